Context: an optimization exercise on an open-source flow, tuned for small area, a short achievable clock period and few clock cycles. The choices shown serve that exercise and are no tape-out recipe. At most, simulation tests tie the RTL to the original design; equivalence was not proved. The runs stand in the order in which they began. Some may have run side by side, so a run need not build on the results above it, and the first need not be the original design. Some runs may be left out. An edit can pass the tests and still lose a function that they never use. Only the layout flow was run in runs 2, 5, 6, 8 and 10; the RTL was not checked for function there.

==> design.v <==
module bitcoin_hash(	input logic clk, reset_n, start,
								input logic [15:0] message_addr, output_addr,
								output logic done, mem_we,
								output logic [15:0] mem_addr,
								output logic [31:0] mem_write_data,
								input logic [31:0] mem_read_data);
enum logic [3:0] {IDLE, STEP1, STEP2, STEP3,STEP1b, STEP2b, STEP3b, STEP2c, STEP3c, COMPUTE1, COMPUTE2, COMPUTE3, PRE, WRITE} state;
localparam logic [2047:0] K_ALL = {
   32'H428a2f98,32'H71374491,32'Hb5c0fbcf,32'He9b5dba5,32'H3956c25b,32'H59f111f1,32'H923f82a4,32'Hab1c5ed5,
   32'Hd807aa98,32'H12835b01,32'H243185be,32'H550c7dc3,32'H72be5d74,32'H80deb1fe,32'H9bdc06a7,32'Hc19bf174,
   32'He49b69c1,32'Hefbe4786,32'H0fc19dc6,32'H240ca1cc,32'H2de92c6f,32'H4a7484aa,32'H5cb0a9dc,32'H76f988da,
   32'H983e5152,32'Ha831c66d,32'Hb00327c8,32'Hbf597fc7,32'Hc6e00bf3,32'Hd5a79147,32'H06ca6351,32'H14292967,
   32'H27b70a85,32'H2e1b2138,32'H4d2c6dfc,32'H53380d13,32'H650a7354,32'H766a0abb,32'H81c2c92e,32'H92722c85,
   32'Ha2bfe8a1,32'Ha81a664b,32'Hc24b8b70,32'Hc76c51a3,32'Hd192e819,32'Hd6990624,32'Hf40e3585,32'H106aa070,
   32'H19a4c116,32'H1e376c08,32'H2748774c,32'H34b0bcb5,32'H391c0cb3,32'H4ed8aa4a,32'H5b9cca4f,32'H682e6ff3,
   32'H748f82ee,32'H78a5636f,32'H84c87814,32'H8cc70208,32'H90befffa,32'Ha4506ceb,32'Hbef9a3f7,32'Hc67178f2
};
function logic [31:0] k(input logic [6:0] i);
   k = K_ALL[(63-i[5:0])*32 +: 32];
endfunction
logic [6:0]t;
logic [31:0] a,b,c,d,e,f,g,h; 
logic [31:0] H0, H1, H2, H3, H4, H5, H6, H7;
logic [31:0] B0,B1,B2,B3,B4,B5,B6,B7;
logic [31:0] A[8]; 
logic [31:0] w[16];
logic [31:0] rc;  
logic [3:0] nc;
logic [31:0] temp; 
function logic [31:0] rightrotate(input logic [31:0] x,
                                  input logic [7:0] r);
begin
    rightrotate = (x >> r) | (x << (32-r));
end
endfunction
function logic [255:0] sha256_op(input logic [31:0] a, b, c, d, e, f, g, temp);
    logic [31:0] S1, S0, cH, maj, t1, t2;  
begin
    S1 = rightrotate(e, 6) ^ rightrotate(e, 11) ^ rightrotate(e, 25);
    cH = (e & f) ^ ((~e) & g);
    t1 =  S1 + cH + temp;
    S0 = rightrotate(a, 2) ^ rightrotate(a, 13) ^ rightrotate(a, 22);
    maj = (a & b) ^ (a & c) ^ (b & c);
    t2 = S0 + maj;
    sha256_op = {t1 + t2, a, b, c, d + t1, e, f, g};
end
endfunction
function logic [31:0] wtnew(input logic [31:0] w0, w1, w9, w14);
 logic [31:0] s0, s1;
 s0 = rightrotate(w1,7)^rightrotate(w1,18)^(w1>>3);
 s1 = rightrotate(w14,17)^rightrotate(w14,19)^(w14>>10);
 wtnew = w0 + s0 + w9 + s1;
endfunction
always_ff @(posedge clk, negedge reset_n) 
	begin
    if (!reset_n) begin
    	state <= IDLE;	
		done<=0;
		mem_we<=0;
    end else 
    case (state)
    	IDLE: begin  
        	if (start) begin 
            mem_we <= 0;
				done <= 0;
				mem_addr <= message_addr; 
				rc<=1;
				nc<= 0;
				{H0, H1, H2, H3, H4, H5, H6, H7} <= {32'h6a09e667, 32'hbb67ae85, 32'h3c6ef372, 32'ha54ff53a, 32'h510e527f, 32'h9b05688c, 32'h1f83d9ab, 32'h5be0cd19};
				state <= STEP1;
			end
		end	
		STEP1: begin 
         mem_addr <= message_addr+rc; 
			rc<=rc+1;
			state <= STEP2;	  
		end	
		STEP2: begin  
			t <= 0;
			w[15]<=mem_read_data;  
			mem_addr <= message_addr+rc; 
			rc<=rc+1;
			state <= STEP3;
			{a,b,c,d,e,f,g,h} <= {H0, H1, H2, H3, H4, H5, H6, H7};							
		end		
		STEP3: begin  
         temp <= w[15]+k(t)+h; 
			for(int n=0; n<15;n ++) w[n] <= w[n+1]; 
			w[15]<=mem_read_data;  
			mem_addr <= message_addr+ rc; 
			rc<=rc+1;
			t<=t+1;
			state <= COMPUTE1;
		end
		COMPUTE1: begin
			if(t<65)begin
				for(int n=0; n<15;n ++) w[n] <= w[n+1];
				if(t<15) begin
					w[15] <=mem_read_data;
					mem_addr <= message_addr+rc; 
					rc<=rc+1;
				end else begin
					w[15] <=wtnew(w[0], w[1], w[9], w[14]);
					mem_addr <= message_addr+16; 
					rc<=17;
				end
				{a, b, c, d, e, f, g, h} <= sha256_op(a, b, c, d, e, f, g, temp);  
				t<=t+1;
				temp<= w[15]+k(t)+g;
				state<=COMPUTE1;
			end else begin  
				{B0,B1,B2,B3,B4,B5,B6,B7}<={H0 + a,H1 +b,H2 +c,H3 + d,H4 + e,H5 + f,H6 + g,H7 +h};
				state<=STEP1b;
			end	
		end
		STEP1b:begin
		{H0,H1,H2,H3,H4,H5,H6,H7}<={B0,B1,B2,B3,B4,B5,B6,B7};
		mem_addr <= message_addr+rc; 
		rc<=rc+1;
		state <= STEP2b;
		end
		STEP2b: begin  
			w[15]<=mem_read_data;  
			mem_addr <= message_addr+rc; 
			rc<=rc+1;
			for (int n = 0; n < 15; n++) w[n] <= w[n+1];			
			t <= 0;
			{a,b,c,d,e,f,g,h}<={H0,H1,H2,H3,H4,H5,H6,H7};
			state <= STEP3b;			
		end		
		STEP3b: begin  
         	temp <= w[15]+k(t)+h; 
			for(int n=0; n<15;n ++) w[n] <= w[n+1]; 
			w[15]<=mem_read_data;  
			mem_addr <= message_addr+ rc; 
			rc<=rc+1;
			state<=COMPUTE2;
			t<=t+1;
		end
		COMPUTE2:begin 
			if(t<65)begin  
				{a, b, c, d, e, f, g, h} <= sha256_op(a, b, c, d, e, f, g, temp);  
				temp<= w[15]+k(t)+g;				
				for(int n=0; n<15;n ++) w[n] <= w[n+1];
				if(t<2) begin w[15] <=mem_read_data;
				mem_addr <= message_addr+rc;
				rc<=rc+1;
				end else if(t==2) w[15] <= nc;
				else if(t==3) w[15] <=32'h80000000;
				else if(t<14) w[15] <= 32'h00000000;
				else if(t==14) w[15]<=32'h00000280;					
				else w[15]<=wtnew(w[0], w[1], w[9], w[14]);
				t<=t+1;
				state<=COMPUTE2;
			end else begin  
				{A[0], A[1], A[2], A[3], A[4], A[5], A[6], A[7]} <= {H0 + a, H1 + b, H2 + c, H3 + d, H4 + e, H5 + f, H6 + g, H7 + h};					
            	{H0, H1, H2, H3, H4, H5, H6, H7} <= {32'h6a09e667, 32'hbb67ae85, 32'h3c6ef372, 32'ha54ff53a, 32'h510e527f, 32'h9b05688c, 32'h1f83d9ab, 32'h5be0cd19};
				t<=0;
				state<=STEP2c;
			 end  
		end 
		STEP2c: begin  
			w[15]<=A[t];  
			{a,b,c,d,e,f,g,h}<={H0,H1,H2,H3,H4,H5,H6,H7};
			state <= STEP3c;			
		end		
		STEP3c: begin  
         	temp <= w[15]+k(t)+h; 
			for(int n=0; n<15;n ++) w[n] <= w[n+1]; 
			w[15]<=A[t+1];
			t<=t+1;
			state<=COMPUTE3;
		end
		COMPUTE3:begin
			if(t<65)begin 
				{a, b, c, d, e, f, g, h} <= sha256_op(a, b, c, d, e, f, g, temp);  
				temp<= w[15]+k(t)+g; 
				for(int n=0; n<15;n ++) w[n] <= w[n+1];
				if(t<7) w[15]<=A[t+1];
				else if(t==7) w[15] <=32'h80000000;
				else if(t>7 && t<14) w[15] <= 32'h00000000;
				else if(t==14) w[15]<=32'h00000100;
				else w[15]<=wtnew(w[0], w[1], w[9], w[14]);
				t<=t+1;
				state<=COMPUTE3;
			end else begin  
            mem_we<=1;
				mem_addr<=output_addr+nc;
				mem_write_data <= H0+a;
				rc<=16;
				state <= WRITE;					
			end  
		end  
		WRITE: begin
			if (nc< 15) begin
				state <= STEP1b; 
				nc<=nc+1;
				mem_we <= 0;
				mem_addr <= message_addr + rc;
				rc<=rc+1;
			end else begin  
				state <= IDLE;
				done <= 1;
				mem_we <= 0;
			end
		end
	endcase
 end
endmodule
==> constraint.sdc <==
create_clock -name core_clock -period 8.5 [get_ports {clk}]
set_input_delay 1.7000 -clock core_clock [delete_from_list [all_inputs] [get_ports {clk}]]
set_output_delay 1.7000 -clock core_clock [all_outputs]
set_load 0.01 [all_outputs]
==> run.sh <==
#!/bin/bash
# synth_recipe.tcl (not shown) runs the flow's synth.tcl, then flattens the netlist and writes it again
# the make line also repeats each setting of config.mk as NAME=value (left out here)
make -C /OpenROAD-flow-scripts/flow DESIGN_CONFIG=/design/flow/config.mk WORK_HOME=/design/flow/orfs CLKGATE_MAP_FILE= SYNTH_SCRIPT=/design/flow/synth_recipe.tcl finish
==> config.mk <==
export PLATFORM = sky130hd
export DESIGN_NAME = bitcoin_hash
export DESIGN_NICKNAME = bitcoin_hash
export VERILOG_FILES = /design/flow/design.v
export SDC_FILE = /design/flow/constraint.sdc
export NUM_CORES = 8
export LEC_CHECK = 0
export CAP_MARGIN = 20
export CORE_MARGIN = 2
export CORE_UTILIZATION = 40
export SLEW_MARGIN = 20
==> metrics.md, run 1 <==
| Metric | Value |
|---|---|
| Status | `timing/DRC/antenna clean` |
| Die span in x | `481 µm` |
| Quantity of hold-fixing buffers added after cts | `0` |
| CTS sink count | `1649` |
| Post-route worst hold slack | `0.412 ns` |
| Highest attainable clock frequency | `0.129 GHz` |
| Area of the mapped netlist | `0.0910 mm²` |
| Clock-pin slew of the registers on the worst-case setup and hold paths | `0.06 ns` |
| Accumulated negative setup slack | `0 ns` |
| Number of enable flip-flop cells after synthesis | `1643` |
| Crit path to | `e[30]$_DFFE_PP_` |
| Maximum number of pins on one net before global-route repair | `209` |
| Worst slack after detailed placement | `0.937 ns` |
| Total global routing track utilization | `0.282` |
| Final worst path period share | `0.910` |
| Clock latency on the worst-skew pair | `0.86 ns` |
| Via count | `66.0k` |
| Most used standard cell by instance count after synthesis | `edfxtp_1` |
| Boundary Pins | `117` |
| Setup crit start | `e[12]$_DFFE_PP_` |
| Number of fill cells | `21.0k` |
| Weighted congestion reported at the end of routability-driven placement | `1.01` |
| Wire length of the first global-routing pass | `467 mm` |
| Count of nets after finishing | `8659` |
| Detail-routed via count per cell | `5.91` |
| Clock tree from TritonCTS | `yes` |
| Post-detailed-placement half-perimeter wirelength | `245 mm` |
| Met2 wire length | `142 mm` |
| Fraction of registers with async set/reset | `0.00364` |
| Syn Inst Count | `7877` |
| RSZ-0062 raised after global routing | `false` |
| Post-Synthesis Net Count | `8554` |
| Cell types with the highest counts after synthesis | `edfxtp_1, nand2_1, a21oi_1, xnor2_1, ha_1` |
| Arrival time reported for the critical path endpoint | `8.19 ns` |
| Antenna Nets Post-Route | `0` |
| Setup slack of the worst register-to-register path | `0.76 ns` |
| Combined area of the multi-input logic cells | `0.0388 mm²` |
| Share of synthesized area occupied by flip-flops and latches | `0.544` |
| DRC violation count after routing | `0` |
| Post-CTS sizing | `0` |
| Worst reg2reg path depth | `26` |
| Number of hold-slack violations in the final timing report | `0` |
| Buffer cell driving the clock tree root | `clkbuf_16` |
| Max-cap violations | `0` |
| Total routed wire length on the met1 layer | `142 mm` |
| Highest routing layer actually used | `met5` |
| Register Area | `0.0495 mm²` |
| Type of origin of the critical path | `flip-flop` |
| Mean cell area of the mapped netlist | `11.6 µm²` |
| Fraction of final layout cells sized beyond drive strength 1 | `0.0783` |
| Top flip-flop cell by instance count after synthesis | `edfxtp_1` |
| Register with the most flip-flops | `w` |
| Worst Skew | `0.0676 ns` |
| Transition time of the tightest slew-check pin | `1.26 ns` |
| Final critical path time including I/O delays and setup | `7.74 ns` |
| Post-CTS Setup Repair Bufs | `0` |
| Origin of the critical flop-to-flop path | `e[12]$_DFFE_PP_` |
| Effective utilization at floorplan | `0.401` |
| CP Capture Type | `flip-flop` |
| Distinct cells, synth | `97` |
| Crit path setup slack, layout | `0.761 ns` |
| Routed Wire Length | `332 mm` |
| Initial DRC count | `8285` |
| Inserted Clock Buffers | `186` |
| Antenna violations before repair | `31` |
| H-tree level count | `4` |
| Drt first pass iters | `10` |
| Count of pins over their slew limit | `0` |
| Kind of critical path | `reg2reg` |
| Grt ovf | `0` |
| Max FFs per register | `512` |
| Worst-path maximum fanout | `7` |
| Die H | `481 µm` |
| Met3 routed WL | `30.8 mm` |
| Number of buffers inserted by port buffering | `116` |
| Hold Crit Class | `reg2reg` |
| Worst relative slew slack | `0.153` |
| Routed wire per std cell | `29.7 µm` |
| Die area | `0.231 mm²` |
| Capture point of the worst reg-to-reg path | `e[30]$_DFFE_PP_` |
| Non-Filler Cell Area, Final | `0.102 mm²` |
| Area share of the largest cell type after synthesis | `0.542` |
| Endpoints failing setup | `0` |
| Leading area contributor after synthesis | `edfxtp_1` |
| Area overhead of the layout relative to synthesis | `12.5%` |
| Number of global-route vias before repair | `62.7k` |
| Required @ worst endpoint | `8.95 ns` |
| Placeable core area | `0.227 mm²` |
| Number of core rows | `175` |
| Post-placement cell area | `0.0961 mm²` |
| Maximum count of clock buffers along a single path | `3` |
| Yosys synthesis warning count | `3` |
| Seq cells post-synth | `1649` |
| Area contributors post-synth | `edfxtp_1, ha_1, xnor2_1` |
-- cells in the final DEF (no fill, tap or decap), types with 55 or more instances in the layout --
master           count
nor2_1             358
clkbuf_16          186
o21a_1              81
inv_1              439
nand3_1            104
nand2_1            994
xnor2_1            478
and3_1             174
a21oi_1            516
a31oi_1             55
o21ai_0            391
clkdlybuf4s50_1    116
edfxtp_1          1643
nor3_1              79
ha_1               467
nand2b_1            64
mux2_2             139
a222oi_1            61
or3_1              160
fa_1               139
nor2b_1             71
a21o_1             232
buf_4              124
xor2_1             210
-- metal layers --
layer	global-route usage	up-vias
li1	-	29100
met5	0	-
met2	0.415	3235
met1	0.397	33100
met4	0.127	14
met3	0.0628	559
-- area by class of cell --
cell class,count,share of cell area
sequential,1649,0.483
multi-input combinational,5448,0.379
clock buffer,214,0.0465
tap,3009,0.0368
timing repair buffer,255,0.0235
inverter,442,0.0162
clock inverter,127,0.0141
antenna,17,0.000416
-- cell families (layout without fill, tap and decap cells) --
group                      Yosys count  in the layout  share of synthesized area
and+or+nand+nor                   2131           2131                      0.107
AOI/OAI and AO/OA                 1819           1819                      0.130
adders and majority gates          614            614                     0.0958
DFF                               1649           1649                      0.544
xor gates and xnor gates           690            690                     0.0667
muxes                              194            194                     0.0243
other                                0             17                          0
buffers and inverters              780           1038                     0.0322
-- per-stage QoR --
step,utilization,cells
after global placement,0.423,10800
after floorplan,-,7877
after global routing,0.451,11100
final,0.451,11200
after CTS,0.451,11100
after detailed placement,0.424,10800
-- critical path: stages (launching register included) --
cell	delay, ns
edfxtp_1	0.54
xor2_1	0.32
xnor2_1	0.18
fa_1	0.50
inv_1	0.04
ha_1	0.21
fa_1	0.48
a211oi_1	0.26
nor2_1	0.14
o2111ai_1	0.42
nand2_1	0.16
and3_1	0.25
o21ai_0	0.17
nand2b_1	0.07
a21oi_1	0.17
xnor2_1	0.19
ha_1	0.36
and4_1	0.26
a31o_2	0.24
a21oi_1	0.15
o21ai_0	0.10
a21oi_1	0.45
o2111ai_1	0.16
o211ai_1	0.19
o21ai_0	0.20
xnor2_1	0.16
o21ai_0	0.97
-- worst min-delay path by stage --
| stage | endpoint | start | slack (ns) | depth (start not counted) |
|---|---|---|---|---|
| 2_1_floorplan | w[10][0]$_DFFE_PP_ | w[11][0]$_DFFE_PP_ | 0.40 | 0 |
| 3_3_place_gp | w[3][21]$_DFFE_PP_ | w[4][21]$_DFFE_PP_ | 0.40 | 0 |
| 3_5_place_dp | w[10][7]$_DFFE_PP_ | w[11][7]$_DFFE_PP_ | 0.40 | 0 |
| 4_1_cts | w[4][24]$_DFFE_PP_ | w[5][24]$_DFFE_PP_ | 0.41 | 0 |
| 5_1_grt | w[10][7]$_DFFE_PP_ | w[11][7]$_DFFE_PP_ | 0.42 | 0 |
| 6_report | w[11][14]$_DFFE_PP_ | w[12][14]$_DFFE_PP_ | 0.41 | 0 |
Testbench counts, summed over its fixed seeds: cycles 71,840.
Power of run 1 is not shown: default switching activity piles up to over one toggle a cycle in this logic, so the estimate is an artifact.
==> inputs of run 2 (changes only) <==
==> design.v (replaced) <==
module bitcoin_hash(input logic clk, reset_n, start,
                    input logic [15:0] message_addr, output_addr,
                    output logic done, mem_we,
                    output logic [15:0] mem_addr,
                    output logic [31:0] mem_write_data,
                    input logic [31:0] mem_read_data);
localparam logic [2047:0] K_ALL = {
   32'h428a2f98,32'h71374491,32'hb5c0fbcf,32'he9b5dba5,32'h3956c25b,32'h59f111f1,32'h923f82a4,32'hab1c5ed5,
   32'hd807aa98,32'h12835b01,32'h243185be,32'h550c7dc3,32'h72be5d74,32'h80deb1fe,32'h9bdc06a7,32'hc19bf174,
   32'he49b69c1,32'hefbe4786,32'h0fc19dc6,32'h240ca1cc,32'h2de92c6f,32'h4a7484aa,32'h5cb0a9dc,32'h76f988da,
   32'h983e5152,32'ha831c66d,32'hb00327c8,32'hbf597fc7,32'hc6e00bf3,32'hd5a79147,32'h06ca6351,32'h14292967,
   32'h27b70a85,32'h2e1b2138,32'h4d2c6dfc,32'h53380d13,32'h650a7354,32'h766a0abb,32'h81c2c92e,32'h92722c85,
   32'ha2bfe8a1,32'ha81a664b,32'hc24b8b70,32'hc76c51a3,32'hd192e819,32'hd6990624,32'hf40e3585,32'h106aa070,
   32'h19a4c116,32'h1e376c08,32'h2748774c,32'h34b0bcb5,32'h391c0cb3,32'h4ed8aa4a,32'h5b9cca4f,32'h682e6ff3,
   32'h748f82ee,32'h78a5636f,32'h84c87814,32'h8cc70208,32'h90befffa,32'ha4506ceb,32'hbef9a3f7,32'hc67178f2
};
localparam logic [255:0] IV = {32'h6a09e667, 32'hbb67ae85, 32'h3c6ef372, 32'ha54ff53a,
                               32'h510e527f, 32'h9b05688c, 32'h1f83d9ab, 32'h5be0cd19};
function automatic logic [31:0] kc(input logic [5:0] i);
   kc = K_ALL[(63-i)*32 +: 32];
endfunction
function automatic logic [31:0] iv(input logic [2:0] i);
   iv = IV[(7-i)*32 +: 32];
endfunction
function automatic logic [31:0] rotr(input logic [31:0] x, input int r);
   rotr = (x >> r) | (x << (32-r));
endfunction
localparam logic [1:0] B_LOAD = 2'd0, B_ONE = 2'd1, B_TWO = 2'd2, B_THREE = 2'd3;
logic        busy;
logic [1:0]  blk;
logic [6:0]  cyc;
logic [3:0]  nonce;
logic [31:0] a, b, c, d, e, f, g, h, hk;
logic [31:0] w [16];
logic [31:0] ra [4];    
logic [31:0] re [4];    
logic [31:0] s0, s1, ch, mj, t1, a_rnd, e_rnd;
always_comb begin
   s1    = rotr(e, 6) ^ rotr(e, 11) ^ rotr(e, 25);
   ch    = (e & f) ^ (~e & g);
   s0    = rotr(a, 2) ^ rotr(a, 13) ^ rotr(a, 22);
   mj    = (a & b) ^ (a & c) ^ (b & c);
   t1    = hk + s1 + ch;
   a_rnd = t1 + s0 + mj;
   e_rnd = d + t1;
end
logic [31:0] wexp;
always_comb
   wexp = (rotr(w[14], 17) ^ rotr(w[14], 19) ^ (w[14] >> 10)) + w[9]
        + (rotr(w[1], 7) ^ rotr(w[1], 18) ^ (w[1] >> 3)) + w[0];
logic [31:0] kv;
always_comb begin
   if (cyc == 7'd67)
      kv = kc(6'd0);
   else if (cyc == 7'd62 && blk == B_THREE)
      kv = kc(6'd63) + iv(3'd0);            
   else
      kv = kc(cyc[5:0] + 6'd1);
end
logic [1:0] nblk;
always_comb
   case (blk)
      B_LOAD:  nblk = B_ONE;
      B_ONE:   nblk = B_TWO;
      B_TWO:   nblk = B_THREE;
      default: nblk = B_TWO;
   endcase
logic [31:0] wtop;
always_comb begin
   wtop = wexp;
   if (cyc >= 7'd52) begin
      if (nblk == B_ONE)
         wtop = mem_read_data;
      else if (nblk == B_TWO) begin
         if (cyc <= 7'd54)       wtop = mem_read_data;
         else if (cyc == 7'd55)  wtop = {28'd0, nonce};
         else if (cyc == 7'd56)  wtop = 32'h80000000;
         else if (cyc == 7'd67)  wtop = 32'h00000280;
         else                    wtop = 32'd0;
      end else begin
         if (cyc == 7'd60)       wtop = 32'h80000000;
         else if (cyc == 7'd67)  wtop = 32'h00000100;
         else                    wtop = 32'd0;
      end
   end
end
logic [1:0]  fj;
logic [31:0] ffa, ffe;
always_comb begin
   fj  = 2'd3 - (cyc[1:0] - 2'd1);     
   ffa = a + ((blk == B_ONE) ? iv({1'b0, fj}) : ra[3]);
   ffe = e + ((blk == B_ONE) ? iv({1'b1, fj}) : re[3]);
end
wire ff_win = (cyc >= 7'd61) && (cyc <= 7'd64);
wire inj    = (cyc >= 7'd64);
always_ff @(posedge clk) begin
   b <= a; c <= b; d <= c;
   f <= e; g <= f; h <= g;
   if (inj) begin
      if (nblk == B_TWO) begin
         a <= ra[0];
         e <= re[0];
      end else begin
         a <= iv({1'b0, 2'd3 - cyc[1:0]});    
         e <= iv({1'b1, 2'd3 - cyc[1:0]});    
      end
   end else begin
      a <= a_rnd;
      e <= e_rnd;
   end
   hk <= g + kv + w[1];
   ra[0] <= ra[1]; ra[1] <= ra[2]; ra[3] <= ra[0];
   re[0] <= re[1]; re[1] <= re[2]; re[3] <= re[0];
   if (blk == B_ONE && ff_win) begin
      ra[2] <= ffa;
      re[2] <= ffe;
   end else begin
      ra[2] <= ra[3];
      re[2] <= re[3];
   end
   for (int i = 0; i < 15; i++) w[i] <= w[i+1];
   w[15] <= wtop;
   if (blk == B_TWO && ff_win) begin
      case (cyc[1:0])
         2'd1: begin w[9] <= ffa; w[13] <= ffe; end    
         2'd2: begin w[7] <= ffa; w[11] <= ffe; end    
         2'd3: begin w[5] <= ffa; w[9]  <= ffe; end    
         2'd0: begin w[3] <= ffa; w[7]  <= ffe; end    
      endcase
   end
end
assign mem_write_data = a;
always_ff @(posedge clk, negedge reset_n) begin
   if (!reset_n) begin
      busy   <= 1'b0;
      done   <= 1'b0;
      mem_we <= 1'b0;
   end else begin
      mem_we <= 1'b0;
      if (!busy) begin
         if (start) begin
            busy <= 1'b1;
            done <= 1'b0;
         end
      end else if (blk == B_THREE && cyc == 7'd63) begin
         mem_we <= 1'b1;
      end else if (blk == B_THREE && cyc == 7'd64 && nonce == 4'd0) begin
         busy <= 1'b0;
         done <= 1'b1;
      end
   end
end
always_ff @(posedge clk) begin
   if (!busy) begin
      blk      <= B_LOAD;
      cyc      <= 7'd51;
      nonce    <= 4'd0;
      mem_addr <= message_addr;
   end else begin
      if (cyc == 7'd67) begin
         cyc <= 7'd0;
         blk <= nblk;
         if (blk == B_TWO) nonce <= nonce + 4'd1;
      end else
         cyc <= cyc + 7'd1;
      if (blk == B_LOAD)
         mem_addr <= mem_addr + 16'd1;
      else if (cyc == 7'd50)
         mem_addr <= message_addr + 16'd16;
      else if (cyc == 7'd51 || cyc == 7'd52)
         mem_addr <= mem_addr + 16'd1;
      else if (cyc == 7'd63)
         mem_addr <= output_addr + {12'd0, nonce - 4'd1};
   end
end
endmodule
==> metrics.md, run 2 <==
| Metric | Value |
|---|---|
| Post-CTS Setup Repair Bufs | `0 (unchanged)` |
| Leading cell types in the layout, fill and taps excluded | `dfxtp_1, nand2_1, o21ai_0 (was edfxtp_1, nand2_1, a21oi_1)` |
| Antenna violations before repair | `2 (was 31)` |
| Arrival time reported for the critical path endpoint | `7.57 ns (was 8.19 ns)` |
| Most used standard cell by instance count after synthesis | `dfxtp_1 (was edfxtp_1)` |
| Post-synthesis share of cell area spent on full adders, half adders and majority gates | `0.134 (was 0.0958)` |
| Transition time of the tightest slew-check pin | `1.17 ns (was 1.26 ns)` |
| Count of nets after finishing | `5570 (was 8659)` |
| Proportion of synthesized area in mux cells | `0.0110 (was 0.0243)` |
| Effective utilization at floorplan | `0.403 (was 0.401)` |
| Setup slack of the worst register-to-register path | `1.53 ns (was 0.76 ns)` |
| Mean cell area of the mapped netlist | `9.59 µm² (was 11.6 µm²)` |
| Dominant combinational cell family by area after synthesis | `compound AO/OA/AOI/OAI gates (unchanged)` |
| Clock tree from TritonCTS | `yes (unchanged)` |
| Number of enable flip-flop cells after synthesis | `16 (was 1643)` |
| Worst Skew | `0.0650 ns (was 0.0676 ns)` |
| CTS sink count | `1056 (was 1649)` |
| Compound-cell area share of the yosys netlist | `0.179 (was 0.130)` |
| Routed wire per std cell | `24.5 µm (was 29.7 µm)` |
| Buffers & Inverters on Critical Path | `3 (was 1)` |
| Type of origin of the critical path | `flip-flop (unchanged)` |
| Clock latency on the worst-skew pair | `0.72 ns (was 0.86 ns)` |
| Final critical path time including I/O delays and setup | `6.97 ns (was 7.74 ns)` |
| Final core occ | `0.460 (was 0.451)` |
| Xor/xnor share of the synthesized area | `0.0878 (was 0.0667)` |
| Share of synthesized cell area in and, or, nand and nor gates | `0.108 (was 0.107)` |
| Critical Path Max Stage Delay | `0.82 ns (was 0.97 ns)` |
| Drt first pass iters | `6 (was 10)` |
| Quantity of hold-fixing buffers added after cts | `0 (unchanged)` |
| Register with the most flip-flops | `w (unchanged)` |
| Die area | `0.124 mm² (was 0.231 mm²)` |
| DRC violation count after routing | `0 (unchanged)` |
| Detail-routed via count per cell | `5.54 (was 5.91)` |
| Cell types with the highest counts after synthesis | `dfxtp_1, nand2_1, o21ai_0, xnor2_1, a21oi_1 (was edfxtp_1, nand2_1, a21oi_1, xnor2_1, ha_1)` |
| Buffer cell driving the clock tree root | `clkbuf_16 (unchanged)` |
| RSZ-0062 raised after global routing | `false (unchanged)` |
| Accumulated negative setup slack | `0 ns (unchanged)` |
| Origin of the critical flop-to-flop path | `cyc[1]$_SDFF_PN1_ (was e[12]$_DFFE_PP_)` |
| Seq cells post-synth | `1056 (was 1649)` |
| Post-route worst hold slack | `0.303 ns (was 0.412 ns)` |
| Top flip-flop cell by instance count after synthesis | `dfxtp_1 (was edfxtp_1)` |
| Placeable core area | `0.120 mm² (was 0.227 mm²)` |
| Setup crit start | `cyc[1]$_SDFF_PN1_ (was e[12]$_DFFE_PP_)` |
| Required @ worst endpoint | `9.10 ns (was 8.95 ns)` |
| Grt ovf | `0 (unchanged)` |
| H-tree level count | `3 (was 4)` |
| Highest attainable clock frequency | `0.144 GHz (was 0.129 GHz)` |
| Area overhead of the layout relative to synthesis | `14.0% (was 12.5%)` |
| Antenna Nets Post-Route | `0 (unchanged)` |
| Status | `timing/DRC/antenna clean (unchanged)` |
| Die span in x | `352 µm (was 481 µm)` |
| Worst relative slew slack | `0.215 (was 0.153)` |
| Number of buffers inserted by port buffering | `116 (unchanged)` |
| Area share of the largest cell type after synthesis | `0.430 (was 0.542)` |
| Layout Cells excl Fill | `6806 (was 11.2k)` |
| Fraction of registers with async set/reset | `0.00284 (was 0.00364)` |
| Routed Wire Length | `167 mm (was 332 mm)` |
| Distinct cells, synth | `98 (was 97)` |
| Final worst path period share | `0.820 (was 0.910)` |
| Area of the mapped netlist | `0.0483 mm² (was 0.0910 mm²)` |
| Hold Crit Class | `reg2reg (unchanged)` |
| Number of hold-slack violations in the final timing report | `0 (unchanged)` |
| Endpoints failing setup | `0 (unchanged)` |
| Maximum count of clock buffers along a single path | `3 (unchanged)` |
| Cell chain of the critical path | `clkinv_1, ha_1, buf_4, ha_1, nand2_1, a31oi_1, a21oi_1, o21ai_0, nor2_1, fa_1, inv_1, ha_1, a21o_1, a21o_1, a21oi_1, o21ai_1, a21o_1, a41o_1, a211oi_2, nor3_1, or4b_1, and3_1` |
| DP Cell Count | `6608 (was 10.8k)` |
| Wire length of the first global-routing pass | `243 mm (was 467 mm)` |
| Max FFs per register | `512 (unchanged)` |
| Clock-pin slew of the registers on the worst-case setup and hold paths | `0.06 ns (about the same)` |
| Number of fill cells | `11.5k (was 21.0k)` |
| Post-Synthesis Net Count | `5507 (was 8554)` |
| Area contributors post-synth | `dfxtp_1, fa_1, xnor2_1 (was edfxtp_1, ha_1, xnor2_1)` |
| Count of pins over their slew limit | `0 (unchanged)` |
| Via count | `37.7k (was 66.0k)` |
| Post-CTS sizing | `0 (unchanged)` |
| Maximum number of pins on one net before global-route repair | `99 (was 209)` |
| Fraction of final layout cells sized beyond drive strength 1 | `0.0587 (was 0.0783)` |
| CP Capture Type | `flip-flop (unchanged)` |
| Number of core rows | `127 (was 175)` |
| Die H | `352 µm (was 481 µm)` |
| Syn Inst Count | `5040 (was 7877)` |
| Total global routing track utilization | `0.266 (was 0.282)` |
| Post-detailed-placement half-perimeter wirelength | `129 mm (was 245 mm)` |
| Share of synthesized area occupied by flip-flops and latches | `0.441 (was 0.544)` |
| Boundary Pins | `117 (unchanged)` |
| Slowest cell on the critical path | `ha_1 (was o21ai_0)` |
| Category of cells accounting for the largest share of critical-path delay | `adder cells (was compound AO/OA/AOI/OAI gates)` |
| Initial DRC count | `3590 (was 8285)` |
| Leading area contributor after synthesis | `dfxtp_1 (was edfxtp_1)` |
| Kind of critical path | `reg2reg (unchanged)` |
| Worst-path maximum fanout | `12 (was 7)` |
| Inserted Clock Buffers | `105 (was 186)` |
| Max-cap violations | `0 (unchanged)` |
| Most frequent standard cell in the layout excluding fill and tap cells | `dfxtp_1 (was edfxtp_1)` |
| Source of the worst hold timing path | `ra[1][7]$_DFF_P_ (was w[12][14]$_DFFE_PP_)` |
| Number of global-route vias before repair | `36.2k (was 62.7k)` |
| Weighted congestion reported at the end of routability-driven placement | `0.979 (was 1.01)` |
| Yosys synthesis warning count | `4 (was 3)` |
run 2: cell types whose count changed in the layout (fill, tap and decap cells not counted), moves of 83 or more:
cell,delta
edfxtp_1,-1627
dfxtp_1,+1035
nand2_1,-496
ha_1,-231
a21oi_1,-206
inv_1,-161
or3_1,-143
and3_1,-140
mux2_2,-133
xnor2_1,-130
a21o_1,-115
xor2_1,-83
run 2: path summary, 6_finish.rpt:
check / depth (start not counted) / end
hold / removal: 0 / ra[0][7]$_DFF_P_
setup reg to reg: 22 / hk[30]$_DFF_P_
hold reg to reg: 0 / ra[0][7]$_DFF_P_
max in group asynchronous: 1 / done$_DFFE_PN0P_
setup / recovery: 22 / hk[30]$_DFF_P_
min in group asynchronous: 1 / mem_we$_DFF_PN0_
run 2: kinds of logic after synthesis:
kind of cell,count (synthesis)
simple gates,1176
compound gates,1348
xor+xnor,482
buf+inv,504
flops,1056
fa+ha+maj,423
mux,51
run 2: through the flow:
| step | cell area, µm² | setup WS [ns] |
|---|---|---|
| after global placement | 51300 | 1.72 |
| after global routing | 55100 | 1.22 |
| after CTS | 55100 | 1.66 |
| after floorplan | 48300 | 2.65 |
| final | 55100 | 1.53 |
| after detailed placement | 51300 | 1.66 |
run 2: layer usage:
layer / track usage / vias up / wire length [µm]
met3: 0.0316 / 303 / 9820
met2: 0.425 / 1367 / 75700
met4: 0.103 / 0 / 6930
li1: - / 17600 / -
met1: 0.368 / 18400 / 74600
met5: 0 / - / 0
run 2: final cells by class:
cell class / count / area (µm²) / area share
clock buffers: 142 / 2950 / 0.0535
inverters: 282 / 1060 / 0.0192
well taps: 1612 / 2020 / 0.0366
flip-flops and latches: 1056 / 21300 / 0.387
repair buffers: 178 / 1650 / 0.0300
clock inverters: 55 / 858 / 0.0156
multi-input cells: 3480 / 25200 / 0.458
diodes: 1 / 2.50 / 0.0000454
Power of run 2 is left out for the same reason.
==> inputs of run 3 (changes only) <==
==> design.v (replaced) <==
module bitcoin_hash(input logic clk, reset_n, start,
                    input logic [15:0] message_addr, output_addr,
                    output logic done, mem_we,
                    output logic [15:0] mem_addr,
                    output logic [31:0] mem_write_data,
                    input logic [31:0] mem_read_data);
localparam logic [2047:0] K_ALL = {
   32'h428a2f98,32'h71374491,32'hb5c0fbcf,32'he9b5dba5,32'h3956c25b,32'h59f111f1,32'h923f82a4,32'hab1c5ed5,
   32'hd807aa98,32'h12835b01,32'h243185be,32'h550c7dc3,32'h72be5d74,32'h80deb1fe,32'h9bdc06a7,32'hc19bf174,
   32'he49b69c1,32'hefbe4786,32'h0fc19dc6,32'h240ca1cc,32'h2de92c6f,32'h4a7484aa,32'h5cb0a9dc,32'h76f988da,
   32'h983e5152,32'ha831c66d,32'hb00327c8,32'hbf597fc7,32'hc6e00bf3,32'hd5a79147,32'h06ca6351,32'h14292967,
   32'h27b70a85,32'h2e1b2138,32'h4d2c6dfc,32'h53380d13,32'h650a7354,32'h766a0abb,32'h81c2c92e,32'h92722c85,
   32'ha2bfe8a1,32'ha81a664b,32'hc24b8b70,32'hc76c51a3,32'hd192e819,32'hd6990624,32'hf40e3585,32'h106aa070,
   32'h19a4c116,32'h1e376c08,32'h2748774c,32'h34b0bcb5,32'h391c0cb3,32'h4ed8aa4a,32'h5b9cca4f,32'h682e6ff3,
   32'h748f82ee,32'h78a5636f,32'h84c87814,32'h8cc70208,32'h90befffa,32'ha4506ceb,32'hbef9a3f7,32'hc67178f2
};
localparam logic [255:0] IV = {32'h6a09e667, 32'hbb67ae85, 32'h3c6ef372, 32'ha54ff53a,
                               32'h510e527f, 32'h9b05688c, 32'h1f83d9ab, 32'h5be0cd19};
function automatic logic [31:0] kc(input logic [5:0] i);
   kc = K_ALL[(63-i)*32 +: 32];
endfunction
function automatic logic [31:0] iv(input logic [2:0] i);
   iv = IV[(7-i)*32 +: 32];
endfunction
function automatic logic [31:0] rotr(input logic [31:0] x, input int r);
   rotr = (x >> r) | (x << (32-r));
endfunction
localparam logic [1:0] B_LOAD = 2'd0, B_ONE = 2'd1, B_TWO = 2'd2, B_THREE = 2'd3;
logic        busy;
logic [1:0]  blk;
logic [6:0]  cyc;
logic [3:0]  nonce;
logic        c_inj, c_injring, c_ffiv, c_ffr, c_topexp, c_topmem;
logic        c_wn, c_w8, c_w280, c_w100;
logic [3:0]  c_ffw;
logic [1:0]  c_fj, c_ivi;       
logic [31:0] a, b, c, d, e, f, g, h, hk;
logic [31:0] w [16];
logic [31:0] ra [4];    
logic [31:0] re [4];    
function automatic logic [63:0] csa(input logic [31:0] x, y, z);
   csa = {x ^ y ^ z, ((x & y) | (x & z) | (y & z)) << 1};
endfunction
function automatic logic [31:0] add_bk(input logic [31:0] x, y);
   logic [31:0] gg, pp;
   gg = x & y;
   pp = x ^ y;
   for (int dd = 1; dd < 32; dd = dd * 2)
      for (int i = 2*dd - 1; i < 32; i += 2*dd) begin
         gg[i] = gg[i] | (pp[i] & gg[i-dd]);
         pp[i] = pp[i] & pp[i-dd];
      end
   for (int dd = 8; dd >= 1; dd = dd / 2)
      for (int i = 3*dd - 1; i < 32; i += 2*dd) begin
         gg[i] = gg[i] | (pp[i] & gg[i-dd]);
         pp[i] = pp[i] & pp[i-dd];
      end
   add_bk = (x ^ y) ^ {gg[30:0], 1'b0};
endfunction
logic [31:0] s0, s1, ch, mj, a_rnd, e_rnd;
logic [31:0] p1, q1, p2, q2, p3, q3, p4, q4;
always_comb begin
   s1    = rotr(e, 6) ^ rotr(e, 11) ^ rotr(e, 25);
   ch    = (e & f) ^ (~e & g);
   s0    = rotr(a, 2) ^ rotr(a, 13) ^ rotr(a, 22);
   mj    = (a & b) ^ (a & c) ^ (b & c);
   {p1, q1} = csa(hk, s1, ch);
   {p2, q2} = csa(p1, q1, s0);
   {p3, q3} = csa(p2, q2, mj);
   a_rnd = p3 + q3;
   {p4, q4} = csa(p1, q1, d);
   e_rnd = p4 + q4;
end
logic [31:0] wexp, x1, y1, x2, y2;
always_comb begin
   {x1, y1} = csa(rotr(w[14], 17) ^ rotr(w[14], 19) ^ (w[14] >> 10), w[9],
                  rotr(w[1], 7) ^ rotr(w[1], 18) ^ (w[1] >> 3));
   {x2, y2} = csa(x1, y1, w[0]);
   wexp = add_bk(x2, y2);
end
logic [31:0] kv, kreg;
always_comb begin
   if (cyc == 7'd66)
      kv = kc(6'd0);
   else if (cyc == 7'd67)
      kv = kc(6'd1);
   else if (cyc == 7'd61 && blk == B_THREE)
      kv = kc(6'd63) + iv(3'd0);            
   else
      kv = kc(cyc[5:0] + 6'd2);
end
logic [31:0] hx, hy;
always_comb {hx, hy} = csa(g, kreg, w[1]);
function automatic logic [1:0] next_blk(input logic [1:0] bk);
   case (bk)
      B_LOAD:  next_blk = B_ONE;
      B_ONE:   next_blk = B_TWO;
      B_TWO:   next_blk = B_THREE;
      default: next_blk = B_TWO;
   endcase
endfunction
logic [6:0] cyc_n;
logic [1:0] blk_n, nb_n;
logic [3:0] nonce_n;
always_comb begin
   if (!busy) begin
      cyc_n   = 7'd51;
      blk_n   = B_LOAD;
      nonce_n = 4'd0;
   end else if (cyc == 7'd67) begin
      cyc_n   = 7'd0;
      blk_n   = next_blk(blk);
      nonce_n = (blk == B_TWO) ? nonce + 4'd1 : nonce;
   end else begin
      cyc_n   = cyc + 7'd1;
      blk_n   = blk;
      nonce_n = nonce;
   end
   nb_n = next_blk(blk_n);
end
always_ff @(posedge clk) begin
   cyc   <= cyc_n;
   blk   <= blk_n;
   nonce <= nonce_n;
   c_inj     <= (cyc_n >= 7'd64);
   c_injring <= (nb_n == B_TWO);
   c_ffiv    <= (blk_n == B_ONE);
   c_fj      <= 2'd1 - cyc_n[1:0];
   c_ivi     <= 2'd3 - cyc_n[1:0];
   c_ffr     <= (blk_n == B_ONE) && (cyc_n >= 7'd62) && (cyc_n <= 7'd65);
   for (int i = 0; i < 4; i++)
      c_ffw[i] <= (blk_n == B_TWO) && (cyc_n == 7'd62 + i);
   c_topexp  <= (cyc_n < 7'd52);
   c_topmem  <= (cyc_n >= 7'd52) && (nb_n == B_ONE || (nb_n == B_TWO && cyc_n <= 7'd54));
   c_wn      <= (nb_n == B_TWO) && (cyc_n == 7'd55);
   c_w8      <= ((nb_n == B_TWO) && (cyc_n == 7'd56)) || ((nb_n == B_THREE) && (cyc_n == 7'd60));
   c_w280    <= (nb_n == B_TWO) && (cyc_n == 7'd67);
   c_w100    <= (nb_n == B_THREE) && (cyc_n == 7'd67);
end
logic [31:0] wtop;
always_comb begin
   if (c_topexp)
      wtop = wexp;
   else if (c_topmem)
      wtop = mem_read_data;
   else
      wtop = {c_w8, 21'd0, c_w280, c_w100, c_w280, 3'd0, nonce & {4{c_wn}}};
end
logic [31:0] ffa, ffe;
always_comb begin
   ffa = add_bk(b, c_ffiv ? iv({1'b0, c_fj}) : ra[2]);
   ffe = add_bk(f, c_ffiv ? iv({1'b1, c_fj}) : re[2]);
end
always_ff @(posedge clk) begin
   b <= a; c <= b; d <= c;
   f <= e; g <= f; h <= g;
   if (c_inj) begin
      if (c_injring) begin
         a <= ra[0];
         e <= re[0];
      end else begin
         a <= iv({1'b0, c_ivi});    
         e <= iv({1'b1, c_ivi});    
      end
   end else begin
      a <= a_rnd;
      e <= e_rnd;
   end
   hk <= add_bk(hx, hy);
   kreg <= kv;
   ra[0] <= ra[1]; ra[2] <= ra[3]; ra[3] <= ra[0];
   re[0] <= re[1]; re[2] <= re[3]; re[3] <= re[0];
   if (c_ffr) begin
      ra[1] <= ffa;
      re[1] <= ffe;
   end else begin
      ra[1] <= ra[2];
      re[1] <= re[2];
   end
   for (int i = 0; i < 15; i++) w[i] <= w[i+1];
   w[15] <= wtop;
   if (c_ffw[0]) begin w[8] <= ffa; w[12] <= ffe; end    
   if (c_ffw[1]) begin w[6] <= ffa; w[10] <= ffe; end    
   if (c_ffw[2]) begin w[4] <= ffa; w[8]  <= ffe; end    
   if (c_ffw[3]) begin w[2] <= ffa; w[6]  <= ffe; end    
end
assign mem_write_data = a;
always_ff @(posedge clk, negedge reset_n) begin
   if (!reset_n) begin
      busy   <= 1'b0;
      done   <= 1'b0;
      mem_we <= 1'b0;
   end else begin
      mem_we <= 1'b0;
      if (!busy) begin
         if (start) begin
            busy <= 1'b1;
            done <= 1'b0;
         end
      end else if (blk == B_THREE && cyc == 7'd63) begin
         mem_we <= 1'b1;
      end else if (blk == B_THREE && cyc == 7'd64 && nonce == 4'd0) begin
         busy <= 1'b0;
         done <= 1'b1;
      end
   end
end
always_ff @(posedge clk) begin
   if (!busy)
      mem_addr <= message_addr;
   else if (blk == B_LOAD)
      mem_addr <= mem_addr + 16'd1;
   else if (cyc == 7'd50)
      mem_addr <= message_addr + 16'd16;
   else if (cyc == 7'd51 || cyc == 7'd52)
      mem_addr <= mem_addr + 16'd1;
   else if (cyc == 7'd63)
      mem_addr <= output_addr + {12'd0, nonce - 4'd1};
end
endmodule
==> metrics.md, run 3 <==
| Metric | Value |
|---|---|
| Status | `timing/DRC/antenna clean (unchanged)` |
| Fraction of registers with async set/reset | `0.00272 (was 0.00284)` |
| Highest routing layer actually used | `met4 (unchanged)` |
| Cell types with the highest counts after synthesis | `dfxtp_1, a21oi_1, xnor2_1, inv_1, nand2_1 (was dfxtp_1, nand2_1, o21ai_0, xnor2_1, a21oi_1)` |
| Die span in x | `352 µm (about the same)` |
| H-tree level count | `3 (unchanged)` |
| Most used standard cell by instance count after synthesis | `dfxtp_1 (unchanged)` |
| Worst-path maximum fanout | `11 (was 12)` |
| Area overhead of the layout relative to synthesis | `14.4% (was 14.0%)` |
| Count of nets after finishing | `5246 (was 5570)` |
| Antenna Nets Post-Route | `0 (unchanged)` |
| Cell chain of the critical path | `inv_1, ha_1, nand2b_1, nor2_1, nor2_1, ha_1, a21oi_1, nor2_1, a211oi_1, o311ai_1, a311oi_1, o21ai_1, a41oi_1, a211o_1, fa_1, xnor2_1, xnor2_1, mux2i_1, o21ai_0 (was clkinv_1, ha_1, buf_4, ha_1, nand2_1, a31oi_1, a21oi_1, o21ai_0, nor2_1, fa_1, inv_1, ha_1, a21o_1, a21o_1, a21oi_1, o21ai_1, a21o_1, a41o_1, a211oi_2, nor3_1, or4b_1, and3_1)` |
| Capture point of the worst reg-to-reg path | `w[8][31]$_DFF_P_ (was hk[30]$_DFF_P_)` |
| Syn Inst Count | `4592 (was 5040)` |
| Yosys synthesis warning count | `4 (unchanged)` |
| Maximum count of clock buffers along a single path | `3 (unchanged)` |
| Distinct cells, synth | `79 (was 98)` |
| Endpoints failing setup | `0 (unchanged)` |
| Most frequent standard cell in the layout excluding fill and tap cells | `dfxtp_1 (unchanged)` |
| Quantity of hold-fixing buffers added after cts | `0 (unchanged)` |
| Final worst path period share | `0.708 (was 0.820)` |
| Placeable core area | `0.120 mm² (about the same)` |
| Crit path setup slack, layout | `2.48 ns (was 1.53 ns)` |
| Initial DRC count | `3371 (was 3590)` |
| Detail-routed via count per cell | `5.31 (was 5.54)` |
| Worst relative slew slack | `0.130 (was 0.215)` |
| Die H | `352 µm (about the same)` |
| Maximum number of pins on one net before global-route repair | `92 (was 99)` |
| Highest attainable clock frequency | `0.166 GHz (was 0.144 GHz)` |
| Leading area contributor after synthesis | `dfxtp_1 (unchanged)` |
| Area of the mapped netlist | `0.0485 mm² (was 0.0483 mm²)` |
| Worst reg2reg path depth | `19 (was 22)` |
| Worst Skew | `0.0685 ns (was 0.0650 ns)` |
| Top flip-flop cell by instance count after synthesis | `dfxtp_1 (unchanged)` |
| Number of buffers inserted by port buffering | `116 (unchanged)` |
| Met3 routed WL | `10.4 mm (was 9.82 mm)` |
| Number of hold-slack violations in the final timing report | `0 (unchanged)` |
| Fraction of final layout cells sized beyond drive strength 1 | `0.0821 (was 0.0587)` |
| Clock latency on the worst-skew pair | `0.72 ns (about the same)` |
| Kind of critical path | `reg2reg (unchanged)` |
| Critical Path Max Stage Delay | `1.00 ns (was 0.82 ns)` |
| Register with the most flip-flops | `w (unchanged)` |
| Most repeated library cell on the critical path | `nor2_1` |
| CTS sink count | `1102 (was 1056)` |
| Leading cell types in the layout, fill and taps excluded | `dfxtp_1, a21oi_1, inv_1 (was dfxtp_1, nand2_1, o21ai_0)` |
| Mean cell area of the mapped netlist | `10.6 µm² (was 9.59 µm²)` |
| Post-CTS Setup Repair Bufs | `0 (unchanged)` |
| Total routed wire length on the met1 layer | `69.4 mm (was 74.6 mm)` |
| Post-CTS sizing | `0 (unchanged)` |
| Boundary Pins | `117 (unchanged)` |
| Clock-pin slew of the registers on the worst-case setup and hold paths | `0.06 ns (about the same)` |
| Area contributors post-synth | `dfxtp_1, fa_1, ha_1 (was dfxtp_1, fa_1, xnor2_1)` |
| Origin of the critical flop-to-flop path | `c_ivi[0]$_DFF_P_ (was cyc[1]$_SDFF_PN1_)` |
| Final core occ | `0.462 (was 0.460)` |
| Setup slack of the worst register-to-register path | `2.48 ns (was 1.53 ns)` |
| Total global routing track utilization | `0.247 (was 0.266)` |
| Wire length of the first global-routing pass | `227 mm (was 243 mm)` |
| RSZ-0062 raised after global routing | `false (unchanged)` |
| Max FFs per register | `512 (unchanged)` |
| Slowest cell on the critical path | `a311oi_1 (was ha_1)` |
| Share of synthesized area occupied by flip-flops and latches | `0.459 (was 0.441)` |
| Accumulated negative setup slack | `0 ns (unchanged)` |
| Post-route worst hold slack | `0.285 ns (was 0.303 ns)` |
| Seq cells post-synth | `1102 (was 1056)` |
| Post-detailed-placement half-perimeter wirelength | `120 mm (was 129 mm)` |
| Clock tree from TritonCTS | `yes (unchanged)` |
| DRC violation count after routing | `0 (unchanged)` |
| Number of stages on the worst hold path | `0 (unchanged)` |
| Antenna violations before repair | `6 (was 2)` |
| Transition time of the tightest slew-check pin | `1.30 ns (was 1.17 ns)` |
| Post-Synthesis Net Count | `5161 (was 5507)` |
| Inserted Clock Buffers | `114 (was 105)` |
| Weighted congestion reported at the end of routability-driven placement | `0.989 (was 0.979)` |
| Drt first pass iters | `9 (was 6)` |
| Arrival time reported for the critical path endpoint | `6.65 ns (was 7.57 ns)` |
| Routed Wire Length | `156 mm (was 167 mm)` |
| Die area | `0.124 mm² (about the same)` |
| Max-cap violations | `0 (unchanged)` |
| Area share of the largest cell type after synthesis | `0.447 (was 0.430)` |
| CP Capture Type | `flip-flop (unchanged)` |
| Number of enable flip-flop cells after synthesis | `16 (unchanged)` |
| Routed wire per std cell | `24.5 µm (about the same)` |
| Buffer cell driving the clock tree root | `clkbuf_16 (unchanged)` |
| Hold Crit Endpoint | `re[2][4]$_DFF_P_ (was ra[0][7]$_DFF_P_)` |
| Met2 wire length | `70.7 mm (was 75.7 mm)` |
| Via count | `33.9k (was 37.7k)` |
| Type of origin of the critical path | `flip-flop (unchanged)` |
| Effective utilization at floorplan | `0.403 (about the same)` |
| Final critical path time including I/O delays and setup | `6.02 ns (was 6.97 ns)` |
| Source of the worst hold timing path | `re[3][4]$_DFF_P_ (was ra[1][7]$_DFF_P_)` |
| Hold Crit Class | `reg2reg (unchanged)` |
| Required @ worst endpoint | `9.13 ns (was 9.10 ns)` |
| Grt ovf | `0 (unchanged)` |
| Worst slack after detailed placement | `2.57 ns (was 1.66 ns)` |
| Count of pins over their slew limit | `0 (unchanged)` |
| Number of global-route vias before repair | `33.0k (was 36.2k)` |
| Number of core rows | `127 (unchanged)` |
run 3: cell types whose count changed in the layout (fill, tap and decap cells not counted), moves of 43 or more:
cell	previous run	this run
o221ai_1	61	10
mux2_2	6	97
fa_1	163	282
nand2_1	498	294
xnor2_1	348	305
o21ai_0	403	280
run 3: per-layer routing:
metal  vias to the layer above  track usage
met1                     16700        0.343
met5                         -            0
li1                      15700            -
met4                         0       0.0848
met2                      1256        0.394
met3                       217       0.0371
run 3: critical path, delay by kind of cell, from the launching register on:
family | cells | cell delay (ns)
AO/OA/AOI/OAI | 8 | 2.71
AND/OR/NAND/NOR | 4 | 0.75
XOR/XNOR | 2 | 0.47
flip-flops | 1 | 0.77
buffers and inverters | 1 | 0.34
adder cells (fa/ha/maj) | 3 | 0.75
multiplexers | 1 | 0.13
run 3: area by class of cell:
| cell class | count | area, µm² |
|---|---|---|
| timing repair buffer | 160 | 1490 |
| multi-input combinational | 2988 | 24400 |
| clock buffer | 150 | 3210 |
| tap | 1612 | 2020 |
| antenna | 2 | 5.00 |
| inverter | 311 | 1170 |
| clock inverter | 61 | 853 |
| sequential | 1102 | 22300 |
| fill | 11200 | 64700 |
run 3: worst max-delay path by stage:
stage / startpoint / end / slack (ns) / depth (start not counted)
2_1_floorplan: w[1][9]$_DFF_P_ / w[15][31]$_DFF_P_ / 3.48 / 21
3_3_place_gp: c_ivi[0]$_DFF_P_ / w[6][31]$_DFF_P_ / 2.79 / 19
3_5_place_dp: c_ivi[0]$_DFF_P_ / w[8][31]$_DFF_P_ / 2.57 / 19
4_1_cts: c_ivi[0]$_DFF_P_ / w[8][31]$_DFF_P_ / 2.51 / 19
5_1_grt: c_ivi[0]$_DFF_P_ / w[8][31]$_DFF_P_ / 2.17 / 19
6_report: c_ivi[0]$_DFF_P_ / w[8][31]$_DFF_P_ / 2.48 / 19
run 3: logic make-up (layout without fill, tap and decap cells):
kind of cell / count (synthesis) / in the layout / share of synthesized area
flops: 1102 / 1102 / 0.459
compound gates: 988 / 988 / 0.124
simple gates: 856 / 856 / 0.0793
fa+ha+maj: 534 / 534 / 0.180
buf+inv: 502 / 682 / 0.0392
xor+xnor: 425 / 425 / 0.0771
mux: 185 / 185 / 0.0417
other cells: 0 / 2 / 0
run 3: metrics by stage:
step / area (µm²) / instances
final: 55400 / 6386
after global routing: 55400 / 6385
after CTS: 55400 / 6384
after detailed placement: 51400 / 6173
after global placement: 51400 / 6173
after floorplan: 48500 / 4592
Testbench counts for the RTL of run 3, summed over its fixed seeds: cycles 72,288.
Power of run 3 is left out for the same reason.
==> inputs of run 4 (changes only) <==
--- a/config.mk
+++ b/config.mk
@@ -10,2 +10,3 @@
 export CORE_UTILIZATION = 40
+export SETUP_SLACK_MARGIN = 3.5
 export SLEW_MARGIN = 20
==> metrics.md, run 4 <==
| Metric | Value |
|---|---|
| Most used standard cell by instance count after synthesis | `dfxtp_1 (unchanged)` |
| Grt ovf | `0 (unchanged)` |
| Detail-routed via count per cell | `5.28 (was 5.31)` |
| Number of buffers inserted by port buffering | `116 (unchanged)` |
| Effective utilization at floorplan | `0.403 (unchanged)` |
| Placeable core area | `0.120 mm² (unchanged)` |
| Register with the most flip-flops | `w (unchanged)` |
| Number of enable flip-flop cells after synthesis | `16 (unchanged)` |
| Count of nets after finishing | `5270 (was 5246)` |
| Type of origin of the critical path | `flip-flop (unchanged)` |
| Number of stages on the worst hold path | `0 (unchanged)` |
| Most frequent standard cell in the layout excluding fill and tap cells | `dfxtp_1 (unchanged)` |
| Leading cell types in the layout, fill and taps excluded | `dfxtp_1, a21oi_1, inv_1 (unchanged)` |
| Final worst path period share | `0.602 (was 0.708)` |
| Kind of critical path | `reg2reg (unchanged)` |
| Cell types with the highest counts after synthesis | `dfxtp_1, a21oi_1, xnor2_1, inv_1, nand2_1 (unchanged)` |
| Area of the mapped netlist | `0.0485 mm² (unchanged)` |
| Routed Wire Length | `157 mm (was 156 mm)` |
| Fraction of final layout cells sized beyond drive strength 1 | `0.113 (was 0.0821)` |
| Count of pins over their slew limit | `0 (unchanged)` |
| Yosys synthesis warning count | `4 (unchanged)` |
| Final core occ | `0.468 (was 0.462)` |
| Number of hold-slack violations in the final timing report | `0 (unchanged)` |
| Clock latency on the worst-skew pair | `0.73 ns (was 0.72 ns)` |
| CP Capture Type | `flip-flop (unchanged)` |
| Wire length of the first global-routing pass | `228 mm (was 227 mm)` |
| RSZ-0062 raised after global routing | `true (was false)` |
| Accumulated negative setup slack | `0 ns (unchanged)` |
| Seq cells post-synth | `1102 (unchanged)` |
| Top flip-flop cell by instance count after synthesis | `dfxtp_1 (unchanged)` |
| Leading area contributor after synthesis | `dfxtp_1 (unchanged)` |
| Setup crit start | `w[1][9]$_DFF_P_ (was c_ivi[0]$_DFF_P_)` |
| DRC violation count after routing | `0 (unchanged)` |
| Area contributors post-synth | `dfxtp_1, fa_1, ha_1 (unchanged)` |
| Die span in x | `352 µm (unchanged)` |
| Maximum number of pins on one net before global-route repair | `81 (was 92)` |
| Number of global-route vias before repair | `32.9k (was 33.0k)` |
| Die area | `0.124 mm² (unchanged)` |
| Final critical path time including I/O delays and setup | `5.12 ns (was 6.02 ns)` |
| Hold Crit Class | `reg2reg (unchanged)` |
| Worst relative slew slack | `0.169 (was 0.130)` |
| Worst Skew | `0.0403 ns (was 0.0685 ns)` |
| Clock tree from TritonCTS | `yes (unchanged)` |
| Initial DRC count | `3299 (was 3371)` |
| Inserted Clock Buffers | `114 (unchanged)` |
| Boundary Pins | `117 (unchanged)` |
| Origin of the critical flop-to-flop path | `w[1][9]$_DFF_P_ (was c_ivi[0]$_DFF_P_)` |
| Fraction of registers with async set/reset | `0.00272 (unchanged)` |
| Arrival time reported for the critical path endpoint | `5.77 ns (was 6.65 ns)` |
| Post-Synthesis Net Count | `5161 (unchanged)` |
| Highest attainable clock frequency | `0.195 GHz (was 0.166 GHz)` |
| Total global routing track utilization | `0.249 (was 0.247)` |
| Share of synthesized area occupied by flip-flops and latches | `0.459 (unchanged)` |
| Max-cap violations | `0 (unchanged)` |
| Status | `timing/DRC/antenna clean (unchanged)` |
| Worst reg2reg path depth | `22 (was 19)` |
| H-tree level count | `3 (unchanged)` |
| Max FFs per register | `512 (unchanged)` |
| Via count | `33.8k (was 33.9k)` |
| Transition time of the tightest slew-check pin | `1.24 ns (was 1.30 ns)` |
| Post-detailed-placement half-perimeter wirelength | `121 mm (was 120 mm)` |
| Endpoints failing setup | `0 (unchanged)` |
| Antenna Nets Post-Route | `0 (unchanged)` |
| Required @ worst endpoint | `9.15 ns (was 9.13 ns)` |
| Area overhead of the layout relative to synthesis | `16.0% (was 14.4%)` |
| Syn Inst Count | `4592 (unchanged)` |
| Drt first pass iters | `6 (was 9)` |
| Worst-path maximum fanout | `3 (was 11)` |
| Die H | `352 µm (unchanged)` |
| Distinct cells, synth | `79 (unchanged)` |
| Maximum count of clock buffers along a single path | `3 (unchanged)` |
| Buffer cell driving the clock tree root | `clkbuf_16 (unchanged)` |
| CTS sink count | `1102 (unchanged)` |
| Source of the worst hold timing path | `re[3][8]$_DFF_P_ (was re[3][4]$_DFF_P_)` |
| Area share of the largest cell type after synthesis | `0.447 (unchanged)` |
| Antenna violations before repair | `6 (unchanged)` |
| Weighted congestion reported at the end of routability-driven placement | `0.965 (was 0.989)` |
| Routed wire per std cell | `24.6 µm (was 24.5 µm)` |
| Number of core rows | `127 (unchanged)` |
| Mean cell area of the mapped netlist | `10.6 µm² (unchanged)` |
| Clock-pin slew of the registers on the worst-case setup and hold paths | `0.06 ns (about the same)` |
## run 4: changes by cell type in the layout (fill, tap and decap cells not counted), moves of 4 or more
cell and change:
fa_2 +5, dfxtp_2 +48, xnor2_2 +19, clkbuf_1 +4, a21oi_2 +6, fa_1 -5
a21oi_1 -8, dfxtp_1 -68, o21ai_0 -5, dfxtp_4 +20, clkinv_4 -4, xnor2_1 -21
buf_4 +24, o21ai_2 +4
## run 4: cells by family (layout without fill, tap and decap cells)
group | count (synthesis) | in the layout | synth area share
buffers and inverters | 502 | 705 | 0.0392
adders and majority gates | 534 | 534 | 0.180
muxes | 185 | 185 | 0.0417
xor gates and xnor gates | 425 | 425 | 0.0771
and+or+nand+nor | 856 | 856 | 0.0793
DFF | 1102 | 1102 | 0.459
other | 0 | 1 | 0
AOI/OAI and AO/OA | 988 | 988 | 0.124
## run 4: repair_timing
item,CTS,global route
hold buffers,0,0
pin swaps,29,21
gates resized for setup,109,62
buffers inserted,15,8
endpoints found under the setup margin,145,56
gates cloned,0,0
## run 4: path summary, 6_finish.rpt
kind,end,slack (ns)
max in group asynchronous,mem_we$_DFF_PN0_,7.19
max reg2reg,w[15][31]$_DFF_P_,3.38
min reg2reg,re[2][8]$_DFF_P_,0.31
min,re[2][8]$_DFF_P_,0.31
min in group asynchronous,done$_DFFE_PN0P_,1.17
max,w[15][31]$_DFF_P_,3.38
## run 4: worst max-delay path, stage by stage, from the launching register on
cell and delay (ns):
dfxtp_4 0.36, buf_4 0.15, xnor2_2 0.14, xnor2_2 0.16, fa_1 0.58, fa_1 0.46
ha_1 0.24, a21o_1 0.22, or3_1 0.34, o2111ai_2 0.14, o31ai_4 0.11, a211oi_4 0.30
o311ai_2 0.13, a21o_1 0.17, a21o_1 0.17, a31o_1 0.22, fa_2 0.37, xnor2_2 0.15
xnor2_1 0.14, xnor2_1 0.21, xnor2_1 0.14, nand2_1 0.06, o21ai_1 0.08
## run 4: layout make-up
cell class,instances,area (µm²)
fillers,11200,63900
multi-input cells,2988,24900
flip-flops and latches,1102,22400
clock buffers,158,3290
well taps,1612,2020
repair buffers,184,1670
inverters,311,1180
clock inverters,52,792
diodes,1,2.50
## run 4: per-layer routing
metal / global-route usage / vias to the layer above / part of all wire
met2: 0.392 / 1296 / 0.45
met3: 0.0397 / 264 / 0.068
met4: 0.0861 / 2 / 0.038
met5: 0 / - / 0.000057
met1: 0.346 / 16600 / 0.44
li1: - / 15700 / -
## run 4: metrics by stage
stage / cell area [µm²] / hold slack, ns / instances / worst slack [ns]
final: 56200 / 0.310 / 6408 / 3.38
after global routing: 56200 / 0.317 / 6407 / 3.20
after CTS: 55900 / 0.305 / 6399 / 3.30
after detailed placement: 51400 / 0.312 / 6174 / 2.45
after global placement: 51400 / 0.310 / 6174 / 2.57
after floorplan: 48500 / 0.310 / 4592 / 3.52
Power of run 4 is left out for the same reason.
==> inputs of run 5 (changes only) <==
--- a/design.v
+++ b/design.v
@@ -78,3 +78,3 @@
    {x2, y2} = csa(x1, y1, w[0]);
-   wexp = add_bk(x2, y2);
+   wexp = x2 + y2;
 end
--- a/config.mk
+++ b/config.mk
@@ -9,4 +9,5 @@
 export CORE_MARGIN = 2
-export CORE_UTILIZATION = 40
-export SETUP_SLACK_MARGIN = 3.5
+export CORE_UTILIZATION = 60
+export PLACE_DENSITY = 0.75
+export SETUP_SLACK_MARGIN = 4.0
 export SLEW_MARGIN = 20
==> metrics.md, run 5 <==
| Metric | Value |
|---|---|
| Status | `timing/DRC/antenna clean (unchanged)` |
| Die area | `0.0837 mm² (was 0.124 mm²)` |
| Max FFs per register | `512 (unchanged)` |
| Setup crit start | `e[12]$_DFF_P_ (was w[1][9]$_DFF_P_)` |
| Placeable core area | `0.0805 mm² (was 0.120 mm²)` |
| Clock tree from TritonCTS | `yes (unchanged)` |
| Transition time of the tightest slew-check pin | `1.05 ns (was 1.24 ns)` |
| Worst relative slew slack | `0.293 (was 0.169)` |
| Number of enable flip-flop cells after synthesis | `16 (unchanged)` |
| Die span in x | `289 µm (was 352 µm)` |
| Fraction of registers with async set/reset | `0.00272 (unchanged)` |
| Number of global-route vias before repair | `34.9k (was 32.9k)` |
| Hold Crit Class | `reg2reg (unchanged)` |
| Type of origin of the critical path | `flip-flop (unchanged)` |
| Required @ worst endpoint | `9.04 ns (was 9.15 ns)` |
| Number of buffers inserted by port buffering | `116 (unchanged)` |
| Accumulated negative setup slack | `0 ns (unchanged)` |
| Grt ovf | `0 (unchanged)` |
| Via count | `35.8k (was 33.8k)` |
| Number of core rows | `104 (was 127)` |
| Maximum count of clock buffers along a single path | `3 (unchanged)` |
| Endpoints failing setup | `0 (unchanged)` |
| Layout Cells excl Fill | `5989 (was 6408)` |
| Count of nets after finishing | `5386 (was 5270)` |
| Source of the worst hold timing path | `re[3][25]$_DFF_P_ (was re[3][8]$_DFF_P_)` |
| Origin of the critical flop-to-flop path | `e[12]$_DFF_P_ (was w[1][9]$_DFF_P_)` |
| CTS sink count | `1102 (unchanged)` |
| Die H | `289 µm (was 352 µm)` |
| Detail-routed via count per cell | `5.98 (was 5.28)` |
| DP Cell Count | `5728 (was 6174)` |
| Effective utilization at floorplan | `0.607 (was 0.403)` |
| Highest attainable clock frequency | `0.211 GHz (was 0.195 GHz)` |
| Initial DRC count | `3559 (was 3299)` |
| Register with the most flip-flops | `w (unchanged)` |
| Post-Synthesis Net Count | `5265 (was 5161)` |
| Kind of critical path | `reg2reg (unchanged)` |
| Leading area contributor after synthesis | `dfxtp_1 (unchanged)` |
| Share of synthesized area occupied by flip-flops and latches | `0.455 (was 0.459)` |
| Clock latency on the worst-skew pair | `0.68 ns (was 0.73 ns)` |
| Drt first pass iters | `6 (unchanged)` |
| Number of hold-slack violations in the final timing report | `0 (unchanged)` |
| Seq cells post-synth | `1102 (unchanged)` |
| Area contributors post-synth | `dfxtp_1, fa_1, xnor2_1 (was dfxtp_1, fa_1, ha_1)` |
| Syn Inst Count | `4717 (was 4592)` |
| Wire length of the first global-routing pass | `220 mm (was 228 mm)` |
| Final worst path period share | `0.559 (was 0.602)` |
| Antenna Nets Post-Route | `0 (unchanged)` |
| Yosys synthesis warning count | `4 (unchanged)` |
| Maximum number of pins on one net before global-route repair | `86 (was 81)` |
| Mean cell area of the mapped netlist | `10.4 µm² (was 10.6 µm²)` |
| Weighted congestion reported at the end of routability-driven placement | `1.00 (was 0.965)` |
| Antenna violations before repair | `10 (was 6)` |
| Most used standard cell by instance count after synthesis | `dfxtp_1 (unchanged)` |
| Worst-path maximum fanout | `4 (was 3)` |
| Buffer cell driving the clock tree root | `clkbuf_16 (unchanged)` |
| Cell types with the highest counts after synthesis | `dfxtp_1, inv_1, a21oi_1, xnor2_1, nor2_1 (was dfxtp_1, a21oi_1, xnor2_1, inv_1, nand2_1)` |
| Final critical path time including I/O delays and setup | `4.75 ns (was 5.12 ns)` |
| RSZ-0062 raised after global routing | `true (unchanged)` |
| Arrival time reported for the critical path endpoint | `5.29 ns (was 5.77 ns)` |
| Number of fill cells | `5821 (was 11.2k)` |
| Fraction of final layout cells sized beyond drive strength 1 | `0.128 (was 0.113)` |
| H-tree level count | `3 (unchanged)` |
| Inserted Clock Buffers | `107 (was 114)` |
| Total global routing track utilization | `0.359 (was 0.249)` |
| Boundary Pins | `117 (unchanged)` |
| Area share of the largest cell type after synthesis | `0.444 (was 0.447)` |
| DRC violation count after routing | `0 (unchanged)` |
| Max-cap violations | `0 (unchanged)` |
| Post-detailed-placement half-perimeter wirelength | `112 mm (was 121 mm)` |
| Distinct cells, synth | `89 (was 79)` |
| Leading cell types in the layout, fill and taps excluded | `dfxtp_1, inv_1, a21oi_1 (was dfxtp_1, a21oi_1, inv_1)` |
| CP Capture Type | `flip-flop (unchanged)` |
| Routed wire per std cell | `25.3 µm (was 24.6 µm)` |
| Routed Wire Length | `151 mm (was 157 mm)` |
| Worst Skew | `0.0384 ns (was 0.0403 ns)` |
| Area overhead of the layout relative to synthesis | `15.4% (was 16.0%)` |
| Top flip-flop cell by instance count after synthesis | `dfxtp_1 (unchanged)` |
| Most frequent standard cell in the layout excluding fill and tap cells | `dfxtp_1 (unchanged)` |
| Count of pins over their slew limit | `0 (unchanged)` |
| Clock-pin slew of the registers on the worst-case setup and hold paths | `0.06 ns (about the same)` |
| Area of the mapped netlist | `0.0489 mm² (was 0.0485 mm²)` |
## run 5: cell types whose count changed in the layout (fill, tap and decap cells not counted), moves of 13 or more
cell      previous run  this run
a221oi_1             4        19
buf_4               68        83
dfxtp_4             26        42
fa_1               277       255
ha_1               217       198
inv_1              307       351
mux2i_1             84        69
nand2_1            291       262
nor2_1             273       301
nor3_1              44        60
o211ai_1            29        55
o22ai_1              8        21
## run 5: cell type report
cell class	instances	area, µm²	share of cell area
Antenna cell	1	2.50	0.0000444
Clock buffer	143	3050	0.0542
Clock inverter	56	830	0.0147
Inverter	362	1370	0.0243
Multi-Input combinational cell	3059	25500	0.452
Sequential cell	1102	22400	0.398
Tap cell	1060	1330	0.0235
Timing Repair Buffer	206	1890	0.0335
## run 5: what timing repair did
action | CTS | global route
buffers inserted | 27 | 34
resized for setup | 153 | 127
endpoints found under the setup margin | 200 | 105
pin swaps | 34 | 67
hold buffers | 0 | 0
## run 5: path summary, 6_finish.rpt
path,slack (ns),cells after the start,end
worst max-delay path,3.75,19,a[31]$_DFF_P_
worst min-delay path,0.32,0,re[2][25]$_DFF_P_
worst max register to register,3.75,19,a[31]$_DFF_P_
worst min register to register,0.32,0,re[2][25]$_DFF_P_
max in group asynchronous,7.13,1,mem_we$_DFF_PN0_
min in group asynchronous,1.23,1,done$_DFFE_PN0P_
## run 5: kinds of logic (layout without fill, tap and decap cells)
family                     count (synthesis)  after routing  share of synthesized area
other                                      0              1                          0
and+or+nand+nor                          871            871                     0.0798
adders and majority gates                512            512                      0.170
buffers and inverters                    556            767                     0.0431
DFF                                     1102           1102                      0.455
xor gates and xnor gates                 430            430                     0.0771
muxes                                    177            177                     0.0390
AOI/OAI and AO/OA                       1069           1069                      0.136
## run 5: routing by layer
metal  vias up  part of all wire  global-route usage
met5         -          0.000086                   0
met4         2             0.065               0.203
met3       381             0.090              0.0814
met2      1722              0.44               0.544
met1     17500              0.40               0.474
li1      16200                 -                   -
## run 5: per-stage QoR
step                worst slack [ns]  area (µm²)  hold slack [ns]  utilization
floorplan                       4.02       48900            0.310            -
global placement                3.21       50900            0.310        0.632
detailed placement              3.00       50900            0.312        0.632
CTS                             3.78       55600            0.303        0.690
global route                    3.64       56400            0.308        0.700
finish                          3.75       56400            0.316        0.700
## run 5: critical path, cell delays in order (launching register included)
cell and delay, ns:
dfxtp_4 0.37, xnor2_4 0.13, xnor2_2 0.24, fa_1 0.47, inv_2 0.08, fa_1 0.44
fa_1 0.51, inv_1 0.05, ha_2 0.19, inv_2 0.06, fa_2 0.22, nor2b_2 0.05
o31a_1 0.31, o2111ai_4 0.30, a31oi_4 0.17, o41ai_4 0.38, o21ai_1 0.11, a21oi_1 0.18
xnor2_1 0.08, mux2_2 0.27
Power of run 5 is left out for the same reason.
==> inputs of run 6 (changes only) <==
--- a/design.v
+++ b/design.v
@@ -27,17 +27,30 @@
 endfunction
-localparam logic [1:0] B_LOAD = 2'd0, B_ONE = 2'd1, B_TWO = 2'd2, B_THREE = 2'd3;
-logic        busy;
-logic [1:0]  blk;
-logic [6:0]  cyc;
-logic [3:0]  nonce;
-logic        c_inj, c_injring, c_ffiv, c_ffr, c_topexp, c_topmem;
-logic        c_wn, c_w8, c_w280, c_w100;
-logic [3:0]  c_ffw;
-logic [1:0]  c_fj, c_ivi;       
-logic [31:0] a, b, c, d, e, f, g, h, hk;
-logic [31:0] w [16];
-logic [31:0] ra [4];    
-logic [31:0] re [4];    
 function automatic logic [63:0] csa(input logic [31:0] x, y, z);
-   csa = {x ^ y ^ z, ((x & y) | (x & z) | (y & z)) << 1};
+   logic [31:0] u;
+   u = x ^ y;
+   csa = {u ^ z, ((u & z) | (~u & x)) << 1};
+endfunction
+function automatic logic [63:0] c42(input logic [31:0] x1, x2, x3, x4);
+   logic [31:0] u, uv, co, ci, sm, cy;
+   u  = x1 ^ x2;
+   uv = u ^ x3 ^ x4;
+   co = (u & x3) | (~u & x1);
+   ci = {co[30:0], 1'b0};
+   sm = uv ^ ci;
+   cy = (uv & ci) | (~uv & x4);
+   c42 = {sm, cy << 1};
+endfunction
+function automatic logic [31:0] add_ks(input logic [31:0] x, y);
+   logic [31:0] gg, pp, g2, p2;
+   gg = x & y;
+   pp = x ^ y;
+   for (int dd = 1; dd < 32; dd = dd * 2) begin
+      g2 = gg; p2 = pp;
+      for (int i = dd; i < 32; i++) begin
+         g2[i] = gg[i] | (pp[i] & gg[i-dd]);
+         p2[i] = pp[i] & pp[i-dd];
+      end
+      gg = g2; pp = p2;
+   end
+   add_ks = (x ^ y) ^ {gg[30:0], 1'b0};
 endfunction
@@ -59,36 +72,3 @@
 endfunction
-logic [31:0] s0, s1, ch, mj, a_rnd, e_rnd;
-logic [31:0] p1, q1, p2, q2, p3, q3, p4, q4;
-always_comb begin
-   s1    = rotr(e, 6) ^ rotr(e, 11) ^ rotr(e, 25);
-   ch    = (e & f) ^ (~e & g);
-   s0    = rotr(a, 2) ^ rotr(a, 13) ^ rotr(a, 22);
-   mj    = (a & b) ^ (a & c) ^ (b & c);
-   {p1, q1} = csa(hk, s1, ch);
-   {p2, q2} = csa(p1, q1, s0);
-   {p3, q3} = csa(p2, q2, mj);
-   a_rnd = p3 + q3;
-   {p4, q4} = csa(p1, q1, d);
-   e_rnd = p4 + q4;
-end
-logic [31:0] wexp, x1, y1, x2, y2;
-always_comb begin
-   {x1, y1} = csa(rotr(w[14], 17) ^ rotr(w[14], 19) ^ (w[14] >> 10), w[9],
-                  rotr(w[1], 7) ^ rotr(w[1], 18) ^ (w[1] >> 3));
-   {x2, y2} = csa(x1, y1, w[0]);
-   wexp = x2 + y2;
-end
-logic [31:0] kv, kreg;
-always_comb begin
-   if (cyc == 7'd66)
-      kv = kc(6'd0);
-   else if (cyc == 7'd67)
-      kv = kc(6'd1);
-   else if (cyc == 7'd61 && blk == B_THREE)
-      kv = kc(6'd63) + iv(3'd0);            
-   else
-      kv = kc(cyc[5:0] + 6'd2);
-end
-logic [31:0] hx, hy;
-always_comb {hx, hy} = csa(g, kreg, w[1]);
+localparam logic [1:0] B_LOAD = 2'd0, B_ONE = 2'd1, B_TWO = 2'd2, B_THREE = 2'd3;
 function automatic logic [1:0] next_blk(input logic [1:0] bk);
@@ -101,2 +81,51 @@
 endfunction
+logic        busy;
+logic [1:0]  blk;
+logic [6:0]  cyc;
+logic [3:0]  nonce;
+logic [5:0]  kidx;        
+logic        c_inj, c_injring, c_injhk, c_ffiv, c_ffr, c_err, c_topexp, c_topmem;
+logic        c_wn, c_w8, c_w280, c_w100, c_kring, c_kiv, c_kfold;
+logic [3:0]  c_ffw;       
+logic [3:0]  c_hkw;       
+logic [1:0]  c_fj, c_ivi;
+logic [31:0] a, b, c, d, e, f, g, hk, kreg;
+logic [31:0] w [16];
+logic [31:0] ra [4];      
+logic [31:0] re [4];      
+logic [31:0] s0, s1, ch, mj, a_rnd, e_rnd;
+logic [31:0] p1, q1, p3, q3, p4, q4;
+always_comb begin
+   s1    = rotr(e, 6) ^ rotr(e, 11) ^ rotr(e, 25);
+   ch    = (e & f) ^ (~e & g);
+   s0    = rotr(a, 2) ^ rotr(a, 13) ^ rotr(a, 22);
+   mj    = (a & b) ^ (a & c) ^ (b & c);
+   {p1, q1} = csa(hk, s1, ch);
+   {p3, q3} = c42(s0, mj, p1, q1);
+   a_rnd = add_ks(p3, q3);
+   {p4, q4} = csa(p1, q1, d);
+   e_rnd = add_ks(p4, q4);
+end
+logic [31:0] wexp, x2, y2;
+always_comb begin
+   {x2, y2} = c42(w[9], w[0], rotr(w[14], 17) ^ rotr(w[14], 19) ^ (w[14] >> 10),
+                  rotr(w[1], 7) ^ rotr(w[1], 18) ^ (w[1] >> 3));
+   wexp = x2 + y2;
+end
+logic [31:0] hx, hy, hk_n;
+always_comb begin
+   {hx, hy} = csa(g, kreg, w[1]);
+   hk_n = add_bk(hx, hy);
+end
+logic [31:0] kv;
+always_comb begin
+   if (c_kiv)
+      kv = iv({1'b1, c_fj});                
+   else if (c_kring)
+      kv = re[2];                           
+   else if (c_kfold)
+      kv = kc(6'd63) + iv(3'd0);            
+   else
+      kv = kc(kidx);
+end
 logic [6:0] cyc_n;
@@ -104,2 +133,3 @@
 logic [3:0] nonce_n;
+logic [5:0] kidx_n;
 always_comb begin
@@ -119,2 +149,8 @@
    nb_n = next_blk(blk_n);
+   if (cyc_n == 7'd66)
+      kidx_n = 6'd0;
+   else if (cyc_n >= 7'd62 && cyc_n <= 7'd65)
+      kidx_n = kidx;
+   else
+      kidx_n = kidx + 6'd1;
 end
@@ -124,4 +160,6 @@
    nonce <= nonce_n;
+   kidx  <= kidx_n;
    c_inj     <= (cyc_n >= 7'd64);
    c_injring <= (nb_n == B_TWO);
+   c_injhk   <= (blk_n == B_ONE);
    c_ffiv    <= (blk_n == B_ONE);
@@ -130,5 +168,11 @@
    c_ffr     <= (blk_n == B_ONE) && (cyc_n >= 7'd62) && (cyc_n <= 7'd65);
-   for (int i = 0; i < 4; i++)
+   c_err     <= (blk_n == B_ONE) && (cyc_n >= 7'd64);
+   c_kiv     <= (blk_n == B_ONE) && (cyc_n >= 7'd62) && (cyc_n <= 7'd65);
+   c_kring   <= (blk_n == B_TWO) && (cyc_n >= 7'd62) && (cyc_n <= 7'd65);
+   c_kfold   <= (blk_n == B_THREE) && (cyc_n == 7'd61);
+   for (int i = 0; i < 4; i++) begin
       c_ffw[i] <= (blk_n == B_TWO) && (cyc_n == 7'd62 + i);
-   c_topexp  <= (cyc_n < 7'd52);
+      c_hkw[i] <= (blk_n == B_TWO) && (cyc_n == 7'd64 + i);
+   end
+   c_topexp  <= (cyc_n < 7'd48);
    c_topmem  <= (cyc_n >= 7'd52) && (nb_n == B_ONE || (nb_n == B_TWO && cyc_n <= 7'd54));
@@ -148,10 +192,7 @@
 end
-logic [31:0] ffa, ffe;
-always_comb begin
-   ffa = add_bk(b, c_ffiv ? iv({1'b0, c_fj}) : ra[2]);
-   ffe = add_bk(f, c_ffiv ? iv({1'b1, c_fj}) : re[2]);
-end
+logic [31:0] ffa;
+always_comb ffa = b + (c_ffiv ? iv({1'b0, c_fj}) : ra[2]);
 always_ff @(posedge clk) begin
    b <= a; c <= b; d <= c;
-   f <= e; g <= f; h <= g;
+   f <= e; g <= f;
    if (c_inj) begin
@@ -159,3 +200,3 @@
          a <= ra[0];
-         e <= re[0];
+         e <= c_injhk ? hk : re[0];
       end else begin
@@ -168,19 +209,18 @@
    end
-   hk <= add_bk(hx, hy);
+   hk   <= hk_n;
    kreg <= kv;
    ra[0] <= ra[1]; ra[2] <= ra[3]; ra[3] <= ra[0];
-   re[0] <= re[1]; re[2] <= re[3]; re[3] <= re[0];
-   if (c_ffr) begin
-      ra[1] <= ffa;
-      re[1] <= ffe;
-   end else begin
-      ra[1] <= ra[2];
-      re[1] <= re[2];
-   end
+   ra[1] <= c_ffr ? ffa : ra[2];
+   re[0] <= re[1]; re[1] <= re[2]; re[2] <= re[3];
+   re[3] <= c_err ? hk : re[0];
    for (int i = 0; i < 15; i++) w[i] <= w[i+1];
    w[15] <= wtop;
-   if (c_ffw[0]) begin w[8] <= ffa; w[12] <= ffe; end    
-   if (c_ffw[1]) begin w[6] <= ffa; w[10] <= ffe; end    
-   if (c_ffw[2]) begin w[4] <= ffa; w[8]  <= ffe; end    
-   if (c_ffw[3]) begin w[2] <= ffa; w[6]  <= ffe; end    
+   if (c_ffw[0]) w[8] <= ffa;     
+   if (c_ffw[1]) w[6] <= ffa;     
+   if (c_ffw[2]) w[4] <= ffa;     
+   if (c_ffw[3]) w[2] <= ffa;     
+   if (c_hkw[0]) w[10] <= hk;     
+   if (c_hkw[1]) w[8]  <= hk;     
+   if (c_hkw[2]) w[6]  <= hk;     
+   if (c_hkw[3]) w[4]  <= hk;     
 end
--- a/config.mk
+++ b/config.mk
@@ -7,2 +7,3 @@
 export LEC_CHECK = 0
+export ABC_AREA = 1
 export CAP_MARGIN = 20
==> metrics.md, run 6 <==
| Metric | Value |
|---|---|
| Drt first pass iters | `9 (was 6)` |
| Leading area contributor after synthesis | `dfxtp_1 (unchanged)` |
| Count of nets after finishing | `6926 (was 5386)` |
| Number of core rows | `107 (was 104)` |
| Buffer cell driving the clock tree root | `clkbuf_16 (unchanged)` |
| Type of origin of the critical path | `flip-flop (unchanged)` |
| Boundary Pins | `117 (unchanged)` |
| Final worst path period share | `0.527 (was 0.559)` |
| Area of the mapped netlist | `0.0513 mm² (was 0.0489 mm²)` |
| Wire length of the first global-routing pass | `279 mm (was 220 mm)` |
| CP Capture Type | `flip-flop (unchanged)` |
| Fraction of final layout cells sized beyond drive strength 1 | `0.0537 (was 0.128)` |
| Quantity of hold-fixing buffers added after cts | `0 (unchanged)` |
| Die H | `296 µm (was 289 µm)` |
| Inserted Clock Buffers | `106 (was 107)` |
| Seq cells post-synth | `1113 (was 1102)` |
| Count of pins over their slew limit | `0 (unchanged)` |
| Worst relative slew slack | `0.193 (was 0.293)` |
| CTS sink count | `1113 (was 1102)` |
| Final core occ | `0.675 (was 0.700)` |
| Area contributors post-synth | `dfxtp_1, nand2_1, xor2_1 (was dfxtp_1, fa_1, xnor2_1)` |
| Register with the most flip-flops | `w (unchanged)` |
| Number of fill cells | `7070 (was 5821)` |
| Status | `timing/DRC/antenna clean (unchanged)` |
| Detail-routed via count per cell | `5.99 (was 5.98)` |
| Final critical path time including I/O delays and setup | `4.48 ns (was 4.75 ns)` |
| Required @ worst endpoint | `9.08 ns (was 9.04 ns)` |
| Clock latency on the worst-skew pair | `0.72 ns (was 0.68 ns)` |
| Placeable core area | `0.0849 mm² (was 0.0805 mm²)` |
| Clock-pin slew of the registers on the worst-case setup and hold paths | `0.07 ns (was 0.06 ns)` |
| Crit path setup slack, layout | `4.02 ns (was 3.75 ns)` |
| Worst slack after detailed placement | `3.97 ns (was 3.00 ns)` |
| Clock tree from TritonCTS | `yes (unchanged)` |
| Kind of critical path | `reg2reg (unchanged)` |
| Worst Skew | `0.0316 ns (was 0.0384 ns)` |
| RSZ-0062 raised after global routing | `true (unchanged)` |
| Highest attainable clock frequency | `0.223 GHz (was 0.211 GHz)` |
| Post-Synthesis Net Count | `6860 (was 5265)` |
| Weighted congestion reported at the end of routability-driven placement | `1.10 (was 1.00)` |
| Via count | `47.2k (was 35.8k)` |
| Total global routing track utilization | `0.434 (was 0.359)` |
| Number of buffers inserted by port buffering | `116 (unchanged)` |
| Grt ovf | `0 (unchanged)` |
| Most used standard cell by instance count after synthesis | `nand2_1 (was dfxtp_1)` |
| DRC violation count after routing | `0 (unchanged)` |
| Arrival time reported for the critical path endpoint | `5.06 ns (was 5.29 ns)` |
| Number of global-route vias before repair | `43.7k (was 34.9k)` |
| Leading cell types in the layout, fill and taps excluded | `nand2_1, dfxtp_1, inv_1 (was dfxtp_1, inv_1, a21oi_1)` |
| Top flip-flop cell by instance count after synthesis | `dfxtp_1 (unchanged)` |
| Transition time of the tightest slew-check pin | `1.21 ns (was 1.05 ns)` |
| Number of enable flip-flop cells after synthesis | `16 (unchanged)` |
| Worst-path maximum fanout | `6 (was 4)` |
| Routed Wire Length | `195 mm (was 151 mm)` |
| Fraction of registers with async set/reset | `0.00270 (was 0.00272)` |
| Max-cap violations | `0 (unchanged)` |
| Endpoints failing setup | `0 (unchanged)` |
| Initial DRC count | `5801 (was 3559)` |
| Syn Inst Count | `6573 (was 4717)` |
| Die span in x | `296 µm (was 289 µm)` |
| Effective utilization at floorplan | `0.604 (was 0.607)` |
| Yosys synthesis warning count | `4 (unchanged)` |
| Number of hold-slack violations in the final timing report | `0 (unchanged)` |
| Max FFs per register | `512 (unchanged)` |
| H-tree level count | `3 (unchanged)` |
| Accumulated negative setup slack | `0 ns (unchanged)` |
| Routed wire per std cell | `24.7 µm (was 25.3 µm)` |
| Mean cell area of the mapped netlist | `7.80 µm² (was 10.4 µm²)` |
| Share of synthesized area occupied by flip-flops and latches | `0.438 (was 0.455)` |
| Hold Crit Class | `reg2reg (unchanged)` |
| Antenna violations before repair | `12 (was 10)` |
| Cell types with the highest counts after synthesis | `nand2_1, dfxtp_1, inv_1, nor2_1, o21ai_0 (was dfxtp_1, inv_1, a21oi_1, xnor2_1, nor2_1)` |
| Maximum number of pins on one net before global-route repair | `83 (was 86)` |
| Die area | `0.0878 mm² (was 0.0837 mm²)` |
| Maximum count of clock buffers along a single path | `3 (unchanged)` |
| Area overhead of the layout relative to synthesis | `11.7% (was 15.4%)` |
| Post-detailed-placement half-perimeter wirelength | `148 mm (was 112 mm)` |
| Most frequent standard cell in the layout excluding fill and tap cells | `nand2_1 (was dfxtp_1)` |
| Area share of the largest cell type after synthesis | `0.427 (was 0.444)` |
| Distinct cells, synth | `77 (was 89)` |
| Antenna Nets Post-Route | `0 (unchanged)` |
run 6: changes by cell type in the layout (fill, tap and decap cells not counted), sizes merged, moves of 173 or more:
cell,previous run,this run
fa,264,20
nor2,305,609
o21ai,291,500
nand3,70,279
inv,363,687
nand2,268,1454
xor2,117,290
run 6: what timing repair did:
| item | 4_1_cts | 5_1_grt |
|---|---|---|
| endpoints found under the setup margin | 3 | 95 |
| cloned | 0 | 1 |
| buffers inserted | 0 | 1 |
| pin swaps | 0 | 2 |
| resized for setup | 3 | 36 |
run 6: cell type report:
class                   count  area (µm²)  share of cell area
multi-input cells        4575       25500               0.445
flip-flops and latches   1113       22500               0.392
clock buffers             143        3010              0.0526
inverters                 688        2590              0.0452
repair buffers            154        1450              0.0253
well taps                1144        1430              0.0250
clock inverters            50         788              0.0138
diodes                      8        20.0            0.000350
repair inverters            1        5.00           0.0000874
run 6: final timing paths:
kind | startpoint | end | slack (ns) | depth (start not counted)
max | e[23]$_DFF_P_ | e[27]$_DFF_P_ | 4.02 | 16
min | w[13][20]$_DFF_P_ | w[12][20]$_DFF_P_ | 0.31 | 0
max reg2reg | e[23]$_DFF_P_ | e[27]$_DFF_P_ | 4.02 | 16
min reg2reg | w[13][20]$_DFF_P_ | w[12][20]$_DFF_P_ | 0.31 | 0
max in group asynchronous | reset_n | busy$_DFF_PN0_ | 7.19 | 1
min in group asynchronous | reset_n | mem_we$_DFF_PN0_ | 1.17 | 1
run 6: logic make-up (layout without fill, tap and decap cells):
kind of cell,count (synthesis),in the layout,share of synthesized area
buf+inv,885,1036,0.0664
compound gates,1293,1293,0.146
flops,1113,1113,0.438
mux,22,22,0.00447
other cells,0,8,0
simple gates,2552,2552,0.205
xor+xnor,473,473,0.0808
fa+ha+maj,235,235,0.0595
run 6: critical path, stage by stage, from the launching register on:
cell	delay, ns
dfxtp_1	0.62
xnor2_1	0.16
xor2_1	0.17
inv_1	0.07
nand2_1	0.06
a21boi_0	0.76
nand2_1	0.22
nand2_1	0.16
xor2_1	0.27
ha_1	0.35
a21oi_1	0.28
o21ai_0	0.31
a21oi_1	0.25
o211ai_1	0.14
or2_2	0.29
nand3_1	0.12
o211ai_1	0.11
run 6: stage by stage:
step | hold slack, ns | cell area, µm² | cells
final | 0.309 | 57300 | 7876
after floorplan | 0.310 | 51300 | 6573
after global placement | 0.309 | 53300 | 7673
after global routing | 0.322 | 57300 | 7868
after CTS | 0.310 | 57200 | 7866
after detailed placement | 0.312 | 53300 | 7673
run 6: per-layer routing:
metal / part of all wire / GRT usage
met1: 0.38 / 0.558
met2: 0.41 / 0.636
met3: 0.12 / 0.0982
met4: 0.091 / 0.331
met5: 0.00015 / 0
Power of run 6 is left out for the same reason.
==> inputs of run 7 (changes only) <==
--- a/design.v
+++ b/design.v
@@ -193,3 +193,3 @@
 logic [31:0] ffa;
-always_comb ffa = b + (c_ffiv ? iv({1'b0, c_fj}) : ra[2]);
+always_comb ffa = add_bk(b, c_ffiv ? iv({1'b0, c_fj}) : ra[2]);
 always_ff @(posedge clk) begin
==> metrics.md, run 7 <==
| Metric | Value |
|---|---|
| DRC violation count after routing | `0 (unchanged)` |
| Number of enable flip-flop cells after synthesis | `16 (unchanged)` |
| Drt first pass iters | `8 (was 9)` |
| Seq cells post-synth | `1113 (unchanged)` |
| Area of the mapped netlist | `0.0503 mm² (was 0.0513 mm²)` |
| Grt ovf | `0 (unchanged)` |
| Routed wire per std cell | `24.4 µm (was 24.7 µm)` |
| Setup slack of the worst register-to-register path | `4.05 ns (was 4.02 ns)` |
| Wire length of the first global-routing pass | `268 mm (was 279 mm)` |
| Antenna violations before repair | `6 (was 12)` |
| Maximum number of pins on one net before global-route repair | `83 (unchanged)` |
| Origin of the critical flop-to-flop path | `a[25]$_DFF_P_ (was e[23]$_DFF_P_)` |
| Worst slack after detailed placement | `3.74 ns (was 3.97 ns)` |
| Area contributors post-synth | `dfxtp_1, nand2_1, xor2_1 (unchanged)` |
| Worst-path maximum fanout | `6 (unchanged)` |
| Leading cell types in the layout, fill and taps excluded | `nand2_1, dfxtp_1, inv_1 (unchanged)` |
| Share of synthesized area occupied by flip-flops and latches | `0.446 (was 0.438)` |
| Kind of critical path | `reg2reg (unchanged)` |
| Fraction of final layout cells sized beyond drive strength 1 | `0.0593 (was 0.0537)` |
| Hold Crit Class | `reg2reg (unchanged)` |
| Placeable core area | `0.0833 mm² (was 0.0849 mm²)` |
| Most frequent standard cell in the layout excluding fill and tap cells | `nand2_1 (unchanged)` |
| Die H | `294 µm (was 296 µm)` |
| Clock tree from TritonCTS | `yes (unchanged)` |
| Register with the most flip-flops | `w (unchanged)` |
| Clock latency on the worst-skew pair | `0.73 ns (was 0.72 ns)` |
| Worst relative slew slack | `0.231 (was 0.193)` |
| Maximum count of clock buffers along a single path | `3 (unchanged)` |
| Post-detailed-placement half-perimeter wirelength | `140 mm (was 148 mm)` |
| Top flip-flop cell by instance count after synthesis | `dfxtp_1 (unchanged)` |
| Number of core rows | `106 (was 107)` |
| RSZ-0062 raised after global routing | `false (was true)` |
| Number of fill cells | `6796 (was 7070)` |
| Hold Crit Endpoint | `d[24]$_DFF_P_ (was w[12][20]$_DFF_P_)` |
| Clock-pin slew of the registers on the worst-case setup and hold paths | `0.07 ns (about the same)` |
| Mean cell area of the mapped netlist | `8.01 µm² (was 7.80 µm²)` |
| Routed Wire Length | `184 mm (was 195 mm)` |
| Highest attainable clock frequency | `0.225 GHz (was 0.223 GHz)` |
| Required @ worst endpoint | `9.03 ns (was 9.08 ns)` |
| H-tree level count | `3 (unchanged)` |
| Antenna Nets Post-Route | `0 (unchanged)` |
| Worst reg2reg path depth | `14 (was 16)` |
| Type of origin of the critical path | `flip-flop (unchanged)` |
| Area share of the largest cell type after synthesis | `0.435 (was 0.427)` |
| Final worst path period share | `0.523 (was 0.527)` |
| Accumulated negative setup slack | `0 ns (unchanged)` |
| Most used standard cell by instance count after synthesis | `nand2_1 (unchanged)` |
| Number of hold-slack violations in the final timing report | `0 (unchanged)` |
| CP Capture Type | `flip-flop (unchanged)` |
| Post-Synthesis Net Count | `6582 (was 6860)` |
| Capture point of the worst reg-to-reg path | `a[24]$_DFF_P_ (was e[27]$_DFF_P_)` |
| Transition time of the tightest slew-check pin | `1.15 ns (was 1.21 ns)` |
| Via count | `44.7k (was 47.2k)` |
| Yosys synthesis warning count | `4 (unchanged)` |
| Fraction of registers with async set/reset | `0.00270 (unchanged)` |
| Status | `timing/DRC/antenna clean (unchanged)` |
| Boundary Pins | `117 (unchanged)` |
| Detail-routed via count per cell | `5.93 (was 5.99)` |
| Arrival time reported for the critical path endpoint | `4.97 ns (was 5.06 ns)` |
| Source of the worst hold timing path | `c[24]$_DFF_P_ (was w[13][20]$_DFF_P_)` |
| Quantity of hold-fixing buffers added after cts | `0 (unchanged)` |
| Number of buffers inserted by port buffering | `116 (unchanged)` |
| Total global routing track utilization | `0.420 (was 0.434)` |
| Weighted congestion reported at the end of routability-driven placement | `1.04 (was 1.10)` |
| Endpoints failing setup | `0 (unchanged)` |
| Syn Inst Count | `6282 (was 6573)` |
| Max-cap violations | `0 (unchanged)` |
| Die span in x | `294 µm (was 296 µm)` |
| Crit path setup slack, layout | `4.05 ns (was 4.02 ns)` |
| Number of stages on the worst hold path | `0 (unchanged)` |
| Post-route worst hold slack | `0.291 ns (was 0.309 ns)` |
| Cell types with the highest counts after synthesis | `nand2_1, dfxtp_1, inv_1, o21ai_0, nor2_1 (was nand2_1, dfxtp_1, inv_1, nor2_1, o21ai_0)` |
| Count of nets after finishing | `6677 (was 6926)` |
| Max FFs per register | `512 (unchanged)` |
| Count of pins over their slew limit | `0 (unchanged)` |
| Die area | `0.0862 mm² (was 0.0878 mm²)` |
| Area overhead of the layout relative to synthesis | `12.3% (was 11.7%)` |
| Worst Skew | `0.0740 ns (was 0.0316 ns)` |
| Number of global-route vias before repair | `42.2k (was 43.7k)` |
| Inserted Clock Buffers | `106 (unchanged)` |
| Initial DRC count | `4899 (was 5801)` |
| Leading area contributor after synthesis | `dfxtp_1 (unchanged)` |
| Final critical path time including I/O delays and setup | `4.45 ns (was 4.48 ns)` |
| Effective utilization at floorplan | `0.604 (about the same)` |
| Buffer cell driving the clock tree root | `clkbuf_16 (unchanged)` |
| Distinct cells, synth | `75 (was 77)` |
| CTS sink count | `1113 (unchanged)` |
-- run 7: cells by family (layout without fill, tap and decap cells) --
group | after synthesis | in the layout | share of synthesized area
AOI/OAI and AO/OA | 1289 | 1289 | 0.147
buffers and inverters | 847 | 1027 | 0.0638
muxes | 16 | 16 | 0.00348
adders and majority gates | 252 | 252 | 0.0669
other | 0 | 2 | 0
xor gates and xnor gates | 478 | 478 | 0.0838
DFF | 1113 | 1113 | 0.446
and+or+nand+nor | 2287 | 2287 | 0.189
-- run 7: worst max-delay path, cell delays in order (launching register included) --
cell and delay, ns:
dfxtp_1 0.69, xnor2_1 0.20, xor2_1 0.55, xor2_1 0.22, xor2_2 0.22, or2_1 0.24
nand3_1 0.07, nand2_1 0.06, ha_1 0.45, a21oi_1 0.57, o21ai_0 0.19, a21oi_1 0.19
nand3_1 0.21, o21ai_0 0.28, nand2_1 0.09
-- run 7: layer usage --
layer / GRT usage / routed length [µm] / vias to the layer above
met5: 0 / 41 / -
met4: 0.303 / 15900 / 6
met3: 0.0793 / 18400 / 598
met2: 0.637 / 78100 / 2358
met1: 0.537 / 71700 / 21100
li1: - / - / 20700
-- run 7: final cells by class --
type	count	area (µm²)	share of cell area
timing repair buffer	169	1600	0.0283
inverter	664	2500	0.0442
sequential	1113	22500	0.398
tap	1080	1350	0.0239
clock buffer	146	3040	0.0537
timing repair inverter	1	5.00	0.0000886
antenna	2	5.00	0.0000886
multi-input combinational	4322	24800	0.438
clock inverter	47	759	0.0134
-- run 7: what timing repair did --
item | in CTS | in global routing
endpoints found under the setup margin | 20 | 59
gates cloned | 1 | 1
buffers inserted | 0 | 6
hold endpoints to repair | 0 | 0
gates resized for setup | 7 | 44
pin swaps | 1 | 5
-- run 7: worst max-delay path by stage --
stage	startpoint	end	slack, ns	depth (start not counted)
final	a[25]$_DFF_P_	a[24]$_DFF_P_	4.05	14
after global routing	c_injhk$_DFF_P_	w[6][31]$_DFF_P_	3.95	26
after CTS	c_injhk$_DFF_P_	w[4][31]$_DFF_P_	4.01	26
after detailed placement	c_injhk$_DFF_P_	w[6][31]$_DFF_P_	3.74	26
after global placement	c_injhk$_DFF_P_	w[6][31]$_DFF_P_	3.83	26
after floorplan	c_injhk$_DFF_P_	w[6][31]$_DFF_P_	4.46	24
-- run 7: metrics by stage --
| step | util | cells | area [µm²] |
|---|---|---|---|
| after floorplan | - | 6282 | 50300 |
| after global placement | 0.630 | 7341 | 52500 |
| after detailed placement | 0.630 | 7341 | 52500 |
| after CTS | 0.676 | 7535 | 56300 |
| after global routing | 0.678 | 7542 | 56500 |
| final | 0.678 | 7544 | 56500 |
Testbench counts for the RTL of run 7, summed over its fixed seeds: cycles 72,288.
Power of run 7 is left out for the same reason.
==> inputs of run 8 (changes only) <==
--- a/design.v
+++ b/design.v
@@ -193,3 +193,3 @@
 logic [31:0] ffa;
-always_comb ffa = add_bk(b, c_ffiv ? iv({1'b0, c_fj}) : ra[2]);
+always_comb ffa = b + (c_ffiv ? iv({1'b0, c_fj}) : ra[2]);
 always_ff @(posedge clk) begin
--- a/config.mk
+++ b/config.mk
@@ -10,5 +10,7 @@
 export CORE_MARGIN = 2
-export CORE_UTILIZATION = 60
-export PLACE_DENSITY = 0.75
-export SETUP_SLACK_MARGIN = 4.0
+export CORE_UTILIZATION = 50
+export CTS_CLUSTER_DIAMETER = 80
+export CTS_CLUSTER_SIZE = 20
+export PLACE_DENSITY = 0.65
+export SETUP_SLACK_MARGIN = 5.0
 export SLEW_MARGIN = 20
==> metrics.md, run 8 <==
| Metric | Value |
|---|---|
| Transition time of the tightest slew-check pin | `1.16 ns (was 1.15 ns)` |
| Effective utilization at floorplan | `0.504 (was 0.604)` |
| Max FFs per register | `512 (unchanged)` |
| Area overhead of the layout relative to synthesis | `19.7% (was 12.3%)` |
| Register with the most flip-flops | `w (unchanged)` |
| Leading cell types in the layout, fill and taps excluded | `nand2_1, dfxtp_1, inv_1 (unchanged)` |
| Maximum number of pins on one net before global-route repair | `81 (was 83)` |
| Worst Skew | `0.0455 ns (was 0.0740 ns)` |
| Via count | `46.5k (was 44.7k)` |
| Number of stages on the worst hold path | `0 (unchanged)` |
| Initial DRC count | `4974 (was 4899)` |
| Category of cells accounting for the largest share of critical-path delay | `simple AND/OR/NAND/NOR gates (was compound AO/OA/AOI/OAI gates)` |
| Total global routing track utilization | `0.371 (was 0.420)` |
| Highest attainable clock frequency | `0.261 GHz (was 0.225 GHz)` |
| Placeable core area | `0.102 mm² (was 0.0833 mm²)` |
| Worst reg2reg path depth | `22 (was 14)` |
| Clock latency on the worst-skew pair | `0.69 ns (was 0.73 ns)` |
| Worst-path maximum fanout | `4 (was 6)` |
| Distinct cells, synth | `77 (was 75)` |
| Share of synthesized area occupied by flip-flops and latches | `0.438 (was 0.446)` |
| Weighted congestion reported at the end of routability-driven placement | `1.05 (was 1.04)` |
| Source of the worst hold timing path | `re[3][3]$_DFF_P_ (was c[24]$_DFF_P_)` |
| Most repeated library cell on the critical path | `nand2_1` |
| Die area | `0.105 mm² (was 0.0862 mm²)` |
| Setup slack of the worst register-to-register path | `4.66 ns (was 4.05 ns)` |
| Hold Crit Class | `reg2reg (unchanged)` |
| Type of origin of the critical path | `flip-flop (unchanged)` |
| Detail-routed via count per cell | `5.66 (was 5.93)` |
| Post-detailed-placement half-perimeter wirelength | `152 mm (was 140 mm)` |
| Arrival time reported for the critical path endpoint | `4.39 ns (was 4.97 ns)` |
| Accumulated negative setup slack | `0 ns (unchanged)` |
| Worst relative slew slack | `0.223 (was 0.231)` |
| Die H | `324 µm (was 294 µm)` |
| Capture point of the worst reg-to-reg path | `a[20]$_DFF_P_ (was a[24]$_DFF_P_)` |
| Count of pins over their slew limit | `0 (unchanged)` |
| Die span in x | `324 µm (was 294 µm)` |
| Clock-pin slew of the registers on the worst-case setup and hold paths | `0.08 ns (was 0.07 ns)` |
| Buffers & Inverters on Critical Path | `3 (was 0)` |
| Inserted Clock Buffers | `72 (was 106)` |
| Seq cells post-synth | `1113 (unchanged)` |
| Grt ovf | `0 (unchanged)` |
| Cell types with the highest counts after synthesis | `nand2_1, dfxtp_1, inv_1, nor2_1, o21ai_0 (was nand2_1, dfxtp_1, inv_1, o21ai_0, nor2_1)` |
| Hold Crit Endpoint | `re[2][3]$_DFF_P_ (was d[24]$_DFF_P_)` |
| Final core occ | `0.603 (was 0.678)` |
| Antenna Nets Post-Route | `0 (unchanged)` |
| Number of enable flip-flop cells after synthesis | `16 (unchanged)` |
| RSZ-0062 raised after global routing | `true (was false)` |
| Critical Path Max Stage Delay | `0.65 ns (was 0.69 ns)` |
| Antenna violations before repair | `2 (was 6)` |
| Final worst path period share | `0.452 (was 0.523)` |
| Final critical path time including I/O delays and setup | `3.84 ns (was 4.45 ns)` |
| Boundary Pins | `117 (unchanged)` |
| CTS sink count | `1113 (unchanged)` |
| Area share of the largest cell type after synthesis | `0.427 (was 0.435)` |
| Cell chain of the critical path | `a21oi_1, o21ai_0, nand2_1, inv_1, nand3_1, nand2_1, nand2_1, nand2_1, inv_2, ha_4, fa_2, nand2_4, o21ai_4, a21oi_4, inv_1, nand2_1, nand2_2, a21oi_2, o21bai_2, or2_1, nand3_1, nand2_1 (was xnor2_1, xor2_1, xor2_1, xor2_2, or2_1, nand3_1, nand2_1, ha_1, a21oi_1, o21ai_0, a21oi_1, nand3_1, o21ai_0, nand2_1)` |
| Routed wire per std cell | `24.7 µm (was 24.4 µm)` |
| Fraction of registers with async set/reset | `0.00270 (unchanged)` |
| Origin of the critical flop-to-flop path | `b[2]$_DFF_P_ (was a[25]$_DFF_P_)` |
| Maximum count of clock buffers along a single path | `3 (unchanged)` |
| Mean cell area of the mapped netlist | `7.80 µm² (was 8.01 µm²)` |
| Number of global-route vias before repair | `42.0k (was 42.2k)` |
| DRC violation count after routing | `0 (unchanged)` |
| Post-Synthesis Net Count | `6860 (was 6582)` |
| Most frequent standard cell in the layout excluding fill and tap cells | `nand2_1 (unchanged)` |
| H-tree level count | `3 (unchanged)` |
| Area contributors post-synth | `dfxtp_1, nand2_1, xor2_1 (unchanged)` |
| Drt first pass iters | `6 (was 8)` |
| Kind of critical path | `reg2reg (unchanged)` |
| Endpoints failing setup | `0 (unchanged)` |
| Status | `timing/DRC/antenna clean (unchanged)` |
| Clock tree from TritonCTS | `yes (unchanged)` |
| Count of nets after finishing | `7098 (was 6677)` |
| Area of the mapped netlist | `0.0513 mm² (was 0.0503 mm²)` |
| Max-cap violations | `0 (unchanged)` |
| Wire length of the first global-routing pass | `283 mm (was 268 mm)` |
| Syn Inst Count | `6573 (was 6282)` |
| Number of hold-slack violations in the final timing report | `0 (unchanged)` |
| Number of core rows | `117 (was 106)` |
| CP Capture Type | `flip-flop (unchanged)` |
| Slowest cell on the critical path | `dfxtp_1 (unchanged)` |
| Most used standard cell by instance count after synthesis | `nand2_1 (unchanged)` |
| Routed Wire Length | `203 mm (was 184 mm)` |
| Yosys synthesis warning count | `4 (unchanged)` |
| Required @ worst endpoint | `9.05 ns (was 9.03 ns)` |
| Leading area contributor after synthesis | `dfxtp_1 (unchanged)` |
| Top flip-flop cell by instance count after synthesis | `dfxtp_1 (unchanged)` |
| Number of buffers inserted by port buffering | `116 (unchanged)` |
| Buffer cell driving the clock tree root | `clkbuf_16 (unchanged)` |
| Fraction of final layout cells sized beyond drive strength 1 | `0.167 (was 0.0593)` |
## run 8: cell types whose count changed in the layout (fill, tap and decap cells not counted), sizes merged, moves of 35 or more
cell    change
a31oi      +35
clkbuf     -70
buf       +191
nor2      +157
nand2      +85
a22oi      -42
a21oi      -53
## run 8: worst max path at each step
stage                  startpoint             to  slack, ns  cells after the start
finish               b[2]$_DFF_P_  a[20]$_DFF_P_       4.66                     22
global route        a[15]$_DFF_P_  a[20]$_DFF_P_       4.53                     22
floorplan            e[8]$_DFF_P_  a[26]$_DFF_P_       5.00                     25
detailed placement  e[12]$_DFF_P_  e[25]$_DFF_P_       3.93                     26
CTS                  e[2]$_DFF_P_  a[31]$_DFF_P_       4.86                     23
global placement    e[12]$_DFF_P_  e[25]$_DFF_P_       3.99                     26
## run 8: logic make-up (layout without fill, tap and decap cells)
| group | Yosys count | after routing | share of synthesized area |
|---|---|---|---|
| and+or+nand+nor | 2552 | 2552 | 0.205 |
| AOI/OAI and AO/OA | 1293 | 1293 | 0.146 |
| DFF | 1113 | 1113 | 0.438 |
| buffers and inverters | 885 | 1146 | 0.0664 |
| xor gates and xnor gates | 473 | 473 | 0.0808 |
| adders and majority gates | 235 | 235 | 0.0595 |
| muxes | 22 | 22 | 0.00447 |
| other | 0 | 3 | 0 |
## run 8: per-layer routing
metal,part of all wire,wire [µm],track usage
met5,0,0,0
met4,0.073,14700,0.220
met3,0.085,17300,0.0572
met2,0.42,84600,0.549
met1,0.42,86000,0.511
## run 8: through the flow
step / instances / setup WS (ns) / hold WS (ns) / area, µm²
floorplan: 6573 / 5.00 / 0.310 / 51300
global placement: 7898 / 3.99 / 0.310 / 53600
detailed placement: 7898 / 3.93 / 0.312 / 53600
CTS: 8096 / 4.86 / 0.317 / 58200
global route: 8202 / 4.53 / 0.316 / 61400
finish: 8205 / 4.66 / 0.315 / 61400
## run 8: area by class of cell
| cell class | count | area, µm² |
|---|---|---|
| multi-input cells | 4575 | 28800 |
| clock buffers | 76 | 1860 |
| clock inverters | 21 | 313 |
| repair inverters | 1 | 5.00 |
| inverters | 688 | 2640 |
| fillers | 9068 | 40400 |
| diodes | 3 | 7.51 |
| flip-flops and latches | 1113 | 22800 |
| repair buffers | 360 | 3230 |
| well taps | 1368 | 1710 |
## run 8: repair_timing
item / 4_1_cts / 5_1_grt
pin swaps: 84 / 191
endpoints found under the setup margin: 282 / 176
gates resized for setup: 482 / 550
hold buffers: 0 / 0
cloned: 1 / 1
buffers inserted: 100 / 105
Power of run 8 is left out for the same reason.
==> inputs of run 9 (changes only) <==
--- a/design.v
+++ b/design.v
@@ -193,3 +193,3 @@
 logic [31:0] ffa;
-always_comb ffa = b + (c_ffiv ? iv({1'b0, c_fj}) : ra[2]);
+always_comb ffa = add_bk(b, c_ffiv ? iv({1'b0, c_fj}) : ra[2]);
 always_ff @(posedge clk) begin
--- a/config.mk
+++ b/config.mk
@@ -11,4 +11,4 @@
 export CORE_UTILIZATION = 50
-export CTS_CLUSTER_DIAMETER = 80
-export CTS_CLUSTER_SIZE = 20
+export CTS_CLUSTER_DIAMETER = 100
+export CTS_CLUSTER_SIZE = 30
 export PLACE_DENSITY = 0.65
==> metrics.md, run 9 <==
| Metric | Value |
|---|---|
| Proportion of synthesized area in mux cells | `0.00348 (was 0.00447)` |
| Total global routing track utilization | `0.350 (was 0.371)` |
| Busiest metal layer after global routing | `met2 (unchanged)` |
| Worst Skew | `0.0340 ns (was 0.0455 ns)` |
| Area share of the largest cell type after synthesis | `0.435 (was 0.427)` |
| Seq cells post-synth | `1113 (unchanged)` |
| Die H | `321 µm (was 324 µm)` |
| Leading area contributor after synthesis | `dfxtp_1 (unchanged)` |
| Number of stages on the worst hold path | `0 (unchanged)` |
| Area of the mapped netlist | `0.0503 mm² (was 0.0513 mm²)` |
| Post-detailed-placement half-perimeter wirelength | `142 mm (was 152 mm)` |
| Wire length of the first global-routing pass | `266 mm (was 283 mm)` |
| Area overhead of the layout relative to synthesis | `20.5% (was 19.7%)` |
| Grt ovf | `0 (unchanged)` |
| Weighted congestion reported at the end of routability-driven placement | `1.05 (about the same)` |
| Inserted Clock Buffers | `48 (was 72)` |
| Post-Synthesis Net Count | `6582 (was 6860)` |
| RSZ-0062 raised after global routing | `true (unchanged)` |
| Routed Wire Length | `190 mm (was 203 mm)` |
| Effective utilization at floorplan | `0.503 (was 0.504)` |
| Syn Inst Count | `6282 (was 6573)` |
| M1 GR Usage | `0.480 (was 0.511)` |
| Most used standard cell by instance count after synthesis | `nand2_1 (unchanged)` |
| CP Capture Type | `flip-flop (unchanged)` |
| Hold Crit Endpoint | `w[14][24]$_DFF_P_ (was re[2][3]$_DFF_P_)` |
| Initial DRC count | `4896 (was 4974)` |
| Max-cap violations | `0 (unchanged)` |
| Mean cell area of the mapped netlist | `8.01 µm² (was 7.80 µm²)` |
| Yosys synthesis warning count | `4 (unchanged)` |
| Final critical path time including I/O delays and setup | `3.82 ns (was 3.84 ns)` |
| Drt first pass iters | `7 (was 6)` |
| Origin of the critical flop-to-flop path | `cyc[1]$_DFF_P_ (was b[2]$_DFF_P_)` |
| Transition time of the tightest slew-check pin | `1.07 ns (was 1.16 ns)` |
| Number of global-route vias before repair | `40.1k (was 42.0k)` |
| Kind of critical path | `reg2reg (unchanged)` |
| Routed wire per std cell | `24.2 µm (was 24.7 µm)` |
| Area contributors post-synth | `dfxtp_1, nand2_1, xor2_1 (unchanged)` |
| Leading cell types in the layout, fill and taps excluded | `nand2_1, dfxtp_1, inv_1 (unchanged)` |
| Worst reg2reg path depth | `26 (was 22)` |
| Clock-pin slew of the registers on the worst-case setup and hold paths | `0.11 ns (was 0.08 ns)` |
| Required @ worst endpoint | `9.06 ns (was 9.05 ns)` |
| Share of synthesized area occupied by flip-flops and latches | `0.446 (was 0.438)` |
| Buffer cell driving the clock tree root | `clkbuf_16 (unchanged)` |
| Setup crit start | `cyc[1]$_DFF_P_ (was b[2]$_DFF_P_)` |
| Die area | `0.103 mm² (was 0.105 mm²)` |
| Antenna Nets Post-Route | `0 (unchanged)` |
| Register Area | `0.0228 mm² (about the same)` |
| Dominant combinational cell family by area after synthesis | `simple AND/OR/NAND/NOR gates (unchanged)` |
| Worst-path maximum fanout | `3 (was 4)` |
| Clock latency on the worst-skew pair | `0.70 ns (was 0.69 ns)` |
| Maximum count of clock buffers along a single path | `3 (unchanged)` |
| Type of origin of the critical path | `flip-flop (unchanged)` |
| Distinct cells, synth | `75 (was 77)` |
| Worst relative slew slack | `0.285 (was 0.223)` |
| CTS sink count | `1113 (unchanged)` |
| Detail-routed via count per cell | `5.67 (was 5.66)` |
| Number of enable flip-flop cells after synthesis | `16 (unchanged)` |
| Source of the worst hold timing path | `w[15][24]$_DFF_P_ (was re[3][3]$_DFF_P_)` |
| H-tree level count | `2 (was 3)` |
| Clock tree from TritonCTS | `yes (unchanged)` |
| Fraction of met3 tracks used by global routing | `0.0448 (was 0.0572)` |
| Placeable core area | `0.100 mm² (was 0.102 mm²)` |
| Share of synthesized cell area in and, or, nand and nor gates | `0.189 (was 0.205)` |
| Antenna violations before repair | `6 (was 2)` |
| Number of buffers inserted by port buffering | `116 (unchanged)` |
| DRC violation count after routing | `0 (unchanged)` |
| Die span in x | `321 µm (was 324 µm)` |
| Setup slack of the worst register-to-register path | `4.68 ns (was 4.66 ns)` |
| Xor/xnor share of the synthesized area | `0.0838 (was 0.0808)` |
| Arrival time reported for the critical path endpoint | `4.38 ns (was 4.39 ns)` |
| Maximum number of pins on one net before global-route repair | `91 (was 81)` |
| Max FFs per register | `512 (unchanged)` |
| Highest attainable clock frequency | `0.262 GHz (was 0.261 GHz)` |
| Cell types with the highest counts after synthesis | `nand2_1, dfxtp_1, inv_1, o21ai_0, nor2_1 (was nand2_1, dfxtp_1, inv_1, nor2_1, o21ai_0)` |
| Global-route met2 utilization | `0.543 (was 0.549)` |
| Count of pins over their slew limit | `0 (unchanged)` |
| Combined area of the multi-input logic cells | `0.0288 mm² (about the same)` |
| Final worst path period share | `0.449 (was 0.452)` |
| Status | `timing/DRC/antenna clean (unchanged)` |
| Number of fill cells | `8652 (was 9068)` |
| Via count | `44.5k (was 46.5k)` |
| Boundary Pins | `117 (unchanged)` |
| Number of core rows | `116 (was 117)` |
| Capture point of the worst reg-to-reg path | `w[6][31]$_DFF_P_ (was a[20]$_DFF_P_)` |
| Compound-cell area share of the yosys netlist | `0.147 (was 0.146)` |
| Fraction of registers with async set/reset | `0.00270 (unchanged)` |
| Hold Crit Class | `reg2reg (unchanged)` |
| Count of nets after finishing | `6826 (was 7098)` |
| Endpoints failing setup | `0 (unchanged)` |
| Most frequent standard cell in the layout excluding fill and tap cells | `nand2_1 (unchanged)` |
| Post-synthesis share of cell area spent on full adders, half adders and majority gates | `0.0669 (was 0.0595)` |
| Register with the most flip-flops | `w (unchanged)` |
| Number of hold-slack violations in the final timing report | `0 (unchanged)` |
| Accumulated negative setup slack | `0 ns (unchanged)` |
| Top flip-flop cell by instance count after synthesis | `dfxtp_1 (unchanged)` |
| Quantity of hold-fixing buffers added after cts | `0 (unchanged)` |
| Fraction of final layout cells sized beyond drive strength 1 | `0.193 (was 0.167)` |
==> run 9: layer usage <==
| metal | share of wire | up-vias |
|---|---|---|
| met4 | 0.068 | 2 |
| met5 | 0.00010 | - |
| met3 | 0.080 | 445 |
| li1 | - | 20900 |
| met2 | 0.43 | 2078 |
| met1 | 0.42 | 21000 |
==> run 9: worst max-delay path, stage by stage (launching register included) <==
cell	delay, ns
dfxtp_4	0.37
buf_4	0.18
nand2_4	0.12
inv_8	0.06
a21oi_2	0.10
ha_2	0.17
inv_2	0.03
fa_2	0.32
inv_2	0.07
nand2_2	0.06
nand2_2	0.06
o21ai_2	0.08
o21ai_4	0.20
a21o_1	0.22
nand3_2	0.08
nand2_2	0.12
nand2_2	0.05
nand2_2	0.10
nand2_2	0.07
nand2_4	0.08
a31oi_4	0.09
fa_2	0.42
xnor2_2	0.17
xnor2_2	0.21
inv_2	0.08
nor2_1	0.10
o22ai_1	0.08
==> run 9: cells by family after synthesis <==
kind of cell | count (synthesis)
XOR/XNOR | 478
AO/OA/AOI/OAI | 1289
AND/OR/NAND/NOR | 2287
multiplexers | 16
flip-flops | 1113
buffers and inverters | 847
adder cells (fa/ha/maj) | 252
==> run 9: worst max-delay path by stage <==
stage | end | slack [ns] | cells after the start
finish | w[6][31]$_DFF_P_ | 4.68 | 26
CTS | w[6][31]$_DFF_P_ | 4.80 | 25
global placement | ra[1][27]$_DFF_P_ | 3.67 | 15
detailed placement | w[2][27]$_DFF_P_ | 3.64 | 15
global route | a[20]$_DFF_P_ | 4.52 | 22
floorplan | w[6][31]$_DFF_P_ | 4.93 | 27
==> run 9: repair_timing <==
action | 4_1_cts | 5_1_grt
endpoints found under the setup margin | 236 | 213
buffers inserted | 89 | 118
pin swaps | 105 | 283
gates cloned | 1 | 1
resized for setup | 501 | 678
==> run 9: area by class of cell <==
| class | instances | area share |
|---|---|---|
| Antenna cell | 3 | 0.000124 |
| Clock buffer | 51 | 0.0204 |
| Clock inverter | 17 | 0.00456 |
| Inverter | 664 | 0.0421 |
| Multi-Input combinational cell | 4322 | 0.475 |
| Sequential cell | 1113 | 0.376 |
| Tap cell | 1298 | 0.0268 |
| Timing Repair Buffer | 377 | 0.0552 |
==> run 9: per-stage QoR <==
stage | hold slack (ns) | area [µm²] | setup WS (ns) | instances | utilization
5_1_grt | 0.322 | 60600 | 4.52 | 7842 | 0.606
4_1_cts | 0.315 | 56900 | 4.80 | 7723 | 0.569
3_3_place_gp | 0.310 | 52800 | 3.67 | 7564 | 0.528
2_1_floorplan | 0.310 | 50400 | 4.93 | 6282 | -
3_5_place_dp | 0.312 | 52900 | 3.64 | 7565 | 0.529
6_report | 0.321 | 60600 | 4.68 | 7845 | 0.606
Testbench counts for the RTL of run 9, summed over its fixed seeds: cycles 72,288.
Power of run 9 is left out for the same reason.
==> inputs of run 10 (changes only) <==
--- a/design.v
+++ b/design.v
@@ -95,3 +95,3 @@
 logic [31:0] re [4];      
-logic [31:0] s0, s1, ch, mj, a_rnd, e_rnd;
+logic [31:0] s0, s1, ch, mj, hc, a_rnd, e_rnd;
 logic [31:0] p1, q1, p3, q3, p4, q4;
@@ -102,3 +102,5 @@
    mj    = (a & b) ^ (a & c) ^ (b & c);
-   {p1, q1} = csa(hk, s1, ch);
+   hc    = (e & (hk ^ f)) | (~e & (hk ^ g));    
+   p1    = hc ^ s1;
+   q1    = ((hc & s1) | (~hc & hk)) << 1;         
    {p3, q3} = c42(s0, mj, p1, q1);
--- a/config.mk
+++ b/config.mk
@@ -8,3 +8,3 @@
 export ABC_AREA = 1
-export CAP_MARGIN = 20
+export CAP_MARGIN = 30
 export CORE_MARGIN = 2
@@ -15,2 +15,2 @@
 export SETUP_SLACK_MARGIN = 5.0
-export SLEW_MARGIN = 20
+export SLEW_MARGIN = 30
==> metrics.md, run 10 <==
| Metric | Value |
|---|---|
| Antenna violations before repair | `6 (unchanged)` |
| Seq cells post-synth | `1113 (unchanged)` |
| Total global routing track utilization | `0.326 (was 0.350)` |
| Fraction of final layout cells sized beyond drive strength 1 | `0.168 (was 0.193)` |
| Antenna Nets Post-Route | `0 (unchanged)` |
| Global-route met2 utilization | `0.512 (was 0.543)` |
| Status | `timing/DRC/antenna clean (unchanged)` |
| Boundary Pins | `117 (unchanged)` |
| DRC violation count after routing | `0 (unchanged)` |
| Drt first pass iters | `8 (was 7)` |
| Count of nets after finishing | `6659 (was 6826)` |
| Max FFs per register | `512 (unchanged)` |
| Number of hold-slack violations in the final timing report | `0 (unchanged)` |
| Max-cap violations | `0 (unchanged)` |
| Buffer cell driving the clock tree root | `clkbuf_16 (unchanged)` |
| Grt ovf | `0 (unchanged)` |
| Cell types with the highest counts after synthesis | `nand2_1, dfxtp_1, inv_1, nor2_1, a21oi_1 (was nand2_1, dfxtp_1, inv_1, o21ai_0, nor2_1)` |
| Worst Skew | `0.0595 ns (was 0.0340 ns)` |
| Area contributors post-synth | `dfxtp_1, nand2_1, xor2_1 (unchanged)` |
| Die area | `0.103 mm² (about the same)` |
| Detail-routed via count per cell | `5.57 (was 5.67)` |
| Arrival time reported for the critical path endpoint | `4.26 ns (was 4.38 ns)` |
| Top flip-flop cell by instance count after synthesis | `dfxtp_1 (unchanged)` |
| Distinct cells, synth | `68 (was 75)` |
| Fraction of registers with async set/reset | `0.00270 (unchanged)` |
| Highest attainable clock frequency | `0.271 GHz (was 0.262 GHz)` |
| Initial DRC count | `4451 (was 4896)` |
| Critical Path Max Stage Delay | `0.41 ns (was 0.42 ns)` |
| Via count | `42.8k (was 44.5k)` |
| Share of synthesized area occupied by flip-flops and latches | `0.448 (was 0.446)` |
| Number of core rows | `116 (unchanged)` |
| Slowest cell on the critical path | `dfxtp_4 (was fa_2)` |
| Routed Wire Length | `175 mm (was 190 mm)` |
| Routed wire per std cell | `22.7 µm (was 24.2 µm)` |
| Number of global-route vias before repair | `39.6k (was 40.1k)` |
| Quantity of hold-fixing buffers added after cts | `0 (unchanged)` |
| Buffers & Inverters on Critical Path | `4 (was 5)` |
| Maximum count of clock buffers along a single path | `3 (unchanged)` |
| Busiest metal layer after global routing | `met2 (unchanged)` |
| Cell chain of the critical path | `xnor2_2, xor2_1, buf_4, xnor2_4, or2_1, nand2_2, xor2_2, xor2_1, inv_1, ha_4, fa_2, nand2_2, nand2_2, o21ai_4, inv_2, nand4_1, nand3_4, a21o_1, nand2_1, inv_1, nor2_1, nand2_1, nand3_1, nand2_1` |
| Number of enable flip-flop cells after synthesis | `16 (unchanged)` |
| M1 GR Usage | `0.436 (was 0.480)` |
| Weighted congestion reported at the end of routability-driven placement | `0.999 (was 1.05)` |
| CP Capture Type | `flip-flop (unchanged)` |
| Clock tree from TritonCTS | `yes (unchanged)` |
| Effective utilization at floorplan | `0.502 (was 0.503)` |
| Register with the most flip-flops | `w (unchanged)` |
| Area overhead of the layout relative to synthesis | `18.4% (was 20.5%)` |
| Clock latency on the worst-skew pair | `0.68 ns (was 0.70 ns)` |
| Category of cells accounting for the largest share of critical-path delay | `simple AND/OR/NAND/NOR gates (was adder cells)` |
| Mean cell area of the mapped netlist | `8.15 µm² (was 8.01 µm²)` |
| Inserted Clock Buffers | `47 (was 48)` |
| Clock-pin slew of the registers on the worst-case setup and hold paths | `0.12 ns (was 0.11 ns)` |
| Type of origin of the critical path | `flip-flop (unchanged)` |
| Final critical path time including I/O delays and setup | `3.69 ns (was 3.82 ns)` |
| H-tree level count | `2 (unchanged)` |
| CTS sink count | `1113 (unchanged)` |
| Accumulated negative setup slack | `0 ns (unchanged)` |
| Required @ worst endpoint | `9.06 ns (about the same)` |
| Die span in x | `321 µm (about the same)` |
| Wire length of the first global-routing pass | `250 mm (was 266 mm)` |
| Transition time of the tightest slew-check pin | `0.982 ns (was 1.07 ns)` |
| Area of the mapped netlist | `0.0501 mm² (was 0.0503 mm²)` |
| Leading cell types in the layout, fill and taps excluded | `nand2_1, dfxtp_1, inv_1 (unchanged)` |
| Kind of critical path | `reg2reg (unchanged)` |
| Count of pins over their slew limit | `0 (unchanged)` |
| Post-Synthesis Net Count | `6447 (was 6582)` |
| Final worst path period share | `0.435 (was 0.449)` |
| Endpoints failing setup | `0 (unchanged)` |
| Placeable core area | `0.0997 mm² (was 0.100 mm²)` |
| Number of buffers inserted by port buffering | `116 (unchanged)` |
| Die H | `321 µm (about the same)` |
| RSZ-0062 raised after global routing | `true (unchanged)` |
| Post-detailed-placement half-perimeter wirelength | `133 mm (was 142 mm)` |
| Maximum number of pins on one net before global-route repair | `87 (was 91)` |
| Most frequent standard cell in the layout excluding fill and tap cells | `nand2_1 (unchanged)` |
| Most used standard cell by instance count after synthesis | `nand2_1 (unchanged)` |
| Area share of the largest cell type after synthesis | `0.437 (was 0.435)` |
| Hold Crit Class | `reg2reg (unchanged)` |
| Worst-path maximum fanout | `3 (unchanged)` |
| Leading area contributor after synthesis | `dfxtp_1 (unchanged)` |
| Yosys synthesis warning count | `4 (unchanged)` |
| Worst relative slew slack | `0.341 (was 0.285)` |
| Syn Inst Count | `6147 (was 6282)` |
| Fraction of met3 tracks used by global routing | `0.0601 (was 0.0448)` |
run 10: metal layers:
layer	vias to the layer above	part of all wire
met5	-	0.000069
met1	20300	0.42
met4	2	0.055
met3	375	0.086
li1	20300	-
met2	1764	0.44
run 10: metrics by stage:
step	instance area [µm²]	hold slack, ns	setup slack, ns	std cells	util
floorplan	50100	0.310	5.03	6147	-
global placement	52500	0.310	4.24	7420	0.526
detailed placement	52500	0.312	4.10	7421	0.527
CTS	56300	0.317	4.89	7578	0.565
global route	59300	0.316	4.65	7678	0.595
finish	59300	0.309	4.81	7679	0.595
run 10: cells by family after synthesis:
family	Yosys count	share of synthesized area
AND/OR/NAND/NOR	2089	0.172
AO/OA/AOI/OAI	1299	0.148
flip-flops	1113	0.448
buffers and inverters	833	0.0634
XOR/XNOR	553	0.100
adder cells (fa/ha/maj)	258	0.0684
multiplexers	2	0.000449
run 10: what timing repair did:
action	CTS	global route
setup endpoints to repair	239	165
gates resized for setup	404	531
buffers inserted	84	98
pin swaps	78	196
gates cloned	3	1
run 10: final cells by class:
cell class | count | area (µm²)
inverter | 651 | 2480
sequential | 1113 | 22800
tap | 1298 | 1620
antenna | 1 | 2.50
clock inverter | 15 | 249
fill | 8694 | 40400
timing repair inverter | 1 | 8.76
clock buffer | 55 | 1250
multi-input combinational | 4201 | 27900
timing repair buffer | 344 | 3040
run 10: worst paths after layout:
kind | slack [ns] | start | to | cells after the start
max | 4.81 | e[13]$_DFF_P_ | a[28]$_DFF_P_ | 24
min | 0.31 | f[1]$_DFF_P_ | g[1]$_DFF_P_ | 0
max reg2reg | 4.81 | e[13]$_DFF_P_ | a[28]$_DFF_P_ | 24
min reg2reg | 0.31 | f[1]$_DFF_P_ | g[1]$_DFF_P_ | 0
max in group asynchronous | 7.14 | reset_n | mem_we$_DFF_PN0_ | 1
min in group asynchronous | 1.20 | reset_n | busy$_DFF_PN0_ | 1
Power of run 10 is left out for the same reason.
==> inputs of run 11 (changes only) <==
--- a/design.v
+++ b/design.v
@@ -72,18 +72,30 @@
 endfunction
-localparam logic [1:0] B_LOAD = 2'd0, B_ONE = 2'd1, B_TWO = 2'd2, B_THREE = 2'd3;
-function automatic logic [1:0] next_blk(input logic [1:0] bk);
-   case (bk)
-      B_LOAD:  next_blk = B_ONE;
-      B_ONE:   next_blk = B_TWO;
-      B_TWO:   next_blk = B_THREE;
-      default: next_blk = B_TWO;
-   endcase
-endfunction
+function automatic logic [63:0] round(input logic [31:0] a, b, c, d, e, f, g, hk);
+   logic [31:0] s0, s1, ch, mj, u, p1, q1, p3, q3, p4, q4;
+   s1 = rotr(e, 6) ^ rotr(e, 11) ^ rotr(e, 25);
+   ch = (e & f) ^ (~e & g);
+   s0 = rotr(a, 2) ^ rotr(a, 13) ^ rotr(a, 22);
+   mj = (a & b) ^ (a & c) ^ (b & c);
+   u  = (e & (hk ^ f)) | (~e & (hk ^ g));    
+   p1 = u ^ s1;
+   q1 = ((u & s1) | (~u & hk)) << 1;         
+   {p3, q3} = c42(s0, mj, p1, q1);
+   {p4, q4} = csa(p1, q1, d);
+   round = {add_ks(p3, q3), add_ks(p4, q4)};
+endfunction
+function automatic logic [31:0] wnext(input logic [31:0] w0, w1, w9, w14);
+   logic [31:0] x, y;
+   {x, y} = c42(w9, w0, rotr(w14, 17) ^ rotr(w14, 19) ^ (w14 >> 10),
+                rotr(w1, 7) ^ rotr(w1, 18) ^ (w1 >> 3));
+   wnext = x + y;
+endfunction
+localparam logic [1:0] P_LOAD = 2'd0, P_ONE = 2'd1, P_RUN = 2'd2;
 logic        busy;
-logic [1:0]  blk;
+logic [1:0]  ph;
 logic [6:0]  cyc;
-logic [3:0]  nonce;
+logic [4:0]  na;          
+logic [3:0]  nw;          
 logic [5:0]  kidx;        
-logic        c_inj, c_injring, c_injhk, c_ffiv, c_ffr, c_err, c_topexp, c_topmem;
-logic        c_wn, c_w8, c_w280, c_w100, c_kring, c_kiv, c_kfold;
+logic        c_inj, c_injiv, c_injhk, c_ffiv, c_ffr, c_err, c_topexp, c_topmem;
+logic        c_wn, c_w8, c_w280, c_kring, c_kiv, c_kfold, c_bw8, c_bw100;
 logic [3:0]  c_ffw;       
@@ -95,24 +107,15 @@
 logic [31:0] re [4];      
-logic [31:0] s0, s1, ch, mj, hc, a_rnd, e_rnd;
-logic [31:0] p1, q1, p3, q3, p4, q4;
-always_comb begin
-   s1    = rotr(e, 6) ^ rotr(e, 11) ^ rotr(e, 25);
-   ch    = (e & f) ^ (~e & g);
-   s0    = rotr(a, 2) ^ rotr(a, 13) ^ rotr(a, 22);
-   mj    = (a & b) ^ (a & c) ^ (b & c);
-   hc    = (e & (hk ^ f)) | (~e & (hk ^ g));    
-   p1    = hc ^ s1;
-   q1    = ((hc & s1) | (~hc & hk)) << 1;         
-   {p3, q3} = c42(s0, mj, p1, q1);
-   a_rnd = add_ks(p3, q3);
-   {p4, q4} = csa(p1, q1, d);
-   e_rnd = add_ks(p4, q4);
-end
-logic [31:0] wexp, x2, y2;
-always_comb begin
-   {x2, y2} = c42(w[9], w[0], rotr(w[14], 17) ^ rotr(w[14], 19) ^ (w[14] >> 10),
-                  rotr(w[1], 7) ^ rotr(w[1], 18) ^ (w[1] >> 3));
-   wexp = x2 + y2;
-end
-logic [31:0] hx, hy, hk_n;
+logic [31:0] ba, bb, bc, bd, be, bf, bg, bhk, bkreg;
+logic [31:0] bw [16];
+logic [31:0] a_rnd, e_rnd, ba_rnd, be_rnd;
+always_comb begin
+   {a_rnd, e_rnd}   = round(a, b, c, d, e, f, g, hk);
+   {ba_rnd, be_rnd} = round(ba, bb, bc, bd, be, bf, bg, bhk);
+end
+logic [31:0] wexp, bwexp;
+always_comb begin
+   wexp  = wnext(w[0], w[1], w[9], w[14]);
+   bwexp = wnext(bw[0], bw[1], bw[9], bw[14]);
+end
+logic [31:0] hx, hy, hk_n, bhx, bhy, bhk_n;
 always_comb begin
@@ -120,17 +123,22 @@
    hk_n = add_bk(hx, hy);
-end
-logic [31:0] kv;
-always_comb begin
+   {bhx, bhy} = csa(bg, bkreg, bw[1]);
+   bhk_n = add_bk(bhx, bhy);
+end
+logic [31:0] kv, kva, kvb;
+always_comb begin
+   kv = kc(kidx);
    if (c_kiv)
-      kv = iv({1'b1, c_fj});                
+      kva = iv({1'b1, c_fj});               
    else if (c_kring)
-      kv = re[2];                           
-   else if (c_kfold)
-      kv = kc(6'd63) + iv(3'd0);            
-   else
-      kv = kc(kidx);
+      kva = re[2];                          
+   else
+      kva = kv;
+   if (c_kfold)
+      kvb = kc(6'd63) + iv(3'd0);           
+   else
+      kvb = kv;
 end
 logic [6:0] cyc_n;
-logic [1:0] blk_n, nb_n;
-logic [3:0] nonce_n;
+logic [1:0] ph_n;
+logic [4:0] na_n;
 logic [5:0] kidx_n;
@@ -138,15 +146,14 @@
    if (!busy) begin
-      cyc_n   = 7'd51;
-      blk_n   = B_LOAD;
-      nonce_n = 4'd0;
+      cyc_n = 7'd51;
+      ph_n  = P_LOAD;
+      na_n  = 5'd0;
    end else if (cyc == 7'd67) begin
-      cyc_n   = 7'd0;
-      blk_n   = next_blk(blk);
-      nonce_n = (blk == B_TWO) ? nonce + 4'd1 : nonce;
-   end else begin
-      cyc_n   = cyc + 7'd1;
-      blk_n   = blk;
-      nonce_n = nonce;
-   end
-   nb_n = next_blk(blk_n);
+      cyc_n = 7'd0;
+      ph_n  = (ph == P_LOAD) ? P_ONE : P_RUN;
+      na_n  = (ph == P_RUN) ? na + 5'd1 : 5'd0;
+   end else begin
+      cyc_n = cyc + 7'd1;
+      ph_n  = ph;
+      na_n  = na;
+   end
    if (cyc_n == 7'd66)
@@ -159,29 +166,34 @@
 always_ff @(posedge clk) begin
-   cyc   <= cyc_n;
-   blk   <= blk_n;
-   nonce <= nonce_n;
-   kidx  <= kidx_n;
+   cyc  <= cyc_n;
+   ph   <= ph_n;
+   na   <= na_n;
+   kidx <= kidx_n;
+   if (!busy)
+      nw <= 4'd0;
+   else if (ph != P_LOAD && cyc == 7'd55)
+      nw <= nw + 4'd1;
    c_inj     <= (cyc_n >= 7'd64);
-   c_injring <= (nb_n == B_TWO);
-   c_injhk   <= (blk_n == B_ONE);
-   c_ffiv    <= (blk_n == B_ONE);
+   c_injiv   <= (ph_n == P_LOAD);
+   c_injhk   <= (ph_n == P_ONE);
+   c_ffiv    <= (ph_n == P_ONE);
    c_fj      <= 2'd1 - cyc_n[1:0];
    c_ivi     <= 2'd3 - cyc_n[1:0];
-   c_ffr     <= (blk_n == B_ONE) && (cyc_n >= 7'd62) && (cyc_n <= 7'd65);
-   c_err     <= (blk_n == B_ONE) && (cyc_n >= 7'd64);
-   c_kiv     <= (blk_n == B_ONE) && (cyc_n >= 7'd62) && (cyc_n <= 7'd65);
-   c_kring   <= (blk_n == B_TWO) && (cyc_n >= 7'd62) && (cyc_n <= 7'd65);
-   c_kfold   <= (blk_n == B_THREE) && (cyc_n == 7'd61);
+   c_ffr     <= (ph_n == P_ONE) && (cyc_n >= 7'd62) && (cyc_n <= 7'd65);
+   c_err     <= (ph_n == P_ONE) && (cyc_n >= 7'd64);
+   c_kiv     <= (ph_n == P_ONE) && (cyc_n >= 7'd62) && (cyc_n <= 7'd65);
+   c_kring   <= (ph_n == P_RUN) && (cyc_n >= 7'd62) && (cyc_n <= 7'd65);
+   c_kfold   <= (cyc_n == 7'd61);
    for (int i = 0; i < 4; i++) begin
-      c_ffw[i] <= (blk_n == B_TWO) && (cyc_n == 7'd62 + i);
-      c_hkw[i] <= (blk_n == B_TWO) && (cyc_n == 7'd64 + i);
+      c_ffw[i] <= (ph_n == P_RUN) && (cyc_n == 7'd62 + i);
+      c_hkw[i] <= (ph_n == P_RUN) && (cyc_n == 7'd64 + i);
    end
    c_topexp  <= (cyc_n < 7'd48);
-   c_topmem  <= (cyc_n >= 7'd52) && (nb_n == B_ONE || (nb_n == B_TWO && cyc_n <= 7'd54));
-   c_wn      <= (nb_n == B_TWO) && (cyc_n == 7'd55);
-   c_w8      <= ((nb_n == B_TWO) && (cyc_n == 7'd56)) || ((nb_n == B_THREE) && (cyc_n == 7'd60));
-   c_w280    <= (nb_n == B_TWO) && (cyc_n == 7'd67);
-   c_w100    <= (nb_n == B_THREE) && (cyc_n == 7'd67);
-end
-logic [31:0] wtop;
+   c_topmem  <= (cyc_n >= 7'd52) && (ph_n == P_LOAD || cyc_n <= 7'd54);
+   c_wn      <= (ph_n != P_LOAD) && (cyc_n == 7'd55);
+   c_w8      <= (ph_n != P_LOAD) && (cyc_n == 7'd56);
+   c_w280    <= (ph_n != P_LOAD) && (cyc_n == 7'd67);
+   c_bw8     <= (cyc_n == 7'd60);
+   c_bw100   <= (cyc_n == 7'd67);
+end
+logic [31:0] wtop, bwtop;
 always_comb begin
@@ -192,3 +204,7 @@
    else
-      wtop = {c_w8, 21'd0, c_w280, c_w100, c_w280, 3'd0, nonce & {4{c_wn}}};
+      wtop = {c_w8, 21'd0, c_w280, 1'b0, c_w280, 3'd0, nw & {4{c_wn}}};
+   if (c_topexp)
+      bwtop = bwexp;
+   else
+      bwtop = {c_bw8, 22'd0, c_bw100, 8'd0};
 end
@@ -200,8 +216,8 @@
    if (c_inj) begin
-      if (c_injring) begin
+      if (c_injiv) begin
+         a <= iv({1'b0, c_ivi});    
+         e <= iv({1'b1, c_ivi});    
+      end else begin
          a <= ra[0];
          e <= c_injhk ? hk : re[0];
-      end else begin
-         a <= iv({1'b0, c_ivi});    
-         e <= iv({1'b1, c_ivi});    
       end
@@ -212,3 +228,3 @@
    hk   <= hk_n;
-   kreg <= kv;
+   kreg <= kva;
    ra[0] <= ra[1]; ra[2] <= ra[3]; ra[3] <= ra[0];
@@ -219,12 +235,25 @@
    w[15] <= wtop;
-   if (c_ffw[0]) w[8] <= ffa;     
-   if (c_ffw[1]) w[6] <= ffa;     
-   if (c_ffw[2]) w[4] <= ffa;     
-   if (c_ffw[3]) w[2] <= ffa;     
-   if (c_hkw[0]) w[10] <= hk;     
-   if (c_hkw[1]) w[8]  <= hk;     
-   if (c_hkw[2]) w[6]  <= hk;     
-   if (c_hkw[3]) w[4]  <= hk;     
-end
-assign mem_write_data = a;
+   bb <= ba; bc <= bb; bd <= bc;
+   bf <= be; bg <= bf;
+   if (c_inj) begin
+      ba <= iv({1'b0, c_ivi});
+      be <= iv({1'b1, c_ivi});
+   end else begin
+      ba <= ba_rnd;
+      be <= be_rnd;
+   end
+   bhk   <= bhk_n;
+   bkreg <= kvb;
+   for (int i = 0; i < 15; i++) bw[i] <= bw[i+1];
+   bw[15] <= bwtop;
+   if (c_ffw[0]) bw[8] <= ffa;     
+   if (c_ffw[1]) bw[6] <= ffa;     
+   if (c_ffw[2]) bw[4] <= ffa;     
+   if (c_ffw[3]) bw[2] <= ffa;     
+   if (c_hkw[0]) bw[10] <= hk;     
+   if (c_hkw[1]) bw[8]  <= hk;     
+   if (c_hkw[2]) bw[6]  <= hk;     
+   if (c_hkw[3]) bw[4]  <= hk;     
+end
+assign mem_write_data = ba;
 always_ff @(posedge clk, negedge reset_n) begin
@@ -241,5 +270,5 @@
          end
-      end else if (blk == B_THREE && cyc == 7'd63) begin
+      end else if (ph == P_RUN && na != 5'd0 && cyc == 7'd63) begin
          mem_we <= 1'b1;
-      end else if (blk == B_THREE && cyc == 7'd64 && nonce == 4'd0) begin
+      end else if (ph == P_RUN && na == 5'd16 && cyc == 7'd64) begin
          busy <= 1'b0;
@@ -252,3 +281,3 @@
       mem_addr <= message_addr;
-   else if (blk == B_LOAD)
+   else if (ph == P_LOAD)
       mem_addr <= mem_addr + 16'd1;
@@ -259,3 +288,3 @@
    else if (cyc == 7'd63)
-      mem_addr <= output_addr + {12'd0, nonce - 4'd1};
+      mem_addr <= output_addr + {12'd0, na[3:0] - 4'd1};
 end
--- a/config.mk
+++ b/config.mk
@@ -11,4 +11,4 @@
 export CORE_UTILIZATION = 50
-export CTS_CLUSTER_DIAMETER = 100
-export CTS_CLUSTER_SIZE = 30
+export CTS_CLUSTER_DIAMETER = 80
+export CTS_CLUSTER_SIZE = 20
 export PLACE_DENSITY = 0.65
==> metrics.md, run 11 <==
| Metric | Value |
|---|---|
| H-tree level count | `3 (was 2)` |
| Number of global-route vias before repair | `64.5k (was 39.6k)` |
| Capture point of the worst reg-to-reg path | `a[29]$_DFF_P_ (was a[28]$_DFF_P_)` |
| Final worst path period share | `0.431 (was 0.435)` |
| Most frequent standard cell in the layout excluding fill and tap cells | `nand2_1 (unchanged)` |
| Yosys synthesis warning count | `5 (was 4)` |
| Slowest cell on the critical path | `dfxtp_4 (unchanged)` |
| Top flip-flop cell by instance count after synthesis | `dfxtp_1 (unchanged)` |
| Leading cell types in the layout, fill and taps excluded | `nand2_1, dfxtp_1, inv_1 (unchanged)` |
| Syn Inst Count | `9899 (was 6147)` |
| Die span in x | `411 µm (was 321 µm)` |
| Area of the mapped netlist | `0.0829 mm² (was 0.0501 mm²)` |
| CP Capture Type | `flip-flop (unchanged)` |
| Worst relative slew slack | `0.301 (was 0.341)` |
| Category of cells accounting for the largest share of critical-path delay | `compound AO/OA/AOI/OAI gates (was simple AND/OR/NAND/NOR gates)` |
| Number of enable flip-flop cells after synthesis | `16 (unchanged)` |
| Setup slack of the worst register-to-register path | `4.84 ns (was 4.81 ns)` |
| Cell types with the highest counts after synthesis | `nand2_1, dfxtp_1, inv_1, o21ai_0, nor2_1 (was nand2_1, dfxtp_1, inv_1, nor2_1, a21oi_1)` |
| Count of pins over their slew limit | `0 (unchanged)` |
| Count of nets after finishing | `10.8k (was 6659)` |
| Number of core rows | `149 (was 116)` |
| DP Cell Count | `12.0k (was 7421)` |
| Antenna Nets Post-Route | `0 (unchanged)` |
| Worst reg2reg path depth | `21 (was 24)` |
| Grt ovf | `0 (unchanged)` |
| M1 GR Usage | `0.466 (was 0.436)` |
| Kind of critical path | `reg2reg (unchanged)` |
| Fraction of registers with async set/reset | `0.00156 (was 0.00270)` |
| Share of synthesized area occupied by flip-flops and latches | `0.466 (was 0.448)` |
| Final critical path time including I/O delays and setup | `3.66 ns (was 3.69 ns)` |
| Number of stages on the worst hold path | `0 (unchanged)` |
| Worst-path maximum fanout | `4 (was 3)` |
| Routed Wire Length | `307 mm (was 175 mm)` |
| Clock latency on the worst-skew pair | `0.83 ns (was 0.68 ns)` |
| Layout Cells excl Fill | `12.6k (was 7679)` |
| Max-cap violations | `0 (unchanged)` |
| Initial DRC count | `6806 (was 4451)` |
| Status | `timing/DRC/antenna clean (unchanged)` |
| Maximum number of pins on one net before global-route repair | `89 (was 87)` |
| Worst Skew | `0.0532 ns (was 0.0595 ns)` |
| Endpoints failing setup | `0 (unchanged)` |
| CTS sink count | `1921 (was 1113)` |
| Inserted Clock Buffers | `118 (was 47)` |
| Number of fill cells | `14.1k (was 8694)` |
| Number of buffers inserted by port buffering | `116 (unchanged)` |
| Source of the worst hold timing path | `bw[13][11]$_DFF_P_ (was f[1]$_DFF_P_)` |
| DRC violation count after routing | `0 (unchanged)` |
| Quantity of hold-fixing buffers added after cts | `0 (unchanged)` |
| Clock tree from TritonCTS | `yes (unchanged)` |
| Arrival time reported for the critical path endpoint | `4.44 ns (was 4.26 ns)` |
| Drt first pass iters | `8 (unchanged)` |
| Area share of the largest cell type after synthesis | `0.459 (was 0.437)` |
| Leading area contributor after synthesis | `dfxtp_1 (unchanged)` |
| Fraction of final layout cells sized beyond drive strength 1 | `0.207 (was 0.168)` |
| Highest attainable clock frequency | `0.273 GHz (was 0.271 GHz)` |
| Most repeated library cell on the critical path | `a21oi_1` |
| Mean cell area of the mapped netlist | `8.38 µm² (was 8.15 µm²)` |
| Type of origin of the critical path | `flip-flop (unchanged)` |
| Buffer cell driving the clock tree root | `clkbuf_16 (unchanged)` |
| Seq cells post-synth | `1921 (was 1113)` |
| Effective utilization at floorplan | `0.503 (was 0.502)` |
| Hold Crit Endpoint | `bw[12][11]$_DFF_P_ (was g[1]$_DFF_P_)` |
| Clock-pin slew of the registers on the worst-case setup and hold paths | `0.09 ns (was 0.12 ns)` |
| Total global routing track utilization | `0.345 (was 0.326)` |
| Number of hold-slack violations in the final timing report | `0 (unchanged)` |
| Via count | `70.1k (was 42.8k)` |
| Weighted congestion reported at the end of routability-driven placement | `1.01 (was 0.999)` |
| Distinct cells, synth | `71 (was 68)` |
| Area overhead of the layout relative to synthesis | `22.1% (was 18.4%)` |
| Detail-routed via count per cell | `5.55 (was 5.57)` |
| Wire length of the first global-routing pass | `428 mm (was 250 mm)` |
| Placeable core area | `0.165 mm² (was 0.0997 mm²)` |
| Maximum count of clock buffers along a single path | `3 (unchanged)` |
| Post-Synthesis Net Count | `10.3k (was 6447)` |
| RSZ-0062 raised after global routing | `true (unchanged)` |
| Routed wire per std cell | `24.3 µm (was 22.7 µm)` |
| Buffers & Inverters on Critical Path | `3 (was 4)` |
| Boundary Pins | `117 (unchanged)` |
| Global-route met2 utilization | `0.537 (was 0.512)` |
| Required @ worst endpoint | `9.27 ns (was 9.06 ns)` |
| Accumulated negative setup slack | `0 ns (unchanged)` |
| Die area | `0.169 mm² (was 0.103 mm²)` |
| Transition time of the tightest slew-check pin | `1.04 ns (was 0.982 ns)` |
| Hold Crit Class | `reg2reg (unchanged)` |
| Cell chain of the critical path | `inv_1, o21ai_2, nor2_2, inv_1, nand2_1, xor2_2, buf_4, or2_1, nand2_2, xnor2_2, nand2_1, o21ai_1, ha_4, a21oi_1, o21a_1, o21ai_0, a21oi_1, o21ai_2, o21ai_0, a21oi_1, nor2_1 (was xnor2_2, xor2_1, buf_4, xnor2_4, or2_1, nand2_2, xor2_2, xor2_1, inv_1, ha_4, fa_2, nand2_2, nand2_2, o21ai_4, inv_2, nand4_1, nand3_4, a21o_1, nand2_1, inv_1, nor2_1, nand2_1, nand3_1, nand2_1)` |
| Critical Path Max Stage Delay | `0.39 ns (was 0.41 ns)` |
| Busiest metal layer after global routing | `met2 (unchanged)` |
| Post-detailed-placement half-perimeter wirelength | `232 mm (was 133 mm)` |
| Die H | `411 µm (was 321 µm)` |
| Antenna violations before repair | `18 (was 6)` |
| Fraction of met3 tracks used by global routing | `0.0527 (was 0.0601)` |
| Area contributors post-synth | `dfxtp_1, nand2_1, xor2_1 (unchanged)` |
| Origin of the critical flop-to-flop path | `g[19]$_DFF_P_ (was e[13]$_DFF_P_)` |
| Most used standard cell by instance count after synthesis | `nand2_1 (unchanged)` |
-- run 11: cell count changes after synthesis, moves of 41 or more --
cell	previous run	this run
dfxtp_1	1094	1902
nand2_1	1198	1979
inv_1	639	1017
o21ai_0	458	772
xor2_1	338	587
nor2_1	508	721
xnor2_1	193	403
a21oi_1	474	674
ha_1	198	315
nand3_1	197	281
xnor2_2	2	43
-- run 11: stage by stage --
step	worst slack [ns]	cell area, µm²	util	hold slack [ns]
after floorplan	5.01	82900	-	0.310
after global placement	4.01	86400	0.524	0.310
after detailed placement	3.97	86400	0.525	0.312
after CTS	4.90	94900	0.576	0.295
after global routing	4.69	101000	0.614	0.292
final	4.84	101000	0.614	0.299
-- run 11: metal layers --
metal / vias to the layer above / wire, µm
met1: 33600 / 130000
met3: 715 / 23600
li1: 32900 / -
met2: 2871 / 135000
met5: - / 26
met4: 4 / 18700
-- run 11: layout make-up --
cell class,count,area [µm²],share of cell area
Sequential cell,1921,39300,0.388
Clock inverter,37,533,0.00527
Inverter,1033,3910,0.0386
Clock buffer,130,3070,0.0303
Tap cell,2189,2740,0.0271
Timing Repair Buffer,589,4980,0.0492
Antenna cell,8,20.0,0.000198
Multi-Input combinational cell,6726,46700,0.461
-- run 11: worst max-delay path by stage --
stage	from	endpoint	depth (start not counted)
floorplan	c_injhk$_DFF_P_	bw[6][31]$_DFF_P_	25
global placement	c_ivi[0]$_DFF_P_	bw[4][31]$_DFF_P_	18
detailed placement	c_ivi[0]$_DFF_P_	ra[1][27]$_DFF_P_	15
CTS	be[1]$_DFF_P_	ba[30]$_DFF_P_	16
global route	be[18]$_DFF_P_	ba[28]$_DFF_P_	25
finish	g[19]$_DFF_P_	a[29]$_DFF_P_	21
-- run 11: cell families after synthesis --
logic type,Yosys count,synth area share
simple gates,3305,0.163
compound gates,1970,0.134
flops,1921,0.466
buf+inv,1252,0.0572
xor+xnor,1040,0.114
fa+ha+maj,410,0.0654
mux,1,0.000136
-- run 11: repair_timing --
action                     CTS  global route
resized for setup          954          1100
setup endpoints to repair  353           231
buffers inserted           192           222
cloned                       2             0
pin swaps                  193           400
Testbench counts for the RTL of run 11, summed over its fixed seeds: cycles 39,648.
Power of run 11 is left out for the same reason.
==> inputs of run 12 (changes only) <==
--- a/config.mk
+++ b/config.mk
@@ -10,6 +10,6 @@
 export CORE_MARGIN = 2
-export CORE_UTILIZATION = 50
-export CTS_CLUSTER_DIAMETER = 80
-export CTS_CLUSTER_SIZE = 20
-export PLACE_DENSITY = 0.65
+export CORE_UTILIZATION = 55
+export CTS_CLUSTER_DIAMETER = 90
+export CTS_CLUSTER_SIZE = 26
+export PLACE_DENSITY = 0.72
 export SETUP_SLACK_MARGIN = 5.0
==> metrics.md, run 12 <==
| Metric | Value |
|---|---|
| Number of core rows | `142 (was 149)` |
| Kind of critical path | `reg2reg (unchanged)` |
| Dominant combinational cell family by area after synthesis | `simple AND/OR/NAND/NOR gates (unchanged)` |
| Quantity of hold-fixing buffers added after cts | `0 (unchanged)` |
| Transition time of the tightest slew-check pin | `1.10 ns (was 1.04 ns)` |
| Area of the mapped netlist | `0.0829 mm² (unchanged)` |
| Placeable core area | `0.150 mm² (was 0.165 mm²)` |
| Accumulated negative setup slack | `0 ns (unchanged)` |
| RSZ-0062 raised after global routing | `true (unchanged)` |
| Compound-cell area share of the yosys netlist | `0.134 (unchanged)` |
| CP Capture Type | `flip-flop (unchanged)` |
| Top flip-flop cell by instance count after synthesis | `dfxtp_1 (unchanged)` |
| Detail-routed via count per cell | `5.70 (was 5.55)` |
| Area overhead of the layout relative to synthesis | `20.6% (was 22.1%)` |
| Required @ worst endpoint | `9.15 ns (was 9.27 ns)` |
| Distinct cells, synth | `71 (unchanged)` |
| Antenna Nets Post-Route | `0 (unchanged)` |
| Number of hold-slack violations in the final timing report | `0 (unchanged)` |
| Maximum number of pins on one net before global-route repair | `89 (unchanged)` |
| Weighted congestion reported at the end of routability-driven placement | `1.03 (was 1.01)` |
| Via count | `70.6k (was 70.1k)` |
| Seq cells post-synth | `1921 (unchanged)` |
| Share of synthesized area occupied by flip-flops and latches | `0.466 (unchanged)` |
| Cell types with the highest counts after synthesis | `nand2_1, dfxtp_1, inv_1, o21ai_0, nor2_1 (unchanged)` |
| Category of cells accounting for the largest share of critical-path delay | `XOR/XNOR gates (was compound AO/OA/AOI/OAI gates)` |
| H-tree level count | `3 (unchanged)` |
| Fraction of registers with async set/reset | `0.00156 (unchanged)` |
| Type of origin of the critical path | `flip-flop (unchanged)` |
| Cell chain of the critical path | `xnor2_2, xor2_2, xor2_2, nand2b_4, nand2_4, xor2_4, xor2_1, inv_1, ha_4, fa_2, nand3_2, nand2_4, nand4_1, nand3_4, a21o_1, buf_4, nand2_1, inv_1, o31ai_1 (was inv_1, o21ai_2, nor2_2, inv_1, nand2_1, xor2_2, buf_4, or2_1, nand2_2, xnor2_2, nand2_1, o21ai_1, ha_4, a21oi_1, o21a_1, o21ai_0, a21oi_1, o21ai_2, o21ai_0, a21oi_1, nor2_1)` |
| Most used standard cell by instance count after synthesis | `nand2_1 (unchanged)` |
| Total global routing track utilization | `0.373 (was 0.345)` |
| Die H | `392 µm (was 411 µm)` |
| Syn Inst Count | `9899 (unchanged)` |
| Area share of the largest cell type after synthesis | `0.459 (unchanged)` |
| Xor/xnor share of the synthesized area | `0.114 (unchanged)` |
| Wire length of the first global-routing pass | `422 mm (was 428 mm)` |
| Final critical path time including I/O delays and setup | `3.74 ns (was 3.66 ns)` |
| Status | `timing/DRC/antenna clean (unchanged)` |
| DRC violation count after routing | `0 (unchanged)` |
| Routed wire per std cell | `24.3 µm (about the same)` |
| Inserted Clock Buffers | `92 (was 118)` |
| Proportion of synthesized area in mux cells | `0.000136 (unchanged)` |
| Critical Path Max Stage Delay | `0.41 ns (was 0.39 ns)` |
| Most frequent standard cell in the layout excluding fill and tap cells | `nand2_1 (unchanged)` |
| Boundary Pins | `117 (unchanged)` |
| Clock tree from TritonCTS | `yes (unchanged)` |
| Worst Skew | `0.0640 ns (was 0.0532 ns)` |
| Buffers & Inverters on Critical Path | `3 (unchanged)` |
| Post-synthesis share of cell area spent on full adders, half adders and majority gates | `0.0654 (unchanged)` |
| Clock latency on the worst-skew pair | `0.79 ns (was 0.83 ns)` |
| Leading cell types in the layout, fill and taps excluded | `nand2_1, dfxtp_1, inv_1 (unchanged)` |
| Max-cap violations | `0 (unchanged)` |
| Count of nets after finishing | `10.8k (about the same)` |
| Share of synthesized cell area in and, or, nand and nor gates | `0.163 (unchanged)` |
| Post-detailed-placement half-perimeter wirelength | `227 mm (was 232 mm)` |
| Number of fill cells | `12.0k (was 14.1k)` |
| Arrival time reported for the critical path endpoint | `4.39 ns (was 4.44 ns)` |
| Post-Synthesis Net Count | `10.3k (unchanged)` |
| Die span in x | `392 µm (was 411 µm)` |
| Area contributors post-synth | `dfxtp_1, nand2_1, xor2_1 (unchanged)` |
| Routed Wire Length | `301 mm (was 307 mm)` |
| Final worst path period share | `0.440 (was 0.431)` |
| Maximum count of clock buffers along a single path | `3 (unchanged)` |
| Fraction of final layout cells sized beyond drive strength 1 | `0.196 (was 0.207)` |
| Clock-pin slew of the registers on the worst-case setup and hold paths | `0.10 ns (was 0.09 ns)` |
| Worst-path maximum fanout | `6 (was 4)` |
| Hold Crit Class | `reg2reg (unchanged)` |
| Yosys synthesis warning count | `5 (unchanged)` |
| Number of global-route vias before repair | `65.2k (was 64.5k)` |
| Endpoints failing setup | `0 (unchanged)` |
| CTS sink count | `1921 (unchanged)` |
| Mean cell area of the mapped netlist | `8.38 µm² (unchanged)` |
| Worst relative slew slack | `0.268 (was 0.301)` |
| Highest attainable clock frequency | `0.268 GHz (was 0.273 GHz)` |
| Slowest cell on the critical path | `fa_2 (was dfxtp_4)` |
| Initial DRC count | `7251 (was 6806)` |
| Buffer cell driving the clock tree root | `clkbuf_16 (unchanged)` |
| Grt ovf | `0 (unchanged)` |
| Setup slack of the worst register-to-register path | `4.76 ns (was 4.84 ns)` |
| Number of enable flip-flop cells after synthesis | `16 (unchanged)` |
| Leading area contributor after synthesis | `dfxtp_1 (unchanged)` |
| Die area | `0.154 mm² (was 0.169 mm²)` |
| Number of buffers inserted by port buffering | `116 (unchanged)` |
| Count of pins over their slew limit | `0 (unchanged)` |
| Effective utilization at floorplan | `0.554 (was 0.503)` |
| Drt first pass iters | `8 (unchanged)` |
| Antenna violations before repair | `7 (was 18)` |
run 12: cell types whose count changed in the layout (fill, tap and decap cells not counted), moves of 11 or more:
cell / previous run / this run
clkbuf_16: 119 / 93
xnor2_2: 84 / 95
nor2_1: 629 / 641
o21ai_1: 109 / 125
nand2_1: 1753 / 1790
nand2_2: 199 / 158
buf_4: 435 / 401
o21ai_2: 94 / 70
dlygate4sd2_1: 41 / 7
o21ai_0: 578 / 590
clkdlybuf4s50_1: 75 / 102
run 12: per-layer routing:
layer,track usage,wire (µm),vias to the layer above
li1,-,-,32800
met1,0.501,124000,33600
met2,0.569,130000,3357
met3,0.0592,25900,809
met4,0.216,21700,8
met5,0,40,-
run 12: cell type report:
class / count / area, µm² / area share
diodes: 2 / 5.00 / 0.0000501
clock buffers: 95 / 2320 / 0.0232
clock inverters: 32 / 507 / 0.00507
inverters: 1033 / 3910 / 0.0391
multi-input cells: 6726 / 46700 / 0.467
flip-flops and latches: 1921 / 39300 / 0.393
well taps: 2016 / 2520 / 0.0252
repair buffers: 554 / 4720 / 0.0472
repair inverters: 1 / 5.00 / 0.0000501
run 12: metrics by stage:
stage	utilization	cell area [µm²]	hold slack, ns	worst slack (ns)	std cells
final	0.668	100000	0.302	4.76	12400
after global routing	0.668	100000	0.292	4.64	12400
after CTS	0.628	94000	0.290	4.89	12200
after detailed placement	0.576	86200	0.312	3.87	11900
after global placement	0.575	86100	0.310	3.90	11900
after floorplan	-	82900	0.310	5.01	9899
run 12: final timing paths:
check / start / to / depth (start not counted)
worst max-delay path: be[8]$_DFF_P_ / ba[26]$_DFF_P_ / 19
worst min-delay path: f[26]$_DFF_P_ / g[26]$_DFF_P_ / 0
worst max register to register: be[8]$_DFF_P_ / ba[26]$_DFF_P_ / 19
worst min register to register: f[26]$_DFF_P_ / g[26]$_DFF_P_ / 0
max in group asynchronous: reset_n / done$_DFFE_PN0P_ / 1
min in group asynchronous: reset_n / mem_we$_DFF_PN0_ / 1
run 12: cells by family (layout without fill, tap and decap cells):
| logic type | after synthesis | in the layout |
|---|---|---|
| buffers and inverters | 1252 | 1715 |
| flip-flops | 1921 | 1921 |
| AO/OA/AOI/OAI | 1970 | 1970 |
| adder cells (fa/ha/maj) | 410 | 410 |
| XOR/XNOR | 1040 | 1040 |
| other | 0 | 2 |
| AND/OR/NAND/NOR | 3305 | 3305 |
| multiplexers | 1 | 1 |
run 12: timing repair:
item	in CTS	in global routing
setup buffers	180	206
pin swaps	189	404
setup endpoints to repair	360	265
resized for setup	945	1017
gates cloned	3	1
Power of run 12 is left out for the same reason.
==> inputs of run 13 (changes only) <==
==> flow/run.sh (new file) <==
#!/bin/bash
set -euo pipefail
bash standard.sh SETUP_SLACK_MARGIN=6 finish > flow_make.log 2>&1
==> standard.sh (new file) <==
#!/bin/bash
# synth_recipe.tcl (not shown) runs the flow's synth.tcl, then flattens the netlist and writes it again
# the make line also repeats each setting of config.mk as NAME=value (left out here)
make -C /OpenROAD-flow-scripts/flow DESIGN_CONFIG=/design/flow/config.mk WORK_HOME=/design/flow/orfs CLKGATE_MAP_FILE= SYNTH_SCRIPT=/design/flow/synth_recipe.tcl "${@:-finish}"
--- a/config.mk
+++ b/config.mk
@@ -10,7 +10,6 @@
 export CORE_MARGIN = 2
-export CORE_UTILIZATION = 55
-export CTS_CLUSTER_DIAMETER = 90
-export CTS_CLUSTER_SIZE = 26
-export PLACE_DENSITY = 0.72
-export SETUP_SLACK_MARGIN = 5.0
+export CORE_UTILIZATION = 50
+export CTS_CLUSTER_DIAMETER = 80
+export CTS_CLUSTER_SIZE = 20
+export PLACE_DENSITY = 0.65
 export SLEW_MARGIN = 30
removed: run.sh
==> metrics.md, run 13 <==
| Metric | Value |
|---|---|
| Worst reg2reg path depth | `21 (was 19)` |
| Inserted Clock Buffers | `120 (was 92)` |
| Via count | `73.4k (was 70.6k)` |
| Buffers & Inverters on Critical Path | `4 (was 3)` |
| Weighted congestion reported at the end of routability-driven placement | `1.02 (was 1.03)` |
| Worst Skew | `0.0906 ns (was 0.0640 ns)` |
| Syn Inst Count | `9899 (unchanged)` |
| Number of enable flip-flop cells after synthesis | `16 (unchanged)` |
| Drt first pass iters | `6 (was 8)` |
| Boundary Pins | `117 (unchanged)` |
| Fraction of final layout cells sized beyond drive strength 1 | `0.329 (was 0.196)` |
| Hold Crit Class | `reg2reg (unchanged)` |
| Leading cell types in the layout, fill and taps excluded | `nand2_1, dfxtp_1, inv_1 (unchanged)` |
| Antenna violations before repair | `14 (was 7)` |
| Clock latency on the worst-skew pair | `0.86 ns (was 0.79 ns)` |
| Die span in x | `411 µm (was 392 µm)` |
| Post-detailed-placement half-perimeter wirelength | `240 mm (was 227 mm)` |
| Antenna Nets Post-Route | `0 (unchanged)` |
| Buffer cell driving the clock tree root | `clkbuf_16 (unchanged)` |
| Number of stages on the worst hold path | `0 (unchanged)` |
| Cell types with the highest counts after synthesis | `nand2_1, dfxtp_1, inv_1, o21ai_0, nor2_1 (unchanged)` |
| Clock tree from TritonCTS | `yes (unchanged)` |
| Type of origin of the critical path | `flip-flop (unchanged)` |
| Most used standard cell by instance count after synthesis | `nand2_1 (unchanged)` |
| Worst slack after detailed placement | `3.94 ns (was 3.87 ns)` |
| Accumulated negative setup slack | `0 ns (unchanged)` |
| Distinct cells, synth | `71 (unchanged)` |
| Status | `timing/DRC/antenna clean (unchanged)` |
| Final worst path period share | `0.435 (was 0.440)` |
| Final core occ | `0.680 (was 0.668)` |
| Maximum number of pins on one net before global-route repair | `80 (was 89)` |
| Total global routing track utilization | `0.368 (was 0.373)` |
| Detail-routed via count per cell | `5.62 (was 5.70)` |
| Placeable core area | `0.165 mm² (was 0.150 mm²)` |
| DRC violation count after routing | `0 (unchanged)` |
| Required @ worst endpoint | `9.14 ns (was 9.15 ns)` |
| Routed Wire Length | `328 mm (was 301 mm)` |
| Area overhead of the layout relative to synthesis | `35.1% (was 20.6%)` |
| Kind of critical path | `reg2reg (unchanged)` |
| Mean cell area of the mapped netlist | `8.38 µm² (unchanged)` |
| Worst-path maximum fanout | `4 (was 6)` |
| Number of buffers inserted by port buffering | `116 (unchanged)` |
| Share of synthesized area occupied by flip-flops and latches | `0.466 (unchanged)` |
| Initial DRC count | `7466 (was 7251)` |
| Hold Crit Endpoint | `w[2][25]$_DFF_P_ (was g[26]$_DFF_P_)` |
| Area contributors post-synth | `dfxtp_1, nand2_1, xor2_1 (unchanged)` |
| Count of nets after finishing | `11.3k (was 10.8k)` |
| Seq cells post-synth | `1921 (unchanged)` |
| Area of the mapped netlist | `0.0829 mm² (unchanged)` |
| CP Capture Type | `flip-flop (unchanged)` |
| Effective utilization at floorplan | `0.503 (was 0.554)` |
| Arrival time reported for the critical path endpoint | `4.33 ns (was 4.39 ns)` |
| Origin of the critical flop-to-flop path | `be[14]$_SDFF_PP1_ (was be[8]$_DFF_P_)` |
| Post-Synthesis Net Count | `10.3k (unchanged)` |
| Source of the worst hold timing path | `w[3][25]$_DFF_P_ (was f[26]$_DFF_P_)` |
| Non-Filler Cell Area, Final | `0.112 mm² (was 0.100 mm²)` |
| Routed wire per std cell | `25.1 µm (was 24.3 µm)` |
| H-tree level count | `3 (unchanged)` |
| Slowest cell on the critical path | `dfxtp_4 (was fa_2)` |
| Category of cells accounting for the largest share of critical-path delay | `XOR/XNOR gates (unchanged)` |
| Worst relative slew slack | `0.289 (was 0.268)` |
| Fraction of registers with async set/reset | `0.00156 (unchanged)` |
| Final critical path time including I/O delays and setup | `3.69 ns (was 3.74 ns)` |
| Die H | `411 µm (was 392 µm)` |
| Area share of the largest cell type after synthesis | `0.459 (unchanged)` |
| Setup slack of the worst register-to-register path | `4.81 ns (was 4.76 ns)` |
| Number of hold-slack violations in the final timing report | `0 (unchanged)` |
| Grt ovf | `0 (unchanged)` |
| RSZ-0062 raised after global routing | `true (unchanged)` |
| Number of core rows | `149 (was 142)` |
| Top flip-flop cell by instance count after synthesis | `dfxtp_1 (unchanged)` |
| Wire length of the first global-routing pass | `457 mm (was 422 mm)` |
| CTS sink count | `1921 (unchanged)` |
| Die area | `0.169 mm² (was 0.154 mm²)` |
| Most frequent standard cell in the layout excluding fill and tap cells | `nand2_1 (unchanged)` |
| Highest attainable clock frequency | `0.271 GHz (was 0.268 GHz)` |
| Clock-pin slew of the registers on the worst-case setup and hold paths | `0.08 ns (was 0.10 ns)` |
| Transition time of the tightest slew-check pin | `1.06 ns (was 1.10 ns)` |
| Yosys synthesis warning count | `5 (unchanged)` |
| Count of pins over their slew limit | `0 (unchanged)` |
| Critical Path Max Stage Delay | `0.39 ns (was 0.41 ns)` |
| Cell chain of the critical path | `buf_12, xnor2_4, xor2_4, xor2_4, or2_4, nand2_8, xnor2_4, xnor2_2, inv_2, ha_4, nand3_4, nand2_4, a21boi_4, o21ai_4, buf_4, buf_6, a21oi_4, o21bai_1, nand2_1, nand2_1, o21ai_1 (was xnor2_2, xor2_2, xor2_2, nand2b_4, nand2_4, xor2_4, xor2_1, inv_1, ha_4, fa_2, nand3_2, nand2_4, nand4_1, nand3_4, a21o_1, buf_4, nand2_1, inv_1, o31ai_1)` |
| Number of global-route vias before repair | `68.5k (was 65.2k)` |
| Max-cap violations | `0 (unchanged)` |
| Crit path setup slack, layout | `4.81 ns (was 4.76 ns)` |
| Leading area contributor after synthesis | `dfxtp_1 (unchanged)` |
| Post-placement cell area | `0.0885 mm² (was 0.0862 mm²)` |
| Capture point of the worst reg-to-reg path | `ba[17]$_DFF_P_ (was ba[26]$_DFF_P_)` |
| Maximum count of clock buffers along a single path | `3 (unchanged)` |
| Endpoints failing setup | `0 (unchanged)` |
==> run 13: final cells by class <==
type / instances / area (µm²)
diodes: 1 / 2.50
clock buffers: 135 / 3090
clock inverters: 36 / 611
fillers: 12700 / 52800
inverters: 1033 / 3980
multi-input cells: 6728 / 53000
flip-flops and latches: 1921 / 39400
well taps: 2189 / 2740
repair buffers: 1014 / 9210
==> run 13: how the worst max path moves through the flow <==
stage	start	to	depth (start not counted)
final	be[14]$_SDFF_PP1_	ba[17]$_DFF_P_	21
after global routing	be[12]$_DFF_P_	ba[28]$_DFF_P_	25
after CTS	c_injhk$_DFF_P_	bw[4][31]$_DFF_P_	26
after detailed placement	ba[1]$_DFF_P_	ba[31]$_DFF_P_	17
after global placement	ba[1]$_DFF_P_	ba[31]$_DFF_P_	18
after floorplan	c_injhk$_DFF_P_	bw[6][31]$_DFF_P_	25
==> run 13: layer usage <==
layer  vias to the layer above  wire length, µm  global-route usage
met3                       751            31900              0.0792
met2                      3341           142000               0.559
met5                         -               55                   0
met4                         6            16600               0.143
li1                      33800                -                   -
met1                     35500           138000               0.510
==> run 13: logic make-up after synthesis <==
kind of cell	share of synthesized area
AND/OR/NAND/NOR	0.163
AO/OA/AOI/OAI	0.134
flip-flops	0.466
buffers and inverters	0.0572
XOR/XNOR	0.114
adder cells (fa/ha/maj)	0.0654
multiplexers	0.000136
==> run 13: repair_timing <==
item / 4_1_cts / 5_1_grt
pin swaps: 651 / 636
resized for setup: 2228 / 1137
endpoints found under the setup margin: 546 / 491
hold buffers: 0 / 0
gates cloned: 5 / 1
buffers inserted: 557 / 289
==> run 13: metrics by stage <==
stage	hold WS, ns	std cells
CTS	0.283	12800
finish	0.283	13100
global placement	0.310	12000
detailed placement	0.312	12000
global route	0.285	13100
floorplan	0.309	9899
Power of run 13 is left out for the same reason.
==> inputs of run 14 (changes only) <==
==> flow/run.sh (replaced) <==
#!/bin/bash
set -euo pipefail
bash standard.sh SETUP_SLACK_MARGIN=7 finish > flow_make.log 2>&1
==> metrics.md, run 14 <==
| Metric | Value |
|---|---|
| Buffer cell driving the clock tree root | `clkbuf_16 (unchanged)` |
| Die H | `411 µm (unchanged)` |
| Antenna Nets Post-Route | `0 (unchanged)` |
| Maximum count of clock buffers along a single path | `3 (unchanged)` |
| Detail-routed via count per cell | `5.61 (was 5.62)` |
| Area of the mapped netlist | `0.0829 mm² (unchanged)` |
| Inserted Clock Buffers | `117 (was 120)` |
| Kind of critical path | `reg2reg (unchanged)` |
| Die area | `0.169 mm² (unchanged)` |
| Count of pins over their slew limit | `0 (unchanged)` |
| Boundary Pins | `117 (unchanged)` |
| Endpoints failing setup | `0 (unchanged)` |
| RSZ-0062 raised after global routing | `true (unchanged)` |
| CP Capture Type | `flip-flop (unchanged)` |
| Source of the worst hold timing path | `bw[2][8]$_DFF_P_ (was w[3][25]$_DFF_P_)` |
| Number of enable flip-flop cells after synthesis | `16 (unchanged)` |
| DP Cell Count | `12.0k (about the same)` |
| Number of core rows | `149 (unchanged)` |
| Distinct cells, synth | `71 (unchanged)` |
| Leading cell types in the layout, fill and taps excluded | `dfxtp_1, nand2_1, inv_1 (was nand2_1, dfxtp_1, inv_1)` |
| Number of buffers inserted by port buffering | `116 (unchanged)` |
| Wire length of the first global-routing pass | `461 mm (was 457 mm)` |
| Effective utilization at floorplan | `0.503 (unchanged)` |
| Die span in x | `411 µm (unchanged)` |
| DRC violation count after routing | `0 (unchanged)` |
| Initial DRC count | `7239 (was 7466)` |
| Slowest cell on the critical path | `fa_2 (was dfxtp_4)` |
| Clock latency on the worst-skew pair | `0.83 ns (was 0.86 ns)` |
| Seq cells post-synth | `1921 (unchanged)` |
| Most frequent standard cell in the layout excluding fill and tap cells | `dfxtp_1 (was nand2_1)` |
| Maximum number of pins on one net before global-route repair | `78 (was 80)` |
| Total global routing track utilization | `0.371 (was 0.368)` |
| Most repeated library cell on the critical path | `buf_6` |
| Fraction of final layout cells sized beyond drive strength 1 | `0.361 (was 0.329)` |
| Non-Filler Cell Area, Final | `0.116 mm² (was 0.112 mm²)` |
| Accumulated negative setup slack | `0 ns (unchanged)` |
| H-tree level count | `3 (unchanged)` |
| Setup slack of the worst register-to-register path | `4.80 ns (was 4.81 ns)` |
| Post-placement cell area | `0.0891 mm² (was 0.0885 mm²)` |
| Number of stages on the worst hold path | `0 (unchanged)` |
| Syn Inst Count | `9899 (unchanged)` |
| CTS sink count | `1921 (unchanged)` |
| Capture point of the worst reg-to-reg path | `a[28]$_DFF_P_ (was ba[17]$_DFF_P_)` |
| Weighted congestion reported at the end of routability-driven placement | `0.989 (was 1.02)` |
| Status | `timing/DRC/antenna clean (unchanged)` |
| Worst reg2reg path depth | `25 (was 21)` |
| Crit path setup slack, layout | `4.80 ns (was 4.81 ns)` |
| Mean cell area of the mapped netlist | `8.38 µm² (unchanged)` |
| Critical Path Max Stage Delay | `0.42 ns (was 0.39 ns)` |
| Placeable core area | `0.165 mm² (unchanged)` |
| Layout Cells excl Fill | `13.2k (was 13.1k)` |
| Max-cap violations | `0 (unchanged)` |
| Post-Synthesis Net Count | `10.3k (unchanged)` |
| Clock tree from TritonCTS | `yes (unchanged)` |
| Fraction of registers with async set/reset | `0.00156 (unchanged)` |
| Routed wire per std cell | `25.0 µm (was 25.1 µm)` |
| Cell types with the highest counts after synthesis | `nand2_1, dfxtp_1, inv_1, o21ai_0, nor2_1 (unchanged)` |
| Required @ worst endpoint | `9.26 ns (was 9.14 ns)` |
| Yosys synthesis warning count | `5 (unchanged)` |
| Share of synthesized area occupied by flip-flops and latches | `0.466 (unchanged)` |
| Worst slack after detailed placement | `4.11 ns (was 3.94 ns)` |
| Antenna violations before repair | `13 (was 14)` |
| Arrival time reported for the critical path endpoint | `4.46 ns (was 4.33 ns)` |
| Post-detailed-placement half-perimeter wirelength | `234 mm (was 240 mm)` |
| Final worst path period share | `0.435 (about the same)` |
| Type of origin of the critical path | `flip-flop (unchanged)` |
| Area overhead of the layout relative to synthesis | `40.3% (was 35.1%)` |
| Count of nets after finishing | `11.4k (was 11.3k)` |
| Clock-pin slew of the registers on the worst-case setup and hold paths | `0.09 ns (was 0.08 ns)` |
| Highest attainable clock frequency | `0.270 GHz (was 0.271 GHz)` |
| Area share of the largest cell type after synthesis | `0.459 (unchanged)` |
| Worst Skew | `0.0583 ns (was 0.0906 ns)` |
| Hold Crit Endpoint | `bw[1][8]$_DFF_P_ (was w[2][25]$_DFF_P_)` |
| Worst-path maximum fanout | `5 (was 4)` |
| Via count | `74.2k (was 73.4k)` |
| Hold Crit Class | `reg2reg (unchanged)` |
| Number of global-route vias before repair | `70.0k (was 68.5k)` |
| Area contributors post-synth | `dfxtp_1, nand2_1, xor2_1 (unchanged)` |
| Worst relative slew slack | `0.320 (was 0.289)` |
| Grt ovf | `0 (unchanged)` |
| Origin of the critical flop-to-flop path | `e[8]$_DFF_P_ (was be[14]$_SDFF_PP1_)` |
| Routed Wire Length | `331 mm (was 328 mm)` |
| Final critical path time including I/O delays and setup | `3.70 ns (was 3.69 ns)` |
| Transition time of the tightest slew-check pin | `1.02 ns (was 1.06 ns)` |
| Most used standard cell by instance count after synthesis | `nand2_1 (unchanged)` |
| Leading area contributor after synthesis | `dfxtp_1 (unchanged)` |
| Number of hold-slack violations in the final timing report | `0 (unchanged)` |
| Drt first pass iters | `6 (unchanged)` |
| Top flip-flop cell by instance count after synthesis | `dfxtp_1 (unchanged)` |
| Quantity of hold-fixing buffers added after cts | `0 (unchanged)` |
-- run 14: cell count changes in the layout (fill, tap and decap cells not counted), sizes merged --
| cell | previous run | this run |
|---|---|---|
| clkinvlp | 16 | 17 |
| inv | 1035 | 1030 |
| buf | 947 | 1119 |
| nand3 | 284 | 283 |
| clkdlybuf4s15 | 2 | 5 |
| clkinv | 15 | 18 |
| bufbuf | 4 | 10 |
| clkdlybuf4s50 | 45 | 50 |
| dlymetal6s2s | 8 | 2 |
| diode | 1 | 6 |
-- run 14: critical path: cells and delay by family, from the launching register on --
kind | cells | cell delay, ns
and+or+nand+nor | 11 | 1.01
buffers and inverters | 6 | 0.73
xor gates and xnor gates | 4 | 0.55
AOI/OAI and AO/OA | 3 | 0.53
adders and majority gates | 1 | 0.42
DFF | 1 | 0.38
-- run 14: stage by stage --
stage,utilization,hold WS [ns]
2_1_floorplan,-,0.309
3_3_place_gp,0.541,0.310
3_5_place_dp,0.541,0.312
4_1_cts,0.661,0.302
5_1_grt,0.706,0.301
6_report,0.706,0.296
-- run 14: layer usage --
metal | vias to the layer above | wire [µm] | global-route usage
li1 | 34100 | - | -
met1 | 35800 | 136000 | 0.497
met2 | 3415 | 144000 | 0.568
met3 | 875 | 31000 | 0.0793
met4 | 12 | 20500 | 0.178
met5 | - | 87 | 0
-- run 14: final cells by class --
class	count	area (µm²)
Timing Repair inverter	1	8.76
Antenna cell	6	15.0
Clock inverter	34	522
Clock buffer	133	3040
Inverter	1033	4150
Timing Repair Buffer	1196	11800
Fill cell	12100	48500
Multi-Input combinational cell	6727	54600
Tap cell	2189	2740
Sequential cell	1921	39400
-- run 14: cell families (layout without fill, tap and decap cells) --
| group | count (synthesis) | after routing | synth area share |
|---|---|---|---|
| and+or+nand+nor | 3305 | 3306 | 0.163 |
| AOI/OAI and AO/OA | 1970 | 1970 | 0.134 |
| DFF | 1921 | 1921 | 0.466 |
| buffers and inverters | 1252 | 2397 | 0.0572 |
| xor gates and xnor gates | 1040 | 1040 | 0.114 |
| adders and majority gates | 410 | 410 | 0.0654 |
| muxes | 1 | 1 | 0.000136 |
| other | 0 | 6 | 0 |
-- run 14: worst max-delay path by stage --
stage	slack, ns	depth (start not counted)	end	from
finish	4.80	25	a[28]$_DFF_P_	e[8]$_DFF_P_
global route	4.61	21	a[28]$_DFF_P_	e[13]$_DFF_P_
detailed placement	4.11	24	bw[4][31]$_DFF_P_	c_injhk$_DFF_P_
global placement	4.15	20	ba[28]$_DFF_P_	be[12]$_DFF_P_
CTS	4.97	25	bw[6][31]$_DFF_P_	cyc[1]$_DFF_P_
floorplan	5.18	11	mem_addr[8]$_DFFE_PP_	output_addr[0]
-- run 14: repair_timing --
item                                    4_1_cts  5_1_grt
endpoints found under the setup margin      636      601
setup buffers                               743      283
gates resized for setup                    2556     1142
gates cloned                                 16        3
pin swaps                                   803      711
Power of run 14 is left out for the same reason.
==> inputs of run 15 (changes only) <==
==> run.sh (new file) <==
#!/bin/bash
# synth_recipe.tcl (not shown) runs the flow's synth.tcl, then flattens the netlist and writes it again
# the make line also repeats each setting of config.mk as NAME=value (left out here)
make -C /OpenROAD-flow-scripts/flow DESIGN_CONFIG=/design/flow/config.mk WORK_HOME=/design/flow/orfs CLKGATE_MAP_FILE= SYNTH_SCRIPT=/design/flow/synth_recipe.tcl finish
--- a/config.mk
+++ b/config.mk
@@ -14,2 +14,3 @@
 export PLACE_DENSITY = 0.65
+export SETUP_SLACK_MARGIN = 4.5
 export SLEW_MARGIN = 30
removed: flow/run.sh
removed: standard.sh
==> metrics.md, run 15 <==
| Metric | Value |
|---|---|
| Area overhead of the layout relative to synthesis | `11.0% (was 40.3%)` |
| Clock latency on the worst-skew pair | `0.83 ns (about the same)` |
| Worst-path maximum fanout | `5 (unchanged)` |
| Kind of critical path | `reg2reg (unchanged)` |
| Status | `timing/DRC/antenna clean (unchanged)` |
| Required @ worst endpoint | `9.14 ns (was 9.26 ns)` |
| Number of stages on the worst hold path | `0 (unchanged)` |
| Number of hold-slack violations in the final timing report | `0 (unchanged)` |
| Maximum number of pins on one net before global-route repair | `89 (was 78)` |
| Fraction of registers with async set/reset | `0.00156 (unchanged)` |
| Die H | `411 µm (unchanged)` |
| Total global routing track utilization | `0.336 (was 0.371)` |
| Weighted congestion reported at the end of routability-driven placement | `1.05 (was 0.989)` |
| Arrival time reported for the critical path endpoint | `4.56 ns (was 4.46 ns)` |
| Most frequent standard cell in the layout excluding fill and tap cells | `nand2_1 (was dfxtp_1)` |
| Yosys synthesis warning count | `5 (unchanged)` |
| Syn Inst Count | `9899 (unchanged)` |
| Grt ovf | `0 (unchanged)` |
| Hold Crit Class | `reg2reg (unchanged)` |
| Cell types with the highest counts after synthesis | `nand2_1, dfxtp_1, inv_1, o21ai_0, nor2_1 (unchanged)` |
| Count of nets after finishing | `10.5k (was 11.4k)` |
| Source of the worst hold timing path | `ra[1][4]$_DFF_P_ (was bw[2][8]$_DFF_P_)` |
| Most used standard cell by instance count after synthesis | `nand2_1 (unchanged)` |
| Area contributors post-synth | `dfxtp_1, nand2_1, xor2_1 (unchanged)` |
| Die span in x | `411 µm (unchanged)` |
| Highest attainable clock frequency | `0.255 GHz (was 0.270 GHz)` |
| Placeable core area | `0.165 mm² (unchanged)` |
| Number of buffers inserted by port buffering | `116 (unchanged)` |
| Final critical path time including I/O delays and setup | `3.92 ns (was 3.70 ns)` |
| Effective utilization at floorplan | `0.503 (unchanged)` |
| Distinct cells, synth | `71 (unchanged)` |
| Post-detailed-placement half-perimeter wirelength | `232 mm (was 234 mm)` |
| Post-Synthesis Net Count | `10.3k (unchanged)` |
| Capture point of the worst reg-to-reg path | `a[16]$_DFF_P_ (was a[28]$_DFF_P_)` |
| Initial DRC count | `7038 (was 7239)` |
| Buffer cell driving the clock tree root | `clkbuf_16 (unchanged)` |
| Accumulated negative setup slack | `0 ns (unchanged)` |
| Number of enable flip-flop cells after synthesis | `16 (unchanged)` |
| Origin of the critical flop-to-flop path | `a[15]$_DFF_P_ (was e[8]$_DFF_P_)` |
| Setup slack of the worst register-to-register path | `4.58 ns (was 4.80 ns)` |
| Detail-routed via count per cell | `5.52 (was 5.61)` |
| Mean cell area of the mapped netlist | `8.38 µm² (unchanged)` |
| CTS sink count | `1921 (unchanged)` |
| Final worst path period share | `0.461 (was 0.435)` |
| Routed Wire Length | `292 mm (was 331 mm)` |
| Area share of the largest cell type after synthesis | `0.459 (unchanged)` |
| Type of origin of the critical path | `flip-flop (unchanged)` |
| Area of the mapped netlist | `0.0829 mm² (unchanged)` |
| Wire length of the first global-routing pass | `418 mm (was 461 mm)` |
| Clock tree from TritonCTS | `yes (unchanged)` |
| Top flip-flop cell by instance count after synthesis | `dfxtp_1 (unchanged)` |
| Count of pins over their slew limit | `0 (unchanged)` |
| Antenna Nets Post-Route | `0 (unchanged)` |
| Worst reg2reg path depth | `17 (was 25)` |
| Routed wire per std cell | `23.8 µm (was 25.0 µm)` |
| Transition time of the tightest slew-check pin | `1.00 ns (was 1.02 ns)` |
| Die area | `0.169 mm² (unchanged)` |
| Share of synthesized area occupied by flip-flops and latches | `0.466 (unchanged)` |
| Via count | `67.6k (was 74.2k)` |
| Setup crit start | `a[15]$_DFF_P_ (was e[8]$_DFF_P_)` |
| Antenna violations before repair | `12 (was 13)` |
| Worst Skew | `0.106 ns (was 0.0583 ns)` |
| RSZ-0062 raised after global routing | `true (unchanged)` |
| Maximum count of clock buffers along a single path | `3 (unchanged)` |
| Inserted Clock Buffers | `116 (was 117)` |
| Fraction of final layout cells sized beyond drive strength 1 | `0.0782 (was 0.361)` |
| Number of core rows | `149 (unchanged)` |
| Boundary Pins | `117 (unchanged)` |
| DRC violation count after routing | `0 (unchanged)` |
| CP Capture Type | `flip-flop (unchanged)` |
| Clock-pin slew of the registers on the worst-case setup and hold paths | `0.09 ns (about the same)` |
| H-tree level count | `3 (unchanged)` |
| Number of global-route vias before repair | `63.0k (was 70.0k)` |
| Worst relative slew slack | `0.325 (was 0.320)` |
| Leading area contributor after synthesis | `dfxtp_1 (unchanged)` |
| Endpoints failing setup | `0 (unchanged)` |
| Leading cell types in the layout, fill and taps excluded | `nand2_1, dfxtp_1, inv_1 (was dfxtp_1, nand2_1, inv_1)` |
| Seq cells post-synth | `1921 (unchanged)` |
| Hold Crit Endpoint | `ra[0][4]$_DFF_P_ (was bw[1][8]$_DFF_P_)` |
| Max-cap violations | `0 (unchanged)` |
| Drt first pass iters | `6 (unchanged)` |
## run 15: cell counts after synthesis
No cell type changed its count.
## run 15: layout make-up
cell class	count	area (µm²)
Antenna cell	1	2.50
Clock buffer	128	2980
Clock inverter	33	487
Fill cell	15200	72800
Inverter	1033	3890
Multi-Input combinational cell	6726	41100
Sequential cell	1921	38800
Tap cell	2189	2740
Timing Repair Buffer	225	2010
Timing Repair inverter	1	5.00
## run 15: timing repair
item                                    in CTS  in global routing
cloned                                       1                  0
endpoints found under the setup margin     151                144
hold buffers                                 0                  0
setup buffers                               13                 37
gates resized for setup                    121                354
pin swaps                                    5                 58
## run 15: cell families (layout without fill, tap and decap cells)
| family | Yosys count | in the layout | share of synthesized area |
|---|---|---|---|
| compound gates | 1970 | 1970 | 0.134 |
| mux | 1 | 1 | 0.000136 |
| buf+inv | 1252 | 1420 | 0.0572 |
| fa+ha+maj | 410 | 410 | 0.0654 |
| other cells | 0 | 1 | 0 |
| simple gates | 3305 | 3305 | 0.163 |
| flops | 1921 | 1921 | 0.466 |
| xor+xnor | 1040 | 1040 | 0.114 |
## run 15: critical path, stage by stage, from the launching register on
cell and delay (ns):
dfxtp_1 0.55, xnor2_1 0.18, xor2_1 0.35, or2_2 0.19, nand2_1 0.13, xor2_2 0.22, xnor2_1 0.13, ha_1 0.25
fa_1 0.46, nand2_1 0.10, nand2_1 0.14, o21ai_4 0.14, o21ai_2 0.13, nand2_1 0.07, nand2_1 0.17, a21oi_2 0.24
xor2_2 0.21, o221ai_1 0.12
## run 15: worst max path at each step
| stage | to | cells after the start |
|---|---|---|
| final | a[16]$_DFF_P_ | 17 |
| after global routing | ba[27]$_DFF_P_ | 21 |
| after CTS | ba[28]$_DFF_P_ | 21 |
| after detailed placement | bw[6][31]$_DFF_P_ | 18 |
| after global placement | bw[6][31]$_DFF_P_ | 18 |
| after floorplan | bw[6][31]$_DFF_P_ | 23 |
## run 15: metal layers
layer  wire (µm)  GRT usage  up-vias  share of wire
met5          45          0        -        0.00015
met4       16000      0.159        6          0.055
met3       21900     0.0453      572          0.075
met2      126000      0.518     2754           0.43
met1      128000      0.465    32100           0.44
li1            -          -    32200              -
## run 15: metrics by stage
stage,setup slack (ns),utilization,hold slack [ns],std cells,instance area (µm²)
finish,4.58,0.558,0.257,12300,92000
global route,4.31,0.558,0.244,12300,92000
CTS,4.49,0.549,0.238,12200,90400
detailed placement,3.82,0.525,0.312,12000,86500
global placement,3.81,0.524,0.310,12000,86400
floorplan,4.62,-,0.310,9899,82900
Power of run 15 is left out for the same reason.
==> inputs of run 16 (changes only) <==
--- a/config.mk
+++ b/config.mk
@@ -14,3 +14,3 @@
 export PLACE_DENSITY = 0.65
-export SETUP_SLACK_MARGIN = 4.5
+export SETUP_SLACK_MARGIN = 4.8
 export SLEW_MARGIN = 30
==> metrics.md, run 16 <==
| Metric | Value |
|---|---|
| Status | `timing/DRC/antenna clean (unchanged)` |
| CTS sink count | `1921 (unchanged)` |
| Clock latency on the worst-skew pair | `0.84 ns (was 0.83 ns)` |
| Leading area contributor after synthesis | `dfxtp_1 (unchanged)` |
| Routed wire per std cell | `24.1 µm (was 23.8 µm)` |
| Number of enable flip-flop cells after synthesis | `16 (unchanged)` |
| Effective utilization at floorplan | `0.503 (unchanged)` |
| H-tree level count | `3 (unchanged)` |
| Post-Synthesis Net Count | `10.3k (unchanged)` |
| Final worst path period share | `0.439 (was 0.461)` |
| Most frequent standard cell in the layout excluding fill and tap cells | `nand2_1 (unchanged)` |
| DP Cell Count | `12.0k (about the same)` |
| Area contributors post-synth | `dfxtp_1, nand2_1, xor2_1 (unchanged)` |
| Max-cap violations | `0 (unchanged)` |
| Area share of the largest cell type after synthesis | `0.459 (unchanged)` |
| Initial DRC count | `6612 (was 7038)` |
| Most used standard cell by instance count after synthesis | `nand2_1 (unchanged)` |
| Routed Wire Length | `298 mm (was 292 mm)` |
| Weighted congestion reported at the end of routability-driven placement | `0.999 (was 1.05)` |
| Transition time of the tightest slew-check pin | `1.11 ns (was 1.00 ns)` |
| Syn Inst Count | `9899 (unchanged)` |
| Wire length of the first global-routing pass | `421 mm (was 418 mm)` |
| Die H | `411 µm (unchanged)` |
| RSZ-0062 raised after global routing | `true (unchanged)` |
| Top flip-flop cell by instance count after synthesis | `dfxtp_1 (unchanged)` |
| Register Area | `0.0391 mm² (was 0.0388 mm²)` |
| Number of global-route vias before repair | `63.2k (was 63.0k)` |
| Antenna violations before repair | `12 (unchanged)` |
| Die span in x | `411 µm (unchanged)` |
| Total global routing track utilization | `0.340 (was 0.336)` |
| Final critical path time including I/O delays and setup | `3.73 ns (was 3.92 ns)` |
| Worst Skew | `0.0687 ns (was 0.106 ns)` |
| Worst-path maximum fanout | `6 (was 5)` |
| Inserted Clock Buffers | `120 (was 116)` |
| Antenna Nets Post-Route | `0 (unchanged)` |
| Via count | `68.5k (was 67.6k)` |
| Layout Cells excl Fill | `12.4k (was 12.3k)` |
| Buffer cell driving the clock tree root | `clkbuf_16 (unchanged)` |
| Post-detailed-placement half-perimeter wirelength | `234 mm (was 232 mm)` |
| Detail-routed via count per cell | `5.53 (was 5.52)` |
| Yosys synthesis warning count | `5 (unchanged)` |
| Area of the mapped netlist | `0.0829 mm² (unchanged)` |
| Arrival time reported for the critical path endpoint | `4.43 ns (was 4.56 ns)` |
| Non-Filler Cell Area, Final | `0.0960 mm² (was 0.0920 mm²)` |
| Placeable core area | `0.165 mm² (unchanged)` |
| Number of core rows | `149 (unchanged)` |
| Post-placement cell area | `0.0864 mm² (was 0.0865 mm²)` |
| Fraction of final layout cells sized beyond drive strength 1 | `0.137 (was 0.0782)` |
| Clock-pin slew of the registers on the worst-case setup and hold paths | `0.09 ns (about the same)` |
| Combined area of the multi-input logic cells | `0.0435 mm² (was 0.0411 mm²)` |
| Type of origin of the critical path | `flip-flop (unchanged)` |
| Maximum number of pins on one net before global-route repair | `89 (unchanged)` |
| Seq cells post-synth | `1921 (unchanged)` |
| DRC violation count after routing | `0 (unchanged)` |
| Hold Crit Class | `reg2reg (unchanged)` |
| Count of nets after finishing | `10.6k (was 10.5k)` |
| Boundary Pins | `117 (unchanged)` |
| Number of fill cells | `14.8k (was 15.2k)` |
| Area overhead of the layout relative to synthesis | `15.8% (was 11.0%)` |
| Clock tree from TritonCTS | `yes (unchanged)` |
| CP Capture Type | `flip-flop (unchanged)` |
| Kind of critical path | `reg2reg (unchanged)` |
| Fraction of registers with async set/reset | `0.00156 (unchanged)` |
| Share of synthesized area occupied by flip-flops and latches | `0.466 (unchanged)` |
| Worst slack after detailed placement | `3.96 ns (was 3.82 ns)` |
| Leading cell types in the layout, fill and taps excluded | `nand2_1, dfxtp_1, inv_1 (unchanged)` |
| Drt first pass iters | `8 (was 6)` |
| Highest attainable clock frequency | `0.268 GHz (was 0.255 GHz)` |
| Accumulated negative setup slack | `0 ns (unchanged)` |
| Worst relative slew slack | `0.260 (was 0.325)` |
| Mean cell area of the mapped netlist | `8.38 µm² (unchanged)` |
| Maximum count of clock buffers along a single path | `3 (unchanged)` |
| Endpoints failing setup | `0 (unchanged)` |
| Grt ovf | `0 (unchanged)` |
| Distinct cells, synth | `71 (unchanged)` |
| Required @ worst endpoint | `9.20 ns (was 9.14 ns)` |
| Die area | `0.169 mm² (unchanged)` |
| Number of hold-slack violations in the final timing report | `0 (unchanged)` |
| Count of pins over their slew limit | `0 (unchanged)` |
| Crit path setup slack, layout | `4.77 ns (was 4.58 ns)` |
| Cell types with the highest counts after synthesis | `nand2_1, dfxtp_1, inv_1, o21ai_0, nor2_1 (unchanged)` |
| Number of buffers inserted by port buffering | `116 (unchanged)` |
-- run 16: worst max-delay path: stages (launching register included) --
cell,delay (ns)
dfxtp_4,0.42
xnor2_4,0.27
xor2_4,0.28
xor2_4,0.26
or2_1,0.17
nand2_2,0.08
xnor2_2,0.24
buf_4,0.16
xnor2_1,0.10
inv_1,0.11
ha_4,0.34
nand2_1,0.09
inv_1,0.11
a21boi_4,0.08
o21ai_4,0.21
nand2_1,0.10
nand2_2,0.09
inv_2,0.06
o21ai_1,0.17
o21ai_0,0.09
a21oi_1,0.16
-- run 16: routing by layer --
metal / part of all wire / global-route usage / wire (µm) / up-vias
li1: - / - / - / 32500
met1: 0.43 / 0.469 / 129000 / 32800
met2: 0.44 / 0.528 / 131000 / 2683
met3: 0.074 / 0.0451 / 22100 / 621
met4: 0.056 / 0.158 / 16600 / 4
met5: 0.00010 / 0 / 31 / -
-- run 16: cell families (layout without fill, tap and decap cells) --
group	after synthesis	after routing	share of synthesized area
adders and majority gates	410	410	0.0654
muxes	1	1	0.000136
xor gates and xnor gates	1040	1040	0.114
other	0	5	0
AOI/OAI and AO/OA	1970	1970	0.134
DFF	1921	1921	0.466
and+or+nand+nor	3305	3305	0.163
buffers and inverters	1252	1548	0.0572
-- run 16: final cells by class --
| class | count | share of cell area |
|---|---|---|
| clock buffer | 131 | 0.0327 |
| sequential | 1921 | 0.407 |
| timing repair buffer | 346 | 0.0309 |
| inverter | 1033 | 0.0406 |
| antenna | 5 | 0.000130 |
| timing repair inverter | 1 | 0.0000521 |
| tap | 2189 | 0.0285 |
| multi-input combinational | 6726 | 0.453 |
| clock inverter | 37 | 0.00642 |
-- run 16: through the flow --
step	utilization	hold WS, ns
6_report	0.583	0.300
5_1_grt	0.583	0.294
4_1_cts	0.559	0.285
3_5_place_dp	0.525	0.312
3_3_place_gp	0.524	0.310
2_1_floorplan	-	0.310
-- run 16: path summary, 6_finish.rpt --
path	startpoint	end	slack, ns	cells after the start
worst max register to register	be[16]$_DFF_P_	ba[23]$_SDFF_PP0_	4.77	20
worst max-delay path	be[16]$_DFF_P_	ba[23]$_SDFF_PP0_	4.77	20
max in group asynchronous	reset_n	mem_we$_DFF_PN0_	7.28	1
worst min-delay path	f[18]$_DFF_P_	g[18]$_DFF_P_	0.30	0
worst min register to register	f[18]$_DFF_P_	g[18]$_DFF_P_	0.30	0
min in group asynchronous	reset_n	busy$_DFF_PN0_	1.07	1
-- run 16: what timing repair did --
item                       4_1_cts  5_1_grt
setup endpoints to repair      298      217
gates cloned                     2        0
buffers inserted                62      114
hold buffers                     0        0
gates resized for setup        446      721
pin swaps                       48      200
Power of run 16 is left out for the same reason.
==> inputs of run 17 (changes only) <==
--- a/config.mk
+++ b/config.mk
@@ -11,6 +11,6 @@
 export CORE_UTILIZATION = 50
-export CTS_CLUSTER_DIAMETER = 80
-export CTS_CLUSTER_SIZE = 20
+export CTS_CLUSTER_DIAMETER = 90
+export CTS_CLUSTER_SIZE = 26
 export PLACE_DENSITY = 0.65
-export SETUP_SLACK_MARGIN = 4.8
+export SETUP_SLACK_MARGIN = 4.7
 export SLEW_MARGIN = 30
==> metrics.md, run 17 <==
| Metric | Value |
|---|---|
| Status | `timing/DRC/antenna clean (unchanged)` |
| Kind of critical path | `reg2reg (unchanged)` |
| Routed Wire Length | `289 mm (was 298 mm)` |
| Fraction of final layout cells sized beyond drive strength 1 | `0.117 (was 0.137)` |
| Fraction of registers with async set/reset | `0.00156 (unchanged)` |
| Drt first pass iters | `6 (was 8)` |
| Area of the mapped netlist | `0.0829 mm² (unchanged)` |
| Number of fill cells | `14.9k (was 14.8k)` |
| Yosys synthesis warning count | `5 (unchanged)` |
| Worst Skew | `0.0632 ns (was 0.0687 ns)` |
| Arrival time reported for the critical path endpoint | `4.53 ns (was 4.43 ns)` |
| Most frequent standard cell in the layout excluding fill and tap cells | `nand2_1 (unchanged)` |
| Wire length of the first global-routing pass | `412 mm (was 421 mm)` |
| Max-cap violations | `0 (unchanged)` |
| Quantity of hold-fixing buffers added after cts | `0 (unchanged)` |
| Area contributors post-synth | `dfxtp_1, nand2_1, xor2_1 (unchanged)` |
| Cell types with the highest counts after synthesis | `nand2_1, dfxtp_1, inv_1, o21ai_0, nor2_1 (unchanged)` |
| Syn Inst Count | `9899 (unchanged)` |
| Worst relative slew slack | `0.283 (was 0.260)` |
| Via count | `67.9k (was 68.5k)` |
| Clock tree from TritonCTS | `yes (unchanged)` |
| Distinct cells, synth | `71 (unchanged)` |
| Post-Synthesis Net Count | `10.3k (unchanged)` |
| Die span in x | `411 µm (unchanged)` |
| Number of enable flip-flop cells after synthesis | `16 (unchanged)` |
| Count of nets after finishing | `10.5k (was 10.6k)` |
| Total global routing track utilization | `0.330 (was 0.340)` |
| Highest attainable clock frequency | `0.255 GHz (was 0.268 GHz)` |
| Accumulated negative setup slack | `0 ns (unchanged)` |
| Weighted congestion reported at the end of routability-driven placement | `0.987 (was 0.999)` |
| Final critical path time including I/O delays and setup | `3.93 ns (was 3.73 ns)` |
| Number of hold-slack violations in the final timing report | `0 (unchanged)` |
| Leading cell types in the layout, fill and taps excluded | `nand2_1, dfxtp_1, inv_1 (unchanged)` |
| Die area | `0.169 mm² (unchanged)` |
| Seq cells post-synth | `1921 (unchanged)` |
| Buffer cell driving the clock tree root | `clkbuf_16 (unchanged)` |
| Share of synthesized area occupied by flip-flops and latches | `0.466 (unchanged)` |
| Initial DRC count | `6889 (was 6612)` |
| Mean cell area of the mapped netlist | `8.38 µm² (unchanged)` |
| Number of buffers inserted by port buffering | `116 (unchanged)` |
| Number of global-route vias before repair | `62.7k (was 63.2k)` |
| RSZ-0062 raised after global routing | `true (unchanged)` |
| Area overhead of the layout relative to synthesis | `13.4% (was 15.8%)` |
| Maximum number of pins on one net before global-route repair | `74 (was 89)` |
| Top flip-flop cell by instance count after synthesis | `dfxtp_1 (unchanged)` |
| Area share of the largest cell type after synthesis | `0.459 (unchanged)` |
| Hold Crit Class | `reg2reg (unchanged)` |
| Routed wire per std cell | `23.5 µm (was 24.1 µm)` |
| Final worst path period share | `0.462 (was 0.439)` |
| Count of pins over their slew limit | `0 (unchanged)` |
| Antenna violations before repair | `20 (was 12)` |
| CTS sink count | `1921 (unchanged)` |
| Placeable core area | `0.165 mm² (unchanged)` |
| Grt ovf | `0 (unchanged)` |
| Post-detailed-placement half-perimeter wirelength | `228 mm (was 234 mm)` |
| Post-route worst hold slack | `0.315 ns (was 0.300 ns)` |
| CP Capture Type | `flip-flop (unchanged)` |
| Clock-pin slew of the registers on the worst-case setup and hold paths | `0.10 ns (was 0.09 ns)` |
| Boundary Pins | `117 (unchanged)` |
| Combined area of the multi-input logic cells | `0.0427 mm² (was 0.0435 mm²)` |
| Effective utilization at floorplan | `0.503 (unchanged)` |
| Worst-path maximum fanout | `33 (was 6)` |
| Most used standard cell by instance count after synthesis | `nand2_1 (unchanged)` |
| Maximum count of clock buffers along a single path | `3 (unchanged)` |
| Transition time of the tightest slew-check pin | `1.07 ns (was 1.11 ns)` |
| Register Area | `0.0391 mm² (about the same)` |
| Number of core rows | `149 (unchanged)` |
| Antenna Nets Post-Route | `0 (unchanged)` |
| DRC violation count after routing | `0 (unchanged)` |
| Die H | `411 µm (unchanged)` |
| Detail-routed via count per cell | `5.51 (was 5.53)` |
| Clock latency on the worst-skew pair | `0.79 ns (was 0.84 ns)` |
| Inserted Clock Buffers | `93 (was 120)` |
| Type of origin of the critical path | `flip-flop (unchanged)` |
| H-tree level count | `3 (unchanged)` |
| Endpoints failing setup | `0 (unchanged)` |
| Required @ worst endpoint | `9.11 ns (was 9.20 ns)` |
| Leading area contributor after synthesis | `dfxtp_1 (unchanged)` |
run 17: cell counts after synthesis:
Identical to the previous run, type by type.
run 17: cells by family after synthesis:
logic type / share of synthesized area
xor gates and xnor gates: 0.114
and+or+nand+nor: 0.163
DFF: 0.466
buffers and inverters: 0.0572
AOI/OAI and AO/OA: 0.134
muxes: 0.000136
adders and majority gates: 0.0654
run 17: critical path, stage by stage (launching register included):
cell	delay [ns]
dfxtp_1	0.32
buf_4	0.34
clkinv_1	0.50
nor2_1	0.82
inv_1	0.19
nand3_1	0.15
nand3_1	0.15
nand3_1	0.29
nand2_1	0.25
nor2_1	0.46
o21ai_0	0.28
run 17: worst paths after layout:
path | start | end | slack, ns | depth (start not counted)
min | bw[6][25]$_DFF_P_ | bw[5][25]$_DFF_P_ | 0.31 | 0
max | kidx[2]$_SDFFE_PP0N_ | kreg[25]$_DFF_P_ | 4.57 | 10
min in group asynchronous | reset_n | busy$_DFF_PN0_ | 1.08 | 1
max reg2reg | kidx[2]$_SDFFE_PP0N_ | kreg[25]$_DFF_P_ | 4.57 | 10
max in group asynchronous | reset_n | mem_we$_DFF_PN0_ | 7.26 | 1
min reg2reg | bw[6][25]$_DFF_P_ | bw[5][25]$_DFF_P_ | 0.31 | 0
run 17: area by class of cell:
class,instances,area share
flip-flops and latches,1921,0.416
inverters,1033,0.0415
well taps,2189,0.0291
multi-input cells,6726,0.454
clock inverters,33,0.00575
repair inverters,1,0.0000532
repair buffers,308,0.0284
clock buffers,99,0.0252
diodes,4,0.000106
run 17: repair_timing:
item / in CTS / in global routing
buffers inserted: 28 / 106
pin swaps: 19 / 139
resized for setup: 306 / 640
cloned: 2 / 0
setup endpoints to repair: 232 / 190
run 17: stage by stage:
step                      utilization  setup slack [ns]  instances  area [µm²]
after global placement          0.524              3.87      12000       86400
after detailed placement        0.524              3.88      12000       86400
final                           0.570              4.57      12300       94000
after floorplan                     -              4.70       9899       82900
after CTS                       0.550              4.67      12200       90600
after global routing            0.570              4.58      12300       94000
run 17: metal layers:
layer | share of wire | vias up | track usage
met5 | 0.00028 | - | 0
met3 | 0.073 | 600 | 0.0469
li1 | - | 32300 | -
met1 | 0.44 | 32300 | 0.457
met2 | 0.43 | 2650 | 0.508
met4 | 0.057 | 14 | 0.156
Power of run 17 is left out for the same reason.
==> inputs of run 18 (changes only) <==
--- a/config.mk
+++ b/config.mk
@@ -14,3 +14,3 @@
 export PLACE_DENSITY = 0.65
-export SETUP_SLACK_MARGIN = 4.7
+export SETUP_SLACK_MARGIN = 4.8
 export SLEW_MARGIN = 30
==> metrics.md, run 18 <==
| Metric | Value |
|---|---|
| Status | `timing/DRC/antenna clean (unchanged)` |
| Seq cells post-synth | `1921 (unchanged)` |
| Cell chain of the critical path | `xnor2_1, xor2_2, buf_4, xor2_2, or2_1, nand2_1, xnor2_2, xnor2_1, inv_1, ha_1, nand2_1, nor2_1, nand2_1, o211ai_1, a21oi_2, inv_1, a21oi_1, xor2_1, o21ai_0 (was buf_4, clkinv_1, nor2_1, inv_1, nand3_1, nand3_1, nand3_1, nand2_1, nor2_1, o21ai_0)` |
| Max-cap violations | `0 (unchanged)` |
| Buffer cell driving the clock tree root | `clkbuf_16 (unchanged)` |
| Maximum number of pins on one net before global-route repair | `89 (was 74)` |
| Leading area contributor after synthesis | `dfxtp_1 (unchanged)` |
| Area contributors post-synth | `dfxtp_1, nand2_1, xor2_1 (unchanged)` |
| Fraction of met3 tracks used by global routing | `0.0433 (was 0.0469)` |
| Inserted Clock Buffers | `93 (unchanged)` |
| Die area | `0.169 mm² (unchanged)` |
| Highest attainable clock frequency | `0.269 GHz (was 0.255 GHz)` |
| Final worst path period share | `0.437 (was 0.462)` |
| Arrival time reported for the critical path endpoint | `4.35 ns (was 4.53 ns)` |
| Mean cell area of the mapped netlist | `8.38 µm² (unchanged)` |
| Busiest metal layer after global routing | `met2 (unchanged)` |
| Area of the mapped netlist | `0.0829 mm² (unchanged)` |
| Antenna Nets Post-Route | `0 (unchanged)` |
| Effective utilization at floorplan | `0.503 (unchanged)` |
| Number of buffers inserted by port buffering | `116 (unchanged)` |
| Worst relative slew slack | `0.256 (was 0.283)` |
| Most used standard cell by instance count after synthesis | `nand2_1 (unchanged)` |
| Share of synthesized area occupied by flip-flops and latches | `0.466 (unchanged)` |
| Number of core rows | `149 (unchanged)` |
| Distinct cells, synth | `71 (unchanged)` |
| Post-detailed-placement half-perimeter wirelength | `234 mm (was 228 mm)` |
| Global-route met2 utilization | `0.529 (was 0.508)` |
| Hold Crit Class | `reg2reg (unchanged)` |
| Worst-path maximum fanout | `6 (was 33)` |
| Routed wire per std cell | `24.1 µm (was 23.5 µm)` |
| H-tree level count | `3 (unchanged)` |
| Required @ worst endpoint | `9.14 ns (was 9.11 ns)` |
| Endpoints failing setup | `0 (unchanged)` |
| Via count | `68.3k (was 67.9k)` |
| Compound-cell area share of the yosys netlist | `0.134 (unchanged)` |
| Grt ovf | `0 (unchanged)` |
| Number of global-route vias before repair | `62.9k (was 62.7k)` |
| Fraction of final layout cells sized beyond drive strength 1 | `0.139 (was 0.117)` |
| Slowest cell on the critical path | `dfxtp_4 (was nor2_1)` |
| Cell types with the highest counts after synthesis | `nand2_1, dfxtp_1, inv_1, o21ai_0, nor2_1 (unchanged)` |
| Antenna violations before repair | `17 (was 20)` |
| Post-Synthesis Net Count | `10.3k (unchanged)` |
| Count of nets after finishing | `10.6k (was 10.5k)` |
| Final critical path time including I/O delays and setup | `3.72 ns (was 3.93 ns)` |
| Area overhead of the layout relative to synthesis | `15.2% (was 13.4%)` |
| Clock tree from TritonCTS | `yes (unchanged)` |
| Type of origin of the critical path | `flip-flop (unchanged)` |
| Maximum count of clock buffers along a single path | `3 (unchanged)` |
| Clock latency on the worst-skew pair | `0.80 ns (was 0.79 ns)` |
| Die H | `411 µm (unchanged)` |
| Most frequent standard cell in the layout excluding fill and tap cells | `nand2_1 (unchanged)` |
| CTS sink count | `1921 (unchanged)` |
| Top flip-flop cell by instance count after synthesis | `dfxtp_1 (unchanged)` |
| Yosys synthesis warning count | `5 (unchanged)` |
| CP Capture Type | `flip-flop (unchanged)` |
| Syn Inst Count | `9899 (unchanged)` |
| Proportion of synthesized area in mux cells | `0.000136 (unchanged)` |
| Leading cell types in the layout, fill and taps excluded | `nand2_1, dfxtp_1, inv_1 (unchanged)` |
| Number of hold-slack violations in the final timing report | `0 (unchanged)` |
| Accumulated negative setup slack | `0 ns (unchanged)` |
| Number of fill cells | `14.8k (was 14.9k)` |
| Wire length of the first global-routing pass | `420 mm (was 412 mm)` |
| Kind of critical path | `reg2reg (unchanged)` |
| Initial DRC count | `6740 (was 6889)` |
| DRC violation count after routing | `0 (unchanged)` |
| Critical Path Max Stage Delay | `0.39 ns (was 0.82 ns)` |
| Worst Skew | `0.0607 ns (was 0.0632 ns)` |
| Number of enable flip-flop cells after synthesis | `16 (unchanged)` |
| Boundary Pins | `117 (unchanged)` |
| Detail-routed via count per cell | `5.52 (was 5.51)` |
| Most repeated library cell on the critical path | `nand2_1 (was nand3_1)` |
| Placeable core area | `0.165 mm² (unchanged)` |
| Routed Wire Length | `298 mm (was 289 mm)` |
| Die span in x | `411 µm (unchanged)` |
| Transition time of the tightest slew-check pin | `1.11 ns (was 1.07 ns)` |
| Count of pins over their slew limit | `0 (unchanged)` |
| Xor/xnor share of the synthesized area | `0.114 (unchanged)` |
| Dominant combinational cell family by area after synthesis | `simple AND/OR/NAND/NOR gates (unchanged)` |
| RSZ-0062 raised after global routing | `true (unchanged)` |
| M1 GR Usage | `0.469 (was 0.457)` |
| Post-synthesis share of cell area spent on full adders, half adders and majority gates | `0.0654 (unchanged)` |
| Share of synthesized cell area in and, or, nand and nor gates | `0.163 (unchanged)` |
| Drt first pass iters | `8 (was 6)` |
| Clock-pin slew of the registers on the worst-case setup and hold paths | `0.10 ns (about the same)` |
| Weighted congestion reported at the end of routability-driven placement | `0.999 (was 0.987)` |
| Fraction of registers with async set/reset | `0.00156 (unchanged)` |
| Area share of the largest cell type after synthesis | `0.459 (unchanged)` |
| Total global routing track utilization | `0.339 (was 0.330)` |
[run 18: cell counts after synthesis]
Identical to the previous run, type by type.
[run 18: final timing paths]
check / startpoint / end / slack, ns / depth (start not counted)
hold reg to reg: bw[10][28]$_DFF_P_ / bw[9][28]$_DFF_P_ / 0.30 / 0
setup / recovery: e[16]$_DFF_P_ / a[17]$_DFF_P_ / 4.78 / 19
min in group asynchronous: reset_n / busy$_DFF_PN0_ / 1.10 / 1
max in group asynchronous: reset_n / done$_DFFE_PN0P_ / 7.25 / 1
hold / removal: bw[10][28]$_DFF_P_ / bw[9][28]$_DFF_P_ / 0.30 / 0
setup reg to reg: e[16]$_DFF_P_ / a[17]$_DFF_P_ / 4.78 / 19
[run 18: critical path, delay by kind of cell (launching register included)]
family | cells | cell delay (ns)
buffers and inverters | 3 | 0.32
adders and majority gates | 1 | 0.37
and+or+nand+nor | 5 | 0.48
AOI/OAI and AO/OA | 4 | 0.71
DFF | 1 | 0.39
xor gates and xnor gates | 6 | 1.27
[run 18: what timing repair did]
| action | 4_1_cts | 5_1_grt |
|---|---|---|
| pin swaps | 54 | 228 |
| setup endpoints to repair | 298 | 221 |
| hold buffers | 0 | 0 |
| cloned | 2 | 0 |
| resized for setup | 454 | 785 |
| setup buffers | 63 | 131 |
[run 18: kinds of logic (layout without fill, tap and decap cells)]
family / Yosys count / after routing
simple gates: 3305 / 3305
compound gates: 1970 / 1970
flops: 1921 / 1921
buf+inv: 1252 / 1529
xor+xnor: 1040 / 1040
fa+ha+maj: 410 / 410
mux: 1 / 1
other cells: 0 / 5
[run 18: final cells by class]
| class | instances | area, µm² | share of cell area |
|---|---|---|---|
| clock buffer | 102 | 2370 | 0.0248 |
| antenna | 5 | 12.5 | 0.000131 |
| multi-input combinational | 6726 | 43800 | 0.459 |
| inverter | 1033 | 3900 | 0.0408 |
| timing repair inverter | 1 | 5.00 | 0.0000524 |
| clock inverter | 29 | 419 | 0.00439 |
| timing repair buffer | 364 | 3150 | 0.0330 |
| sequential | 1921 | 39100 | 0.409 |
| tap | 2189 | 2740 | 0.0287 |
[run 18: layer usage]
| layer | vias to the layer above | part of all wire | wire length, µm |
|---|---|---|---|
| met5 | - | 0.000080 | 24 |
| met4 | 4 | 0.056 | 16900 |
| met3 | 600 | 0.072 | 21400 |
| met2 | 2594 | 0.44 | 131000 |
| met1 | 32600 | 0.43 | 130000 |
| li1 | 32400 | - | - |
[run 18: metrics by stage]
stage               std cells  setup WS [ns]   util  hold slack, ns  area (µm²)
CTS                     12200           4.80  0.554           0.303       91200
global placement        12000           4.02  0.524           0.310       86400
floorplan                9899           4.86      -           0.310       82900
detailed placement      12000           3.96  0.525           0.312       86400
finish                  12400           4.78  0.580           0.302       95500
global route            12400           4.61  0.580           0.307       95500
Power of run 18 is left out for the same reason.
==> inputs of run 19 (changes only) <==
--- a/config.mk
+++ b/config.mk
@@ -10,6 +10,6 @@
 export CORE_MARGIN = 2
-export CORE_UTILIZATION = 50
+export CORE_UTILIZATION = 60
 export CTS_CLUSTER_DIAMETER = 90
 export CTS_CLUSTER_SIZE = 26
-export PLACE_DENSITY = 0.65
+export PLACE_DENSITY = 0.78
 export SETUP_SLACK_MARGIN = 4.8
==> metrics.md, run 19 <==
| Metric | Value |
|---|---|
| Status | `timing/DRC/antenna clean (unchanged)` |
| Most frequent standard cell in the layout excluding fill and tap cells | `nand2_1 (unchanged)` |
| Maximum number of pins on one net before global-route repair | `89 (unchanged)` |
| Post-Synthesis Net Count | `10.3k (unchanged)` |
| Placeable core area | `0.137 mm² (was 0.165 mm²)` |
| Share of synthesized cell area in and, or, nand and nor gates | `0.163 (unchanged)` |
| Worst relative slew slack | `0.270 (was 0.256)` |
| Grt ovf | `0 (unchanged)` |
| Cell chain of the critical path | `inv_1, o21ai_1, nand2_1, nand2_1, xor2_2, or2_1, nand2_1, xnor2_2, o21ai_0, ha_4, a21oi_2, o21ai_0, a21oi_1, nand3_2, a21o_1, nand3_1, nand2_1, nand2_1, nand3_1, nand2_1 (was xnor2_1, xor2_2, buf_4, xor2_2, or2_1, nand2_1, xnor2_2, xnor2_1, inv_1, ha_1, nand2_1, nor2_1, nand2_1, o211ai_1, a21oi_2, inv_1, a21oi_1, xor2_1, o21ai_0)` |
| Number of global-route vias before repair | `65.1k (was 62.9k)` |
| Top flip-flop cell by instance count after synthesis | `dfxtp_1 (unchanged)` |
| Required @ worst endpoint | `9.24 ns (was 9.14 ns)` |
| Final critical path time including I/O delays and setup | `3.74 ns (was 3.72 ns)` |
| Arrival time reported for the critical path endpoint | `4.49 ns (was 4.35 ns)` |
| Dominant combinational cell family by area after synthesis | `simple AND/OR/NAND/NOR gates (unchanged)` |
| Number of fill cells | `10.8k (was 14.8k)` |
| Antenna Nets Post-Route | `0 (unchanged)` |
| RSZ-0062 raised after global routing | `true (unchanged)` |
| Most repeated library cell on the critical path | `nand2_1 (unchanged)` |
| Clock-pin slew of the registers on the worst-case setup and hold paths | `0.11 ns (was 0.10 ns)` |
| Post-synthesis share of cell area spent on full adders, half adders and majority gates | `0.0654 (unchanged)` |
| Post-route worst hold slack | `0.279 ns (was 0.302 ns)` |
| Worst slack after detailed placement | `4.07 ns (was 3.96 ns)` |
| Max-cap violations | `0 (unchanged)` |
| Mean cell area of the mapped netlist | `8.38 µm² (unchanged)` |
| Leading area contributor after synthesis | `dfxtp_1 (unchanged)` |
| Distinct cells, synth | `71 (unchanged)` |
| Yosys synthesis warning count | `5 (unchanged)` |
| Area overhead of the layout relative to synthesis | `13.9% (was 15.2%)` |
| Quantity of hold-fixing buffers added after cts | `0 (unchanged)` |
| Antenna violations before repair | `9 (was 17)` |
| Worst Skew | `0.0850 ns (was 0.0607 ns)` |
| Via count | `70.0k (was 68.3k)` |
| Routed wire per std cell | `24.4 µm (was 24.1 µm)` |
| Transition time of the tightest slew-check pin | `1.09 ns (was 1.11 ns)` |
| Endpoints failing setup | `0 (unchanged)` |
| Kind of critical path | `reg2reg (unchanged)` |
| Clock tree from TritonCTS | `yes (unchanged)` |
| Number of buffers inserted by port buffering | `116 (unchanged)` |
| Buffer cell driving the clock tree root | `clkbuf_16 (unchanged)` |
| Maximum count of clock buffers along a single path | `3 (unchanged)` |
| Weighted congestion reported at the end of routability-driven placement | `1.01 (was 0.999)` |
| Seq cells post-synth | `1921 (unchanged)` |
| Area contributors post-synth | `dfxtp_1, nand2_1, xor2_1 (unchanged)` |
| Hold Crit Class | `reg2reg (unchanged)` |
| Detail-routed via count per cell | `5.85 (was 5.52)` |
| Post-detailed-placement half-perimeter wirelength | `223 mm (was 234 mm)` |
| Routed Wire Length | `292 mm (was 298 mm)` |
| Wire length of the first global-routing pass | `411 mm (was 420 mm)` |
| Cell types with the highest counts after synthesis | `nand2_1, dfxtp_1, inv_1, o21ai_0, nor2_1 (unchanged)` |
| Accumulated negative setup slack | `0 ns (unchanged)` |
| DRC violation count after routing | `0 (unchanged)` |
| Number of enable flip-flop cells after synthesis | `16 (unchanged)` |
| Type of origin of the critical path | `flip-flop (unchanged)` |
| Clock latency on the worst-skew pair | `0.81 ns (was 0.80 ns)` |
| Die H | `376 µm (was 411 µm)` |
| Highest attainable clock frequency | `0.267 GHz (was 0.269 GHz)` |
| CTS sink count | `1921 (unchanged)` |
| Fraction of registers with async set/reset | `0.00156 (unchanged)` |
| Compound-cell area share of the yosys netlist | `0.134 (unchanged)` |
| Worst-path maximum fanout | `4 (was 6)` |
| Xor/xnor share of the synthesized area | `0.114 (unchanged)` |
| Fraction of final layout cells sized beyond drive strength 1 | `0.132 (was 0.139)` |
| Number of hold-slack violations in the final timing report | `0 (unchanged)` |
| Inserted Clock Buffers | `90 (was 93)` |
| CP Capture Type | `flip-flop (unchanged)` |
| Die span in x | `376 µm (was 411 µm)` |
| Most used standard cell by instance count after synthesis | `nand2_1 (unchanged)` |
| Effective utilization at floorplan | `0.604 (was 0.503)` |
| Crit path setup slack, layout | `4.76 ns (was 4.78 ns)` |
| Area of the mapped netlist | `0.0829 mm² (unchanged)` |
| Boundary Pins | `117 (unchanged)` |
| Critical Path Max Stage Delay | `0.40 ns (was 0.39 ns)` |
| Share of synthesized area occupied by flip-flops and latches | `0.466 (unchanged)` |
| Drt first pass iters | `8 (unchanged)` |
| Initial DRC count | `7813 (was 6740)` |
| Number of core rows | `136 (was 149)` |
| Syn Inst Count | `9899 (unchanged)` |
| Proportion of synthesized area in mux cells | `0.000136 (unchanged)` |
| Die area | `0.141 mm² (was 0.169 mm²)` |
| H-tree level count | `3 (unchanged)` |
| Slowest cell on the critical path | `dfxtp_2 (was dfxtp_4)` |
| Total global routing track utilization | `0.394 (was 0.339)` |
| Leading cell types in the layout, fill and taps excluded | `nand2_1, dfxtp_1, inv_1 (unchanged)` |
| Final worst path period share | `0.441 (was 0.437)` |
| Count of nets after finishing | `10.6k (about the same)` |
| Area share of the largest cell type after synthesis | `0.459 (unchanged)` |
| Count of pins over their slew limit | `0 (unchanged)` |
[run 19: cell counts after synthesis]
Identical to the previous run, type by type.
[run 19: stage by stage]
step | instance area, µm² | cells | utilization
final | 94400 | 12000 | 0.688
after floorplan | 82900 | 9899 | -
after CTS | 90300 | 11800 | 0.658
after detailed placement | 85900 | 11600 | 0.626
after global placement | 85800 | 11600 | 0.625
after global routing | 94400 | 12000 | 0.688
[run 19: metal layers]
layer	track usage	wire length (µm)	vias up
met5	0	57	-
met4	0.252	23100	8
met3	0.0650	27300	886
met2	0.595	124000	3520
met1	0.523	117000	33200
li1	-	-	32300
[run 19: path summary, 6_finish.rpt]
kind                             startpoint          endpoint  slack, ns  cells past startpoint
min in group asynchronous           reset_n  done$_DFFE_PN0P_       1.09                      1
max in group asynchronous           reset_n    busy$_DFF_PN0_       7.20                      1
hold reg to reg            bw[2][2]$_DFF_P_  bw[1][2]$_DFF_P_       0.28                      0
setup reg to reg              g[14]$_DFF_P_     a[28]$_DFF_P_       4.76                     20
hold / removal             bw[2][2]$_DFF_P_  bw[1][2]$_DFF_P_       0.28                      0
setup / recovery              g[14]$_DFF_P_     a[28]$_DFF_P_       4.76                     20
[run 19: area by class of cell]
cell class                      instances  area [µm²]  area share
Antenna cell                            2        5.00   0.0000530
Multi-Input combinational cell       6726       43400       0.459
Tap cell                             1794        2240      0.0238
Clock buffer                           95        2290      0.0243
Inverter                             1033        3890      0.0412
Sequential cell                      1921       39100       0.414
Timing Repair Buffer                  356        3040      0.0322
Clock inverter                         25         478     0.00506
[run 19: repair_timing]
action / CTS / global route
setup buffers: 56 / 137
endpoints found under the setup margin: 260 / 219
resized for setup: 384 / 754
gates cloned: 0 / 1
pin swaps: 59 / 239
[run 19: cell families after synthesis]
kind of cell | Yosys count
AND/OR/NAND/NOR | 3305
AO/OA/AOI/OAI | 1970
flip-flops | 1921
buffers and inverters | 1252
XOR/XNOR | 1040
adder cells (fa/ha/maj) | 410
multiplexers | 1
[run 19: critical path: cells and delay by family (launching register included)]
| family | cells | cell delay (ns) |
|---|---|---|
| AOI/OAI and AO/OA | 6 | 1.32 |
| buffers and inverters | 1 | 0.06 |
| xor gates and xnor gates | 2 | 0.47 |
| adders and majority gates | 1 | 0.29 |
| and+or+nand+nor | 10 | 1.11 |
| DFF | 1 | 0.40 |
Power of run 19 is left out for the same reason.
==> inputs of run 20 (changes only) <==
--- a/config.mk
+++ b/config.mk
@@ -7,9 +7,8 @@
 export LEC_CHECK = 0
-export ABC_AREA = 1
 export CAP_MARGIN = 30
 export CORE_MARGIN = 2
-export CORE_UTILIZATION = 60
+export CORE_UTILIZATION = 50
 export CTS_CLUSTER_DIAMETER = 90
 export CTS_CLUSTER_SIZE = 26
-export PLACE_DENSITY = 0.78
+export PLACE_DENSITY = 0.65
 export SETUP_SLACK_MARGIN = 4.8
==> metrics.md, run 20 <==
| Metric | Value |
|---|---|
| Most frequent standard cell in the layout excluding fill and tap cells | `dfxtp_1 (was nand2_1)` |
| Combined area of the multi-input logic cells | `0.0477 mm² (was 0.0434 mm²)` |
| Number of global-route vias before repair | `56.3k (was 65.1k)` |
| Final worst path period share | `0.532 (was 0.441)` |
| Detail-routed via count per cell | `5.56 (was 5.85)` |
| Most used standard cell by instance count after synthesis | `dfxtp_1 (was nand2_1)` |
| Post-synthesis share of cell area spent on full adders, half adders and majority gates | `0.0950 (was 0.0654)` |
| Type of origin of the critical path | `flip-flop (unchanged)` |
| Final core occ | `0.608 (was 0.688)` |
| Quantity of hold-fixing buffers added after cts | `0 (unchanged)` |
| Routed wire per std cell | `24.7 µm (was 24.4 µm)` |
| Arrival time reported for the critical path endpoint | `5.21 ns (was 4.49 ns)` |
| Cell types with the highest counts after synthesis | `dfxtp_1, xnor2_1, nand2_1, o21ai_0, nor2_1 (was nand2_1, dfxtp_1, inv_1, o21ai_0, nor2_1)` |
| H-tree level count | `3 (unchanged)` |
| Grt ovf | `0 (unchanged)` |
| Count of nets after finishing | `8783 (was 10.6k)` |
| Number of core rows | `148 (was 136)` |
| Register Area | `0.0392 mm² (was 0.0391 mm²)` |
| Proportion of synthesized area in mux cells | `0.0444 (was 0.000136)` |
| Kind of critical path | `reg2reg (unchanged)` |
| Leading area contributor after synthesis | `dfxtp_1 (unchanged)` |
| Buffer cell driving the clock tree root | `clkbuf_16 (unchanged)` |
| Initial DRC count | `5489 (was 7813)` |
| Wire length of the first global-routing pass | `373 mm (was 411 mm)` |
| Compound-cell area share of the yosys netlist | `0.110 (was 0.134)` |
| Mean cell area of the mapped netlist | `10.3 µm² (was 8.38 µm²)` |
| Post-route worst hold slack | `0.298 ns (was 0.279 ns)` |
| Antenna violations before repair | `8 (was 9)` |
| Total global routing track utilization | `0.302 (was 0.394)` |
| Hold Crit Class | `reg2reg (unchanged)` |
| Post-placement cell area | `0.0856 mm² (was 0.0859 mm²)` |
| Distinct cells, synth | `102 (was 71)` |
| Post-Synthesis Net Count | `8386 (was 10.3k)` |
| Seq cells post-synth | `1921 (unchanged)` |
| Clock-pin slew of the registers on the worst-case setup and hold paths | `0.10 ns (was 0.11 ns)` |
| Worst-path maximum fanout | `5 (was 4)` |
| Post-detailed-placement half-perimeter wirelength | `192 mm (was 223 mm)` |
| Die span in x | `408 µm (was 376 µm)` |
| Xor/xnor share of the synthesized area | `0.169 (was 0.114)` |
| Worst relative slew slack | `0.309 (was 0.270)` |
| Fraction of registers with async set/reset | `0.00156 (unchanged)` |
| Leading cell types in the layout, fill and taps excluded | `dfxtp_1, xnor2_1, nand2_1 (was nand2_1, dfxtp_1, inv_1)` |
| Routed Wire Length | `261 mm (was 292 mm)` |
| Die H | `408 µm (was 376 µm)` |
| Accumulated negative setup slack | `0 ns (unchanged)` |
| Max-cap violations | `0 (unchanged)` |
| Number of hold-slack violations in the final timing report | `0 (unchanged)` |
| DRC violation count after routing | `0 (unchanged)` |
| Share of synthesized area occupied by flip-flops and latches | `0.474 (was 0.466)` |
| Die area | `0.166 mm² (was 0.141 mm²)` |
| Highest attainable clock frequency | `0.221 GHz (was 0.267 GHz)` |
| Clock tree from TritonCTS | `yes (unchanged)` |
| CTS sink count | `1921 (unchanged)` |
| Top flip-flop cell by instance count after synthesis | `dfxtp_1 (unchanged)` |
| Syn Inst Count | `7951 (was 9899)` |
| Maximum number of pins on one net before global-route repair | `90 (was 89)` |
| Share of synthesized cell area in and, or, nand and nor gates | `0.0818 (was 0.163)` |
| Area contributors post-synth | `dfxtp_1, xnor2_1, ha_1 (was dfxtp_1, nand2_1, xor2_1)` |
| Inserted Clock Buffers | `92 (was 90)` |
| Dominant combinational cell family by area after synthesis | `XOR/XNOR gates (was simple AND/OR/NAND/NOR gates)` |
| Worst Skew | `0.0695 ns (was 0.0850 ns)` |
| Count of pins over their slew limit | `0 (unchanged)` |
| Non-Filler Cell Area, Final | `0.0988 mm² (was 0.0944 mm²)` |
| Status | `timing/DRC/antenna clean (unchanged)` |
| CP Capture Type | `flip-flop (unchanged)` |
| Weighted congestion reported at the end of routability-driven placement | `0.942 (was 1.01)` |
| Number of enable flip-flop cells after synthesis | `16 (unchanged)` |
| Antenna Nets Post-Route | `0 (unchanged)` |
| Area overhead of the layout relative to synthesis | `21.2% (was 13.9%)` |
| Effective utilization at floorplan | `0.502 (was 0.604)` |
| Endpoints failing setup | `0 (unchanged)` |
| Via count | `58.7k (was 70.0k)` |
| Fraction of final layout cells sized beyond drive strength 1 | `0.234 (was 0.132)` |
| Final critical path time including I/O delays and setup | `4.52 ns (was 3.74 ns)` |
| Area share of the largest cell type after synthesis | `0.467 (was 0.459)` |
| Area of the mapped netlist | `0.0815 mm² (was 0.0829 mm²)` |
| Yosys synthesis warning count | `5 (unchanged)` |
| Transition time of the tightest slew-check pin | `1.03 ns (was 1.09 ns)` |
| Placeable core area | `0.162 mm² (was 0.137 mm²)` |
| Clock latency on the worst-skew pair | `0.79 ns (was 0.81 ns)` |
| Boundary Pins | `117 (unchanged)` |
| Required @ worst endpoint | `9.18 ns (was 9.24 ns)` |
| Number of fill cells | `13.3k (was 10.8k)` |
| Number of buffers inserted by port buffering | `116 (unchanged)` |
| RSZ-0062 raised after global routing | `true (unchanged)` |
| Maximum count of clock buffers along a single path | `3 (unchanged)` |
| Drt first pass iters | `6 (was 8)` |
[run 20: changes by cell type in the layout (fill, tap and decap cells not counted), moves of 135 or more]
cell | before | now
a21o_1 | 44 | 179
xor2_1 | 495 | 334
inv_1 | 1002 | 204
a21oi_1 | 572 | 263
nand2_1 | 1879 | 576
mux2i_1 | 0 | 147
nor2_1 | 674 | 450
o21ai_0 | 647 | 358
xnor2_1 | 346 | 816
maj3_1 | 42 | 250
buf_4 | 231 | 397
nand3_1 | 267 | 93
[run 20: path summary, 6_finish.rpt]
check                                      startpoint            endpoint  slack, ns  depth (start not counted)
worst min-delay path            bw[15][28]$_SDFF_PN0_  bw[14][28]$_DFF_P_       0.30                          0
max in group asynchronous                     reset_n      busy$_DFF_PN0_       7.26                          1
worst min register to register  bw[15][28]$_SDFF_PN0_  bw[14][28]$_DFF_P_       0.30                          0
worst max register to register         cyc[1]$_DFF_P_   bw[4][31]$_DFF_P_       3.98                         21
min in group asynchronous                     reset_n    mem_we$_DFF_PN0_       1.10                          1
worst max-delay path                   cyc[1]$_DFF_P_   bw[4][31]$_DFF_P_       3.98                         21
[run 20: layout make-up]
class                           instances  share of cell area
Clock buffer                          102              0.0239
Antenna cell                            3           0.0000760
Inverter                              222             0.00856
Multi-Input combinational cell       5491               0.483
Clock inverter                         34             0.00507
Tap cell                             2175              0.0275
Timing Repair Buffer                  620              0.0556
Sequential cell                      1921               0.397
[run 20: cells by family after synthesis]
logic type               count (synthesis)
flip-flops                            1921
XOR/XNOR                              1530
AND/OR/NAND/NOR                       1508
AO/OA/AOI/OAI                         1477
adder cells (fa/ha/maj)                642
buffers and inverters                  539
multiplexers                           334
[run 20: per-stage QoR]
stage	cells	setup WS, ns
final	10600	3.98
after global routing	10600	3.76
after CTS	10400	3.91
after detailed placement	9981	3.30
after global placement	9981	3.36
after floorplan	7951	4.26
[run 20: timing repair]
| item | in CTS | in global routing |
|---|---|---|
| pin swaps | 395 | 351 |
| gates resized for setup | 1017 | 460 |
| endpoints found under the setup margin | 340 | 262 |
| buffers inserted | 285 | 162 |
| gates cloned | 1 | 0 |
[run 20: routing by layer]
metal	GRT usage	vias up	routed length [µm]
met1	0.412	28800	114000
met3	0.0463	459	17400
met4	0.129	2	13200
li1	-	27500	-
met2	0.476	2009	117000
met5	0	-	16
[run 20: critical path, cell delays in order, from the launching register on]
cell and delay (ns):
dfxtp_2 0.35, buf_12 0.14, inv_8 0.04, ha_4 0.15, nand2b_4 0.14, a21boi_4 0.14, fa_2 0.34, nor2b_1 0.14
o21a_1 0.18, o21ai_2 0.08, a211oi_2 0.25, nor3_2 0.09, nor4_2 0.19, a31oi_1 0.17, a311oi_2 0.39, a41oi_2 0.19
a211o_1 0.36, fa_2 0.38, xnor2_2 0.16, xnor2_2 0.25, mux2i_1 0.14, o21ai_1 0.14
Power of run 20 is left out for the same reason.

[separate check: timing with driven ports]
In the flow no input, the clock included, has a driving cell. The finished layouts below were timed again as built, in two steps. Step 1: set_driving_cell puts a clkbuf_16 on clk and a buf_2 on each other input, an assumption about the parent block. Step 2 also shifts input and output timing later by t, the mid clock arrival at the registers, as if the neighbouring blocks saw the same clock. a / b / c = ideal / step 1 / step 2; a / b = the first two.
run | t (ns) | setup slack, ns | worst register clock-pin slew, ns
run 1 | 0.919 | 0.761 / 0.761 / 0.761 | 0.07 / 0.07
run 2 | 0.760 | 1.532 / 1.532 / 1.532 | 0.07 / 0.07
run 3 | 0.765 | 2.480 / 2.480 / 2.480 | 0.07 / 0.07
run 4 | 0.786 | 3.383 / 3.383 / 3.383 | 0.07 / 0.07
run 5 | 0.736 | 3.749 / 3.749 / 3.749 | 0.07 / 0.07
run 6 | 0.782 | 4.022 / 4.022 / 4.022 | 0.07 / 0.07
run 7 | 0.765 | 4.052 / 4.052 / 4.052 | 0.08 / 0.08
run 8 | 0.734 | 4.662 / 4.662 / 4.436 | 0.10 / 0.10
run 9 | 0.760 | 4.681 / 4.681 / 4.422 | 0.12 / 0.12
run 10 | 0.729 | 4.806 / 4.806 / 4.469 | 0.12 / 0.12
run 11 | 0.895 | 4.835 / 4.835 / 4.400 | 0.09 / 0.09
run 12 | 0.842 | 4.764 / 4.764 / 4.332 | 0.11 / 0.11
run 13 | 0.910 | 4.806 / 4.806 / 4.806 | 0.10 / 0.10
run 14 | 0.881 | 4.799 / 4.799 / 4.799 | 0.09 / 0.09
run 15 | 0.867 | 4.578 / 4.578 / 4.195 | 0.09 / 0.09
run 16 | 0.887 | 4.770 / 4.770 / 4.220 | 0.09 / 0.09
run 17 | 0.854 | 4.573 / 4.573 / 4.235 | 0.11 / 0.11
run 18 | 0.853 | 4.785 / 4.771 / 4.214 | 0.11 / 0.11
run 19 | 0.853 | 4.755 / 4.748 / 4.303 | 0.11 / 0.11
run 20 | 0.842 | 3.976 / 3.976 / 3.976 | 0.11 / 0.11
After both steps setup and hold are still met in every run listed. The setup slack of run 18, which loses most, moves by -0.014 ns with the drivers and by -0.571 ns with both steps.
